This is an optimization exercise on Yosys and OpenROAD, whose aim is small area, a short achievable clock period and few clock cycles per item, not a production implementation.
RTL that was checked went through simulation tests only; none was proved equivalent to the original.
Runs are listed by start time; runs that overlapped did not see each other's results, and the first one shown may already differ from the original design.
Not every run is shown, and edits may drop behaviour that the tests do not exercise.
No functional check of the RTL was part of runs 2 and 5.
Power is estimated from default activity; no workload was simulated.

[config.mk]
export PLATFORM = sky130hd
export DESIGN_NAME = pu_hbm_top
export DESIGN_NICKNAME = pu_hbm_top
export VERILOG_FILES = /design/flow/design.v
export SDC_FILE = /design/flow/constraint.sdc
export NUM_CORES = 4
export LEC_CHECK = 0
export CAP_MARGIN = 20
export CORE_MARGIN = 2
export CORE_UTILIZATION = 35
export PLACE_DENSITY = 0.45
export SLEW_MARGIN = 20
[constraint.sdc]
create_clock -name core_clock -period 15.0 [get_ports {clk}]
set_input_delay 3.0000 -clock core_clock [delete_from_list [all_inputs] [get_ports {clk}]]
set_output_delay 3.0000 -clock core_clock [all_outputs]
set_load 0.01 [all_outputs]
[design.v]
module  pu_mul#(
    parameter INPUT_WD1      = 20,
    parameter INPUT_WD2      = 16,
    parameter OUTPUT_WD      = 36
)(
    input   signed [INPUT_WD1  -1 : 0]     op1_i ,
    input          [INPUT_WD2  -1 : 0]     op2_i ,
    output  signed [OUTPUT_WD  -1 : 0]     mul_o  
);
    wire signed  [INPUT_WD2 : 0]                 op2_w;
    assign op2_w = {1'b0, op2_i};
    assign mul_o = op1_i * op2_w;
   endmodule
module  pu_hbm_pipe #(
    parameter HBM_IN_WD         = 20    ,
    parameter HBM_PARAM_WD     = 16     ,  
    parameter HBM_MUL_WD       = 36    , 
    parameter HBM_OUT_WD        = 8     ,
    parameter PE_COL_NUM        = 32    
)(
    input                                                                  clk                         ,
    input                                                                  rstn                        ,
    input                                                                   hbm_vld_i                   ,
    output                                                                  hbm_rdy_o                   ,   
    input  [4 -1 : 0]                                                       layer_cnt_i                 ,
    input    [6                                    -1: 0]                   pu_hbm_shift_i              ,        
    input                                                                   pu_prelu_en_i               ,              
    input    [HBM_IN_WD * PE_COL_NUM               -1: 0]                  conv_oc0_i                  ,   
    input    [HBM_IN_WD * PE_COL_NUM               -1: 0]                  conv_oc1_i                  ,   
    input    [HBM_IN_WD * PE_COL_NUM               -1: 0]                  conv_oc2_i                  ,   
    input    [HBM_IN_WD * PE_COL_NUM               -1: 0]                  conv_oc3_i                  ,   
    input    [HBM_PARAM_WD                         -1: 0]                  hbm_para_oc0_i              ,
    input    [HBM_PARAM_WD                         -1: 0]                  hbm_para_oc1_i              ,
    input    [HBM_PARAM_WD                         -1: 0]                  hbm_para_oc2_i              ,
    input    [HBM_PARAM_WD                         -1: 0]                  hbm_para_oc3_i              ,  
    output                                                                  hbm_vld_o                   ,
    input                                                                   hbm_rdy_i                   ,
    output   [HBM_OUT_WD  * PE_COL_NUM              -1: 0]                 hbm_oc0_o                   ,
    output   [HBM_OUT_WD  * PE_COL_NUM              -1: 0]                 hbm_oc1_o                   ,
    output   [HBM_OUT_WD  * PE_COL_NUM              -1: 0]                 hbm_oc2_o                   ,
    output   [HBM_OUT_WD  * PE_COL_NUM              -1: 0]                 hbm_oc3_o               
);
    wire    [HBM_MUL_WD * PE_COL_NUM                 -1: 0]          hbm_mul_oc0_w            ;
    wire    [HBM_MUL_WD * PE_COL_NUM                 -1: 0]          hbm_mul_oc1_w            ;
    wire    [HBM_MUL_WD * PE_COL_NUM                 -1: 0]          hbm_mul_oc2_w            ;
    wire    [HBM_MUL_WD * PE_COL_NUM                 -1: 0]          hbm_mul_oc3_w            ;
    reg     [HBM_IN_WD * PE_COL_NUM               -1: 0]             prelu_mux_c_0_w                 ;
    reg     [HBM_IN_WD * PE_COL_NUM               -1: 0]             prelu_mux_c_1_w                 ;
    reg     [HBM_IN_WD * PE_COL_NUM               -1: 0]             prelu_mux_c_2_w                 ;
    reg     [HBM_IN_WD * PE_COL_NUM               -1: 0]             prelu_mux_c_3_w                 ;
    reg     [HBM_IN_WD * PE_COL_NUM               -1: 0]             pipe_00_c_0_dat_r              ;
    reg     [HBM_IN_WD * PE_COL_NUM               -1: 0]             pipe_00_c_1_dat_r              ; 
    reg     [HBM_IN_WD * PE_COL_NUM               -1: 0]             pipe_00_c_2_dat_r              ; 
    reg     [HBM_IN_WD * PE_COL_NUM               -1: 0]             pipe_00_c_3_dat_r              ;                                                                
    wire    [HBM_MUL_WD * PE_COL_NUM                 -1: 0]          pipe_0_c_0_dat_w                ;
    wire    [HBM_MUL_WD * PE_COL_NUM                 -1: 0]          pipe_0_c_1_dat_w                ;
    wire    [HBM_MUL_WD * PE_COL_NUM                 -1: 0]          pipe_0_c_2_dat_w                ;
    wire    [HBM_MUL_WD * PE_COL_NUM                 -1: 0]          pipe_0_c_3_dat_w                ;
    reg     [HBM_MUL_WD * PE_COL_NUM                 -1: 0]          pipe_0_c_0_dat_r                ;
    reg     [HBM_MUL_WD * PE_COL_NUM                 -1: 0]          pipe_0_c_1_dat_r                ;
    reg     [HBM_MUL_WD * PE_COL_NUM                 -1: 0]          pipe_0_c_2_dat_r                ;
    reg     [HBM_MUL_WD * PE_COL_NUM                 -1: 0]          pipe_0_c_3_dat_r                ;
    wire    [HBM_MUL_WD * PE_COL_NUM                 -1: 0]          pipe_1_c_0_dat_w                ;
    wire    [HBM_MUL_WD * PE_COL_NUM                 -1: 0]          pipe_1_c_1_dat_w                ;
    wire    [HBM_MUL_WD * PE_COL_NUM                 -1: 0]          pipe_1_c_2_dat_w                ;
    wire    [HBM_MUL_WD * PE_COL_NUM                 -1: 0]          pipe_1_c_3_dat_w                ;
    reg     [HBM_MUL_WD * PE_COL_NUM                 -1: 0]          pipe_1_c_0_dat_r                ;
    reg     [HBM_MUL_WD * PE_COL_NUM                 -1: 0]          pipe_1_c_1_dat_r                ;
    reg     [HBM_MUL_WD * PE_COL_NUM                 -1: 0]          pipe_1_c_2_dat_r                ;
    reg     [HBM_MUL_WD * PE_COL_NUM                 -1: 0]          pipe_1_c_3_dat_r                ;
    wire    [HBM_OUT_WD * PE_COL_NUM                 -1: 0]          pipe_2_c_0_dat_w                ;
    wire    [HBM_OUT_WD * PE_COL_NUM                 -1: 0]          pipe_2_c_1_dat_w                ;
    wire    [HBM_OUT_WD * PE_COL_NUM                 -1: 0]          pipe_2_c_2_dat_w                ;
    wire    [HBM_OUT_WD * PE_COL_NUM                 -1: 0]          pipe_2_c_3_dat_w                ;
    reg     [HBM_OUT_WD * PE_COL_NUM                 -1: 0]          pipe_2_c_0_dat_r                ;
    reg     [HBM_OUT_WD * PE_COL_NUM                 -1: 0]          pipe_2_c_1_dat_r                ;
    reg     [HBM_OUT_WD * PE_COL_NUM                 -1: 0]          pipe_2_c_2_dat_r                ;
    reg     [HBM_OUT_WD * PE_COL_NUM                 -1: 0]          pipe_2_c_3_dat_r                ;
genvar i;
generate 
    for(i = 0; i < PE_COL_NUM; i = i + 1)begin:IN_MUX_0_3
        always @(*)begin
            if(pu_prelu_en_i)begin
                prelu_mux_c_0_w[PE_COL_NUM * HBM_IN_WD - 1 - i * HBM_IN_WD -: HBM_IN_WD] = conv_oc0_i[PE_COL_NUM * HBM_IN_WD - 1 - i * HBM_IN_WD -: 1] ? 'd0 : conv_oc0_i[PE_COL_NUM * HBM_IN_WD - 1 - i * HBM_IN_WD -: HBM_IN_WD];
                prelu_mux_c_1_w[PE_COL_NUM * HBM_IN_WD - 1 - i * HBM_IN_WD -: HBM_IN_WD] = conv_oc1_i[PE_COL_NUM * HBM_IN_WD - 1 - i * HBM_IN_WD -: 1] ? 'd0 : conv_oc1_i[PE_COL_NUM * HBM_IN_WD - 1 - i * HBM_IN_WD -: HBM_IN_WD];
                prelu_mux_c_2_w[PE_COL_NUM * HBM_IN_WD - 1 - i * HBM_IN_WD -: HBM_IN_WD] = conv_oc2_i[PE_COL_NUM * HBM_IN_WD - 1 - i * HBM_IN_WD -: 1] ? 'd0 : conv_oc2_i[PE_COL_NUM * HBM_IN_WD - 1 - i * HBM_IN_WD -: HBM_IN_WD];
                prelu_mux_c_3_w[PE_COL_NUM * HBM_IN_WD - 1 - i * HBM_IN_WD -: HBM_IN_WD] = conv_oc3_i[PE_COL_NUM * HBM_IN_WD - 1 - i * HBM_IN_WD -: 1] ? 'd0 : conv_oc3_i[PE_COL_NUM * HBM_IN_WD - 1 - i * HBM_IN_WD -: HBM_IN_WD];
            end
            else begin
                prelu_mux_c_0_w[PE_COL_NUM * HBM_IN_WD - 1 - i * HBM_IN_WD -: HBM_IN_WD] = conv_oc0_i[PE_COL_NUM * HBM_IN_WD - 1 - i * HBM_IN_WD -: HBM_IN_WD];
                prelu_mux_c_1_w[PE_COL_NUM * HBM_IN_WD - 1 - i * HBM_IN_WD -: HBM_IN_WD] = conv_oc1_i[PE_COL_NUM * HBM_IN_WD - 1 - i * HBM_IN_WD -: HBM_IN_WD];
                prelu_mux_c_2_w[PE_COL_NUM * HBM_IN_WD - 1 - i * HBM_IN_WD -: HBM_IN_WD] = conv_oc2_i[PE_COL_NUM * HBM_IN_WD - 1 - i * HBM_IN_WD -: HBM_IN_WD];
                prelu_mux_c_3_w[PE_COL_NUM * HBM_IN_WD - 1 - i * HBM_IN_WD -: HBM_IN_WD] = conv_oc3_i[PE_COL_NUM * HBM_IN_WD - 1 - i * HBM_IN_WD -: HBM_IN_WD];
             end
        end
    end
endgenerate
generate 
    for(i = 0; i < PE_COL_NUM; i = i + 1)begin:OC0
        pu_mul #(
            .INPUT_WD1(HBM_IN_WD       ),
            .INPUT_WD2(HBM_PARAM_WD    ),
            .OUTPUT_WD(HBM_MUL_WD      )
        )
        pu_relu_mul_oc0(
            .op1_i(pipe_00_c_0_dat_r[PE_COL_NUM * HBM_IN_WD - 1 - i * HBM_IN_WD -: HBM_IN_WD]                  ) ,
            .op2_i(hbm_para_oc0_i                                                                       ) ,       
            .mul_o(hbm_mul_oc0_w[PE_COL_NUM * HBM_MUL_WD - 1 - i * HBM_MUL_WD -: HBM_MUL_WD]            )
        );
        assign pipe_0_c_0_dat_w[PE_COL_NUM * HBM_MUL_WD - 1 - i * HBM_MUL_WD -: HBM_MUL_WD] = hbm_mul_oc0_w[PE_COL_NUM * HBM_MUL_WD - 1 - i * HBM_MUL_WD -: HBM_MUL_WD] ;
    end
endgenerate
generate 
    for(i = 0; i < PE_COL_NUM; i = i + 1)begin:OC1
        pu_mul #(
            .INPUT_WD1(HBM_IN_WD       ),
            .INPUT_WD2(HBM_PARAM_WD    ),
            .OUTPUT_WD(HBM_MUL_WD      )
        )
        pu_relu_mul_oc1(
            .op1_i(pipe_00_c_1_dat_r[PE_COL_NUM * HBM_IN_WD - 1 - i * HBM_IN_WD -: HBM_IN_WD]                  ) ,
            .op2_i(hbm_para_oc1_i                                                                       ) ,       
            .mul_o(hbm_mul_oc1_w[PE_COL_NUM * HBM_MUL_WD - 1 - i * HBM_MUL_WD -: HBM_MUL_WD]            )
        );
        assign pipe_0_c_1_dat_w[PE_COL_NUM * HBM_MUL_WD - 1 - i * HBM_MUL_WD -: HBM_MUL_WD] = hbm_mul_oc1_w[PE_COL_NUM * HBM_MUL_WD - 1 - i * HBM_MUL_WD -: HBM_MUL_WD] ;
    end
endgenerate
generate 
    for(i = 0; i < PE_COL_NUM; i = i + 1)begin:OC2
        pu_mul #(
            .INPUT_WD1(HBM_IN_WD       ),
            .INPUT_WD2(HBM_PARAM_WD    ),
            .OUTPUT_WD(HBM_MUL_WD      )
        )
        pu_relu_mul_oc2(
            .op1_i(pipe_00_c_2_dat_r[PE_COL_NUM * HBM_IN_WD - 1 - i * HBM_IN_WD -: HBM_IN_WD]                  ) ,
            .op2_i(hbm_para_oc2_i                                                                       ) ,       
            .mul_o(hbm_mul_oc2_w[PE_COL_NUM * HBM_MUL_WD - 1 - i * HBM_MUL_WD -: HBM_MUL_WD]            )
        );
        assign pipe_0_c_2_dat_w[PE_COL_NUM * HBM_MUL_WD - 1 - i * HBM_MUL_WD -: HBM_MUL_WD] =  hbm_mul_oc2_w[PE_COL_NUM * HBM_MUL_WD - 1 - i * HBM_MUL_WD -: HBM_MUL_WD] ;
    end
endgenerate
generate 
    for(i = 0; i < PE_COL_NUM; i = i + 1)begin:OC3
        pu_mul #(
            .INPUT_WD1(HBM_IN_WD       ),
            .INPUT_WD2(HBM_PARAM_WD    ),
            .OUTPUT_WD(HBM_MUL_WD      )
        )
        pu_relu_mul_oc3(
            .op1_i(pipe_00_c_3_dat_r[PE_COL_NUM * HBM_IN_WD - 1 - i * HBM_IN_WD -: HBM_IN_WD]                  ) ,
            .op2_i(hbm_para_oc3_i                                                                       ) ,       
            .mul_o(hbm_mul_oc3_w[PE_COL_NUM * HBM_MUL_WD - 1 - i * HBM_MUL_WD -: HBM_MUL_WD]            )
        );
        assign pipe_0_c_3_dat_w[PE_COL_NUM * HBM_MUL_WD - 1 - i * HBM_MUL_WD -: HBM_MUL_WD] =   hbm_mul_oc3_w[PE_COL_NUM * HBM_MUL_WD - 1 - i * HBM_MUL_WD -: HBM_MUL_WD] ; 
    end
endgenerate
wire      pipe_00_vld_w ;
reg       pipe_00_vld_r ;
wire      pipe_00_rdy_w ;
wire      pipe_0_vld_w ;
reg       pipe_0_vld_r ;
wire      pipe_0_rdy_w ;
wire      pipe_1_vld_w ;
reg       pipe_1_vld_r ;
wire      pipe_1_rdy_w ;
wire      pipe_2_vld_w ;
reg       pipe_2_vld_r ;
wire      pipe_2_rdy_w ;
wire      pipe_3_vld_w ;
wire      pipe_3_rdy_w ;
assign hbm_rdy_o     = pipe_00_rdy_w ;
assign pipe_00_vld_w = hbm_vld_i     ;
always @(posedge clk or negedge rstn)begin
    if(~rstn)begin
        pipe_00_vld_r <= 1'b0;
    end
    else if(pipe_00_rdy_w)begin
        pipe_00_vld_r <= pipe_00_vld_w;
    end
end
assign pipe_00_rdy_w = ~pipe_0_vld_w | pipe_0_rdy_w ;
assign pipe_0_vld_w  = pipe_00_vld_r ;
always @(posedge clk or negedge rstn)begin
    if(~rstn)begin
        pipe_0_vld_r <= 1'b0;
    end
    else if(pipe_0_rdy_w)begin
        pipe_0_vld_r <= pipe_0_vld_w ;
    end
end
assign pipe_0_rdy_w = ~pipe_1_vld_w | pipe_1_rdy_w ;
assign pipe_1_vld_w = pipe_0_vld_r ;
always @(posedge clk or negedge rstn)begin
    if(~rstn)begin
        pipe_1_vld_r <= 1'b0;
    end
    else if(pipe_1_rdy_w)begin
        pipe_1_vld_r <= pipe_1_vld_w ;
    end
end
assign pipe_1_rdy_w = ~pipe_2_vld_w | pipe_2_rdy_w ;
assign pipe_2_vld_w = pipe_1_vld_r ;
always @(posedge clk or negedge rstn)begin
    if(~rstn)begin
        pipe_2_vld_r <= 1'b0;
    end
    else if(pipe_2_rdy_w)begin
        pipe_2_vld_r <= pipe_2_vld_w ;
    end
end
assign pipe_2_rdy_w = ~pipe_3_vld_w | pipe_3_rdy_w ;
assign pipe_3_vld_w = pipe_2_vld_r ;
assign hbm_vld_o    = pipe_3_vld_w ;
assign pipe_3_rdy_w = hbm_rdy_i    ;
always @(posedge clk)begin
    if(pipe_00_vld_w & pipe_00_rdy_w)
    begin
            pipe_00_c_0_dat_r <= prelu_mux_c_0_w ;
            pipe_00_c_1_dat_r <= prelu_mux_c_1_w ; 
            pipe_00_c_2_dat_r <= prelu_mux_c_2_w ; 
            pipe_00_c_3_dat_r <= prelu_mux_c_3_w ; 
    end
end
always @(posedge clk)begin
    if(pipe_0_vld_w & pipe_0_rdy_w)
    begin
            pipe_0_c_0_dat_r <= pipe_0_c_0_dat_w ;
            pipe_0_c_1_dat_r <= pipe_0_c_1_dat_w ; 
            pipe_0_c_2_dat_r <= pipe_0_c_2_dat_w ; 
            pipe_0_c_3_dat_r <= pipe_0_c_3_dat_w ; 
    end
end
generate 
    for(i = 0 ; i < PE_COL_NUM ; i = i + 1 ) begin : Shift_C_0
        ArithmeticShift#(
            .DATA_WD(HBM_MUL_WD   )            
        ) shift_c0_u
        (
            .data_i (pipe_0_c_0_dat_r[PE_COL_NUM * HBM_MUL_WD - 1 - i * HBM_MUL_WD -: HBM_MUL_WD]),
            .shift_i(pu_hbm_shift_i                                                              ),
            .data_o (pipe_1_c_0_dat_w[PE_COL_NUM * HBM_MUL_WD - 1 - i * HBM_MUL_WD -: HBM_MUL_WD])
        );
    end
endgenerate
generate 
    for(i = 0 ; i < PE_COL_NUM ; i = i + 1 ) begin : Shift_C_1
        ArithmeticShift#(
            .DATA_WD(HBM_MUL_WD   )            
        )shift_c1_u
        (
            .data_i (pipe_0_c_1_dat_r[PE_COL_NUM * HBM_MUL_WD - 1 - i * HBM_MUL_WD -: HBM_MUL_WD]),
            .shift_i(pu_hbm_shift_i                                                              ),
            .data_o (pipe_1_c_1_dat_w[PE_COL_NUM * HBM_MUL_WD - 1 - i * HBM_MUL_WD -: HBM_MUL_WD])
        );
    end
endgenerate
generate 
    for(i = 0 ; i < PE_COL_NUM ; i = i + 1 ) begin : Shift_C_2
        ArithmeticShift#(
            .DATA_WD(HBM_MUL_WD   )           
        )shift_c2_u
        (
            .data_i (pipe_0_c_2_dat_r[PE_COL_NUM * HBM_MUL_WD - 1 - i * HBM_MUL_WD -: HBM_MUL_WD]),
            .shift_i(pu_hbm_shift_i                                                              ),
            .data_o (pipe_1_c_2_dat_w[PE_COL_NUM * HBM_MUL_WD - 1 - i * HBM_MUL_WD -: HBM_MUL_WD])
        );
    end
endgenerate
generate 
    for(i = 0 ; i < PE_COL_NUM ; i = i + 1 ) begin : Shift_C_3
        ArithmeticShift#(
            .DATA_WD(HBM_MUL_WD   )            
        ) shift_c3_u
        (
            .data_i (pipe_0_c_3_dat_r[PE_COL_NUM * HBM_MUL_WD - 1 - i * HBM_MUL_WD -: HBM_MUL_WD]),
            .shift_i(pu_hbm_shift_i                                                              ),
            .data_o (pipe_1_c_3_dat_w[PE_COL_NUM * HBM_MUL_WD - 1 - i * HBM_MUL_WD -: HBM_MUL_WD])
        );
    end
endgenerate
    wire    [HBM_MUL_WD * PE_COL_NUM                 -1: 0]          pipe_1_c_0_sub_dat_w                ;
    wire    [HBM_MUL_WD * PE_COL_NUM                 -1: 0]          pipe_1_c_1_sub_dat_w                ;
    wire    [HBM_MUL_WD * PE_COL_NUM                 -1: 0]          pipe_1_c_2_sub_dat_w                ;
    wire    [HBM_MUL_WD * PE_COL_NUM                 -1: 0]          pipe_1_c_3_sub_dat_w                ;
generate 
    for(i = 0 ; i < PE_COL_NUM ; i = i + 1 ) begin : SUB_C_0_3
        assign pipe_1_c_0_sub_dat_w[PE_COL_NUM * HBM_MUL_WD - 1 - i * HBM_MUL_WD -: HBM_MUL_WD] = layer_cnt_i == 4'd4 ? $signed(pipe_1_c_0_dat_w[PE_COL_NUM * HBM_MUL_WD - 1 - i * HBM_MUL_WD -: HBM_MUL_WD]) - $signed('d128) : $signed(pipe_1_c_0_dat_w[PE_COL_NUM * HBM_MUL_WD - 1 - i * HBM_MUL_WD -: HBM_MUL_WD]) - $signed('d128);
        assign pipe_1_c_1_sub_dat_w[PE_COL_NUM * HBM_MUL_WD - 1 - i * HBM_MUL_WD -: HBM_MUL_WD] = layer_cnt_i == 4'd4 ? $signed(pipe_1_c_1_dat_w[PE_COL_NUM * HBM_MUL_WD - 1 - i * HBM_MUL_WD -: HBM_MUL_WD]) - $signed('d128) : $signed(pipe_1_c_1_dat_w[PE_COL_NUM * HBM_MUL_WD - 1 - i * HBM_MUL_WD -: HBM_MUL_WD]) - $signed('d128);
        assign pipe_1_c_2_sub_dat_w[PE_COL_NUM * HBM_MUL_WD - 1 - i * HBM_MUL_WD -: HBM_MUL_WD] = layer_cnt_i == 4'd4 ? $signed(pipe_1_c_2_dat_w[PE_COL_NUM * HBM_MUL_WD - 1 - i * HBM_MUL_WD -: HBM_MUL_WD]) - $signed('d128) : $signed(pipe_1_c_2_dat_w[PE_COL_NUM * HBM_MUL_WD - 1 - i * HBM_MUL_WD -: HBM_MUL_WD]) - $signed('d128);
        assign pipe_1_c_3_sub_dat_w[PE_COL_NUM * HBM_MUL_WD - 1 - i * HBM_MUL_WD -: HBM_MUL_WD] = layer_cnt_i == 4'd4 ? $signed(pipe_1_c_3_dat_w[PE_COL_NUM * HBM_MUL_WD - 1 - i * HBM_MUL_WD -: HBM_MUL_WD]) - $signed('d128) : $signed(pipe_1_c_3_dat_w[PE_COL_NUM * HBM_MUL_WD - 1 - i * HBM_MUL_WD -: HBM_MUL_WD]) - $signed('d128);
    end
endgenerate
always @(posedge clk)begin
    if(pipe_1_vld_w & pipe_1_rdy_w)
    begin
        pipe_1_c_0_dat_r <= pipe_1_c_0_sub_dat_w ;
        pipe_1_c_1_dat_r <= pipe_1_c_1_sub_dat_w ;
        pipe_1_c_2_dat_r <= pipe_1_c_2_sub_dat_w ;
        pipe_1_c_3_dat_r <= pipe_1_c_3_sub_dat_w ;
    end
end
generate
    for(i = 0 ; i < PE_COL_NUM ; i = i + 1)begin:Clip_C_0_3
        ArithmeticClip#(
            .DATA_WD(HBM_MUL_WD )      ,
            .CLIP_WD(HBM_OUT_WD ) 
        )clip_c0_u
        (
            .data_i(pipe_1_c_0_dat_r[PE_COL_NUM * HBM_MUL_WD - 1 - i * HBM_MUL_WD -: HBM_MUL_WD]),
            .data_o(pipe_2_c_0_dat_w[PE_COL_NUM * HBM_OUT_WD - 1 - i * HBM_OUT_WD -: HBM_OUT_WD])
        );
        ArithmeticClip#(
            .DATA_WD(HBM_MUL_WD )      ,
            .CLIP_WD(HBM_OUT_WD ) 
        )clip_c1_u
        (
            .data_i(pipe_1_c_1_dat_r[PE_COL_NUM * HBM_MUL_WD - 1 - i * HBM_MUL_WD -: HBM_MUL_WD]),
            .data_o(pipe_2_c_1_dat_w[PE_COL_NUM * HBM_OUT_WD - 1 - i * HBM_OUT_WD -: HBM_OUT_WD])
        );
        ArithmeticClip#(
            .DATA_WD(HBM_MUL_WD )      ,
            .CLIP_WD(HBM_OUT_WD ) 
        )clip_c2_u
        (
            .data_i(pipe_1_c_2_dat_r[PE_COL_NUM * HBM_MUL_WD - 1 - i * HBM_MUL_WD -: HBM_MUL_WD]),
            .data_o(pipe_2_c_2_dat_w[PE_COL_NUM * HBM_OUT_WD - 1 - i * HBM_OUT_WD -: HBM_OUT_WD])
        );
        ArithmeticClip#(
            .DATA_WD(HBM_MUL_WD )      ,
            .CLIP_WD(HBM_OUT_WD ) 
        )clip_c3_u
        (
            .data_i(pipe_1_c_3_dat_r[PE_COL_NUM * HBM_MUL_WD - 1 - i * HBM_MUL_WD -: HBM_MUL_WD]),
            .data_o(pipe_2_c_3_dat_w[PE_COL_NUM * HBM_OUT_WD - 1 - i * HBM_OUT_WD -: HBM_OUT_WD])
        );
    end
endgenerate
always @(posedge clk)begin
    if(pipe_2_vld_w & pipe_2_rdy_w)
    begin
        pipe_2_c_0_dat_r <= pipe_2_c_0_dat_w ;
        pipe_2_c_1_dat_r <= pipe_2_c_1_dat_w ;
        pipe_2_c_2_dat_r <= pipe_2_c_2_dat_w ;
        pipe_2_c_3_dat_r <= pipe_2_c_3_dat_w ;
    end
end
assign hbm_oc0_o = pipe_2_c_0_dat_r ;
assign hbm_oc1_o = pipe_2_c_1_dat_r ;
assign hbm_oc2_o = pipe_2_c_2_dat_r ;
assign hbm_oc3_o = pipe_2_c_3_dat_r ;
endmodule
module ArithmeticShift#(
    parameter DATA_WD  =  32            ,
    parameter SHIFT_WD = $clog2(DATA_WD)
)
(
    input  signed   [DATA_WD - 1 : 0]   data_i ,
    input           [SHIFT_WD -1 : 0]   shift_i,
    output signed  [DATA_WD - 1 : 0]   data_o
);
    wire signed  [DATA_WD - 1 : 0] data_w ;
    wire signed  [DATA_WD - 1 : 0] sft_dat_w [SHIFT_WD - 1 : 0] ;
    assign data_w = data_i + $signed(1<<(shift_i - 'd1));
    genvar i ;
    generate 
    for(i = 0 ; i  < SHIFT_WD ; i = i + 1)begin: sft_levl
        if(i ==0)begin
            assign sft_dat_w[0] = shift_i[0] ? (data_w >>> (1<<i)) : data_w ;
        end
        else begin
            assign sft_dat_w[i] = shift_i[i] ? ( sft_dat_w[i - 1] >>> (1<<i) ) : sft_dat_w[i - 1 ];
        end
    end
    endgenerate
    assign data_o = sft_dat_w[SHIFT_WD - 1] ;
endmodule
module ArithmeticClip#(
    parameter DATA_WD  =  32            ,
    parameter CLIP_WD  =  8 
)
(
    input    [DATA_WD - 1 : 0]   data_i ,
    output   [CLIP_WD - 1 : 0]   data_o
);
    wire    [CLIP_WD - 1 : 0]   pos_clip_data_w ;
    wire    [CLIP_WD - 1 : 0]   neg_clip_data_w ;
    assign neg_clip_data_w =  (& data_i[DATA_WD - 2 : CLIP_WD - 1]) ? {1'b1 , data_i[CLIP_WD - 2 : 0]} : 8'b10000000 ;
    assign pos_clip_data_w =  (| data_i[DATA_WD - 2 : CLIP_WD - 1]) ? 8'b01111111 : {1'b0 , data_i[CLIP_WD - 2 : 0]} ;
    assign data_o = data_i[DATA_WD - 1] ? neg_clip_data_w : pos_clip_data_w ;
endmodule
module pu_hbm_top #(
    parameter PE_COL_NUM = 2
)(
    input                            clk            ,
    input                            rstn           ,
    input                            hbm_vld_i      ,
    output                           hbm_rdy_o      ,
    input   [5:0]                    pu_hbm_shift_i ,
    input                            pu_prelu_en_i  ,
    input   [20 * PE_COL_NUM -1: 0]  conv_oc0_i     ,
    input   [20 * PE_COL_NUM -1: 0]  conv_oc1_i     ,
    input   [20 * PE_COL_NUM -1: 0]  conv_oc2_i     ,
    input   [20 * PE_COL_NUM -1: 0]  conv_oc3_i     ,
    input   [15:0]                   hbm_para_oc0_i ,
    input   [15:0]                   hbm_para_oc1_i ,
    input   [15:0]                   hbm_para_oc2_i ,
    input   [15:0]                   hbm_para_oc3_i ,
    output                           hbm_vld_o      ,
    input                            hbm_rdy_i      ,
    output  [8 * PE_COL_NUM -1: 0]   hbm_oc0_o      ,
    output  [8 * PE_COL_NUM -1: 0]   hbm_oc1_o      ,
    output  [8 * PE_COL_NUM -1: 0]   hbm_oc2_o      ,
    output  [8 * PE_COL_NUM -1: 0]   hbm_oc3_o
);
pu_hbm_pipe #(
    .HBM_IN_WD    (20         ),
    .HBM_PARAM_WD (16         ),
    .HBM_MUL_WD   (36         ),
    .HBM_OUT_WD   (8          ),
    .PE_COL_NUM   (PE_COL_NUM )
) u_hbm (
    .clk            (clk            ),
    .rstn           (rstn           ),
    .hbm_vld_i      (hbm_vld_i      ),
    .hbm_rdy_o      (hbm_rdy_o      ),
    .layer_cnt_i    (4'd0           ),
    .pu_hbm_shift_i (pu_hbm_shift_i ),
    .pu_prelu_en_i  (pu_prelu_en_i  ),
    .conv_oc0_i     (conv_oc0_i     ),
    .conv_oc1_i     (conv_oc1_i     ),
    .conv_oc2_i     (conv_oc2_i     ),
    .conv_oc3_i     (conv_oc3_i     ),
    .hbm_para_oc0_i (hbm_para_oc0_i ),
    .hbm_para_oc1_i (hbm_para_oc1_i ),
    .hbm_para_oc2_i (hbm_para_oc2_i ),
    .hbm_para_oc3_i (hbm_para_oc3_i ),
    .hbm_vld_o      (hbm_vld_o      ),
    .hbm_rdy_i      (hbm_rdy_i      ),
    .hbm_oc0_o      (hbm_oc0_o      ),
    .hbm_oc1_o      (hbm_oc1_o      ),
    .hbm_oc2_o      (hbm_oc2_o      ),
    .hbm_oc3_o      (hbm_oc3_o      )
);
endmodule
[run.sh]
#!/bin/bash
# synth_recipe.tcl (not shown) runs the flow's synth.tcl, then flattens the netlist and writes it again
# the make line also repeats each setting of config.mk as NAME=value (left out here)
make -C /OpenROAD-flow-scripts/flow DESIGN_CONFIG=/design/flow/config.mk WORK_HOME=/design/flow/orfs CLKGATE_MAP_FILE= SYNTH_SCRIPT=/design/flow/synth_recipe.tcl finish
==> results of run 1 <==
-- layout make-up --
| type | count | area, sq um |
|---|---|---|
| antenna | 37 | 92.6 |
| clock buffer | 129 | 2950 |
| clock inverter | 71 | 724 |
| fill | 49600 | 296000 |
| inverter | 3062 | 11500 |
| multi-input combinational | 14400 | 129000 |
| sequential | 804 | 24100 |
| tap | 6400 | 8010 |
| timing repair buffer | 725 | 6200 |
-- sequential cells by signal, indices dropped and copies added, names as in the netlist --
register                 count
u_hbm.pipe_0_c_0_dat_r      72
u_hbm.pipe_0_c_1_dat_r      72
u_hbm.pipe_0_c_2_dat_r      72
u_hbm.pipe_0_c_3_dat_r      72
u_hbm.pipe_1_c_0_dat_r      72
u_hbm.pipe_1_c_1_dat_r      72
u_hbm.pipe_1_c_2_dat_r      72
u_hbm.pipe_1_c_3_dat_r      72
u_hbm.pipe_00_c_0_dat_r     40
u_hbm.pipe_00_c_1_dat_r     40
u_hbm.pipe_00_c_2_dat_r     40
u_hbm.pipe_00_c_3_dat_r     40
u_hbm.pipe_2_c_0_dat_r      16
u_hbm.pipe_2_c_1_dat_r      16
u_hbm.pipe_2_c_2_dat_r      16
u_hbm.pipe_2_c_3_dat_r      16
u_hbm.pipe_00_vld_r          1
u_hbm.pipe_0_vld_r           1
u_hbm.pipe_1_vld_r           1
u_hbm.pipe_2_vld_r           1
-- worst max-delay path: cells and delay by family --
kind	cells	cell delay, ns
fa+ha+maj	3	1.28
buf+inv	3	0.65
simple gates	7	2.78
compound gates	10	3.83
xor+xnor	3	1.29
-- placed cells by master, fill, tap and decap left out, types with 68 or more instances in the layout --
| master | n |
|---|---|
| sky130_fd_sc_hd__inv_1 | 3055 |
| sky130_fd_sc_hd__fa_1 | 2536 |
| sky130_fd_sc_hd__nand2_1 | 2381 |
| sky130_fd_sc_hd__and2_1 | 1339 |
| sky130_fd_sc_hd__ha_1 | 969 |
| sky130_fd_sc_hd__nor2_1 | 839 |
| sky130_fd_sc_hd__a21oi_1 | 806 |
| sky130_fd_sc_hd__edfxtp_1 | 800 |
| sky130_fd_sc_hd__o21ai_0 | 641 |
| sky130_fd_sc_hd__xnor2_1 | 456 |
| sky130_fd_sc_hd__buf_4 | 420 |
| sky130_fd_sc_hd__a21o_1 | 325 |
| sky130_fd_sc_hd__nand3_1 | 324 |
| sky130_fd_sc_hd__nor3_1 | 293 |
| sky130_fd_sc_hd__clkdlybuf4s50_1 | 276 |
| sky130_fd_sc_hd__xor2_1 | 216 |
| sky130_fd_sc_hd__nand4_1 | 207 |
| sky130_fd_sc_hd__a211oi_1 | 199 |
| sky130_fd_sc_hd__mux2i_1 | 199 |
| sky130_fd_sc_hd__nor4_1 | 151 |
| sky130_fd_sc_hd__o211ai_1 | 141 |
| sky130_fd_sc_hd__and3_1 | 125 |
| sky130_fd_sc_hd__or3_1 | 116 |
| sky130_fd_sc_hd__clkbuf_16 | 116 |
| sky130_fd_sc_hd__a31oi_1 | 114 |
| sky130_fd_sc_hd__o21a_1 | 104 |
| sky130_fd_sc_hd__nand2b_1 | 93 |
| sky130_fd_sc_hd__o21bai_1 | 89 |
| sky130_fd_sc_hd__nor2b_1 | 86 |
| sky130_fd_sc_hd__mux2_2 | 83 |
| sky130_fd_sc_hd__a21boi_0 | 82 |
| sky130_fd_sc_hd__a221oi_1 | 82 |
| sky130_fd_sc_hd__o31ai_1 | 80 |
| sky130_fd_sc_hd__o22ai_1 | 76 |
| sky130_fd_sc_hd__a22oi_1 | 70 |
| sky130_fd_sc_hd__mux4_2 | 68 |
-- path summary, 6_finish.rpt --
check	from	endpoint	cells after the start
max	pu_hbm_shift_i[0]	u_hbm.pipe_1_c_0_dat_r[61]$_DFFE_PP_	26
min	u_hbm.pipe_00_vld_r$_DFFE_PN0N_	u_hbm.pipe_0_vld_r$_DFFE_PN0P_	1
min in group asynchronous	rstn	u_hbm.pipe_0_vld_r$_DFFE_PN0P_	1
max reg2reg	u_hbm.pipe_00_c_3_dat_r[6]$_DFFE_PP_	u_hbm.pipe_0_c_3_dat_r[35]$_DFFE_PP_	27
min reg2reg	u_hbm.pipe_00_vld_r$_DFFE_PN0N_	u_hbm.pipe_0_vld_r$_DFFE_PN0P_	1
max in group asynchronous	rstn	u_hbm.pipe_2_vld_r$_DFFE_PN0P_	1
-- synth_stat cells, types with 207 or more instances --
cell type	count
sky130_fd_sc_hd__xor2_1	217
sky130_fd_sc_hd__nand4_1	207
sky130_fd_sc_hd__nand3_1	324
sky130_fd_sc_hd__nor3_1	299
sky130_fd_sc_hd__edfxtp_1	800
sky130_fd_sc_hd__xnor2_1	458
sky130_fd_sc_hd__a21o_1	325
sky130_fd_sc_hd__ha_1	969
sky130_fd_sc_hd__clkbuf_1	901
sky130_fd_sc_hd__nand2_1	2391
sky130_fd_sc_hd__inv_1	3057
sky130_fd_sc_hd__o21ai_0	645
sky130_fd_sc_hd__nor2_1	905
sky130_fd_sc_hd__and2_1	1342
sky130_fd_sc_hd__fa_1	2536
sky130_fd_sc_hd__a21oi_1	807
-- cell families after synthesis --
| kind of cell | Yosys count | share of synthesized area (%) |
|---|---|---|
| AO/OA/AOI/OAI | 3567 | 14.5 |
| XOR/XNOR | 679 | 3.56 |
| adder cells (fa/ha/maj) | 3510 | 37.4 |
| buffers and inverters | 4087 | 9.19 |
| flip-flops | 804 | 14.3 |
| multiplexers | 352 | 2.66 |
| AND/OR/NAND/NOR | 6301 | 18.4 |
-- metrics by stage --
stage / hold WS [ns] / area, sq um / worst slack, ns / std cells / util, %
global route: 0.540 / 183000 / 2.56 / 25600 / 38.2
CTS: 0.499 / 183000 / 3.21 / 25600 / 38.2
global placement: 0.487 / 179000 / 1.96 / 25400 / 37.4
finish: 0.491 / 183000 / 2.66 / 25600 / 38.2
detailed placement: 0.482 / 179000 / 2.25 / 25400 / 37.4
floorplan: 0.437 / 168000 / 1.43 / 19300 / -
-- metal layers --
layer / part of all wire, % / wire (um) / vias to the layer above / global-route usage (%)
li1: - / - / 63800 / -
met1: 46 / 337000 / 74600 / 43.7
met2: 40 / 298000 / 6795 / 42.5
met3: 9.1 / 67500 / 1338 / 6.68
met4: 5.0 / 36800 / 34 / 12.6
met5: 0.073 / 540 / - / 0.353
==> PnR_summary.wiki, run 1 <==
{| class="wikitable"
! Metric !! Value
|-
| Core Area || 479000 sq um
|-
| Share of synthesized area occupied by flip-flops and latches || 14.3%
|-
| Crit end category || flip-flop
|-
| Detailed placement HPWL || 581000 um
|-
| Post-route clock skew || 0.119 ns
|-
| Overall global routing resource usage || 30.0%
|-
| Worst R2R Setup Slack || 6.90 ns
|-
| Post-CTS setup buffers || 0
|-
| Die Span X || 698 um
|-
| Slew Limit Fails || 0
|-
| Most instantiated flip-flop cell in the synthesis netlist || sky130_fd_sc_hd__edfxtp_1
|-
| Floorplan die area || 487000 sq um
|-
| Area Overhead vs Synth || 8.60%
|-
| Final hold violation count || 0
|-
| Share of layout cells above drive strength 1 || 5.52%
|-
| Max capacitance violation total || 0
|-
| Worst hold path type || flip-flop to flip-flop
|-
| Number of synthesized flops with an enable pin || 800
|-
| # port buffers || 300
|-
| Clock Tree Buf Depth || 4
|-
| Result of the run || no timing/DRC/antenna violations
|-
| Synthesis warning total || 2
|-
| RSZ-0062 raised after global routing || false
|-
| Detail-routed net length per standard cell || 28.9 um
|-
| Pin slew with the least headroom to its limit || 1.33 ns
|-
| Biggest cell delay along the critical path || 0.99 ns
|-
| Start-to-end type of the worst setup path || input pin to flip-flop
|-
| Die boundary height || 698 um
|-
| DRC viols || 0
|-
| Setup Viol. Count Final || 0
|-
| Data arrival, critical path || 12.95 ns
|-
| Cell count after synthesis || 19300
|-
| Library cell with the largest summed area after synthesis || sky130_fd_sc_hd__fa_1
|-
| Cell occurring most often along the worst timing path || sky130_fd_sc_hd__o21ai_0
|-
| Data required time at the worst endpoint || 15.61 ns
|-
| Cell at the root of the clock tree || sky130_fd_sc_hd__clkbuf_16
|-
| Number of iterations in the first detailed-routing pass || 9
|-
| Depth of the CTS H-tree || 3
|-
| Residual antenna-violating net count after detailed routing || 0
|-
| Worst-case headroom to the max-slew limit || 8.81%
|-
| Max Fanout on Critical Path || 42
|-
| Number of clock sinks || 804
|-
| Final period utilization || 82.3%
|-
| Antenna violations before repair || 64
|-
| Inserted Clock Buffers || 114
|-
| Post-CTS clock slew at the launch and capture registers of the worst setup and hold paths || 0.06 ns
|-
| Global-route wire length before repair || 1070000 um
|-
| Synth Register Bits || 804
|-
| CTS tree || built
|-
| CP startpoint kind || input pin
|-
| Via/cell ratio || 5.72
|-
| Via count || 147000
|-
| CP max stage cell || sky130_fd_sc_hd__nor2_4
|-
| Starting density of the core || 35.2%
|-
| Number of buffers added to fix hold violations after cts || 0
|-
| Total I/O pin count || 301
|-
| Total length of routed wires || 740000 um
|-
| Clock latency of the later-clocked register in the worst-skew pair || 0.97 ns
|-
| Vias in the first global route || 145000
|-
| Maximum number of pins on one net before global-route repair || 144
|-
| Distinct cells, synth || 129
|-
| Count of standard-cell rows || 254
|-
| Maximum clock frequency || 0.0810 GHz
|-
| Proportion of register bits with asynchronous set or reset after synthesis || 0.498%
|-
| RePlAce Congestion || 1.05
|-
| Yosys top cell area share || 30.2%
|-
| Setup tns final || 0 ns
|-
| Final Critical Period || 12.34 ns
|-
| Nets || 22900
|-
| Detailed router's first-iteration violation count || 16500
|-
| Total congestion overflow after global routing || 0
|-
| Post-CTS Resized || 0
|-
| Average cell area after synthesis || 8.72 sq um
|-
| Biggest area contributors in the synthesized netlist || sky130_fd_sc_hd__fa_1, sky130_fd_sc_hd__edfxtp_1, sky130_fd_sc_hd__ha_1
|-
| Post-synthesis instance area || 168000 sq um
|}
Testbench counts, summed over its fixed seeds: cycles 4,224, items 4,096.
Power of run 1 is not shown: the default activity estimate is doubtful for this run.
==> inputs of run 2 (changes only) <==
==> design.v (replaced) <==
module pu_mul (
    input  [19:0] x_i   ,
    input  [7:0]  one_i ,
    input  [7:0]  two_i ,
    input  [7:0]  neg_i ,
    input         p15_i ,
    input  [35:0] c_i   ,
    output [35:0] ra_o  ,
    output [35:0] rb_o
);
    wire pp0_0;
    wire pp0_1;
    wire pp0_2;
    wire pp0_3;
    wire pp0_4;
    wire pp0_5;
    wire pp0_6;
    wire pp0_7;
    wire pp0_8;
    wire pp0_9;
    wire pp0_10;
    wire pp0_11;
    wire pp0_12;
    wire pp0_13;
    wire pp0_14;
    wire pp0_15;
    wire pp0_16;
    wire pp0_17;
    wire pp0_18;
    wire pp0_19;
    wire pp0_20;
    wire pp1_0;
    wire pp1_1;
    wire pp1_2;
    wire pp1_3;
    wire pp1_4;
    wire pp1_5;
    wire pp1_6;
    wire pp1_7;
    wire pp1_8;
    wire pp1_9;
    wire pp1_10;
    wire pp1_11;
    wire pp1_12;
    wire pp1_13;
    wire pp1_14;
    wire pp1_15;
    wire pp1_16;
    wire pp1_17;
    wire pp1_18;
    wire pp1_19;
    wire pp1_20;
    wire pp2_0;
    wire pp2_1;
    wire pp2_2;
    wire pp2_3;
    wire pp2_4;
    wire pp2_5;
    wire pp2_6;
    wire pp2_7;
    wire pp2_8;
    wire pp2_9;
    wire pp2_10;
    wire pp2_11;
    wire pp2_12;
    wire pp2_13;
    wire pp2_14;
    wire pp2_15;
    wire pp2_16;
    wire pp2_17;
    wire pp2_18;
    wire pp2_19;
    wire pp2_20;
    wire pp3_0;
    wire pp3_1;
    wire pp3_2;
    wire pp3_3;
    wire pp3_4;
    wire pp3_5;
    wire pp3_6;
    wire pp3_7;
    wire pp3_8;
    wire pp3_9;
    wire pp3_10;
    wire pp3_11;
    wire pp3_12;
    wire pp3_13;
    wire pp3_14;
    wire pp3_15;
    wire pp3_16;
    wire pp3_17;
    wire pp3_18;
    wire pp3_19;
    wire pp3_20;
    wire pp4_0;
    wire pp4_1;
    wire pp4_2;
    wire pp4_3;
    wire pp4_4;
    wire pp4_5;
    wire pp4_6;
    wire pp4_7;
    wire pp4_8;
    wire pp4_9;
    wire pp4_10;
    wire pp4_11;
    wire pp4_12;
    wire pp4_13;
    wire pp4_14;
    wire pp4_15;
    wire pp4_16;
    wire pp4_17;
    wire pp4_18;
    wire pp4_19;
    wire pp4_20;
    wire pp5_0;
    wire pp5_1;
    wire pp5_2;
    wire pp5_3;
    wire pp5_4;
    wire pp5_5;
    wire pp5_6;
    wire pp5_7;
    wire pp5_8;
    wire pp5_9;
    wire pp5_10;
    wire pp5_11;
    wire pp5_12;
    wire pp5_13;
    wire pp5_14;
    wire pp5_15;
    wire pp5_16;
    wire pp5_17;
    wire pp5_18;
    wire pp5_19;
    wire pp5_20;
    wire pp6_0;
    wire pp6_1;
    wire pp6_2;
    wire pp6_3;
    wire pp6_4;
    wire pp6_5;
    wire pp6_6;
    wire pp6_7;
    wire pp6_8;
    wire pp6_9;
    wire pp6_10;
    wire pp6_11;
    wire pp6_12;
    wire pp6_13;
    wire pp6_14;
    wire pp6_15;
    wire pp6_16;
    wire pp6_17;
    wire pp6_18;
    wire pp6_19;
    wire pp6_20;
    wire pp7_0;
    wire pp7_1;
    wire pp7_2;
    wire pp7_3;
    wire pp7_4;
    wire pp7_5;
    wire pp7_6;
    wire pp7_7;
    wire pp7_8;
    wire pp7_9;
    wire pp7_10;
    wire pp7_11;
    wire pp7_12;
    wire pp7_13;
    wire pp7_14;
    wire pp7_15;
    wire pp7_16;
    wire pp7_17;
    wire pp7_18;
    wire pp7_19;
    wire pp7_20;
    wire pp8_0;
    wire pp8_1;
    wire pp8_2;
    wire pp8_3;
    wire pp8_4;
    wire pp8_5;
    wire pp8_6;
    wire pp8_7;
    wire pp8_8;
    wire pp8_9;
    wire pp8_10;
    wire pp8_11;
    wire pp8_12;
    wire pp8_13;
    wire pp8_14;
    wire pp8_15;
    wire pp8_16;
    wire pp8_17;
    wire pp8_18;
    wire pp8_19;
    wire hs0, hc0;
    wire hs1, hc1;
    wire fs2, fc2;
    wire fs3, fc3;
    wire fs4, fc4;
    wire fs5, fc5;
    wire fs6, fc6;
    wire hs7, hc7;
    wire hs8, hc8;
    wire hs9, hc9;
    wire hs10, hc10;
    wire fs11, fc11;
    wire hs12, hc12;
    wire fs13, fc13;
    wire hs14, hc14;
    wire fs15, fc15;
    wire fs16, fc16;
    wire hs17, hc17;
    wire fs18, fc18;
    wire fs19, fc19;
    wire hs20, hc20;
    wire fs21, fc21;
    wire fs22, fc22;
    wire fs23, fc23;
    wire fs24, fc24;
    wire fs25, fc25;
    wire fs26, fc26;
    wire fs27, fc27;
    wire fs28, fc28;
    wire fs29, fc29;
    wire fs30, fc30;
    wire fs31, fc31;
    wire fs32, fc32;
    wire fs33, fc33;
    wire fs34, fc34;
    wire fs35, fc35;
    wire fs36, fc36;
    wire fs37, fc37;
    wire fs38, fc38;
    wire fs39, fc39;
    wire fs40, fc40;
    wire fs41, fc41;
    wire fs42, fc42;
    wire fs43, fc43;
    wire fs44, fc44;
    wire fs45, fc45;
    wire fs46, fc46;
    wire fs47, fc47;
    wire fs48, fc48;
    wire fs49, fc49;
    wire fs50, fc50;
    wire fs51, fc51;
    wire fs52, fc52;
    wire hs53, hc53;
    wire fs54, fc54;
    wire fs55, fc55;
    wire fs56, fc56;
    wire hs57, hc57;
    wire fs58, fc58;
    wire hs59, hc59;
    wire hs60, hc60;
    wire hs61, hc61;
    wire fs62, fc62;
    wire hs63, hc63;
    wire fs64, fc64;
    wire hs65, hc65;
    wire fs66, fc66;
    wire fs67, fc67;
    wire fs68, fc68;
    wire fs69, fc69;
    wire fs70, fc70;
    wire fs71, fc71;
    wire fs72, fc72;
    wire fs73, fc73;
    wire fs74, fc74;
    wire fs75, fc75;
    wire fs76, fc76;
    wire fs77, fc77;
    wire fs78, fc78;
    wire fs79, fc79;
    wire fs80, fc80;
    wire fs81, fc81;
    wire fs82, fc82;
    wire fs83, fc83;
    wire fs84, fc84;
    wire fs85, fc85;
    wire fs86, fc86;
    wire fs87, fc87;
    wire fs88, fc88;
    wire fs89, fc89;
    wire fs90, fc90;
    wire fs91, fc91;
    wire fs92, fc92;
    wire fs93, fc93;
    wire fs94, fc94;
    wire fs95, fc95;
    wire fs96, fc96;
    wire fs97, fc97;
    wire fs98, fc98;
    wire fs99, fc99;
    wire fs100, fc100;
    wire fs101, fc101;
    wire fs102, fc102;
    wire fs103, fc103;
    wire fs104, fc104;
    wire fs105, fc105;
    wire fs106, fc106;
    wire fs107, fc107;
    wire fs108, fc108;
    wire fs109, fc109;
    wire fs110, fc110;
    wire hs111, hc111;
    wire fs112, fc112;
    wire hs113, hc113;
    wire hs114, hc114;
    wire hs115, hc115;
    wire fs116, fc116;
    wire fs117, fc117;
    wire fs118, fc118;
    wire fs119, fc119;
    wire fs120, fc120;
    wire fs121, fc121;
    wire fs122, fc122;
    wire fs123, fc123;
    wire fs124, fc124;
    wire fs125, fc125;
    wire fs126, fc126;
    wire fs127, fc127;
    wire fs128, fc128;
    wire fs129, fc129;
    wire fs130, fc130;
    wire fs131, fc131;
    wire fs132, fc132;
    wire fs133, fc133;
    wire fs134, fc134;
    wire fs135, fc135;
    wire fs136, fc136;
    wire fs137, fc137;
    wire fs138, fc138;
    wire fs139, fc139;
    wire fs140, fc140;
    wire fs141, fc141;
    wire fs142, fc142;
    wire fs143, fc143;
    wire fs144, fc144;
    wire fs145, fc145;
    wire hs146, hc146;
    wire hs147, hc147;
    wire hs148, hc148;
    wire fs149, fc149;
    wire fs150, fc150;
    wire fs151, fc151;
    wire fs152, fc152;
    wire fs153, fc153;
    wire fs154, fc154;
    wire fs155, fc155;
    wire fs156, fc156;
    wire fs157, fc157;
    wire fs158, fc158;
    wire fs159, fc159;
    wire fs160, fc160;
    wire fs161, fc161;
    wire fs162, fc162;
    wire fs163, fc163;
    wire fs164, fc164;
    wire fs165, fc165;
    wire fs166, fc166;
    wire fs167, fc167;
    wire fs168, fc168;
    wire fs169, fc169;
    wire fs170, fc170;
    wire fs171, fc171;
    wire fs172, fc172;
    wire fs173, fc173;
    wire fs174, fc174;
    wire fs175, fc175;
    wire fs176, fc176;
    wire fs177, fc177;
    wire fs178, fc178;
    wire fs179, fc179;
    wire fs180, fc180;
    wire fs181, fc181;
    wire fs182, fc182;
    assign pp0_0 = (one_i[0] & x_i[0]) ^ neg_i[0];
    assign pp0_1 = ((one_i[0] & x_i[1]) | (two_i[0] & x_i[0])) ^ neg_i[0];
    assign pp0_2 = ((one_i[0] & x_i[2]) | (two_i[0] & x_i[1])) ^ neg_i[0];
    assign pp0_3 = ((one_i[0] & x_i[3]) | (two_i[0] & x_i[2])) ^ neg_i[0];
    assign pp0_4 = ((one_i[0] & x_i[4]) | (two_i[0] & x_i[3])) ^ neg_i[0];
    assign pp0_5 = ((one_i[0] & x_i[5]) | (two_i[0] & x_i[4])) ^ neg_i[0];
    assign pp0_6 = ((one_i[0] & x_i[6]) | (two_i[0] & x_i[5])) ^ neg_i[0];
    assign pp0_7 = ((one_i[0] & x_i[7]) | (two_i[0] & x_i[6])) ^ neg_i[0];
    assign pp0_8 = ((one_i[0] & x_i[8]) | (two_i[0] & x_i[7])) ^ neg_i[0];
    assign pp0_9 = ((one_i[0] & x_i[9]) | (two_i[0] & x_i[8])) ^ neg_i[0];
    assign pp0_10 = ((one_i[0] & x_i[10]) | (two_i[0] & x_i[9])) ^ neg_i[0];
    assign pp0_11 = ((one_i[0] & x_i[11]) | (two_i[0] & x_i[10])) ^ neg_i[0];
    assign pp0_12 = ((one_i[0] & x_i[12]) | (two_i[0] & x_i[11])) ^ neg_i[0];
    assign pp0_13 = ((one_i[0] & x_i[13]) | (two_i[0] & x_i[12])) ^ neg_i[0];
    assign pp0_14 = ((one_i[0] & x_i[14]) | (two_i[0] & x_i[13])) ^ neg_i[0];
    assign pp0_15 = ((one_i[0] & x_i[15]) | (two_i[0] & x_i[14])) ^ neg_i[0];
    assign pp0_16 = ((one_i[0] & x_i[16]) | (two_i[0] & x_i[15])) ^ neg_i[0];
    assign pp0_17 = ((one_i[0] & x_i[17]) | (two_i[0] & x_i[16])) ^ neg_i[0];
    assign pp0_18 = ((one_i[0] & x_i[18]) | (two_i[0] & x_i[17])) ^ neg_i[0];
    assign pp0_19 = ((one_i[0] & x_i[19]) | (two_i[0] & x_i[18])) ^ neg_i[0];
    assign pp0_20 = ~((((one_i[0] | two_i[0]) & x_i[19])) ^ neg_i[0]);
    assign pp1_0 = (one_i[1] & x_i[0]) ^ neg_i[1];
    assign pp1_1 = ((one_i[1] & x_i[1]) | (two_i[1] & x_i[0])) ^ neg_i[1];
    assign pp1_2 = ((one_i[1] & x_i[2]) | (two_i[1] & x_i[1])) ^ neg_i[1];
    assign pp1_3 = ((one_i[1] & x_i[3]) | (two_i[1] & x_i[2])) ^ neg_i[1];
    assign pp1_4 = ((one_i[1] & x_i[4]) | (two_i[1] & x_i[3])) ^ neg_i[1];
    assign pp1_5 = ((one_i[1] & x_i[5]) | (two_i[1] & x_i[4])) ^ neg_i[1];
    assign pp1_6 = ((one_i[1] & x_i[6]) | (two_i[1] & x_i[5])) ^ neg_i[1];
    assign pp1_7 = ((one_i[1] & x_i[7]) | (two_i[1] & x_i[6])) ^ neg_i[1];
    assign pp1_8 = ((one_i[1] & x_i[8]) | (two_i[1] & x_i[7])) ^ neg_i[1];
    assign pp1_9 = ((one_i[1] & x_i[9]) | (two_i[1] & x_i[8])) ^ neg_i[1];
    assign pp1_10 = ((one_i[1] & x_i[10]) | (two_i[1] & x_i[9])) ^ neg_i[1];
    assign pp1_11 = ((one_i[1] & x_i[11]) | (two_i[1] & x_i[10])) ^ neg_i[1];
    assign pp1_12 = ((one_i[1] & x_i[12]) | (two_i[1] & x_i[11])) ^ neg_i[1];
    assign pp1_13 = ((one_i[1] & x_i[13]) | (two_i[1] & x_i[12])) ^ neg_i[1];
    assign pp1_14 = ((one_i[1] & x_i[14]) | (two_i[1] & x_i[13])) ^ neg_i[1];
    assign pp1_15 = ((one_i[1] & x_i[15]) | (two_i[1] & x_i[14])) ^ neg_i[1];
    assign pp1_16 = ((one_i[1] & x_i[16]) | (two_i[1] & x_i[15])) ^ neg_i[1];
    assign pp1_17 = ((one_i[1] & x_i[17]) | (two_i[1] & x_i[16])) ^ neg_i[1];
    assign pp1_18 = ((one_i[1] & x_i[18]) | (two_i[1] & x_i[17])) ^ neg_i[1];
    assign pp1_19 = ((one_i[1] & x_i[19]) | (two_i[1] & x_i[18])) ^ neg_i[1];
    assign pp1_20 = ~((((one_i[1] | two_i[1]) & x_i[19])) ^ neg_i[1]);
    assign pp2_0 = (one_i[2] & x_i[0]) ^ neg_i[2];
    assign pp2_1 = ((one_i[2] & x_i[1]) | (two_i[2] & x_i[0])) ^ neg_i[2];
    assign pp2_2 = ((one_i[2] & x_i[2]) | (two_i[2] & x_i[1])) ^ neg_i[2];
    assign pp2_3 = ((one_i[2] & x_i[3]) | (two_i[2] & x_i[2])) ^ neg_i[2];
    assign pp2_4 = ((one_i[2] & x_i[4]) | (two_i[2] & x_i[3])) ^ neg_i[2];
    assign pp2_5 = ((one_i[2] & x_i[5]) | (two_i[2] & x_i[4])) ^ neg_i[2];
    assign pp2_6 = ((one_i[2] & x_i[6]) | (two_i[2] & x_i[5])) ^ neg_i[2];
    assign pp2_7 = ((one_i[2] & x_i[7]) | (two_i[2] & x_i[6])) ^ neg_i[2];
    assign pp2_8 = ((one_i[2] & x_i[8]) | (two_i[2] & x_i[7])) ^ neg_i[2];
    assign pp2_9 = ((one_i[2] & x_i[9]) | (two_i[2] & x_i[8])) ^ neg_i[2];
    assign pp2_10 = ((one_i[2] & x_i[10]) | (two_i[2] & x_i[9])) ^ neg_i[2];
    assign pp2_11 = ((one_i[2] & x_i[11]) | (two_i[2] & x_i[10])) ^ neg_i[2];
    assign pp2_12 = ((one_i[2] & x_i[12]) | (two_i[2] & x_i[11])) ^ neg_i[2];
    assign pp2_13 = ((one_i[2] & x_i[13]) | (two_i[2] & x_i[12])) ^ neg_i[2];
    assign pp2_14 = ((one_i[2] & x_i[14]) | (two_i[2] & x_i[13])) ^ neg_i[2];
    assign pp2_15 = ((one_i[2] & x_i[15]) | (two_i[2] & x_i[14])) ^ neg_i[2];
    assign pp2_16 = ((one_i[2] & x_i[16]) | (two_i[2] & x_i[15])) ^ neg_i[2];
    assign pp2_17 = ((one_i[2] & x_i[17]) | (two_i[2] & x_i[16])) ^ neg_i[2];
    assign pp2_18 = ((one_i[2] & x_i[18]) | (two_i[2] & x_i[17])) ^ neg_i[2];
    assign pp2_19 = ((one_i[2] & x_i[19]) | (two_i[2] & x_i[18])) ^ neg_i[2];
    assign pp2_20 = ~((((one_i[2] | two_i[2]) & x_i[19])) ^ neg_i[2]);
    assign pp3_0 = (one_i[3] & x_i[0]) ^ neg_i[3];
    assign pp3_1 = ((one_i[3] & x_i[1]) | (two_i[3] & x_i[0])) ^ neg_i[3];
    assign pp3_2 = ((one_i[3] & x_i[2]) | (two_i[3] & x_i[1])) ^ neg_i[3];
    assign pp3_3 = ((one_i[3] & x_i[3]) | (two_i[3] & x_i[2])) ^ neg_i[3];
    assign pp3_4 = ((one_i[3] & x_i[4]) | (two_i[3] & x_i[3])) ^ neg_i[3];
    assign pp3_5 = ((one_i[3] & x_i[5]) | (two_i[3] & x_i[4])) ^ neg_i[3];
    assign pp3_6 = ((one_i[3] & x_i[6]) | (two_i[3] & x_i[5])) ^ neg_i[3];
    assign pp3_7 = ((one_i[3] & x_i[7]) | (two_i[3] & x_i[6])) ^ neg_i[3];
    assign pp3_8 = ((one_i[3] & x_i[8]) | (two_i[3] & x_i[7])) ^ neg_i[3];
    assign pp3_9 = ((one_i[3] & x_i[9]) | (two_i[3] & x_i[8])) ^ neg_i[3];
    assign pp3_10 = ((one_i[3] & x_i[10]) | (two_i[3] & x_i[9])) ^ neg_i[3];
    assign pp3_11 = ((one_i[3] & x_i[11]) | (two_i[3] & x_i[10])) ^ neg_i[3];
    assign pp3_12 = ((one_i[3] & x_i[12]) | (two_i[3] & x_i[11])) ^ neg_i[3];
    assign pp3_13 = ((one_i[3] & x_i[13]) | (two_i[3] & x_i[12])) ^ neg_i[3];
    assign pp3_14 = ((one_i[3] & x_i[14]) | (two_i[3] & x_i[13])) ^ neg_i[3];
    assign pp3_15 = ((one_i[3] & x_i[15]) | (two_i[3] & x_i[14])) ^ neg_i[3];
    assign pp3_16 = ((one_i[3] & x_i[16]) | (two_i[3] & x_i[15])) ^ neg_i[3];
    assign pp3_17 = ((one_i[3] & x_i[17]) | (two_i[3] & x_i[16])) ^ neg_i[3];
    assign pp3_18 = ((one_i[3] & x_i[18]) | (two_i[3] & x_i[17])) ^ neg_i[3];
    assign pp3_19 = ((one_i[3] & x_i[19]) | (two_i[3] & x_i[18])) ^ neg_i[3];
    assign pp3_20 = ~((((one_i[3] | two_i[3]) & x_i[19])) ^ neg_i[3]);
    assign pp4_0 = (one_i[4] & x_i[0]) ^ neg_i[4];
    assign pp4_1 = ((one_i[4] & x_i[1]) | (two_i[4] & x_i[0])) ^ neg_i[4];
    assign pp4_2 = ((one_i[4] & x_i[2]) | (two_i[4] & x_i[1])) ^ neg_i[4];
    assign pp4_3 = ((one_i[4] & x_i[3]) | (two_i[4] & x_i[2])) ^ neg_i[4];
    assign pp4_4 = ((one_i[4] & x_i[4]) | (two_i[4] & x_i[3])) ^ neg_i[4];
    assign pp4_5 = ((one_i[4] & x_i[5]) | (two_i[4] & x_i[4])) ^ neg_i[4];
    assign pp4_6 = ((one_i[4] & x_i[6]) | (two_i[4] & x_i[5])) ^ neg_i[4];
    assign pp4_7 = ((one_i[4] & x_i[7]) | (two_i[4] & x_i[6])) ^ neg_i[4];
    assign pp4_8 = ((one_i[4] & x_i[8]) | (two_i[4] & x_i[7])) ^ neg_i[4];
    assign pp4_9 = ((one_i[4] & x_i[9]) | (two_i[4] & x_i[8])) ^ neg_i[4];
    assign pp4_10 = ((one_i[4] & x_i[10]) | (two_i[4] & x_i[9])) ^ neg_i[4];
    assign pp4_11 = ((one_i[4] & x_i[11]) | (two_i[4] & x_i[10])) ^ neg_i[4];
    assign pp4_12 = ((one_i[4] & x_i[12]) | (two_i[4] & x_i[11])) ^ neg_i[4];
    assign pp4_13 = ((one_i[4] & x_i[13]) | (two_i[4] & x_i[12])) ^ neg_i[4];
    assign pp4_14 = ((one_i[4] & x_i[14]) | (two_i[4] & x_i[13])) ^ neg_i[4];
    assign pp4_15 = ((one_i[4] & x_i[15]) | (two_i[4] & x_i[14])) ^ neg_i[4];
    assign pp4_16 = ((one_i[4] & x_i[16]) | (two_i[4] & x_i[15])) ^ neg_i[4];
    assign pp4_17 = ((one_i[4] & x_i[17]) | (two_i[4] & x_i[16])) ^ neg_i[4];
    assign pp4_18 = ((one_i[4] & x_i[18]) | (two_i[4] & x_i[17])) ^ neg_i[4];
    assign pp4_19 = ((one_i[4] & x_i[19]) | (two_i[4] & x_i[18])) ^ neg_i[4];
    assign pp4_20 = ~((((one_i[4] | two_i[4]) & x_i[19])) ^ neg_i[4]);
    assign pp5_0 = (one_i[5] & x_i[0]) ^ neg_i[5];
    assign pp5_1 = ((one_i[5] & x_i[1]) | (two_i[5] & x_i[0])) ^ neg_i[5];
    assign pp5_2 = ((one_i[5] & x_i[2]) | (two_i[5] & x_i[1])) ^ neg_i[5];
    assign pp5_3 = ((one_i[5] & x_i[3]) | (two_i[5] & x_i[2])) ^ neg_i[5];
    assign pp5_4 = ((one_i[5] & x_i[4]) | (two_i[5] & x_i[3])) ^ neg_i[5];
    assign pp5_5 = ((one_i[5] & x_i[5]) | (two_i[5] & x_i[4])) ^ neg_i[5];
    assign pp5_6 = ((one_i[5] & x_i[6]) | (two_i[5] & x_i[5])) ^ neg_i[5];
    assign pp5_7 = ((one_i[5] & x_i[7]) | (two_i[5] & x_i[6])) ^ neg_i[5];
    assign pp5_8 = ((one_i[5] & x_i[8]) | (two_i[5] & x_i[7])) ^ neg_i[5];
    assign pp5_9 = ((one_i[5] & x_i[9]) | (two_i[5] & x_i[8])) ^ neg_i[5];
    assign pp5_10 = ((one_i[5] & x_i[10]) | (two_i[5] & x_i[9])) ^ neg_i[5];
    assign pp5_11 = ((one_i[5] & x_i[11]) | (two_i[5] & x_i[10])) ^ neg_i[5];
    assign pp5_12 = ((one_i[5] & x_i[12]) | (two_i[5] & x_i[11])) ^ neg_i[5];
    assign pp5_13 = ((one_i[5] & x_i[13]) | (two_i[5] & x_i[12])) ^ neg_i[5];
    assign pp5_14 = ((one_i[5] & x_i[14]) | (two_i[5] & x_i[13])) ^ neg_i[5];
    assign pp5_15 = ((one_i[5] & x_i[15]) | (two_i[5] & x_i[14])) ^ neg_i[5];
    assign pp5_16 = ((one_i[5] & x_i[16]) | (two_i[5] & x_i[15])) ^ neg_i[5];
    assign pp5_17 = ((one_i[5] & x_i[17]) | (two_i[5] & x_i[16])) ^ neg_i[5];
    assign pp5_18 = ((one_i[5] & x_i[18]) | (two_i[5] & x_i[17])) ^ neg_i[5];
    assign pp5_19 = ((one_i[5] & x_i[19]) | (two_i[5] & x_i[18])) ^ neg_i[5];
    assign pp5_20 = ~((((one_i[5] | two_i[5]) & x_i[19])) ^ neg_i[5]);
    assign pp6_0 = (one_i[6] & x_i[0]) ^ neg_i[6];
    assign pp6_1 = ((one_i[6] & x_i[1]) | (two_i[6] & x_i[0])) ^ neg_i[6];
    assign pp6_2 = ((one_i[6] & x_i[2]) | (two_i[6] & x_i[1])) ^ neg_i[6];
    assign pp6_3 = ((one_i[6] & x_i[3]) | (two_i[6] & x_i[2])) ^ neg_i[6];
    assign pp6_4 = ((one_i[6] & x_i[4]) | (two_i[6] & x_i[3])) ^ neg_i[6];
    assign pp6_5 = ((one_i[6] & x_i[5]) | (two_i[6] & x_i[4])) ^ neg_i[6];
    assign pp6_6 = ((one_i[6] & x_i[6]) | (two_i[6] & x_i[5])) ^ neg_i[6];
    assign pp6_7 = ((one_i[6] & x_i[7]) | (two_i[6] & x_i[6])) ^ neg_i[6];
    assign pp6_8 = ((one_i[6] & x_i[8]) | (two_i[6] & x_i[7])) ^ neg_i[6];
    assign pp6_9 = ((one_i[6] & x_i[9]) | (two_i[6] & x_i[8])) ^ neg_i[6];
    assign pp6_10 = ((one_i[6] & x_i[10]) | (two_i[6] & x_i[9])) ^ neg_i[6];
    assign pp6_11 = ((one_i[6] & x_i[11]) | (two_i[6] & x_i[10])) ^ neg_i[6];
    assign pp6_12 = ((one_i[6] & x_i[12]) | (two_i[6] & x_i[11])) ^ neg_i[6];
    assign pp6_13 = ((one_i[6] & x_i[13]) | (two_i[6] & x_i[12])) ^ neg_i[6];
    assign pp6_14 = ((one_i[6] & x_i[14]) | (two_i[6] & x_i[13])) ^ neg_i[6];
    assign pp6_15 = ((one_i[6] & x_i[15]) | (two_i[6] & x_i[14])) ^ neg_i[6];
    assign pp6_16 = ((one_i[6] & x_i[16]) | (two_i[6] & x_i[15])) ^ neg_i[6];
    assign pp6_17 = ((one_i[6] & x_i[17]) | (two_i[6] & x_i[16])) ^ neg_i[6];
    assign pp6_18 = ((one_i[6] & x_i[18]) | (two_i[6] & x_i[17])) ^ neg_i[6];
    assign pp6_19 = ((one_i[6] & x_i[19]) | (two_i[6] & x_i[18])) ^ neg_i[6];
    assign pp6_20 = ~((((one_i[6] | two_i[6]) & x_i[19])) ^ neg_i[6]);
    assign pp7_0 = (one_i[7] & x_i[0]) ^ neg_i[7];
    assign pp7_1 = ((one_i[7] & x_i[1]) | (two_i[7] & x_i[0])) ^ neg_i[7];
    assign pp7_2 = ((one_i[7] & x_i[2]) | (two_i[7] & x_i[1])) ^ neg_i[7];
    assign pp7_3 = ((one_i[7] & x_i[3]) | (two_i[7] & x_i[2])) ^ neg_i[7];
    assign pp7_4 = ((one_i[7] & x_i[4]) | (two_i[7] & x_i[3])) ^ neg_i[7];
    assign pp7_5 = ((one_i[7] & x_i[5]) | (two_i[7] & x_i[4])) ^ neg_i[7];
    assign pp7_6 = ((one_i[7] & x_i[6]) | (two_i[7] & x_i[5])) ^ neg_i[7];
    assign pp7_7 = ((one_i[7] & x_i[7]) | (two_i[7] & x_i[6])) ^ neg_i[7];
    assign pp7_8 = ((one_i[7] & x_i[8]) | (two_i[7] & x_i[7])) ^ neg_i[7];
    assign pp7_9 = ((one_i[7] & x_i[9]) | (two_i[7] & x_i[8])) ^ neg_i[7];
    assign pp7_10 = ((one_i[7] & x_i[10]) | (two_i[7] & x_i[9])) ^ neg_i[7];
    assign pp7_11 = ((one_i[7] & x_i[11]) | (two_i[7] & x_i[10])) ^ neg_i[7];
    assign pp7_12 = ((one_i[7] & x_i[12]) | (two_i[7] & x_i[11])) ^ neg_i[7];
    assign pp7_13 = ((one_i[7] & x_i[13]) | (two_i[7] & x_i[12])) ^ neg_i[7];
    assign pp7_14 = ((one_i[7] & x_i[14]) | (two_i[7] & x_i[13])) ^ neg_i[7];
    assign pp7_15 = ((one_i[7] & x_i[15]) | (two_i[7] & x_i[14])) ^ neg_i[7];
    assign pp7_16 = ((one_i[7] & x_i[16]) | (two_i[7] & x_i[15])) ^ neg_i[7];
    assign pp7_17 = ((one_i[7] & x_i[17]) | (two_i[7] & x_i[16])) ^ neg_i[7];
    assign pp7_18 = ((one_i[7] & x_i[18]) | (two_i[7] & x_i[17])) ^ neg_i[7];
    assign pp7_19 = ((one_i[7] & x_i[19]) | (two_i[7] & x_i[18])) ^ neg_i[7];
    assign pp7_20 = ~((((one_i[7] | two_i[7]) & x_i[19])) ^ neg_i[7]);
    assign pp8_0 = p15_i & x_i[0];
    assign pp8_1 = p15_i & x_i[1];
    assign pp8_2 = p15_i & x_i[2];
    assign pp8_3 = p15_i & x_i[3];
    assign pp8_4 = p15_i & x_i[4];
    assign pp8_5 = p15_i & x_i[5];
    assign pp8_6 = p15_i & x_i[6];
    assign pp8_7 = p15_i & x_i[7];
    assign pp8_8 = p15_i & x_i[8];
    assign pp8_9 = p15_i & x_i[9];
    assign pp8_10 = p15_i & x_i[10];
    assign pp8_11 = p15_i & x_i[11];
    assign pp8_12 = p15_i & x_i[12];
    assign pp8_13 = p15_i & x_i[13];
    assign pp8_14 = p15_i & x_i[14];
    assign pp8_15 = p15_i & x_i[15];
    assign pp8_16 = p15_i & x_i[16];
    assign pp8_17 = p15_i & x_i[17];
    assign pp8_18 = p15_i & x_i[18];
    assign pp8_19 = ~(p15_i & x_i[19]);
    pu_ha u_ha0 (.a(pp0_14), .b(pp1_12), .s(hs0), .co(hc0));
    pu_ha u_ha1 (.a(pp0_15), .b(pp1_13), .s(hs1), .co(hc1));
    pu_fa u_fa2 (.a(pp0_16), .b(pp1_14), .c(pp2_12), .s(fs2), .co(fc2));
    pu_fa u_fa3 (.a(pp0_17), .b(pp1_15), .c(pp2_13), .s(fs3), .co(fc3));
    pu_fa u_fa4 (.a(pp0_18), .b(pp1_16), .c(pp2_14), .s(fs4), .co(fc4));
    pu_fa u_fa5 (.a(pp0_19), .b(pp1_17), .c(pp2_15), .s(fs5), .co(fc5));
    pu_fa u_fa6 (.a(pp0_20), .b(pp1_18), .c(pp2_16), .s(fs6), .co(fc6));
    pu_ha u_ha7 (.a(pp1_19), .b(pp2_17), .s(hs7), .co(hc7));
    pu_ha u_ha8 (.a(pp1_20), .b(pp2_18), .s(hs8), .co(hc8));
    pu_ha u_ha9 (.a(pp0_8), .b(pp1_6), .s(hs9), .co(hc9));
    pu_ha u_ha10 (.a(pp0_9), .b(pp1_7), .s(hs10), .co(hc10));
    pu_fa u_fa11 (.a(pp0_10), .b(pp1_8), .c(pp2_6), .s(fs11), .co(fc11));
    pu_ha u_ha12 (.a(pp3_4), .b(pp4_2), .s(hs12), .co(hc12));
    pu_fa u_fa13 (.a(pp0_11), .b(pp1_9), .c(pp2_7), .s(fs13), .co(fc13));
    pu_ha u_ha14 (.a(pp3_5), .b(pp4_3), .s(hs14), .co(hc14));
    pu_fa u_fa15 (.a(pp0_12), .b(pp1_10), .c(pp2_8), .s(fs15), .co(fc15));
    pu_fa u_fa16 (.a(pp3_6), .b(pp4_4), .c(pp5_2), .s(fs16), .co(fc16));
    pu_ha u_ha17 (.a(pp6_0), .b(neg_i[6]), .s(hs17), .co(hc17));
    pu_fa u_fa18 (.a(pp0_13), .b(pp1_11), .c(pp2_9), .s(fs18), .co(fc18));
    pu_fa u_fa19 (.a(pp3_7), .b(pp4_5), .c(pp5_3), .s(fs19), .co(fc19));
    pu_ha u_ha20 (.a(pp6_1), .b(c_i[13]), .s(hs20), .co(hc20));
    pu_fa u_fa21 (.a(hs0), .b(pp2_10), .c(pp3_8), .s(fs21), .co(fc21));
    pu_fa u_fa22 (.a(pp4_6), .b(pp5_4), .c(pp6_2), .s(fs22), .co(fc22));
    pu_fa u_fa23 (.a(pp7_0), .b(neg_i[7]), .c(c_i[14]), .s(fs23), .co(fc23));
    pu_fa u_fa24 (.a(hc0), .b(hs1), .c(pp2_11), .s(fs24), .co(fc24));
    pu_fa u_fa25 (.a(pp3_9), .b(pp4_7), .c(pp5_5), .s(fs25), .co(fc25));
    pu_fa u_fa26 (.a(pp6_3), .b(pp7_1), .c(c_i[15]), .s(fs26), .co(fc26));
    pu_fa u_fa27 (.a(hc1), .b(fs2), .c(pp3_10), .s(fs27), .co(fc27));
    pu_fa u_fa28 (.a(pp4_8), .b(pp5_6), .c(pp6_4), .s(fs28), .co(fc28));
    pu_fa u_fa29 (.a(pp7_2), .b(pp8_0), .c(c_i[16]), .s(fs29), .co(fc29));
    pu_fa u_fa30 (.a(fc2), .b(fs3), .c(pp3_11), .s(fs30), .co(fc30));
    pu_fa u_fa31 (.a(pp4_9), .b(pp5_7), .c(pp6_5), .s(fs31), .co(fc31));
    pu_fa u_fa32 (.a(pp7_3), .b(pp8_1), .c(c_i[17]), .s(fs32), .co(fc32));
    pu_fa u_fa33 (.a(fc3), .b(fs4), .c(pp3_12), .s(fs33), .co(fc33));
    pu_fa u_fa34 (.a(pp4_10), .b(pp5_8), .c(pp6_6), .s(fs34), .co(fc34));
    pu_fa u_fa35 (.a(pp7_4), .b(pp8_2), .c(c_i[18]), .s(fs35), .co(fc35));
    pu_fa u_fa36 (.a(fc4), .b(fs5), .c(pp3_13), .s(fs36), .co(fc36));
    pu_fa u_fa37 (.a(pp4_11), .b(pp5_9), .c(pp6_7), .s(fs37), .co(fc37));
    pu_fa u_fa38 (.a(pp7_5), .b(pp8_3), .c(c_i[19]), .s(fs38), .co(fc38));
    pu_fa u_fa39 (.a(fc5), .b(fs6), .c(pp3_14), .s(fs39), .co(fc39));
    pu_fa u_fa40 (.a(pp4_12), .b(pp5_10), .c(pp6_8), .s(fs40), .co(fc40));
    pu_fa u_fa41 (.a(pp7_6), .b(pp8_4), .c(c_i[20]), .s(fs41), .co(fc41));
    pu_fa u_fa42 (.a(fc6), .b(hs7), .c(pp3_15), .s(fs42), .co(fc42));
    pu_fa u_fa43 (.a(pp4_13), .b(pp5_11), .c(pp6_9), .s(fs43), .co(fc43));
    pu_fa u_fa44 (.a(pp7_7), .b(pp8_5), .c(c_i[21]), .s(fs44), .co(fc44));
    pu_fa u_fa45 (.a(hc7), .b(hs8), .c(pp3_16), .s(fs45), .co(fc45));
    pu_fa u_fa46 (.a(pp4_14), .b(pp5_12), .c(pp6_10), .s(fs46), .co(fc46));
    pu_fa u_fa47 (.a(pp7_8), .b(pp8_6), .c(c_i[22]), .s(fs47), .co(fc47));
    pu_fa u_fa48 (.a(hc8), .b(pp2_19), .c(pp3_17), .s(fs48), .co(fc48));
    pu_fa u_fa49 (.a(pp4_15), .b(pp5_13), .c(pp6_11), .s(fs49), .co(fc49));
    pu_fa u_fa50 (.a(pp7_9), .b(pp8_7), .c(c_i[23]), .s(fs50), .co(fc50));
    pu_fa u_fa51 (.a(pp2_20), .b(pp3_18), .c(pp4_16), .s(fs51), .co(fc51));
    pu_fa u_fa52 (.a(pp5_14), .b(pp6_12), .c(pp7_10), .s(fs52), .co(fc52));
    pu_ha u_ha53 (.a(pp8_8), .b(c_i[24]), .s(hs53), .co(hc53));
    pu_fa u_fa54 (.a(pp3_19), .b(pp4_17), .c(pp5_15), .s(fs54), .co(fc54));
    pu_fa u_fa55 (.a(pp6_13), .b(pp7_11), .c(pp8_9), .s(fs55), .co(fc55));
    pu_fa u_fa56 (.a(pp3_20), .b(pp4_18), .c(pp5_16), .s(fs56), .co(fc56));
    pu_ha u_ha57 (.a(pp6_14), .b(pp7_12), .s(hs57), .co(hc57));
    pu_fa u_fa58 (.a(pp4_19), .b(pp5_17), .c(pp6_15), .s(fs58), .co(fc58));
    pu_ha u_ha59 (.a(pp4_20), .b(pp5_18), .s(hs59), .co(hc59));
    pu_ha u_ha60 (.a(pp0_4), .b(pp1_2), .s(hs60), .co(hc60));
    pu_ha u_ha61 (.a(pp0_5), .b(pp1_3), .s(hs61), .co(hc61));
    pu_fa u_fa62 (.a(pp0_6), .b(pp1_4), .c(pp2_2), .s(fs62), .co(fc62));
    pu_ha u_ha63 (.a(pp3_0), .b(neg_i[3]), .s(hs63), .co(hc63));
    pu_fa u_fa64 (.a(pp0_7), .b(pp1_5), .c(pp2_3), .s(fs64), .co(fc64));
    pu_ha u_ha65 (.a(pp3_1), .b(c_i[7]), .s(hs65), .co(hc65));
    pu_fa u_fa66 (.a(hs9), .b(pp2_4), .c(pp3_2), .s(fs66), .co(fc66));
    pu_fa u_fa67 (.a(pp4_0), .b(neg_i[4]), .c(c_i[8]), .s(fs67), .co(fc67));
    pu_fa u_fa68 (.a(hc9), .b(hs10), .c(pp2_5), .s(fs68), .co(fc68));
    pu_fa u_fa69 (.a(pp3_3), .b(pp4_1), .c(c_i[9]), .s(fs69), .co(fc69));
    pu_fa u_fa70 (.a(hc10), .b(fs11), .c(hs12), .s(fs70), .co(fc70));
    pu_fa u_fa71 (.a(pp5_0), .b(neg_i[5]), .c(c_i[10]), .s(fs71), .co(fc71));
    pu_fa u_fa72 (.a(fc11), .b(hc12), .c(fs13), .s(fs72), .co(fc72));
    pu_fa u_fa73 (.a(hs14), .b(pp5_1), .c(c_i[11]), .s(fs73), .co(fc73));
    pu_fa u_fa74 (.a(fc13), .b(hc14), .c(fs15), .s(fs74), .co(fc74));
    pu_fa u_fa75 (.a(fs16), .b(hs17), .c(c_i[12]), .s(fs75), .co(fc75));
    pu_fa u_fa76 (.a(fc15), .b(fc16), .c(hc17), .s(fs76), .co(fc76));
    pu_fa u_fa77 (.a(fs18), .b(fs19), .c(hs20), .s(fs77), .co(fc77));
    pu_fa u_fa78 (.a(fc18), .b(fc19), .c(hc20), .s(fs78), .co(fc78));
    pu_fa u_fa79 (.a(fs21), .b(fs22), .c(fs23), .s(fs79), .co(fc79));
    pu_fa u_fa80 (.a(fc21), .b(fc22), .c(fc23), .s(fs80), .co(fc80));
    pu_fa u_fa81 (.a(fs24), .b(fs25), .c(fs26), .s(fs81), .co(fc81));
    pu_fa u_fa82 (.a(fc24), .b(fc25), .c(fc26), .s(fs82), .co(fc82));
    pu_fa u_fa83 (.a(fs27), .b(fs28), .c(fs29), .s(fs83), .co(fc83));
    pu_fa u_fa84 (.a(fc27), .b(fc28), .c(fc29), .s(fs84), .co(fc84));
    pu_fa u_fa85 (.a(fs30), .b(fs31), .c(fs32), .s(fs85), .co(fc85));
    pu_fa u_fa86 (.a(fc30), .b(fc31), .c(fc32), .s(fs86), .co(fc86));
    pu_fa u_fa87 (.a(fs33), .b(fs34), .c(fs35), .s(fs87), .co(fc87));
    pu_fa u_fa88 (.a(fc33), .b(fc34), .c(fc35), .s(fs88), .co(fc88));
    pu_fa u_fa89 (.a(fs36), .b(fs37), .c(fs38), .s(fs89), .co(fc89));
    pu_fa u_fa90 (.a(fc36), .b(fc37), .c(fc38), .s(fs90), .co(fc90));
    pu_fa u_fa91 (.a(fs39), .b(fs40), .c(fs41), .s(fs91), .co(fc91));
    pu_fa u_fa92 (.a(fc39), .b(fc40), .c(fc41), .s(fs92), .co(fc92));
    pu_fa u_fa93 (.a(fs42), .b(fs43), .c(fs44), .s(fs93), .co(fc93));
    pu_fa u_fa94 (.a(fc42), .b(fc43), .c(fc44), .s(fs94), .co(fc94));
    pu_fa u_fa95 (.a(fs45), .b(fs46), .c(fs47), .s(fs95), .co(fc95));
    pu_fa u_fa96 (.a(fc45), .b(fc46), .c(fc47), .s(fs96), .co(fc96));
    pu_fa u_fa97 (.a(fs48), .b(fs49), .c(fs50), .s(fs97), .co(fc97));
    pu_fa u_fa98 (.a(fc48), .b(fc49), .c(fc50), .s(fs98), .co(fc98));
    pu_fa u_fa99 (.a(fs51), .b(fs52), .c(hs53), .s(fs99), .co(fc99));
    pu_fa u_fa100 (.a(fc51), .b(fc52), .c(hc53), .s(fs100), .co(fc100));
    pu_fa u_fa101 (.a(fs54), .b(fs55), .c(c_i[25]), .s(fs101), .co(fc101));
    pu_fa u_fa102 (.a(fc54), .b(fc55), .c(fs56), .s(fs102), .co(fc102));
    pu_fa u_fa103 (.a(hs57), .b(pp8_10), .c(c_i[26]), .s(fs103), .co(fc103));
    pu_fa u_fa104 (.a(fc56), .b(hc57), .c(fs58), .s(fs104), .co(fc104));
    pu_fa u_fa105 (.a(pp7_13), .b(pp8_11), .c(c_i[27]), .s(fs105), .co(fc105));
    pu_fa u_fa106 (.a(fc58), .b(hs59), .c(pp6_16), .s(fs106), .co(fc106));
    pu_fa u_fa107 (.a(pp7_14), .b(pp8_12), .c(c_i[28]), .s(fs107), .co(fc107));
    pu_fa u_fa108 (.a(hc59), .b(pp5_19), .c(pp6_17), .s(fs108), .co(fc108));
    pu_fa u_fa109 (.a(pp7_15), .b(pp8_13), .c(c_i[29]), .s(fs109), .co(fc109));
    pu_fa u_fa110 (.a(pp5_20), .b(pp6_18), .c(pp7_16), .s(fs110), .co(fc110));
    pu_ha u_ha111 (.a(pp8_14), .b(c_i[30]), .s(hs111), .co(hc111));
    pu_fa u_fa112 (.a(pp6_19), .b(pp7_17), .c(pp8_15), .s(fs112), .co(fc112));
    pu_ha u_ha113 (.a(pp6_20), .b(pp7_18), .s(hs113), .co(hc113));
    pu_ha u_ha114 (.a(pp0_2), .b(pp1_0), .s(hs114), .co(hc114));
    pu_ha u_ha115 (.a(pp0_3), .b(pp1_1), .s(hs115), .co(hc115));
    pu_fa u_fa116 (.a(hs60), .b(pp2_0), .c(neg_i[2]), .s(fs116), .co(fc116));
    pu_fa u_fa117 (.a(hc60), .b(hs61), .c(pp2_1), .s(fs117), .co(fc117));
    pu_fa u_fa118 (.a(hc61), .b(fs62), .c(hs63), .s(fs118), .co(fc118));
    pu_fa u_fa119 (.a(fc62), .b(hc63), .c(fs64), .s(fs119), .co(fc119));
    pu_fa u_fa120 (.a(fc64), .b(hc65), .c(fs66), .s(fs120), .co(fc120));
    pu_fa u_fa121 (.a(fc66), .b(fc67), .c(fs68), .s(fs121), .co(fc121));
    pu_fa u_fa122 (.a(fc68), .b(fc69), .c(fs70), .s(fs122), .co(fc122));
    pu_fa u_fa123 (.a(fc70), .b(fc71), .c(fs72), .s(fs123), .co(fc123));
    pu_fa u_fa124 (.a(fc72), .b(fc73), .c(fs74), .s(fs124), .co(fc124));
    pu_fa u_fa125 (.a(fc74), .b(fc75), .c(fs76), .s(fs125), .co(fc125));
    pu_fa u_fa126 (.a(fc76), .b(fc77), .c(fs78), .s(fs126), .co(fc126));
    pu_fa u_fa127 (.a(fc78), .b(fc79), .c(fs80), .s(fs127), .co(fc127));
    pu_fa u_fa128 (.a(fc80), .b(fc81), .c(fs82), .s(fs128), .co(fc128));
    pu_fa u_fa129 (.a(fc82), .b(fc83), .c(fs84), .s(fs129), .co(fc129));
    pu_fa u_fa130 (.a(fc84), .b(fc85), .c(fs86), .s(fs130), .co(fc130));
    pu_fa u_fa131 (.a(fc86), .b(fc87), .c(fs88), .s(fs131), .co(fc131));
    pu_fa u_fa132 (.a(fc88), .b(fc89), .c(fs90), .s(fs132), .co(fc132));
    pu_fa u_fa133 (.a(fc90), .b(fc91), .c(fs92), .s(fs133), .co(fc133));
    pu_fa u_fa134 (.a(fc92), .b(fc93), .c(fs94), .s(fs134), .co(fc134));
    pu_fa u_fa135 (.a(fc94), .b(fc95), .c(fs96), .s(fs135), .co(fc135));
    pu_fa u_fa136 (.a(fc96), .b(fc97), .c(fs98), .s(fs136), .co(fc136));
    pu_fa u_fa137 (.a(fc98), .b(fc99), .c(fs100), .s(fs137), .co(fc137));
    pu_fa u_fa138 (.a(fc100), .b(fc101), .c(fs102), .s(fs138), .co(fc138));
    pu_fa u_fa139 (.a(fc102), .b(fc103), .c(fs104), .s(fs139), .co(fc139));
    pu_fa u_fa140 (.a(fc104), .b(fc105), .c(fs106), .s(fs140), .co(fc140));
    pu_fa u_fa141 (.a(fc106), .b(fc107), .c(fs108), .s(fs141), .co(fc141));
    pu_fa u_fa142 (.a(fc108), .b(fc109), .c(fs110), .s(fs142), .co(fc142));
    pu_fa u_fa143 (.a(fc110), .b(hc111), .c(fs112), .s(fs143), .co(fc143));
    pu_fa u_fa144 (.a(fc112), .b(hs113), .c(pp8_16), .s(fs144), .co(fc144));
    pu_fa u_fa145 (.a(hc113), .b(pp7_19), .c(pp8_17), .s(fs145), .co(fc145));
    pu_ha u_ha146 (.a(pp7_20), .b(pp8_18), .s(hs146), .co(hc146));
    pu_ha u_ha147 (.a(pp0_0), .b(neg_i[0]), .s(hs147), .co(hc147));
    pu_ha u_ha148 (.a(pp0_1), .b(c_i[1]), .s(hs148), .co(hc148));
    pu_fa u_fa149 (.a(hs114), .b(neg_i[1]), .c(c_i[2]), .s(fs149), .co(fc149));
    pu_fa u_fa150 (.a(hc114), .b(hs115), .c(c_i[3]), .s(fs150), .co(fc150));
    pu_fa u_fa151 (.a(hc115), .b(fs116), .c(c_i[4]), .s(fs151), .co(fc151));
    pu_fa u_fa152 (.a(fc116), .b(fs117), .c(c_i[5]), .s(fs152), .co(fc152));
    pu_fa u_fa153 (.a(fc117), .b(fs118), .c(c_i[6]), .s(fs153), .co(fc153));
    pu_fa u_fa154 (.a(fc118), .b(fs119), .c(hs65), .s(fs154), .co(fc154));
    pu_fa u_fa155 (.a(fc119), .b(fs120), .c(fs67), .s(fs155), .co(fc155));
    pu_fa u_fa156 (.a(fc120), .b(fs121), .c(fs69), .s(fs156), .co(fc156));
    pu_fa u_fa157 (.a(fc121), .b(fs122), .c(fs71), .s(fs157), .co(fc157));
    pu_fa u_fa158 (.a(fc122), .b(fs123), .c(fs73), .s(fs158), .co(fc158));
    pu_fa u_fa159 (.a(fc123), .b(fs124), .c(fs75), .s(fs159), .co(fc159));
    pu_fa u_fa160 (.a(fc124), .b(fs125), .c(fs77), .s(fs160), .co(fc160));
    pu_fa u_fa161 (.a(fc125), .b(fs126), .c(fs79), .s(fs161), .co(fc161));
    pu_fa u_fa162 (.a(fc126), .b(fs127), .c(fs81), .s(fs162), .co(fc162));
    pu_fa u_fa163 (.a(fc127), .b(fs128), .c(fs83), .s(fs163), .co(fc163));
    pu_fa u_fa164 (.a(fc128), .b(fs129), .c(fs85), .s(fs164), .co(fc164));
    pu_fa u_fa165 (.a(fc129), .b(fs130), .c(fs87), .s(fs165), .co(fc165));
    pu_fa u_fa166 (.a(fc130), .b(fs131), .c(fs89), .s(fs166), .co(fc166));
    pu_fa u_fa167 (.a(fc131), .b(fs132), .c(fs91), .s(fs167), .co(fc167));
    pu_fa u_fa168 (.a(fc132), .b(fs133), .c(fs93), .s(fs168), .co(fc168));
    pu_fa u_fa169 (.a(fc133), .b(fs134), .c(fs95), .s(fs169), .co(fc169));
    pu_fa u_fa170 (.a(fc134), .b(fs135), .c(fs97), .s(fs170), .co(fc170));
    pu_fa u_fa171 (.a(fc135), .b(fs136), .c(fs99), .s(fs171), .co(fc171));
    pu_fa u_fa172 (.a(fc136), .b(fs137), .c(fs101), .s(fs172), .co(fc172));
    pu_fa u_fa173 (.a(fc137), .b(fs138), .c(fs103), .s(fs173), .co(fc173));
    pu_fa u_fa174 (.a(fc138), .b(fs139), .c(fs105), .s(fs174), .co(fc174));
    pu_fa u_fa175 (.a(fc139), .b(fs140), .c(fs107), .s(fs175), .co(fc175));
    pu_fa u_fa176 (.a(fc140), .b(fs141), .c(fs109), .s(fs176), .co(fc176));
    pu_fa u_fa177 (.a(fc141), .b(fs142), .c(hs111), .s(fs177), .co(fc177));
    pu_fa u_fa178 (.a(fc142), .b(fs143), .c(c_i[31]), .s(fs178), .co(fc178));
    pu_fa u_fa179 (.a(fc143), .b(fs144), .c(c_i[32]), .s(fs179), .co(fc179));
    pu_fa u_fa180 (.a(fc144), .b(fs145), .c(c_i[33]), .s(fs180), .co(fc180));
    pu_fa u_fa181 (.a(fc145), .b(hs146), .c(c_i[34]), .s(fs181), .co(fc181));
    pu_fa u_fa182 (.a(hc146), .b(pp8_19), .c(c_i[35]), .s(fs182), .co(fc182));
    wire [35:0] ra = {fc181, fc180, fc179, fc178, fc177, fc176, fc175, fc174, fc173, fc172, fc171, fc170, fc169, fc168, fc167, fc166, fc165, fc164, fc163, fc162, fc161, fc160, fc159, fc158, fc157, fc156, fc155, fc154, fc153, fc152, fc151, fc150, fc149, hc148, hc147, hs147};
    wire [35:0] rb = {fs182, fs181, fs180, fs179, fs178, fs177, fs176, fs175, fs174, fs173, fs172, fs171, fs170, fs169, fs168, fs167, fs166, fs165, fs164, fs163, fs162, fs161, fs160, fs159, fs158, fs157, fs156, fs155, fs154, fs153, fs152, fs151, fs150, fs149, hs148, c_i[0]};
    assign ra_o = ra;
    assign rb_o = rb;
endmodule
module pu_fa (
    input  a, b, c,
    output s, co
);
    assign s  = a ^ b ^ c;
    assign co = (a & b) | (a & c) | (b & c);
endmodule
module pu_ha (
    input  a, b,
    output s, co
);
    assign s  = a ^ b;
    assign co = a & b;
endmodule
module pu_hbm_win (
    input  [35:0] a_i   ,
    input  [35:0] b_i   ,
    input  [5:0]  s_i   ,
    input  [34:0] ovm_i ,   
    output [7:0]  w_o   ,
    output        ovf_o ,
    output        neg_o
);
    wire [35:0] v_i = a_i + b_i;
    wire [34:0] sh = v_i[34:0] >> s_i;
    assign w_o   = sh[7:0];
    assign ovf_o = |(v_i[34:0] & ovm_i);
    assign neg_o = v_i[35];
endmodule
module pu_hbm_clip (
    input  [7:0] w_i   ,
    input        ovf_i ,
    input        neg_i ,
    output [7:0] q_o
);
    assign q_o = neg_i ? 8'h80 : (ovf_i ? 8'h7f : {~w_i[7], w_i[6:0]});
endmodule
module pu_hbm_top #(
    parameter PE_COL_NUM = 2
)(
    input                            clk            ,
    input                            rstn           ,
    input                            hbm_vld_i      ,
    output                           hbm_rdy_o      ,
    input   [5:0]                    pu_hbm_shift_i ,
    input                            pu_prelu_en_i  ,
    input   [20 * PE_COL_NUM -1: 0]  conv_oc0_i     ,
    input   [20 * PE_COL_NUM -1: 0]  conv_oc1_i     ,
    input   [20 * PE_COL_NUM -1: 0]  conv_oc2_i     ,
    input   [20 * PE_COL_NUM -1: 0]  conv_oc3_i     ,
    input   [15:0]                   hbm_para_oc0_i ,
    input   [15:0]                   hbm_para_oc1_i ,
    input   [15:0]                   hbm_para_oc2_i ,
    input   [15:0]                   hbm_para_oc3_i ,
    output                           hbm_vld_o      ,
    input                            hbm_rdy_i      ,
    output  [8 * PE_COL_NUM -1: 0]   hbm_oc0_o      ,
    output  [8 * PE_COL_NUM -1: 0]   hbm_oc1_o      ,
    output  [8 * PE_COL_NUM -1: 0]   hbm_oc2_o      ,
    output  [8 * PE_COL_NUM -1: 0]   hbm_oc3_o
);
    localparam NL = 4 * PE_COL_NUM;
    localparam QW = 8 * NL;
    reg        vld_a_r, vld_m_r, full_r;
    reg  [2:0] cnt_r;
    wire       acc   = hbm_vld_i & ~full_r;
    wire       vin   = vld_m_r;                  
    reg        vld_b_r;                          
    wire       pop   = vld_b_r & hbm_rdy_i;
    wire [2:0] cnt_n = cnt_r + {2'b0, acc} - {2'b0, pop};
    assign hbm_rdy_o = ~full_r;
    assign hbm_vld_o = vld_b_r;
    always @(posedge clk or negedge rstn) begin
        if (~rstn) begin
            vld_a_r <= 1'b0;
            vld_m_r <= 1'b0;
            cnt_r   <= 3'd0;
            full_r  <= 1'b0;
        end else begin
            vld_a_r <= acc;
            vld_m_r <= vld_a_r;
            cnt_r   <= cnt_n;
            full_r  <= cnt_n[2];
        end
    end
    reg [5:0]  shift_r;
    reg [35:0] crow_r;
    reg [34:0] ovm_r;
    reg [7:0]  one_r [0:3];
    reg [7:0]  two_r [0:3];
    reg [7:0]  neg_r [0:3];
    reg [3:0]  p15_r;
    wire [31:0] k32  = (pu_hbm_shift_i == 6'd0 || pu_hbm_shift_i > 6'd32) ? 32'd0 : (32'd1 << (pu_hbm_shift_i - 6'd1));
    wire [35:0] crow = {{4{k32[31]}}, k32} + 36'h2aab00000;
    wire [34:0] ovm;
    genvar b;
    generate
        for (b = 0; b < 35; b = b + 1) begin : OVM
            assign ovm[b] = ({1'b0, pu_hbm_shift_i} + 7'd8) <= b;
        end
    endgenerate
    always @(posedge clk) begin
        shift_r <= pu_hbm_shift_i;
        crow_r  <= crow;
        ovm_r   <= ovm;
    end
    wire [63:0] para = {hbm_para_oc3_i, hbm_para_oc2_i, hbm_para_oc1_i, hbm_para_oc0_i};
    genvar c, d;
    generate
        for (c = 0; c < 4; c = c + 1) begin : ENC
            wire [16:0] pe = {para[16*c +: 16], 1'b0};
            wire [7:0]  one, two, neg;
            for (d = 0; d < 8; d = d + 1) begin : DIG
                wire b0 = pe[2*d];
                wire b1 = pe[2*d+1];
                wire b2 = pe[2*d+2];
                assign one[d] = b1 ^ b0;
                assign two[d] = (b2 & ~b1 & ~b0) | (~b2 & b1 & b0);
                assign neg[d] = b2 & ~(b1 & b0);
            end
            always @(posedge clk) begin
                one_r[c] <= one;
                two_r[c] <= two;
                neg_r[c] <= neg;
                p15_r[c] <= pe[16];
            end
        end
    endgenerate
    wire [20*NL-1:0] conv = {conv_oc3_i, conv_oc2_i, conv_oc1_i, conv_oc0_i};
    reg  [20*NL-1:0] x_r;
    integer j;
    always @(posedge clk) begin
        for (j = 0; j < NL; j = j + 1)
            x_r[20*j +: 20] <= (pu_prelu_en_i & conv[20*j+19]) ? 20'd0 : conv[20*j +: 20];
    end
    wire [QW-1:0] res;
    genvar i;
    generate
        for (i = 0; i < NL; i = i + 1) begin : LANE
            wire [35:0] ra, rb;
            reg  [35:0] ra_r, rb_r;
            wire [7:0]  w;
            wire        ovf, ng;
            pu_mul u_mul (
                .x_i   (x_r[20*i +: 20]),
                .one_i (one_r[i/PE_COL_NUM]),
                .two_i (two_r[i/PE_COL_NUM]),
                .neg_i (neg_r[i/PE_COL_NUM]),
                .p15_i (p15_r[i/PE_COL_NUM]),
                .c_i   (crow_r),
                .ra_o  (ra),
                .rb_o  (rb)
            );
            always @(posedge clk) begin
                ra_r <= ra;
                rb_r <= rb;
            end
            pu_hbm_win u_win (
                .a_i   (ra_r),
                .b_i   (rb_r),
                .s_i   (shift_r),
                .ovm_i (ovm_r),
                .w_o   (w),
                .ovf_o (ovf),
                .neg_o (ng)
            );
            pu_hbm_clip u_clip (
                .w_i   (w),
                .ovf_i (ovf),
                .neg_i (ng),
                .q_o   (res[8*i +: 8])
            );
        end
    endgenerate
    reg  [QW-1:0] ob_r;
    reg  [QW-1:0] sq_r [0:2];
    reg  [1:0]    wp_r, rp_r, sn_r;
    wire          b_free = ~vld_b_r | hbm_rdy_i;
    wire          from_q = sn_r != 2'd0;
    wire          ld_b   = b_free & (from_q | vin);
    wire          wr_q   = vin & ~(b_free & ~from_q);
    wire          rd_q   = b_free & from_q;
    wire [1:0]    wp_n   = (wp_r == 2'd2) ? 2'd0 : wp_r + 2'd1;
    wire [1:0]    rp_n   = (rp_r == 2'd2) ? 2'd0 : rp_r + 2'd1;
    always @(posedge clk or negedge rstn) begin
        if (~rstn) begin
            vld_b_r <= 1'b0;
            wp_r    <= 2'd0;
            rp_r    <= 2'd0;
            sn_r    <= 2'd0;
        end else begin
            if (b_free) vld_b_r <= from_q | vin;
            if (wr_q) wp_r <= wp_n;
            if (rd_q) rp_r <= rp_n;
            sn_r <= sn_r + {1'b0, wr_q} - {1'b0, rd_q};
        end
    end
    always @(posedge clk) begin
        if (ld_b) ob_r <= from_q ? sq_r[rp_r] : res;
        if (wr_q && wp_r == 2'd0) sq_r[0] <= res;
        if (wr_q && wp_r == 2'd1) sq_r[1] <= res;
        if (wr_q && wp_r == 2'd2) sq_r[2] <= res;
    end
    assign hbm_oc0_o = ob_r[0*8*PE_COL_NUM +: 8*PE_COL_NUM];
    assign hbm_oc1_o = ob_r[1*8*PE_COL_NUM +: 8*PE_COL_NUM];
    assign hbm_oc2_o = ob_r[2*8*PE_COL_NUM +: 8*PE_COL_NUM];
    assign hbm_oc3_o = ob_r[3*8*PE_COL_NUM +: 8*PE_COL_NUM];
endmodule
==> flow/run.sh (new file) <==
#!/bin/bash
# Standard layout, with timing repair aiming past the clock period: repair_timing
# is asked for SETUP_SLACK_MARGIN ns of extra setup slack.
set -euo pipefail
bash standard.sh SETUP_SLACK_MARGIN=10.6 finish > standard_flow.log 2>&1
==> standard.sh (new file) <==
#!/bin/bash
# synth_recipe.tcl (not shown) runs the flow's synth.tcl, then flattens the netlist and writes it again
# the make line also repeats each setting of config.mk as NAME=value (left out here)
make -C /OpenROAD-flow-scripts/flow DESIGN_CONFIG=/design/flow/config.mk WORK_HOME=/design/flow/orfs CLKGATE_MAP_FILE= SYNTH_SCRIPT=/design/flow/synth_recipe.tcl "${@:-finish}"
--- a/config.mk
+++ b/config.mk
@@ -8,5 +8,9 @@
 export CAP_MARGIN = 20
 export CORE_MARGIN = 2
-export CORE_UTILIZATION = 35
-export PLACE_DENSITY = 0.45
+export CORE_UTILIZATION = 45
+export CTS_CLUSTER_DIAMETER = 80
+export CTS_CLUSTER_SIZE = 30
+export PLACE_DENSITY = 0.55
 export SLEW_MARGIN = 20
+export SYNTH_HIERARCHICAL = 1
+export SYNTH_MINIMUM_KEEP_SIZE = 0
removed: run.sh
==> run 2 against run 1 <==
Compared with the run above: clock-buffer cell count fell by 25; fmax rose to 2.6 times the previous value; setup slack improved by 7.5 ns; cell area fell by 28%; clock skew fell by 0.066 ns; sequential cell count rose by 374; sequential share of layout area rose by 6.9 points; critical endpoint is now hbm_oc1_o[14]; largest cell class unchanged; highest routed layer unchanged.
==> PnR_summary.wiki, run 2 <==
{| class="wikitable"
! Metric !! Value
|-
| Result of the run || no timing/DRC/antenna violations
|-
| Biggest cell delay along the critical path || 0.68 ns
|-
| Post-synthesis instance area || 131000 sq um
|-
| Floorplan die area || 295000 sq um
|-
| Via count || 92800
|-
| Cell count after synthesis || 12100
|-
| Number of synthesized flops with an enable pin || 256
|-
| Antenna violations before repair || 22
|-
| Cell at the root of the clock tree || sky130_fd_sc_hd__clkbuf_16
|-
| Proportion of register bits with asynchronous set or reset after synthesis || 1.02%
|-
| Worst R2R Setup Slack || 10.63 ns
|-
| Share of layout cells above drive strength 1 || 20.3%
|-
| DRC viols || 0
|-
| Slew Limit Fails || 0
|-
| Detailed placement HPWL || 304000 um
|-
| Synthesis warning total || 15
|-
| Data arrival, critical path || 1.80 ns
|-
| Post-layout worst setup margin || 10.20 ns
|-
| Post-route clock skew || 0.0524 ns
|-
| Yosys top cell area share || 19.6%
|-
| Overall global routing resource usage || 28.9%
|-
| Share of synthesized area occupied by flip-flops and latches || 20.0%
|-
| Average cell area after synthesis || 10.8 sq um
|-
| Biggest area contributors in the synthesized netlist || sky130_fd_sc_hd__fa_1, sky130_fd_sc_hd__dfxtp_1, sky130_fd_sc_hd__a22oi_2
|-
| Global-route wire length before repair || 643000 um
|-
| Total congestion overflow after global routing || 0
|-
| Maximum number of pins on one net before global-route repair || 144
|-
| Leading cell types in the layout, fill and taps excluded || sky130_fd_sc_hd__xnor2_1, sky130_fd_sc_hd__fa_1, sky130_fd_sc_hd__a22oi_2, sky130_fd_sc_hd__nand2_1, sky130_fd_sc_hd__dfxtp_1
|-
| Clock Tree Buf Depth || 4
|-
| CP max stage cell || sky130_fd_sc_hd__edfxtp_1
|-
| Peak ir drop on the vdd network || 0.124 mV
|-
| Number of clock sinks || 1178
|-
| Detailed router's first-iteration violation count || 8507
|-
| Routed metal-1 wirelength || 179000 um
|-
| Count of standard-cell rows || 197
|-
| Metal3 WL || 31700 um
|-
| # port buffers || 300
|-
| WP buf/inv || 1
|-
| Critical path cell sequence || buf_2
|-
| Core Area || 289000 sq um
|-
| Fillcell total || 26700
|-
| RSZ-0062 raised after global routing || true
|-
| Final period utilization || 32.0%
|-
| Hold path cells || 0
|-
| Pwr per Cell Area || 235 nW/um^2
|-
| RePlAce Congestion || 0.955
|-
| CTS tree || built
|-
| Synth cell count leaders || sky130_fd_sc_hd__xnor2_1, sky130_fd_sc_hd__fa_1, sky130_fd_sc_hd__a22oi_2
|-
| Max Fanout on Critical Path || 1
|-
| Detail-routed net length per standard cell || 28.8 um
|-
| Largest registers || LANE.ra_r (288), LANE.rb_r (288), sq_r (192)
|-
| Worst hold path type || flip-flop to flip-flop
|-
| Post-CTS clock slew at the launch and capture registers of the worst setup and hold paths || 0.11 ns
|-
| Nets || 13100
|-
| Starting density of the core || 45.3%
|-
| Total I/O pin count || 301
|-
| Critical Path Start || ob_r[30]$_DFFE_PP_
|-
| Start of the worst register-to-register path || shift_r[3]$_DFF_P_
|-
| Pin slew with the least headroom to its limit || 1.24 ns
|-
| Area Overhead vs Synth || 0.567%
|-
| Most frequent cell after synthesis || sky130_fd_sc_hd__xnor2_1
|-
| Vias in the first global route || 96800
|-
| Residual antenna-violating net count after detailed routing || 0
|-
| R2r endpoint || ob_r[40]$_DFFE_PP_
|-
| Data required time at the worst endpoint || 12.00 ns
|-
| Wire length on met2 || 200000 um
|-
| Worst-case headroom to the max-slew limit || 17.2%
|-
| Die Span X || 543 um
|-
| Die boundary height || 543 um
|-
| Max capacitance violation total || 0
|-
| Commonest non-fill, non-tap cell in the layout || sky130_fd_sc_hd__xnor2_1
|-
| CP delay by family, top || flip-flops
|-
| Library cell with the largest summed area after synthesis || sky130_fd_sc_hd__fa_1
|-
| Setup Viol. Count Final || 0
|-
| Clock latency of the later-clocked register in the worst-skew pair || 0.89 ns
|-
| Endpoint of the most critical setup path || hbm_oc1_o[14]
|-
| Depth of the CTS H-tree || 3
|-
| Maximum clock frequency || 0.208 GHz
|-
| Start-to-end type of the worst setup path || flip-flop to output port
|-
| Inserted Clock Buffers || 100
|-
| Total length of routed wires || 433000 um
|-
| Final Critical Period || 4.80 ns
|-
| Setup Slack @ Placement || 9.08 ns
|-
| Crit end category || output port
|-
| Setup tns final || 0 ns
|-
| Distinct cells, synth || 105
|-
| Static leakage power || 0.0477 uW
|-
| Number of cells on the worst reg-to-reg path || 12
|-
| CP startpoint kind || flip-flop
|-
| Highest routed layer || met5
|-
| Logic depth of the worst setup path including buffers || 1
|-
| Most instantiated flip-flop cell in the synthesis netlist || sky130_fd_sc_hd__dfxtp_1
|-
| Final hold violation count || 0
|-
| Number of iterations in the first detailed-routing pass || 8
|-
| Via/cell ratio || 6.18
|-
| Synth Register Bits || 1178
|}
-- run 2: changes by cell type in the layout (fill, tap and decap cells not counted), sizes merged, moves of 544 or more --
| cell | change |
|---|---|
| nand2 | -1619 |
| inv | -2864 |
| a22oi | +1272 |
| and2 | -987 |
| dfxtp | +910 |
| xnor2 | +962 |
| edfxtp | -544 |
| fa | -1255 |
-- run 2: final cells by class --
cell class | count | area (sq um) | area share (%)
Multi-Input combinational cell | 9060 | 91100 | 69.3
Sequential cell | 1178 | 26500 | 20.1
Inverter | 176 | 692 | 0.526
Antenna cell | 16 | 40.0 | 0.0304
Tap cell | 3880 | 4850 | 3.69
Clock buffer | 104 | 2520 | 1.91
Clock inverter | 76 | 1210 | 0.918
Timing Repair inverter | 5 | 25.0 | 0.0190
Timing Repair Buffer | 526 | 4620 | 3.51
-- run 2: worst min path at each step --
| stage | start | end | slack, ns |
|---|---|---|---|
| 3_3_place_gp | vld_a_r$_DFF_PN0_ | vld_m_r$_DFF_PN0_ | 0.34 |
| 4_1_cts | vld_a_r$_DFF_PN0_ | vld_m_r$_DFF_PN0_ | 0.37 |
| 3_5_place_dp | vld_a_r$_DFF_PN0_ | vld_m_r$_DFF_PN0_ | 0.35 |
| 5_1_grt | vld_a_r$_DFF_PN0_ | vld_m_r$_DFF_PN0_ | 0.38 |
| 2_1_floorplan | vld_a_r$_DFF_PN0_ | vld_m_r$_DFF_PN0_ | 0.33 |
| 6_report | vld_a_r$_DFF_PN0_ | vld_m_r$_DFF_PN0_ | 0.37 |
-- run 2: modules after synthesis (local to each module, per instance) --
module	copies in the design	cells inside
pu_hbm_top	1	2073
pu_mul	8	526
pu_ha	192	1
pu_fa	1272	1
pu_hbm_clip	8	9
pu_hbm_win	8	532
-- run 2: cells by family (layout without fill, tap and decap cells) --
| logic type | Yosys count | after routing | synth area share [%] |
|---|---|---|---|
| compound gates | 3241 | 3241 | 22.8 |
| simple gates | 2102 | 2102 | 7.91 |
| buf+inv | 1858 | 887 | 10.8 |
| fa+ha+maj | 1797 | 1797 | 24.5 |
| xor+xnor | 1582 | 1582 | 10.7 |
| flops | 1178 | 1178 | 20.0 |
| mux | 313 | 313 | 3.21 |
| other cells | 2 | 41 | 0.00574 |
-- run 2: metal layers --
layer  GRT usage, %  vias up
met1           37.5    47800
li1               -    40100
met4           13.7       10
met2           46.5     3964
met3           5.11      883
met5              0        -
-- run 2: timing repair --
action                     4_1_cts  5_1_grt
buffers inserted                 5        9
resized for setup              298      117
hold buffers                     0        0
pin swaps                        4       20
gates cloned                     2        4
setup endpoints to repair      114      331
-- run 2: per-stage QoR --
| step | std cells | area (sq um) | total power (uW) | utilization, % | hold WS [ns] |
|---|---|---|---|---|---|
| after global placement | 14800 | 127000 | 27300 | 44.1 | 0.343 |
| after floorplan | 12100 | 131000 | 24200 | - | 0.331 |
| after global routing | 15000 | 131000 | 33200 | 45.6 | 0.384 |
| after detailed placement | 14800 | 127000 | 27500 | 44.1 | 0.348 |
| final | 15000 | 132000 | 30900 | 45.6 | 0.366 |
| after CTS | 15000 | 131000 | 30500 | 45.3 | 0.374 |
-- run 2: where the power goes --
part / switching, uW / total, uW / internal [uW]
combinational: 13500 / 22300 / 8880
sequential: 832 / 5570 / 4740
clock: 1570 / 2960 / 1390
total: 15900 / 30900 / 15000
==> inputs of run 3 (changes only) <==
--- a/design.v
+++ b/design.v
@@ -6,6 +6,5 @@
     input         p15_i ,
     input  [35:0] c_i   ,
-    output [35:0] ra_o  ,
-    output [35:0] rb_o
+    output [35:0] v_o
 );
     wire pp0_0;
@@ -753,6 +752,5 @@
     wire [35:0] ra = {fc181, fc180, fc179, fc178, fc177, fc176, fc175, fc174, fc173, fc172, fc171, fc170, fc169, fc168, fc167, fc166, fc165, fc164, fc163, fc162, fc161, fc160, fc159, fc158, fc157, fc156, fc155, fc154, fc153, fc152, fc151, fc150, fc149, hc148, hc147, hs147};
     wire [35:0] rb = {fs182, fs181, fs180, fs179, fs178, fs177, fs176, fs175, fs174, fs173, fs172, fs171, fs170, fs169, fs168, fs167, fs166, fs165, fs164, fs163, fs162, fs161, fs160, fs159, fs158, fs157, fs156, fs155, fs154, fs153, fs152, fs151, fs150, fs149, hs148, c_i[0]};
-    assign ra_o = ra;
-    assign rb_o = rb;
+    assign v_o = ra + rb;
 endmodule
 module pu_fa (
@@ -771,6 +769,5 @@
 endmodule
 module pu_hbm_win (
-    input  [35:0] a_i   ,
-    input  [35:0] b_i   ,
+    input  [35:0] v_i   ,
     input  [5:0]  s_i   ,
     input  [34:0] ovm_i ,   
@@ -779,5 +776,4 @@
     output        neg_o
 );
-    wire [35:0] v_i = a_i + b_i;
     wire [34:0] sh = v_i[34:0] >> s_i;
     assign w_o   = sh[7:0];
@@ -895,6 +891,6 @@
     generate
         for (i = 0; i < NL; i = i + 1) begin : LANE
-            wire [35:0] ra, rb;
-            reg  [35:0] ra_r, rb_r;
+            wire [35:0] v;
+            reg  [35:0] v_r;
             wire [7:0]  w;
             wire        ovf, ng;
@@ -906,14 +902,9 @@
                 .p15_i (p15_r[i/PE_COL_NUM]),
                 .c_i   (crow_r),
-                .ra_o  (ra),
-                .rb_o  (rb)
+                .v_o   (v)
             );
-            always @(posedge clk) begin
-                ra_r <= ra;
-                rb_r <= rb;
-            end
+            always @(posedge clk) v_r <= v;
             pu_hbm_win u_win (
-                .a_i   (ra_r),
-                .b_i   (rb_r),
+                .v_i   (v_r),
                 .s_i   (shift_r),
                 .ovm_i (ovm_r),
==> flow/run.sh (replaced) <==
#!/bin/bash
# Standard layout, with timing repair aiming past the clock period: repair_timing
# is asked for SETUP_SLACK_MARGIN ns of extra setup slack.
set -euo pipefail
bash standard.sh SETUP_SLACK_MARGIN=10.5 finish > standard_flow.log 2>&1
--- a/config.mk
+++ b/config.mk
@@ -8,8 +8,6 @@
 export CAP_MARGIN = 20
 export CORE_MARGIN = 2
-export CORE_UTILIZATION = 45
-export CTS_CLUSTER_DIAMETER = 80
-export CTS_CLUSTER_SIZE = 30
-export PLACE_DENSITY = 0.55
+export CORE_UTILIZATION = 35
+export PLACE_DENSITY = 0.45
 export SLEW_MARGIN = 20
 export SYNTH_HIERARCHICAL = 1
==> run 3 against run 2 <==
Compared with the run above: still clean on timing, DRC and antenna; register-to-register slack got worse by 0.90 ns; synthesized cell count down 15%; die area is 5.6% higher; via count fell by 5.2%; critical path depth rose by 16; setup slack worse by 0.47 ns; sequential cell count is 288 lower; cell area up 0.87%; critical path type is now flip-flop to flip-flop.
==> PnR_summary.wiki, run 3 <==
{| class="wikitable"
! Metric !! Value
|-
| Via count || 88000
|-
| R2r endpoint || LANE[0].v_r[31]$_DFF_P_
|-
| Worst-case headroom to the max-slew limit || 11.6%
|-
| Biggest cell delay along the critical path || 0.56 ns
|-
| Fraction of met1 tracks used by global routing || 38.0%
|-
| Yosys top cell area share || 23.9%
|-
| Cell count after synthesis || 10200
|-
| Share of the synthesized netlist area taken by xor and xnor gates || 13.0%
|-
| Detail-routed net length per standard cell || 30.8 um
|-
| CP startpoint kind || flip-flop
|-
| Number of iterations in the first detailed-routing pass || 7
|-
| Flip-flop count of the largest register, all copies and words added || 288
|-
| Dominant combinational cell family by area after synthesis || adder cells
|-
| RePlAce Congestion || 0.927
|-
| Synthesized-area fraction occupied by ao, oa, aoi and oai cells || 19.1%
|-
| Largest registers || LANE.v_r (288), sq_r (192), x_r (160)
|-
| Global-route track usage on met2 || 44.0%
|-
| Detailed placement HPWL || 291000 um
|-
| Proportion of register bits with asynchronous set or reset after synthesis || 1.35%
|-
| Post-synthesis instance area || 107000 sq um
|-
| Simple-gate share of the synthesized area || 8.00%
|-
| Share of synthesized area occupied by flip-flops and latches || 19.0%
|-
| Max Fanout on Critical Path || 5
|-
| Crit end category || flip-flop
|-
| Setup tns final || 0 ns
|-
| Via/cell ratio || 6.01
|-
| Data required time at the worst endpoint || 15.76 ns
|-
| Result of the run || no timing/DRC/antenna violations
|-
| Overall global routing resource usage || 28.4%
|-
| Clock latency of the later-clocked register in the worst-skew pair || 0.90 ns
|-
| Antenna violations before repair || 23
|-
| Max capacitance violation total || 0
|-
| Total I/O pin count || 301
|-
| Number of synthesized flops with an enable pin || 256
|-
| Most instantiated flip-flop cell in the synthesis netlist || sky130_fd_sc_hd__dfxtp_1
|-
| Floorplan die area || 311000 sq um
|-
| Worst R2R Setup Slack || 9.73 ns
|-
| Setup Viol. Count Final || 0
|-
| HP Start || vld_a_r$_DFF_PN0_
|-
| # port buffers || 300
|-
| RSZ-0062 raised after global routing || true
|-
| Post-route clock skew || 0.0951 ns
|-
| Global-route wire length before repair || 651000 um
|-
| Hold path cells || 0
|-
| Final Critical Period || 5.27 ns
|-
| Pin slew with the least headroom to its limit || 1.32 ns
|-
| Final hold violation count || 0
|-
| Most Used Layer, Global Route || met2
|-
| Vias in the first global route || 91500
|-
| Area share of fa/ha/maj cells after synthesis || 29.9%
|-
| Reg with most FFs || LANE.v_r
|-
| Distinct cells, synth || 82
|-
| Maximum clock frequency || 0.190 GHz
|-
| Inserted Clock Buffers || 114
|-
| Count of standard-cell rows || 203
|-
| DRC viols || 0
|-
| Synth cell count leaders || sky130_fd_sc_hd__xnor2_1, sky130_fd_sc_hd__a22oi_1, sky130_fd_sc_hd__fa_1
|-
| Biggest area contributors in the synthesized netlist || sky130_fd_sc_hd__fa_1, sky130_fd_sc_hd__xnor2_1, sky130_fd_sc_hd__dfxtp_1
|-
| Clock Tree Buf Depth || 4
|-
| Synthesis warning total || 15
|-
| Total length of routed wires || 451000 um
|-
| Depth of the CTS H-tree || 3
|-
| Slew Limit Fails || 0
|-
| Maximum number of pins on one net before global-route repair || 162
|-
| Cell occurring most often along the worst timing path || sky130_fd_sc_hd__fa_1
|-
| Start of the worst register-to-register path || two_r[0][2]$_DFF_P_
|-
| Share of layout cells above drive strength 1 || 26.9%
|-
| Leading cell types in the layout, fill and taps excluded || sky130_fd_sc_hd__xnor2_1, sky130_fd_sc_hd__a22oi_1, sky130_fd_sc_hd__fa_1, sky130_fd_sc_hd__nand2_1, sky130_fd_sc_hd__buf_4
|-
| Core Area || 306000 sq um
|-
| Worst hold path type || flip-flop to flip-flop
|-
| WP buf/inv || 1
|-
| Met3 Resource Use GR || 5.81%
|-
| Synth Register Bits || 890
|-
| Total congestion overflow after global routing || 0
|-
| Cell at the root of the clock tree || sky130_fd_sc_hd__clkbuf_16
|-
| CP delay by family, top || adder cells
|-
| Library cell with the largest summed area after synthesis || sky130_fd_sc_hd__fa_1
|-
| CP max stage cell || sky130_fd_sc_hd__fa_1
|-
| Area Overhead vs Synth || 23.5%
|-
| Die boundary height || 558 um
|-
| Nets || 12500
|-
| Commonest non-fill, non-tap cell in the layout || sky130_fd_sc_hd__xnor2_1
|-
| Multiplexer share of the synthesized area || 6.51%
|-
| Number of cells on the worst reg-to-reg path || 17
|-
| Start-to-end type of the worst setup path || flip-flop to flip-flop
|-
| Critical path cell sequence || buf_12 -> a22oi_2 -> xnor2_2 -> fa_1 -> fa_2 -> fa_2 -> fa_1 -> fa_1 -> ha_4 -> a21o_1 -> a221oi_2 -> nor2b_1 -> nor3_2 -> o21bai_4 -> a211oi_4 -> o21bai_2 -> xor2_2
|-
| Most frequent cell after synthesis || sky130_fd_sc_hd__xnor2_1
|-
| Number of clock sinks || 890
|-
| Endpoint of the worst hold path || vld_m_r$_DFF_PN0_
|-
| Number of buffers added to fix hold violations after cts || 0
|-
| Detailed router's first-iteration violation count || 8749
|-
| Starting density of the core || 35.2%
|-
| Residual antenna-violating net count after detailed routing || 0
|-
| Die Span X || 558 um
|-
| Final period utilization || 35.2%
|-
| Post-CTS clock slew at the launch and capture registers of the worst setup and hold paths || 0.06 ns
|-
| Average cell area after synthesis || 10.5 sq um
|-
| Data arrival, critical path || 6.03 ns
|-
| CTS tree || built
|}
==> run 3: worst max path at each step <==
stage,slack (ns),depth (start not counted),from,end
2_1_floorplan,9.57,3,hbm_rdy_i,sq_r[1][0]$_DFFE_PP_
3_3_place_gp,9.06,16,two_r[0][1]$_DFF_P_,LANE[0].v_r[31]$_DFF_P_
3_5_place_dp,9.00,16,two_r[2][1]$_DFF_P_,LANE[4].v_r[35]$_DFF_P_
4_1_cts,9.74,17,two_r[0][1]$_DFF_P_,LANE[0].v_r[31]$_DFF_P_
5_1_grt,9.60,17,two_r[0][2]$_DFF_P_,LANE[0].v_r[31]$_DFF_P_
6_report,9.73,17,two_r[0][2]$_DFF_P_,LANE[0].v_r[31]$_DFF_P_
==> run 3: Yosys stat by module, one instance, submodules excluded <==
module | flops+latches | copies in the design | cells inside
pu_hbm_win | 0 | 8 | 156
pu_ha | 0 | 192 | 1
pu_fa | 0 | 1272 | 1
pu_hbm_top | 890 | 1 | 1782
pu_mul | 0 | 8 | 707
pu_hbm_clip | 0 | 8 | 9
==> run 3: cells by family (layout without fill, tap and decap cells) <==
logic type               Yosys count  after routing
XOR/XNOR                        1600           1600
AND/OR/NAND/NOR                 1619           1619
flip-flops                       890            890
adder cells (fa/ha/maj)         1797           1797
AO/OA/AOI/OAI                   2809           2809
buffers and inverters           1113           1394
multiplexers                     392            392
other                              2             42
==> run 3: repair_timing <==
item	4_1_cts	5_1_grt
setup endpoints to repair	331	261
gates cloned	69	2
pin swaps	707	385
buffers inserted	392	122
gates resized for setup	1568	347
==> run 3: layout make-up <==
class,instances,area [sq um]
fillers,28300,173000
multi-input cells,8242,89600
flip-flops and latches,890,21100
repair buffers,1074,12400
well taps,4100,5130
clock buffers,140,3130
clock inverters,67,830
inverters,113,433
diodes,17,42.5
==> run 3: per-stage QoR <==
| step | utilization, % | std cells | hold slack, ns | area (sq um) | setup slack (ns) |
|---|---|---|---|---|---|
| final | 43.4 | 14600 | 0.364 | 133000 | 9.73 |
| after global placement | 37.7 | 13800 | 0.342 | 115000 | 9.06 |
| after floorplan | - | 10200 | 0.331 | 111000 | 9.57 |
| after CTS | 42.5 | 14500 | 0.370 | 130000 | 9.74 |
| after detailed placement | 37.7 | 13800 | 0.340 | 115000 | 9.00 |
| after global routing | 43.4 | 14600 | 0.370 | 133000 | 9.60 |
==> run 3: routing by layer <==
metal / vias to the layer above / wire [um]
li1: 37300 / -
met1: 45600 / 190000
met2: 4065 / 202000
met3: 921 / 35900
met4: 2 / 23000
met5: - / 54
==> run 3: worst register-to-register path, stage by stage (launching register included) <==
cell and delay [ns]:
sky130_fd_sc_hd__dfxtp_4 0.37, sky130_fd_sc_hd__buf_12 0.14, sky130_fd_sc_hd__a22oi_2 0.21, sky130_fd_sc_hd__xnor2_2 0.11
sky130_fd_sc_hd__fa_1 0.57, sky130_fd_sc_hd__fa_2 0.47, sky130_fd_sc_hd__fa_2 0.37, sky130_fd_sc_hd__fa_1 0.49
sky130_fd_sc_hd__fa_1 0.56, sky130_fd_sc_hd__ha_4 0.22, sky130_fd_sc_hd__a21o_1 0.21, sky130_fd_sc_hd__a221oi_2 0.28
sky130_fd_sc_hd__nor2b_1 0.11, sky130_fd_sc_hd__nor3_2 0.23, sky130_fd_sc_hd__o21bai_4 0.10, sky130_fd_sc_hd__a211oi_4 0.32
sky130_fd_sc_hd__o21bai_2 0.13, sky130_fd_sc_hd__xor2_2 0.24
Testbench counts for the RTL of run 3, summed over its fixed seeds: cycles 4,192, items 4,096.
Power of run 3 is not shown: default switching activity piles up to over one toggle a cycle in this logic, so the estimate is an artifact.
==> inputs of run 4 (changes only) <==
==> design.v (replaced) <==
module pu_fa (
    input  a, b, c,
    output s, co
);
    assign s  = a ^ b ^ c;
    assign co = (a & b) | (a & c) | (b & c);
endmodule
module pu_ha (
    input  a, b,
    output s, co
);
    assign s  = a ^ b;
    assign co = a & b;
endmodule
module pu_hbm_win (
    input  [35:0] a_i   ,
    input  [35:0] b_i   ,
    input  [5:0]  s_i   ,
    input  [34:0] ovm_i ,   
    output [7:0]  w_o   ,
    output        ovf_o ,
    output        neg_o
);
    wire [35:0] v_i = a_i + b_i;
    wire [34:0] sh = v_i[34:0] >> s_i;
    assign w_o   = sh[7:0];
    assign ovf_o = |(v_i[34:0] & ovm_i);
    assign neg_o = v_i[35];
endmodule
module pu_hbm_clip (
    input  [7:0] w_i   ,
    input        ovf_i ,
    input        neg_i ,
    output [7:0] q_o
);
    assign q_o = neg_i ? 8'h80 : (ovf_i ? 8'h7f : {~w_i[7], w_i[6:0]});
endmodule
module pu_hbm_top #(
    parameter PE_COL_NUM = 2
)(
    input                            clk            ,
    input                            rstn           ,
    input                            hbm_vld_i      ,
    output                           hbm_rdy_o      ,
    input   [5:0]                    pu_hbm_shift_i ,
    input                            pu_prelu_en_i  ,
    input   [20 * PE_COL_NUM -1: 0]  conv_oc0_i     ,
    input   [20 * PE_COL_NUM -1: 0]  conv_oc1_i     ,
    input   [20 * PE_COL_NUM -1: 0]  conv_oc2_i     ,
    input   [20 * PE_COL_NUM -1: 0]  conv_oc3_i     ,
    input   [15:0]                   hbm_para_oc0_i ,
    input   [15:0]                   hbm_para_oc1_i ,
    input   [15:0]                   hbm_para_oc2_i ,
    input   [15:0]                   hbm_para_oc3_i ,
    output                           hbm_vld_o      ,
    input                            hbm_rdy_i      ,
    output  [8 * PE_COL_NUM -1: 0]   hbm_oc0_o      ,
    output  [8 * PE_COL_NUM -1: 0]   hbm_oc1_o      ,
    output  [8 * PE_COL_NUM -1: 0]   hbm_oc2_o      ,
    output  [8 * PE_COL_NUM -1: 0]   hbm_oc3_o
);
    localparam NL = 4 * PE_COL_NUM;
    localparam QW = 8 * NL;
    reg        vld_a_r, vld_m_r, rdy_r;
    reg  [2:0] cnt_r;
    wire       acc   = hbm_vld_i & rdy_r;
    wire       vin   = vld_m_r;                  
    reg        vld_b_r;                          
    wire       pop   = vld_b_r & hbm_rdy_i;
    wire [2:0] cnt_n = cnt_r + {2'b0, acc} - {2'b0, pop};
    assign hbm_rdy_o = rdy_r;
    assign hbm_vld_o = vld_b_r;
    always @(posedge clk or negedge rstn) begin
        if (~rstn) begin
            vld_a_r <= 1'b0;
            vld_m_r <= 1'b0;
            cnt_r   <= 3'd0;
            rdy_r   <= 1'b1;
        end else begin
            vld_a_r <= acc;
            vld_m_r <= vld_a_r;
            cnt_r   <= cnt_n;
            rdy_r   <= ~cnt_n[2];
        end
    end
    reg [5:0]  shift_r;
    reg [35:0] crow_r;
    reg [7:0]  one_r [0:3];
    reg [7:0]  two_r [0:3];
    reg [7:0]  neg_r [0:3];
    reg [3:0]  p15_r;
    wire [31:0] k32  = (pu_hbm_shift_i == 6'd0 || pu_hbm_shift_i > 6'd32) ? 32'd0 : (32'd1 << (pu_hbm_shift_i - 6'd1));
    wire [35:0] crow = {{4{k32[31]}}, k32} + 36'h2aab00000;
    wire [34:0] ovm;
    genvar b;
    generate
        for (b = 0; b < 35; b = b + 1) begin : OVM
            assign ovm[b] = ({1'b0, shift_r} + 7'd8) <= b;
        end
    endgenerate
    always @(posedge clk) begin
        shift_r <= pu_hbm_shift_i;
        crow_r  <= crow;
    end
    wire [63:0] para = {hbm_para_oc3_i, hbm_para_oc2_i, hbm_para_oc1_i, hbm_para_oc0_i};
    genvar c, d;
    generate
        for (c = 0; c < 4; c = c + 1) begin : ENC
            wire [16:0] pe = {para[16*c +: 16], 1'b0};
            wire [7:0]  one, two, neg;
            for (d = 0; d < 8; d = d + 1) begin : DIG
                wire b0 = pe[2*d];
                wire b1 = pe[2*d+1];
                wire b2 = pe[2*d+2];
                assign one[d] = b1 ^ b0;
                assign two[d] = (b2 & ~b1 & ~b0) | (~b2 & b1 & b0);
                assign neg[d] = b2 & ~(b1 & b0);
            end
            always @(posedge clk) begin
                one_r[c] <= one;
                two_r[c] <= two;
                neg_r[c] <= neg;
                p15_r[c] <= pe[16];
            end
        end
    endgenerate
    wire [20*NL-1:0] conv = {conv_oc3_i, conv_oc2_i, conv_oc1_i, conv_oc0_i};
    reg  [20*NL-1:0] x_r;
    integer j;
    always @(posedge clk) begin
        for (j = 0; j < NL; j = j + 1)
            x_r[20*j +: 20] <= (pu_prelu_en_i & conv[20*j+19]) ? 20'd0 : conv[20*j +: 20];
    end
    wire [QW-1:0] res;
    genvar i;
    generate
        for (i = 0; i < NL; i = i + 1) begin : LANE
            wire [35:0] ra, rb;
            reg  [35:0] ra_r, rb_r;
            wire [7:0]  w;
            wire        ovf, ng;
            wire [19:0] x_i   = x_r[20*i +: 20];
            wire [7:0]  one_i = one_r[i/PE_COL_NUM];
            wire [7:0]  two_i = two_r[i/PE_COL_NUM];
            wire [7:0]  neg_i = neg_r[i/PE_COL_NUM];
            wire        p15_i = p15_r[i/PE_COL_NUM];
            wire [35:0] c_i   = crow_r;
            wire pp0_0;
            wire pp0_1;
            wire pp0_2;
            wire pp0_3;
            wire pp0_4;
            wire pp0_5;
            wire pp0_6;
            wire pp0_7;
            wire pp0_8;
            wire pp0_9;
            wire pp0_10;
            wire pp0_11;
            wire pp0_12;
            wire pp0_13;
            wire pp0_14;
            wire pp0_15;
            wire pp0_16;
            wire pp0_17;
            wire pp0_18;
            wire pp0_19;
            wire pp0_20;
            wire pp1_0;
            wire pp1_1;
            wire pp1_2;
            wire pp1_3;
            wire pp1_4;
            wire pp1_5;
            wire pp1_6;
            wire pp1_7;
            wire pp1_8;
            wire pp1_9;
            wire pp1_10;
            wire pp1_11;
            wire pp1_12;
            wire pp1_13;
            wire pp1_14;
            wire pp1_15;
            wire pp1_16;
            wire pp1_17;
            wire pp1_18;
            wire pp1_19;
            wire pp1_20;
            wire pp2_0;
            wire pp2_1;
            wire pp2_2;
            wire pp2_3;
            wire pp2_4;
            wire pp2_5;
            wire pp2_6;
            wire pp2_7;
            wire pp2_8;
            wire pp2_9;
            wire pp2_10;
            wire pp2_11;
            wire pp2_12;
            wire pp2_13;
            wire pp2_14;
            wire pp2_15;
            wire pp2_16;
            wire pp2_17;
            wire pp2_18;
            wire pp2_19;
            wire pp2_20;
            wire pp3_0;
            wire pp3_1;
            wire pp3_2;
            wire pp3_3;
            wire pp3_4;
            wire pp3_5;
            wire pp3_6;
            wire pp3_7;
            wire pp3_8;
            wire pp3_9;
            wire pp3_10;
            wire pp3_11;
            wire pp3_12;
            wire pp3_13;
            wire pp3_14;
            wire pp3_15;
            wire pp3_16;
            wire pp3_17;
            wire pp3_18;
            wire pp3_19;
            wire pp3_20;
            wire pp4_0;
            wire pp4_1;
            wire pp4_2;
            wire pp4_3;
            wire pp4_4;
            wire pp4_5;
            wire pp4_6;
            wire pp4_7;
            wire pp4_8;
            wire pp4_9;
            wire pp4_10;
            wire pp4_11;
            wire pp4_12;
            wire pp4_13;
            wire pp4_14;
            wire pp4_15;
            wire pp4_16;
            wire pp4_17;
            wire pp4_18;
            wire pp4_19;
            wire pp4_20;
            wire pp5_0;
            wire pp5_1;
            wire pp5_2;
            wire pp5_3;
            wire pp5_4;
            wire pp5_5;
            wire pp5_6;
            wire pp5_7;
            wire pp5_8;
            wire pp5_9;
            wire pp5_10;
            wire pp5_11;
            wire pp5_12;
            wire pp5_13;
            wire pp5_14;
            wire pp5_15;
            wire pp5_16;
            wire pp5_17;
            wire pp5_18;
            wire pp5_19;
            wire pp5_20;
            wire pp6_0;
            wire pp6_1;
            wire pp6_2;
            wire pp6_3;
            wire pp6_4;
            wire pp6_5;
            wire pp6_6;
            wire pp6_7;
            wire pp6_8;
            wire pp6_9;
            wire pp6_10;
            wire pp6_11;
            wire pp6_12;
            wire pp6_13;
            wire pp6_14;
            wire pp6_15;
            wire pp6_16;
            wire pp6_17;
            wire pp6_18;
            wire pp6_19;
            wire pp6_20;
            wire pp7_0;
            wire pp7_1;
            wire pp7_2;
            wire pp7_3;
            wire pp7_4;
            wire pp7_5;
            wire pp7_6;
            wire pp7_7;
            wire pp7_8;
            wire pp7_9;
            wire pp7_10;
            wire pp7_11;
            wire pp7_12;
            wire pp7_13;
            wire pp7_14;
            wire pp7_15;
            wire pp7_16;
            wire pp7_17;
            wire pp7_18;
            wire pp7_19;
            wire pp7_20;
            wire pp8_0;
            wire pp8_1;
            wire pp8_2;
            wire pp8_3;
            wire pp8_4;
            wire pp8_5;
            wire pp8_6;
            wire pp8_7;
            wire pp8_8;
            wire pp8_9;
            wire pp8_10;
            wire pp8_11;
            wire pp8_12;
            wire pp8_13;
            wire pp8_14;
            wire pp8_15;
            wire pp8_16;
            wire pp8_17;
            wire pp8_18;
            wire pp8_19;
            wire hs0, hc0;
            wire hs1, hc1;
            wire fs2, fc2;
            wire fs3, fc3;
            wire fs4, fc4;
            wire fs5, fc5;
            wire fs6, fc6;
            wire hs7, hc7;
            wire hs8, hc8;
            wire hs9, hc9;
            wire hs10, hc10;
            wire fs11, fc11;
            wire hs12, hc12;
            wire fs13, fc13;
            wire hs14, hc14;
            wire fs15, fc15;
            wire fs16, fc16;
            wire hs17, hc17;
            wire fs18, fc18;
            wire fs19, fc19;
            wire hs20, hc20;
            wire fs21, fc21;
            wire fs22, fc22;
            wire fs23, fc23;
            wire fs24, fc24;
            wire fs25, fc25;
            wire fs26, fc26;
            wire fs27, fc27;
            wire fs28, fc28;
            wire fs29, fc29;
            wire fs30, fc30;
            wire fs31, fc31;
            wire fs32, fc32;
            wire fs33, fc33;
            wire fs34, fc34;
            wire fs35, fc35;
            wire fs36, fc36;
            wire fs37, fc37;
            wire fs38, fc38;
            wire fs39, fc39;
            wire fs40, fc40;
            wire fs41, fc41;
            wire fs42, fc42;
            wire fs43, fc43;
            wire fs44, fc44;
            wire fs45, fc45;
            wire fs46, fc46;
            wire fs47, fc47;
            wire fs48, fc48;
            wire fs49, fc49;
            wire fs50, fc50;
            wire fs51, fc51;
            wire fs52, fc52;
            wire hs53, hc53;
            wire fs54, fc54;
            wire fs55, fc55;
            wire fs56, fc56;
            wire hs57, hc57;
            wire fs58, fc58;
            wire hs59, hc59;
            wire hs60, hc60;
            wire hs61, hc61;
            wire fs62, fc62;
            wire hs63, hc63;
            wire fs64, fc64;
            wire hs65, hc65;
            wire fs66, fc66;
            wire fs67, fc67;
            wire fs68, fc68;
            wire fs69, fc69;
            wire fs70, fc70;
            wire fs71, fc71;
            wire fs72, fc72;
            wire fs73, fc73;
            wire fs74, fc74;
            wire fs75, fc75;
            wire fs76, fc76;
            wire fs77, fc77;
            wire fs78, fc78;
            wire fs79, fc79;
            wire fs80, fc80;
            wire fs81, fc81;
            wire fs82, fc82;
            wire fs83, fc83;
            wire fs84, fc84;
            wire fs85, fc85;
            wire fs86, fc86;
            wire fs87, fc87;
            wire fs88, fc88;
            wire fs89, fc89;
            wire fs90, fc90;
            wire fs91, fc91;
            wire fs92, fc92;
            wire fs93, fc93;
            wire fs94, fc94;
            wire fs95, fc95;
            wire fs96, fc96;
            wire fs97, fc97;
            wire fs98, fc98;
            wire fs99, fc99;
            wire fs100, fc100;
            wire fs101, fc101;
            wire fs102, fc102;
            wire fs103, fc103;
            wire fs104, fc104;
            wire fs105, fc105;
            wire fs106, fc106;
            wire fs107, fc107;
            wire fs108, fc108;
            wire fs109, fc109;
            wire fs110, fc110;
            wire hs111, hc111;
            wire fs112, fc112;
            wire hs113, hc113;
            wire hs114, hc114;
            wire hs115, hc115;
            wire fs116, fc116;
            wire fs117, fc117;
            wire fs118, fc118;
            wire fs119, fc119;
            wire fs120, fc120;
            wire fs121, fc121;
            wire fs122, fc122;
            wire fs123, fc123;
            wire fs124, fc124;
            wire fs125, fc125;
            wire fs126, fc126;
            wire fs127, fc127;
            wire fs128, fc128;
            wire fs129, fc129;
            wire fs130, fc130;
            wire fs131, fc131;
            wire fs132, fc132;
            wire fs133, fc133;
            wire fs134, fc134;
            wire fs135, fc135;
            wire fs136, fc136;
            wire fs137, fc137;
            wire fs138, fc138;
            wire fs139, fc139;
            wire fs140, fc140;
            wire fs141, fc141;
            wire fs142, fc142;
            wire fs143, fc143;
            wire fs144, fc144;
            wire fs145, fc145;
            wire hs146, hc146;
            wire hs147, hc147;
            wire hs148, hc148;
            wire fs149, fc149;
            wire fs150, fc150;
            wire fs151, fc151;
            wire fs152, fc152;
            wire fs153, fc153;
            wire fs154, fc154;
            wire fs155, fc155;
            wire fs156, fc156;
            wire fs157, fc157;
            wire fs158, fc158;
            wire fs159, fc159;
            wire fs160, fc160;
            wire fs161, fc161;
            wire fs162, fc162;
            wire fs163, fc163;
            wire fs164, fc164;
            wire fs165, fc165;
            wire fs166, fc166;
            wire fs167, fc167;
            wire fs168, fc168;
            wire fs169, fc169;
            wire fs170, fc170;
            wire fs171, fc171;
            wire fs172, fc172;
            wire fs173, fc173;
            wire fs174, fc174;
            wire fs175, fc175;
            wire fs176, fc176;
            wire fs177, fc177;
            wire fs178, fc178;
            wire fs179, fc179;
            wire fs180, fc180;
            wire fs181, fc181;
            wire fs182, fc182;
            assign pp0_0 = (one_i[0] & x_i[0]) ^ neg_i[0];
            assign pp0_1 = ((one_i[0] & x_i[1]) | (two_i[0] & x_i[0])) ^ neg_i[0];
            assign pp0_2 = ((one_i[0] & x_i[2]) | (two_i[0] & x_i[1])) ^ neg_i[0];
            assign pp0_3 = ((one_i[0] & x_i[3]) | (two_i[0] & x_i[2])) ^ neg_i[0];
            assign pp0_4 = ((one_i[0] & x_i[4]) | (two_i[0] & x_i[3])) ^ neg_i[0];
            assign pp0_5 = ((one_i[0] & x_i[5]) | (two_i[0] & x_i[4])) ^ neg_i[0];
            assign pp0_6 = ((one_i[0] & x_i[6]) | (two_i[0] & x_i[5])) ^ neg_i[0];
            assign pp0_7 = ((one_i[0] & x_i[7]) | (two_i[0] & x_i[6])) ^ neg_i[0];
            assign pp0_8 = ((one_i[0] & x_i[8]) | (two_i[0] & x_i[7])) ^ neg_i[0];
            assign pp0_9 = ((one_i[0] & x_i[9]) | (two_i[0] & x_i[8])) ^ neg_i[0];
            assign pp0_10 = ((one_i[0] & x_i[10]) | (two_i[0] & x_i[9])) ^ neg_i[0];
            assign pp0_11 = ((one_i[0] & x_i[11]) | (two_i[0] & x_i[10])) ^ neg_i[0];
            assign pp0_12 = ((one_i[0] & x_i[12]) | (two_i[0] & x_i[11])) ^ neg_i[0];
            assign pp0_13 = ((one_i[0] & x_i[13]) | (two_i[0] & x_i[12])) ^ neg_i[0];
            assign pp0_14 = ((one_i[0] & x_i[14]) | (two_i[0] & x_i[13])) ^ neg_i[0];
            assign pp0_15 = ((one_i[0] & x_i[15]) | (two_i[0] & x_i[14])) ^ neg_i[0];
            assign pp0_16 = ((one_i[0] & x_i[16]) | (two_i[0] & x_i[15])) ^ neg_i[0];
            assign pp0_17 = ((one_i[0] & x_i[17]) | (two_i[0] & x_i[16])) ^ neg_i[0];
            assign pp0_18 = ((one_i[0] & x_i[18]) | (two_i[0] & x_i[17])) ^ neg_i[0];
            assign pp0_19 = ((one_i[0] & x_i[19]) | (two_i[0] & x_i[18])) ^ neg_i[0];
            assign pp0_20 = ~((((one_i[0] | two_i[0]) & x_i[19])) ^ neg_i[0]);
            assign pp1_0 = (one_i[1] & x_i[0]) ^ neg_i[1];
            assign pp1_1 = ((one_i[1] & x_i[1]) | (two_i[1] & x_i[0])) ^ neg_i[1];
            assign pp1_2 = ((one_i[1] & x_i[2]) | (two_i[1] & x_i[1])) ^ neg_i[1];
            assign pp1_3 = ((one_i[1] & x_i[3]) | (two_i[1] & x_i[2])) ^ neg_i[1];
            assign pp1_4 = ((one_i[1] & x_i[4]) | (two_i[1] & x_i[3])) ^ neg_i[1];
            assign pp1_5 = ((one_i[1] & x_i[5]) | (two_i[1] & x_i[4])) ^ neg_i[1];
            assign pp1_6 = ((one_i[1] & x_i[6]) | (two_i[1] & x_i[5])) ^ neg_i[1];
            assign pp1_7 = ((one_i[1] & x_i[7]) | (two_i[1] & x_i[6])) ^ neg_i[1];
            assign pp1_8 = ((one_i[1] & x_i[8]) | (two_i[1] & x_i[7])) ^ neg_i[1];
            assign pp1_9 = ((one_i[1] & x_i[9]) | (two_i[1] & x_i[8])) ^ neg_i[1];
            assign pp1_10 = ((one_i[1] & x_i[10]) | (two_i[1] & x_i[9])) ^ neg_i[1];
            assign pp1_11 = ((one_i[1] & x_i[11]) | (two_i[1] & x_i[10])) ^ neg_i[1];
            assign pp1_12 = ((one_i[1] & x_i[12]) | (two_i[1] & x_i[11])) ^ neg_i[1];
            assign pp1_13 = ((one_i[1] & x_i[13]) | (two_i[1] & x_i[12])) ^ neg_i[1];
            assign pp1_14 = ((one_i[1] & x_i[14]) | (two_i[1] & x_i[13])) ^ neg_i[1];
            assign pp1_15 = ((one_i[1] & x_i[15]) | (two_i[1] & x_i[14])) ^ neg_i[1];
            assign pp1_16 = ((one_i[1] & x_i[16]) | (two_i[1] & x_i[15])) ^ neg_i[1];
            assign pp1_17 = ((one_i[1] & x_i[17]) | (two_i[1] & x_i[16])) ^ neg_i[1];
            assign pp1_18 = ((one_i[1] & x_i[18]) | (two_i[1] & x_i[17])) ^ neg_i[1];
            assign pp1_19 = ((one_i[1] & x_i[19]) | (two_i[1] & x_i[18])) ^ neg_i[1];
            assign pp1_20 = ~((((one_i[1] | two_i[1]) & x_i[19])) ^ neg_i[1]);
            assign pp2_0 = (one_i[2] & x_i[0]) ^ neg_i[2];
            assign pp2_1 = ((one_i[2] & x_i[1]) | (two_i[2] & x_i[0])) ^ neg_i[2];
            assign pp2_2 = ((one_i[2] & x_i[2]) | (two_i[2] & x_i[1])) ^ neg_i[2];
            assign pp2_3 = ((one_i[2] & x_i[3]) | (two_i[2] & x_i[2])) ^ neg_i[2];
            assign pp2_4 = ((one_i[2] & x_i[4]) | (two_i[2] & x_i[3])) ^ neg_i[2];
            assign pp2_5 = ((one_i[2] & x_i[5]) | (two_i[2] & x_i[4])) ^ neg_i[2];
            assign pp2_6 = ((one_i[2] & x_i[6]) | (two_i[2] & x_i[5])) ^ neg_i[2];
            assign pp2_7 = ((one_i[2] & x_i[7]) | (two_i[2] & x_i[6])) ^ neg_i[2];
            assign pp2_8 = ((one_i[2] & x_i[8]) | (two_i[2] & x_i[7])) ^ neg_i[2];
            assign pp2_9 = ((one_i[2] & x_i[9]) | (two_i[2] & x_i[8])) ^ neg_i[2];
            assign pp2_10 = ((one_i[2] & x_i[10]) | (two_i[2] & x_i[9])) ^ neg_i[2];
            assign pp2_11 = ((one_i[2] & x_i[11]) | (two_i[2] & x_i[10])) ^ neg_i[2];
            assign pp2_12 = ((one_i[2] & x_i[12]) | (two_i[2] & x_i[11])) ^ neg_i[2];
            assign pp2_13 = ((one_i[2] & x_i[13]) | (two_i[2] & x_i[12])) ^ neg_i[2];
            assign pp2_14 = ((one_i[2] & x_i[14]) | (two_i[2] & x_i[13])) ^ neg_i[2];
            assign pp2_15 = ((one_i[2] & x_i[15]) | (two_i[2] & x_i[14])) ^ neg_i[2];
            assign pp2_16 = ((one_i[2] & x_i[16]) | (two_i[2] & x_i[15])) ^ neg_i[2];
            assign pp2_17 = ((one_i[2] & x_i[17]) | (two_i[2] & x_i[16])) ^ neg_i[2];
            assign pp2_18 = ((one_i[2] & x_i[18]) | (two_i[2] & x_i[17])) ^ neg_i[2];
            assign pp2_19 = ((one_i[2] & x_i[19]) | (two_i[2] & x_i[18])) ^ neg_i[2];
            assign pp2_20 = ~((((one_i[2] | two_i[2]) & x_i[19])) ^ neg_i[2]);
            assign pp3_0 = (one_i[3] & x_i[0]) ^ neg_i[3];
            assign pp3_1 = ((one_i[3] & x_i[1]) | (two_i[3] & x_i[0])) ^ neg_i[3];
            assign pp3_2 = ((one_i[3] & x_i[2]) | (two_i[3] & x_i[1])) ^ neg_i[3];
            assign pp3_3 = ((one_i[3] & x_i[3]) | (two_i[3] & x_i[2])) ^ neg_i[3];
            assign pp3_4 = ((one_i[3] & x_i[4]) | (two_i[3] & x_i[3])) ^ neg_i[3];
            assign pp3_5 = ((one_i[3] & x_i[5]) | (two_i[3] & x_i[4])) ^ neg_i[3];
            assign pp3_6 = ((one_i[3] & x_i[6]) | (two_i[3] & x_i[5])) ^ neg_i[3];
            assign pp3_7 = ((one_i[3] & x_i[7]) | (two_i[3] & x_i[6])) ^ neg_i[3];
            assign pp3_8 = ((one_i[3] & x_i[8]) | (two_i[3] & x_i[7])) ^ neg_i[3];
            assign pp3_9 = ((one_i[3] & x_i[9]) | (two_i[3] & x_i[8])) ^ neg_i[3];
            assign pp3_10 = ((one_i[3] & x_i[10]) | (two_i[3] & x_i[9])) ^ neg_i[3];
            assign pp3_11 = ((one_i[3] & x_i[11]) | (two_i[3] & x_i[10])) ^ neg_i[3];
            assign pp3_12 = ((one_i[3] & x_i[12]) | (two_i[3] & x_i[11])) ^ neg_i[3];
            assign pp3_13 = ((one_i[3] & x_i[13]) | (two_i[3] & x_i[12])) ^ neg_i[3];
            assign pp3_14 = ((one_i[3] & x_i[14]) | (two_i[3] & x_i[13])) ^ neg_i[3];
            assign pp3_15 = ((one_i[3] & x_i[15]) | (two_i[3] & x_i[14])) ^ neg_i[3];
            assign pp3_16 = ((one_i[3] & x_i[16]) | (two_i[3] & x_i[15])) ^ neg_i[3];
            assign pp3_17 = ((one_i[3] & x_i[17]) | (two_i[3] & x_i[16])) ^ neg_i[3];
            assign pp3_18 = ((one_i[3] & x_i[18]) | (two_i[3] & x_i[17])) ^ neg_i[3];
            assign pp3_19 = ((one_i[3] & x_i[19]) | (two_i[3] & x_i[18])) ^ neg_i[3];
            assign pp3_20 = ~((((one_i[3] | two_i[3]) & x_i[19])) ^ neg_i[3]);
            assign pp4_0 = (one_i[4] & x_i[0]) ^ neg_i[4];
            assign pp4_1 = ((one_i[4] & x_i[1]) | (two_i[4] & x_i[0])) ^ neg_i[4];
            assign pp4_2 = ((one_i[4] & x_i[2]) | (two_i[4] & x_i[1])) ^ neg_i[4];
            assign pp4_3 = ((one_i[4] & x_i[3]) | (two_i[4] & x_i[2])) ^ neg_i[4];
            assign pp4_4 = ((one_i[4] & x_i[4]) | (two_i[4] & x_i[3])) ^ neg_i[4];
            assign pp4_5 = ((one_i[4] & x_i[5]) | (two_i[4] & x_i[4])) ^ neg_i[4];
            assign pp4_6 = ((one_i[4] & x_i[6]) | (two_i[4] & x_i[5])) ^ neg_i[4];
            assign pp4_7 = ((one_i[4] & x_i[7]) | (two_i[4] & x_i[6])) ^ neg_i[4];
            assign pp4_8 = ((one_i[4] & x_i[8]) | (two_i[4] & x_i[7])) ^ neg_i[4];
            assign pp4_9 = ((one_i[4] & x_i[9]) | (two_i[4] & x_i[8])) ^ neg_i[4];
            assign pp4_10 = ((one_i[4] & x_i[10]) | (two_i[4] & x_i[9])) ^ neg_i[4];
            assign pp4_11 = ((one_i[4] & x_i[11]) | (two_i[4] & x_i[10])) ^ neg_i[4];
            assign pp4_12 = ((one_i[4] & x_i[12]) | (two_i[4] & x_i[11])) ^ neg_i[4];
            assign pp4_13 = ((one_i[4] & x_i[13]) | (two_i[4] & x_i[12])) ^ neg_i[4];
            assign pp4_14 = ((one_i[4] & x_i[14]) | (two_i[4] & x_i[13])) ^ neg_i[4];
            assign pp4_15 = ((one_i[4] & x_i[15]) | (two_i[4] & x_i[14])) ^ neg_i[4];
            assign pp4_16 = ((one_i[4] & x_i[16]) | (two_i[4] & x_i[15])) ^ neg_i[4];
            assign pp4_17 = ((one_i[4] & x_i[17]) | (two_i[4] & x_i[16])) ^ neg_i[4];
            assign pp4_18 = ((one_i[4] & x_i[18]) | (two_i[4] & x_i[17])) ^ neg_i[4];
            assign pp4_19 = ((one_i[4] & x_i[19]) | (two_i[4] & x_i[18])) ^ neg_i[4];
            assign pp4_20 = ~((((one_i[4] | two_i[4]) & x_i[19])) ^ neg_i[4]);
            assign pp5_0 = (one_i[5] & x_i[0]) ^ neg_i[5];
            assign pp5_1 = ((one_i[5] & x_i[1]) | (two_i[5] & x_i[0])) ^ neg_i[5];
            assign pp5_2 = ((one_i[5] & x_i[2]) | (two_i[5] & x_i[1])) ^ neg_i[5];
            assign pp5_3 = ((one_i[5] & x_i[3]) | (two_i[5] & x_i[2])) ^ neg_i[5];
            assign pp5_4 = ((one_i[5] & x_i[4]) | (two_i[5] & x_i[3])) ^ neg_i[5];
            assign pp5_5 = ((one_i[5] & x_i[5]) | (two_i[5] & x_i[4])) ^ neg_i[5];
            assign pp5_6 = ((one_i[5] & x_i[6]) | (two_i[5] & x_i[5])) ^ neg_i[5];
            assign pp5_7 = ((one_i[5] & x_i[7]) | (two_i[5] & x_i[6])) ^ neg_i[5];
            assign pp5_8 = ((one_i[5] & x_i[8]) | (two_i[5] & x_i[7])) ^ neg_i[5];
            assign pp5_9 = ((one_i[5] & x_i[9]) | (two_i[5] & x_i[8])) ^ neg_i[5];
            assign pp5_10 = ((one_i[5] & x_i[10]) | (two_i[5] & x_i[9])) ^ neg_i[5];
            assign pp5_11 = ((one_i[5] & x_i[11]) | (two_i[5] & x_i[10])) ^ neg_i[5];
            assign pp5_12 = ((one_i[5] & x_i[12]) | (two_i[5] & x_i[11])) ^ neg_i[5];
            assign pp5_13 = ((one_i[5] & x_i[13]) | (two_i[5] & x_i[12])) ^ neg_i[5];
            assign pp5_14 = ((one_i[5] & x_i[14]) | (two_i[5] & x_i[13])) ^ neg_i[5];
            assign pp5_15 = ((one_i[5] & x_i[15]) | (two_i[5] & x_i[14])) ^ neg_i[5];
            assign pp5_16 = ((one_i[5] & x_i[16]) | (two_i[5] & x_i[15])) ^ neg_i[5];
            assign pp5_17 = ((one_i[5] & x_i[17]) | (two_i[5] & x_i[16])) ^ neg_i[5];
            assign pp5_18 = ((one_i[5] & x_i[18]) | (two_i[5] & x_i[17])) ^ neg_i[5];
            assign pp5_19 = ((one_i[5] & x_i[19]) | (two_i[5] & x_i[18])) ^ neg_i[5];
            assign pp5_20 = ~((((one_i[5] | two_i[5]) & x_i[19])) ^ neg_i[5]);
            assign pp6_0 = (one_i[6] & x_i[0]) ^ neg_i[6];
            assign pp6_1 = ((one_i[6] & x_i[1]) | (two_i[6] & x_i[0])) ^ neg_i[6];
            assign pp6_2 = ((one_i[6] & x_i[2]) | (two_i[6] & x_i[1])) ^ neg_i[6];
            assign pp6_3 = ((one_i[6] & x_i[3]) | (two_i[6] & x_i[2])) ^ neg_i[6];
            assign pp6_4 = ((one_i[6] & x_i[4]) | (two_i[6] & x_i[3])) ^ neg_i[6];
            assign pp6_5 = ((one_i[6] & x_i[5]) | (two_i[6] & x_i[4])) ^ neg_i[6];
            assign pp6_6 = ((one_i[6] & x_i[6]) | (two_i[6] & x_i[5])) ^ neg_i[6];
            assign pp6_7 = ((one_i[6] & x_i[7]) | (two_i[6] & x_i[6])) ^ neg_i[6];
            assign pp6_8 = ((one_i[6] & x_i[8]) | (two_i[6] & x_i[7])) ^ neg_i[6];
            assign pp6_9 = ((one_i[6] & x_i[9]) | (two_i[6] & x_i[8])) ^ neg_i[6];
            assign pp6_10 = ((one_i[6] & x_i[10]) | (two_i[6] & x_i[9])) ^ neg_i[6];
            assign pp6_11 = ((one_i[6] & x_i[11]) | (two_i[6] & x_i[10])) ^ neg_i[6];
            assign pp6_12 = ((one_i[6] & x_i[12]) | (two_i[6] & x_i[11])) ^ neg_i[6];
            assign pp6_13 = ((one_i[6] & x_i[13]) | (two_i[6] & x_i[12])) ^ neg_i[6];
            assign pp6_14 = ((one_i[6] & x_i[14]) | (two_i[6] & x_i[13])) ^ neg_i[6];
            assign pp6_15 = ((one_i[6] & x_i[15]) | (two_i[6] & x_i[14])) ^ neg_i[6];
            assign pp6_16 = ((one_i[6] & x_i[16]) | (two_i[6] & x_i[15])) ^ neg_i[6];
            assign pp6_17 = ((one_i[6] & x_i[17]) | (two_i[6] & x_i[16])) ^ neg_i[6];
            assign pp6_18 = ((one_i[6] & x_i[18]) | (two_i[6] & x_i[17])) ^ neg_i[6];
            assign pp6_19 = ((one_i[6] & x_i[19]) | (two_i[6] & x_i[18])) ^ neg_i[6];
            assign pp6_20 = ~((((one_i[6] | two_i[6]) & x_i[19])) ^ neg_i[6]);
            assign pp7_0 = (one_i[7] & x_i[0]) ^ neg_i[7];
            assign pp7_1 = ((one_i[7] & x_i[1]) | (two_i[7] & x_i[0])) ^ neg_i[7];
            assign pp7_2 = ((one_i[7] & x_i[2]) | (two_i[7] & x_i[1])) ^ neg_i[7];
            assign pp7_3 = ((one_i[7] & x_i[3]) | (two_i[7] & x_i[2])) ^ neg_i[7];
            assign pp7_4 = ((one_i[7] & x_i[4]) | (two_i[7] & x_i[3])) ^ neg_i[7];
            assign pp7_5 = ((one_i[7] & x_i[5]) | (two_i[7] & x_i[4])) ^ neg_i[7];
            assign pp7_6 = ((one_i[7] & x_i[6]) | (two_i[7] & x_i[5])) ^ neg_i[7];
            assign pp7_7 = ((one_i[7] & x_i[7]) | (two_i[7] & x_i[6])) ^ neg_i[7];
            assign pp7_8 = ((one_i[7] & x_i[8]) | (two_i[7] & x_i[7])) ^ neg_i[7];
            assign pp7_9 = ((one_i[7] & x_i[9]) | (two_i[7] & x_i[8])) ^ neg_i[7];
            assign pp7_10 = ((one_i[7] & x_i[10]) | (two_i[7] & x_i[9])) ^ neg_i[7];
            assign pp7_11 = ((one_i[7] & x_i[11]) | (two_i[7] & x_i[10])) ^ neg_i[7];
            assign pp7_12 = ((one_i[7] & x_i[12]) | (two_i[7] & x_i[11])) ^ neg_i[7];
            assign pp7_13 = ((one_i[7] & x_i[13]) | (two_i[7] & x_i[12])) ^ neg_i[7];
            assign pp7_14 = ((one_i[7] & x_i[14]) | (two_i[7] & x_i[13])) ^ neg_i[7];
            assign pp7_15 = ((one_i[7] & x_i[15]) | (two_i[7] & x_i[14])) ^ neg_i[7];
            assign pp7_16 = ((one_i[7] & x_i[16]) | (two_i[7] & x_i[15])) ^ neg_i[7];
            assign pp7_17 = ((one_i[7] & x_i[17]) | (two_i[7] & x_i[16])) ^ neg_i[7];
            assign pp7_18 = ((one_i[7] & x_i[18]) | (two_i[7] & x_i[17])) ^ neg_i[7];
            assign pp7_19 = ((one_i[7] & x_i[19]) | (two_i[7] & x_i[18])) ^ neg_i[7];
            assign pp7_20 = ~((((one_i[7] | two_i[7]) & x_i[19])) ^ neg_i[7]);
            assign pp8_0 = p15_i & x_i[0];
            assign pp8_1 = p15_i & x_i[1];
            assign pp8_2 = p15_i & x_i[2];
            assign pp8_3 = p15_i & x_i[3];
            assign pp8_4 = p15_i & x_i[4];
            assign pp8_5 = p15_i & x_i[5];
            assign pp8_6 = p15_i & x_i[6];
            assign pp8_7 = p15_i & x_i[7];
            assign pp8_8 = p15_i & x_i[8];
            assign pp8_9 = p15_i & x_i[9];
            assign pp8_10 = p15_i & x_i[10];
            assign pp8_11 = p15_i & x_i[11];
            assign pp8_12 = p15_i & x_i[12];
            assign pp8_13 = p15_i & x_i[13];
            assign pp8_14 = p15_i & x_i[14];
            assign pp8_15 = p15_i & x_i[15];
            assign pp8_16 = p15_i & x_i[16];
            assign pp8_17 = p15_i & x_i[17];
            assign pp8_18 = p15_i & x_i[18];
            assign pp8_19 = ~(p15_i & x_i[19]);
            pu_ha u_ha0 (.a(pp0_14), .b(pp1_12), .s(hs0), .co(hc0));
            pu_ha u_ha1 (.a(pp0_15), .b(pp1_13), .s(hs1), .co(hc1));
            pu_fa u_fa2 (.a(pp0_16), .b(pp1_14), .c(pp2_12), .s(fs2), .co(fc2));
            pu_fa u_fa3 (.a(pp0_17), .b(pp1_15), .c(pp2_13), .s(fs3), .co(fc3));
            pu_fa u_fa4 (.a(pp0_18), .b(pp1_16), .c(pp2_14), .s(fs4), .co(fc4));
            pu_fa u_fa5 (.a(pp0_19), .b(pp1_17), .c(pp2_15), .s(fs5), .co(fc5));
            pu_fa u_fa6 (.a(pp0_20), .b(pp1_18), .c(pp2_16), .s(fs6), .co(fc6));
            pu_ha u_ha7 (.a(pp1_19), .b(pp2_17), .s(hs7), .co(hc7));
            pu_ha u_ha8 (.a(pp1_20), .b(pp2_18), .s(hs8), .co(hc8));
            pu_ha u_ha9 (.a(pp0_8), .b(pp1_6), .s(hs9), .co(hc9));
            pu_ha u_ha10 (.a(pp0_9), .b(pp1_7), .s(hs10), .co(hc10));
            pu_fa u_fa11 (.a(pp0_10), .b(pp1_8), .c(pp2_6), .s(fs11), .co(fc11));
            pu_ha u_ha12 (.a(pp3_4), .b(pp4_2), .s(hs12), .co(hc12));
            pu_fa u_fa13 (.a(pp0_11), .b(pp1_9), .c(pp2_7), .s(fs13), .co(fc13));
            pu_ha u_ha14 (.a(pp3_5), .b(pp4_3), .s(hs14), .co(hc14));
            pu_fa u_fa15 (.a(pp0_12), .b(pp1_10), .c(pp2_8), .s(fs15), .co(fc15));
            pu_fa u_fa16 (.a(pp3_6), .b(pp4_4), .c(pp5_2), .s(fs16), .co(fc16));
            pu_ha u_ha17 (.a(pp6_0), .b(neg_i[6]), .s(hs17), .co(hc17));
            pu_fa u_fa18 (.a(pp0_13), .b(pp1_11), .c(pp2_9), .s(fs18), .co(fc18));
            pu_fa u_fa19 (.a(pp3_7), .b(pp4_5), .c(pp5_3), .s(fs19), .co(fc19));
            pu_ha u_ha20 (.a(pp6_1), .b(c_i[13]), .s(hs20), .co(hc20));
            pu_fa u_fa21 (.a(hs0), .b(pp2_10), .c(pp3_8), .s(fs21), .co(fc21));
            pu_fa u_fa22 (.a(pp4_6), .b(pp5_4), .c(pp6_2), .s(fs22), .co(fc22));
            pu_fa u_fa23 (.a(pp7_0), .b(neg_i[7]), .c(c_i[14]), .s(fs23), .co(fc23));
            pu_fa u_fa24 (.a(hc0), .b(hs1), .c(pp2_11), .s(fs24), .co(fc24));
            pu_fa u_fa25 (.a(pp3_9), .b(pp4_7), .c(pp5_5), .s(fs25), .co(fc25));
            pu_fa u_fa26 (.a(pp6_3), .b(pp7_1), .c(c_i[15]), .s(fs26), .co(fc26));
            pu_fa u_fa27 (.a(hc1), .b(fs2), .c(pp3_10), .s(fs27), .co(fc27));
            pu_fa u_fa28 (.a(pp4_8), .b(pp5_6), .c(pp6_4), .s(fs28), .co(fc28));
            pu_fa u_fa29 (.a(pp7_2), .b(pp8_0), .c(c_i[16]), .s(fs29), .co(fc29));
            pu_fa u_fa30 (.a(fc2), .b(fs3), .c(pp3_11), .s(fs30), .co(fc30));
            pu_fa u_fa31 (.a(pp4_9), .b(pp5_7), .c(pp6_5), .s(fs31), .co(fc31));
            pu_fa u_fa32 (.a(pp7_3), .b(pp8_1), .c(c_i[17]), .s(fs32), .co(fc32));
            pu_fa u_fa33 (.a(fc3), .b(fs4), .c(pp3_12), .s(fs33), .co(fc33));
            pu_fa u_fa34 (.a(pp4_10), .b(pp5_8), .c(pp6_6), .s(fs34), .co(fc34));
            pu_fa u_fa35 (.a(pp7_4), .b(pp8_2), .c(c_i[18]), .s(fs35), .co(fc35));
            pu_fa u_fa36 (.a(fc4), .b(fs5), .c(pp3_13), .s(fs36), .co(fc36));
            pu_fa u_fa37 (.a(pp4_11), .b(pp5_9), .c(pp6_7), .s(fs37), .co(fc37));
            pu_fa u_fa38 (.a(pp7_5), .b(pp8_3), .c(c_i[19]), .s(fs38), .co(fc38));
            pu_fa u_fa39 (.a(fc5), .b(fs6), .c(pp3_14), .s(fs39), .co(fc39));
            pu_fa u_fa40 (.a(pp4_12), .b(pp5_10), .c(pp6_8), .s(fs40), .co(fc40));
            pu_fa u_fa41 (.a(pp7_6), .b(pp8_4), .c(c_i[20]), .s(fs41), .co(fc41));
            pu_fa u_fa42 (.a(fc6), .b(hs7), .c(pp3_15), .s(fs42), .co(fc42));
            pu_fa u_fa43 (.a(pp4_13), .b(pp5_11), .c(pp6_9), .s(fs43), .co(fc43));
            pu_fa u_fa44 (.a(pp7_7), .b(pp8_5), .c(c_i[21]), .s(fs44), .co(fc44));
            pu_fa u_fa45 (.a(hc7), .b(hs8), .c(pp3_16), .s(fs45), .co(fc45));
            pu_fa u_fa46 (.a(pp4_14), .b(pp5_12), .c(pp6_10), .s(fs46), .co(fc46));
            pu_fa u_fa47 (.a(pp7_8), .b(pp8_6), .c(c_i[22]), .s(fs47), .co(fc47));
            pu_fa u_fa48 (.a(hc8), .b(pp2_19), .c(pp3_17), .s(fs48), .co(fc48));
            pu_fa u_fa49 (.a(pp4_15), .b(pp5_13), .c(pp6_11), .s(fs49), .co(fc49));
            pu_fa u_fa50 (.a(pp7_9), .b(pp8_7), .c(c_i[23]), .s(fs50), .co(fc50));
            pu_fa u_fa51 (.a(pp2_20), .b(pp3_18), .c(pp4_16), .s(fs51), .co(fc51));
            pu_fa u_fa52 (.a(pp5_14), .b(pp6_12), .c(pp7_10), .s(fs52), .co(fc52));
            pu_ha u_ha53 (.a(pp8_8), .b(c_i[24]), .s(hs53), .co(hc53));
            pu_fa u_fa54 (.a(pp3_19), .b(pp4_17), .c(pp5_15), .s(fs54), .co(fc54));
            pu_fa u_fa55 (.a(pp6_13), .b(pp7_11), .c(pp8_9), .s(fs55), .co(fc55));
            pu_fa u_fa56 (.a(pp3_20), .b(pp4_18), .c(pp5_16), .s(fs56), .co(fc56));
            pu_ha u_ha57 (.a(pp6_14), .b(pp7_12), .s(hs57), .co(hc57));
            pu_fa u_fa58 (.a(pp4_19), .b(pp5_17), .c(pp6_15), .s(fs58), .co(fc58));
            pu_ha u_ha59 (.a(pp4_20), .b(pp5_18), .s(hs59), .co(hc59));
            pu_ha u_ha60 (.a(pp0_4), .b(pp1_2), .s(hs60), .co(hc60));
            pu_ha u_ha61 (.a(pp0_5), .b(pp1_3), .s(hs61), .co(hc61));
            pu_fa u_fa62 (.a(pp0_6), .b(pp1_4), .c(pp2_2), .s(fs62), .co(fc62));
            pu_ha u_ha63 (.a(pp3_0), .b(neg_i[3]), .s(hs63), .co(hc63));
            pu_fa u_fa64 (.a(pp0_7), .b(pp1_5), .c(pp2_3), .s(fs64), .co(fc64));
            pu_ha u_ha65 (.a(pp3_1), .b(c_i[7]), .s(hs65), .co(hc65));
            pu_fa u_fa66 (.a(hs9), .b(pp2_4), .c(pp3_2), .s(fs66), .co(fc66));
            pu_fa u_fa67 (.a(pp4_0), .b(neg_i[4]), .c(c_i[8]), .s(fs67), .co(fc67));
            pu_fa u_fa68 (.a(hc9), .b(hs10), .c(pp2_5), .s(fs68), .co(fc68));
            pu_fa u_fa69 (.a(pp3_3), .b(pp4_1), .c(c_i[9]), .s(fs69), .co(fc69));
            pu_fa u_fa70 (.a(hc10), .b(fs11), .c(hs12), .s(fs70), .co(fc70));
            pu_fa u_fa71 (.a(pp5_0), .b(neg_i[5]), .c(c_i[10]), .s(fs71), .co(fc71));
            pu_fa u_fa72 (.a(fc11), .b(hc12), .c(fs13), .s(fs72), .co(fc72));
            pu_fa u_fa73 (.a(hs14), .b(pp5_1), .c(c_i[11]), .s(fs73), .co(fc73));
            pu_fa u_fa74 (.a(fc13), .b(hc14), .c(fs15), .s(fs74), .co(fc74));
            pu_fa u_fa75 (.a(fs16), .b(hs17), .c(c_i[12]), .s(fs75), .co(fc75));
            pu_fa u_fa76 (.a(fc15), .b(fc16), .c(hc17), .s(fs76), .co(fc76));
            pu_fa u_fa77 (.a(fs18), .b(fs19), .c(hs20), .s(fs77), .co(fc77));
            pu_fa u_fa78 (.a(fc18), .b(fc19), .c(hc20), .s(fs78), .co(fc78));
            pu_fa u_fa79 (.a(fs21), .b(fs22), .c(fs23), .s(fs79), .co(fc79));
            pu_fa u_fa80 (.a(fc21), .b(fc22), .c(fc23), .s(fs80), .co(fc80));
            pu_fa u_fa81 (.a(fs24), .b(fs25), .c(fs26), .s(fs81), .co(fc81));
            pu_fa u_fa82 (.a(fc24), .b(fc25), .c(fc26), .s(fs82), .co(fc82));
            pu_fa u_fa83 (.a(fs27), .b(fs28), .c(fs29), .s(fs83), .co(fc83));
            pu_fa u_fa84 (.a(fc27), .b(fc28), .c(fc29), .s(fs84), .co(fc84));
            pu_fa u_fa85 (.a(fs30), .b(fs31), .c(fs32), .s(fs85), .co(fc85));
            pu_fa u_fa86 (.a(fc30), .b(fc31), .c(fc32), .s(fs86), .co(fc86));
            pu_fa u_fa87 (.a(fs33), .b(fs34), .c(fs35), .s(fs87), .co(fc87));
            pu_fa u_fa88 (.a(fc33), .b(fc34), .c(fc35), .s(fs88), .co(fc88));
            pu_fa u_fa89 (.a(fs36), .b(fs37), .c(fs38), .s(fs89), .co(fc89));
            pu_fa u_fa90 (.a(fc36), .b(fc37), .c(fc38), .s(fs90), .co(fc90));
            pu_fa u_fa91 (.a(fs39), .b(fs40), .c(fs41), .s(fs91), .co(fc91));
            pu_fa u_fa92 (.a(fc39), .b(fc40), .c(fc41), .s(fs92), .co(fc92));
            pu_fa u_fa93 (.a(fs42), .b(fs43), .c(fs44), .s(fs93), .co(fc93));
            pu_fa u_fa94 (.a(fc42), .b(fc43), .c(fc44), .s(fs94), .co(fc94));
            pu_fa u_fa95 (.a(fs45), .b(fs46), .c(fs47), .s(fs95), .co(fc95));
            pu_fa u_fa96 (.a(fc45), .b(fc46), .c(fc47), .s(fs96), .co(fc96));
            pu_fa u_fa97 (.a(fs48), .b(fs49), .c(fs50), .s(fs97), .co(fc97));
            pu_fa u_fa98 (.a(fc48), .b(fc49), .c(fc50), .s(fs98), .co(fc98));
            pu_fa u_fa99 (.a(fs51), .b(fs52), .c(hs53), .s(fs99), .co(fc99));
            pu_fa u_fa100 (.a(fc51), .b(fc52), .c(hc53), .s(fs100), .co(fc100));
            pu_fa u_fa101 (.a(fs54), .b(fs55), .c(c_i[25]), .s(fs101), .co(fc101));
            pu_fa u_fa102 (.a(fc54), .b(fc55), .c(fs56), .s(fs102), .co(fc102));
            pu_fa u_fa103 (.a(hs57), .b(pp8_10), .c(c_i[26]), .s(fs103), .co(fc103));
            pu_fa u_fa104 (.a(fc56), .b(hc57), .c(fs58), .s(fs104), .co(fc104));
            pu_fa u_fa105 (.a(pp7_13), .b(pp8_11), .c(c_i[27]), .s(fs105), .co(fc105));
            pu_fa u_fa106 (.a(fc58), .b(hs59), .c(pp6_16), .s(fs106), .co(fc106));
            pu_fa u_fa107 (.a(pp7_14), .b(pp8_12), .c(c_i[28]), .s(fs107), .co(fc107));
            pu_fa u_fa108 (.a(hc59), .b(pp5_19), .c(pp6_17), .s(fs108), .co(fc108));
            pu_fa u_fa109 (.a(pp7_15), .b(pp8_13), .c(c_i[29]), .s(fs109), .co(fc109));
            pu_fa u_fa110 (.a(pp5_20), .b(pp6_18), .c(pp7_16), .s(fs110), .co(fc110));
            pu_ha u_ha111 (.a(pp8_14), .b(c_i[30]), .s(hs111), .co(hc111));
            pu_fa u_fa112 (.a(pp6_19), .b(pp7_17), .c(pp8_15), .s(fs112), .co(fc112));
            pu_ha u_ha113 (.a(pp6_20), .b(pp7_18), .s(hs113), .co(hc113));
            pu_ha u_ha114 (.a(pp0_2), .b(pp1_0), .s(hs114), .co(hc114));
            pu_ha u_ha115 (.a(pp0_3), .b(pp1_1), .s(hs115), .co(hc115));
            pu_fa u_fa116 (.a(hs60), .b(pp2_0), .c(neg_i[2]), .s(fs116), .co(fc116));
            pu_fa u_fa117 (.a(hc60), .b(hs61), .c(pp2_1), .s(fs117), .co(fc117));
            pu_fa u_fa118 (.a(hc61), .b(fs62), .c(hs63), .s(fs118), .co(fc118));
            pu_fa u_fa119 (.a(fc62), .b(hc63), .c(fs64), .s(fs119), .co(fc119));
            pu_fa u_fa120 (.a(fc64), .b(hc65), .c(fs66), .s(fs120), .co(fc120));
            pu_fa u_fa121 (.a(fc66), .b(fc67), .c(fs68), .s(fs121), .co(fc121));
            pu_fa u_fa122 (.a(fc68), .b(fc69), .c(fs70), .s(fs122), .co(fc122));
            pu_fa u_fa123 (.a(fc70), .b(fc71), .c(fs72), .s(fs123), .co(fc123));
            pu_fa u_fa124 (.a(fc72), .b(fc73), .c(fs74), .s(fs124), .co(fc124));
            pu_fa u_fa125 (.a(fc74), .b(fc75), .c(fs76), .s(fs125), .co(fc125));
            pu_fa u_fa126 (.a(fc76), .b(fc77), .c(fs78), .s(fs126), .co(fc126));
            pu_fa u_fa127 (.a(fc78), .b(fc79), .c(fs80), .s(fs127), .co(fc127));
            pu_fa u_fa128 (.a(fc80), .b(fc81), .c(fs82), .s(fs128), .co(fc128));
            pu_fa u_fa129 (.a(fc82), .b(fc83), .c(fs84), .s(fs129), .co(fc129));
            pu_fa u_fa130 (.a(fc84), .b(fc85), .c(fs86), .s(fs130), .co(fc130));
            pu_fa u_fa131 (.a(fc86), .b(fc87), .c(fs88), .s(fs131), .co(fc131));
            pu_fa u_fa132 (.a(fc88), .b(fc89), .c(fs90), .s(fs132), .co(fc132));
            pu_fa u_fa133 (.a(fc90), .b(fc91), .c(fs92), .s(fs133), .co(fc133));
            pu_fa u_fa134 (.a(fc92), .b(fc93), .c(fs94), .s(fs134), .co(fc134));
            pu_fa u_fa135 (.a(fc94), .b(fc95), .c(fs96), .s(fs135), .co(fc135));
            pu_fa u_fa136 (.a(fc96), .b(fc97), .c(fs98), .s(fs136), .co(fc136));
            pu_fa u_fa137 (.a(fc98), .b(fc99), .c(fs100), .s(fs137), .co(fc137));
            pu_fa u_fa138 (.a(fc100), .b(fc101), .c(fs102), .s(fs138), .co(fc138));
            pu_fa u_fa139 (.a(fc102), .b(fc103), .c(fs104), .s(fs139), .co(fc139));
            pu_fa u_fa140 (.a(fc104), .b(fc105), .c(fs106), .s(fs140), .co(fc140));
            pu_fa u_fa141 (.a(fc106), .b(fc107), .c(fs108), .s(fs141), .co(fc141));
            pu_fa u_fa142 (.a(fc108), .b(fc109), .c(fs110), .s(fs142), .co(fc142));
            pu_fa u_fa143 (.a(fc110), .b(hc111), .c(fs112), .s(fs143), .co(fc143));
            pu_fa u_fa144 (.a(fc112), .b(hs113), .c(pp8_16), .s(fs144), .co(fc144));
            pu_fa u_fa145 (.a(hc113), .b(pp7_19), .c(pp8_17), .s(fs145), .co(fc145));
            pu_ha u_ha146 (.a(pp7_20), .b(pp8_18), .s(hs146), .co(hc146));
            pu_ha u_ha147 (.a(pp0_0), .b(neg_i[0]), .s(hs147), .co(hc147));
            pu_ha u_ha148 (.a(pp0_1), .b(c_i[1]), .s(hs148), .co(hc148));
            pu_fa u_fa149 (.a(hs114), .b(neg_i[1]), .c(c_i[2]), .s(fs149), .co(fc149));
            pu_fa u_fa150 (.a(hc114), .b(hs115), .c(c_i[3]), .s(fs150), .co(fc150));
            pu_fa u_fa151 (.a(hc115), .b(fs116), .c(c_i[4]), .s(fs151), .co(fc151));
            pu_fa u_fa152 (.a(fc116), .b(fs117), .c(c_i[5]), .s(fs152), .co(fc152));
            pu_fa u_fa153 (.a(fc117), .b(fs118), .c(c_i[6]), .s(fs153), .co(fc153));
            pu_fa u_fa154 (.a(fc118), .b(fs119), .c(hs65), .s(fs154), .co(fc154));
            pu_fa u_fa155 (.a(fc119), .b(fs120), .c(fs67), .s(fs155), .co(fc155));
            pu_fa u_fa156 (.a(fc120), .b(fs121), .c(fs69), .s(fs156), .co(fc156));
            pu_fa u_fa157 (.a(fc121), .b(fs122), .c(fs71), .s(fs157), .co(fc157));
            pu_fa u_fa158 (.a(fc122), .b(fs123), .c(fs73), .s(fs158), .co(fc158));
            pu_fa u_fa159 (.a(fc123), .b(fs124), .c(fs75), .s(fs159), .co(fc159));
            pu_fa u_fa160 (.a(fc124), .b(fs125), .c(fs77), .s(fs160), .co(fc160));
            pu_fa u_fa161 (.a(fc125), .b(fs126), .c(fs79), .s(fs161), .co(fc161));
            pu_fa u_fa162 (.a(fc126), .b(fs127), .c(fs81), .s(fs162), .co(fc162));
            pu_fa u_fa163 (.a(fc127), .b(fs128), .c(fs83), .s(fs163), .co(fc163));
            pu_fa u_fa164 (.a(fc128), .b(fs129), .c(fs85), .s(fs164), .co(fc164));
            pu_fa u_fa165 (.a(fc129), .b(fs130), .c(fs87), .s(fs165), .co(fc165));
            pu_fa u_fa166 (.a(fc130), .b(fs131), .c(fs89), .s(fs166), .co(fc166));
            pu_fa u_fa167 (.a(fc131), .b(fs132), .c(fs91), .s(fs167), .co(fc167));
            pu_fa u_fa168 (.a(fc132), .b(fs133), .c(fs93), .s(fs168), .co(fc168));
            pu_fa u_fa169 (.a(fc133), .b(fs134), .c(fs95), .s(fs169), .co(fc169));
            pu_fa u_fa170 (.a(fc134), .b(fs135), .c(fs97), .s(fs170), .co(fc170));
            pu_fa u_fa171 (.a(fc135), .b(fs136), .c(fs99), .s(fs171), .co(fc171));
            pu_fa u_fa172 (.a(fc136), .b(fs137), .c(fs101), .s(fs172), .co(fc172));
            pu_fa u_fa173 (.a(fc137), .b(fs138), .c(fs103), .s(fs173), .co(fc173));
            pu_fa u_fa174 (.a(fc138), .b(fs139), .c(fs105), .s(fs174), .co(fc174));
            pu_fa u_fa175 (.a(fc139), .b(fs140), .c(fs107), .s(fs175), .co(fc175));
            pu_fa u_fa176 (.a(fc140), .b(fs141), .c(fs109), .s(fs176), .co(fc176));
            pu_fa u_fa177 (.a(fc141), .b(fs142), .c(hs111), .s(fs177), .co(fc177));
            pu_fa u_fa178 (.a(fc142), .b(fs143), .c(c_i[31]), .s(fs178), .co(fc178));
            pu_fa u_fa179 (.a(fc143), .b(fs144), .c(c_i[32]), .s(fs179), .co(fc179));
            pu_fa u_fa180 (.a(fc144), .b(fs145), .c(c_i[33]), .s(fs180), .co(fc180));
            pu_fa u_fa181 (.a(fc145), .b(hs146), .c(c_i[34]), .s(fs181), .co(fc181));
            pu_fa u_fa182 (.a(hc146), .b(pp8_19), .c(c_i[35]), .s(fs182), .co(fc182));
            assign ra = {fc181, fc180, fc179, fc178, fc177, fc176, fc175, fc174, fc173, fc172, fc171, fc170, fc169, fc168, fc167, fc166, fc165, fc164, fc163, fc162, fc161, fc160, fc159, fc158, fc157, fc156, fc155, fc154, fc153, fc152, fc151, fc150, fc149, hc148, hc147, hs147};
            assign rb = {fs182, fs181, fs180, fs179, fs178, fs177, fs176, fs175, fs174, fs173, fs172, fs171, fs170, fs169, fs168, fs167, fs166, fs165, fs164, fs163, fs162, fs161, fs160, fs159, fs158, fs157, fs156, fs155, fs154, fs153, fs152, fs151, fs150, fs149, hs148, c_i[0]};
            always @(posedge clk) begin
                ra_r <= ra;
                rb_r <= rb;
            end
            pu_hbm_win u_win (
                .a_i   (ra_r),
                .b_i   (rb_r),
                .s_i   (shift_r),
                .ovm_i (ovm),
                .w_o   (w),
                .ovf_o (ovf),
                .neg_o (ng)
            );
            pu_hbm_clip u_clip (
                .w_i   (w),
                .ovf_i (ovf),
                .neg_i (ng),
                .q_o   (res[8*i +: 8])
            );
        end
    endgenerate
    reg  [QW-1:0] ob_r;
    reg  [QW-1:0] q_r [0:3];
    reg  [1:0]    wp_r, rp_r;
    reg  [2:0]    qn_r;
    wire [1:0]    rp_n = rp_r + {1'b0, pop};
    wire [2:0]    ql   = qn_r - {2'b0, pop};     
    wire [2:0]    qn_n = ql + {2'b0, vin};
    always @(posedge clk or negedge rstn) begin
        if (~rstn) begin
            vld_b_r <= 1'b0;
            wp_r    <= 2'd0;
            rp_r    <= 2'd0;
            qn_r    <= 3'd0;
        end else begin
            vld_b_r <= qn_n != 3'd0;
            if (vin) wp_r <= wp_r + 2'd1;
            rp_r    <= rp_n;
            qn_r    <= qn_n;
        end
    end
    always @(posedge clk) begin
        if (vin && wp_r == 2'd0) q_r[0] <= res;
        if (vin && wp_r == 2'd1) q_r[1] <= res;
        if (vin && wp_r == 2'd2) q_r[2] <= res;
        if (vin && wp_r == 2'd3) q_r[3] <= res;
        ob_r <= (ql != 3'd0) ? q_r[rp_n] : res;
    end
    assign hbm_oc0_o = ob_r[0*8*PE_COL_NUM +: 8*PE_COL_NUM];
    assign hbm_oc1_o = ob_r[1*8*PE_COL_NUM +: 8*PE_COL_NUM];
    assign hbm_oc2_o = ob_r[2*8*PE_COL_NUM +: 8*PE_COL_NUM];
    assign hbm_oc3_o = ob_r[3*8*PE_COL_NUM +: 8*PE_COL_NUM];
endmodule
==> flow/run.sh (replaced) <==
#!/bin/bash
# Standard layout, with timing repair aiming past the clock period: repair_timing
# is asked for SETUP_SLACK_MARGIN ns of extra setup slack.
set -euo pipefail
bash standard.sh SETUP_SLACK_MARGIN=10.6 finish > standard_flow.log 2>&1
--- a/config.mk
+++ b/config.mk
@@ -8,6 +8,8 @@
 export CAP_MARGIN = 20
 export CORE_MARGIN = 2
-export CORE_UTILIZATION = 35
-export PLACE_DENSITY = 0.45
+export CORE_UTILIZATION = 45
+export CTS_CLUSTER_DIAMETER = 80
+export CTS_CLUSTER_SIZE = 30
+export PLACE_DENSITY = 0.55
 export SLEW_MARGIN = 20
 export SYNTH_HIERARCHICAL = 1
==> run 4 against run 3 <==
Compared with the run above: still clean; synthesized area rose by 9.1%; cell count fell by 0.88%; sequential share of layout area rose by 5.2 points; sequential cell count rose by 312; first-iteration DRC count rose by 19%; global-route usage rose by 3.5 points; synthesized cell count rose by 12%; critical path type is now flip-flop to output port; largest cell class unchanged.
==> PnR_summary.wiki, run 4 <==
{| class="wikitable"
! Metric !! Value
|-
| Result of the run || no timing/DRC/antenna violations
|-
| Start-to-end type of the worst setup path || flip-flop to output port
|-
| Count of standard-cell rows || 187
|-
| Total congestion overflow after global routing || 0
|-
| Final period utilization || 29.6%
|-
| Cell count after synthesis || 11400
|-
| Number of clock sinks || 1202
|-
| Setup tns final || 0 ns
|-
| CP startpoint kind || flip-flop
|-
| Flip-flop count of the largest register, all copies and words added || 288
|-
| CP max stage cell || sky130_fd_sc_hd__dfstp_2
|-
| Endpoint of the worst hold path || LANE[0].rb_r[0]$_DFF_P_
|-
| Core Area || 259000 sq um
|-
| Data arrival, critical path || 1.43 ns
|-
| RSZ-0062 raised after global routing || true
|-
| Vias in the first global route || 96100
|-
| Global-route wire length before repair || 638000 um
|-
| Setup Viol. Count Final || 0
|-
| Crit end category || output port
|-
| Die Span X || 514 um
|-
| Post-CTS clock slew at the launch and capture registers of the worst setup and hold paths || 0.11 ns
|-
| RePlAce Congestion || 0.949
|-
| Proportion of register bits with asynchronous set or reset after synthesis || 1.16%
|-
| Critical Path Start || rdy_r$_DFF_PN1_
|-
| Final cell area excluding filler cells || 128000 sq um
|-
| Biggest area contributors in the synthesized netlist || sky130_fd_sc_hd__fa_1, sky130_fd_sc_hd__dfxtp_1, sky130_fd_sc_hd__xnor2_1
|-
| Residual antenna-violating net count after detailed routing || 0
|-
| HP Start || crow_r[0]$_SDFF_PP0_
|-
| Cell at the root of the clock tree || sky130_fd_sc_hd__clkbuf_16
|-
| Via/cell ratio || 6.46
|-
| Max capacitance violation total || 0
|-
| Final hold violation count || 0
|-
| Worst-case headroom to the max-slew limit || 15.0%
|-
| Overall global routing resource usage || 31.9%
|-
| Reg with most FFs || LANE.ra_r
|-
| Maximum number of pins on one net before global-route repair || 127
|-
| Clock Tree Buf Depth || 3
|-
| Leading cell types in the layout, fill and taps excluded || sky130_fd_sc_hd__xnor2_1, sky130_fd_sc_hd__fa_1, sky130_fd_sc_hd__a22oi_1, sky130_fd_sc_hd__dfxtp_1, sky130_fd_sc_hd__nand2_1
|-
| Hold path cells || 0
|-
| Synthesis warning total || 11
|-
| Inserted Clock Buffers || 101
|-
| Commonest non-fill, non-tap cell in the layout || sky130_fd_sc_hd__xnor2_1
|-
| CTS tree || built
|-
| Synth cell count leaders || sky130_fd_sc_hd__xnor2_1, sky130_fd_sc_hd__fa_1, sky130_fd_sc_hd__a22oi_1
|-
| Worst hold path type || flip-flop to flip-flop
|-
| Detailed placement HPWL || 299000 um
|-
| Antenna violations before repair || 20
|-
| Post-layout util || 49.2%
|-
| Number of synthesized flops with an enable pin || 256
|-
| Worst R2R Setup Slack || 10.68 ns
|-
| Placed instance area || 122000 sq um
|-
| Number of cells on the worst reg-to-reg path || 18
|-
| Total length of routed wires || 432000 um
|-
| # port buffers || 300
|-
| Slew Limit Fails || 0
|-
| WP buf/inv || 1
|-
| Library cell with the largest summed area after synthesis || sky130_fd_sc_hd__fa_1
|-
| Maximum clock frequency || 0.226 GHz
|-
| Area Overhead vs Synth || 8.88%
|-
| Average cell area after synthesis || 10.3 sq um
|-
| Post-route clock skew || 0.0588 ns
|-
| Max Fanout on Critical Path || 2
|-
| Total I/O pin count || 301
|-
| DRC viols || 0
|-
| Start of the worst register-to-register path || LANE[0].rb_r[0]$_DFF_P_
|-
| Synth Register Bits || 1202
|-
| Data required time at the worst endpoint || 12.00 ns
|-
| Largest registers || LANE.ra_r (288), LANE.rb_r (281), q_r (256)
|-
| Yosys top cell area share || 21.9%
|-
| Share of synthesized area occupied by flip-flops and latches || 22.8%
|-
| CP delay by family, top || flip-flops
|-
| Biggest cell delay along the critical path || 0.55 ns
|-
| Floorplan die area || 265000 sq um
|-
| Clock latency of the later-clocked register in the worst-skew pair || 0.82 ns
|-
| Critical path cell sequence || buf_6
|-
| Via count || 93700
|-
| Final Critical Period || 4.43 ns
|-
| Pin slew with the least headroom to its limit || 1.27 ns
|-
| Number of buffers added to fix hold violations after cts || 0
|-
| Detail-routed net length per standard cell || 29.8 um
|-
| Nets || 13000
|-
| Most instantiated flip-flop cell in the synthesis netlist || sky130_fd_sc_hd__dfxtp_1
|-
| Most frequent cell after synthesis || sky130_fd_sc_hd__xnor2_1
|-
| Distinct cells, synth || 96
|-
| Share of layout cells above drive strength 1 || 10.6%
|-
| Depth of the CTS H-tree || 3
|-
| Post-synthesis instance area || 117000 sq um
|-
| Die boundary height || 514 um
|-
| Number of iterations in the first detailed-routing pass || 8
|-
| R2r endpoint || ob_r[35]$_DFF_P_
|-
| Starting density of the core || 45.2%
|-
| Detailed router's first-iteration violation count || 10400
|}
-- run 4: cell types whose count changed after synthesis, moves of 111 or more --
| cell | change |
|---|---|
| sky130_fd_sc_hd__buf_1 | -111 |
| sky130_fd_sc_hd__buf_2 | +122 |
| sky130_fd_sc_hd__dfxtp_1 | +310 |
| sky130_fd_sc_hd__mux2i_1 | +210 |
| sky130_fd_sc_hd__nand2_1 | +174 |
| sky130_fd_sc_hd__nor2_1 | +278 |
-- run 4: layout make-up --
class,count,area (sq um)
diodes,23,57.6
multi-input cells,8977,86600
repair inverters,1,7.51
clock buffers,106,2580
flip-flops and latches,1202,26900
repair buffers,539,5110
fillers,23700,132000
inverters,178,672
well taps,3402,4260
clock inverters,86,1460
-- run 4: cell families after synthesis --
kind of cell / after synthesis / share of synthesized area (%)
AOI/OAI and AO/OA: 3100 / 20.1
xor gates and xnor gates: 1584 / 12.0
adders and majority gates: 1797 / 27.4
buffers and inverters: 1272 / 4.56
DFF: 1202 / 22.8
muxes: 440 / 4.70
other: 2 / 0.00641
and+or+nand+nor: 2030 / 8.55
-- run 4: how the worst max path moves through the flow --
| stage | end | slack [ns] | depth (start not counted) |
|---|---|---|---|
| 3_5_place_dp | ob_r[23]$_DFF_P_ | 9.19 | 9 |
| 3_3_place_gp | ob_r[23]$_DFF_P_ | 9.22 | 9 |
| 6_report | hbm_rdy_o | 10.57 | 1 |
| 2_1_floorplan | ob_r[10]$_DFF_P_ | 10.56 | 9 |
| 4_1_cts | hbm_rdy_o | 10.50 | 1 |
| 5_1_grt | hbm_rdy_o | 10.51 | 1 |
-- run 4: modules after synthesis, one instance, submodules excluded --
| module | copies in the design | flops+latches |
|---|---|---|
| pu_hbm_win | 8 | 0 |
| pu_ha | 192 | 0 |
| pu_hbm_clip | 8 | 0 |
| pu_hbm_top | 1 | 1202 |
| pu_fa | 1272 | 0 |
-- run 4: repair_timing --
action / CTS / global route
buffers inserted: 8 / 25
pin swaps: 11 / 61
setup endpoints to repair: 386 / 339
resized for setup: 491 / 169
cloned: 4 / 4
-- run 4: stage by stage --
step,instances,setup WS [ns],hold slack (ns)
2_1_floorplan,11500,10.56,0.310
3_3_place_gp,14300,9.22,0.337
3_5_place_dp,14300,9.19,0.359
4_1_cts,14500,10.50,0.358
5_1_grt,14500,10.51,0.368
6_report,14500,10.57,0.373
-- run 4: routing by layer --
metal	GRT usage [%]	vias to the layer above	part of all wire (%)
met5	0	-	0.015
met4	18.0	10	6.2
met3	6.49	1055	9.1
met2	49.8	5146	45
met1	41.3	47500	40
li1	-	40000	-
Testbench counts for the RTL of run 4, summed over its fixed seeds: cycles 4,192, items 4,096.
Power of run 4 is not shown: the default activity estimate is doubtful for this run.
==> inputs of run 5 (changes only) <==
--- a/design.v
+++ b/design.v
@@ -90,6 +90,42 @@
     reg [7:0]  neg_r [0:3];
     reg [3:0]  p15_r;
-    wire [31:0] k32  = (pu_hbm_shift_i == 6'd0 || pu_hbm_shift_i > 6'd32) ? 32'd0 : (32'd1 << (pu_hbm_shift_i - 6'd1));
-    wire [35:0] crow = {{4{k32[31]}}, k32} + 36'h2aab00000;
+    reg [35:0] crow;
+    always @(*) begin
+        case (pu_hbm_shift_i)
+            6'd1: crow = 36'h2aab00001;
+            6'd2: crow = 36'h2aab00002;
+            6'd3: crow = 36'h2aab00004;
+            6'd4: crow = 36'h2aab00008;
+            6'd5: crow = 36'h2aab00010;
+            6'd6: crow = 36'h2aab00020;
+            6'd7: crow = 36'h2aab00040;
+            6'd8: crow = 36'h2aab00080;
+            6'd9: crow = 36'h2aab00100;
+            6'd10: crow = 36'h2aab00200;
+            6'd11: crow = 36'h2aab00400;
+            6'd12: crow = 36'h2aab00800;
+            6'd13: crow = 36'h2aab01000;
+            6'd14: crow = 36'h2aab02000;
+            6'd15: crow = 36'h2aab04000;
+            6'd16: crow = 36'h2aab08000;
+            6'd17: crow = 36'h2aab10000;
+            6'd18: crow = 36'h2aab20000;
+            6'd19: crow = 36'h2aab40000;
+            6'd20: crow = 36'h2aab80000;
+            6'd21: crow = 36'h2aac00000;
+            6'd22: crow = 36'h2aad00000;
+            6'd23: crow = 36'h2aaf00000;
+            6'd24: crow = 36'h2ab300000;
+            6'd25: crow = 36'h2abb00000;
+            6'd26: crow = 36'h2acb00000;
+            6'd27: crow = 36'h2aeb00000;
+            6'd28: crow = 36'h2b2b00000;
+            6'd29: crow = 36'h2bab00000;
+            6'd30: crow = 36'h2cab00000;
+            6'd31: crow = 36'h2eab00000;
+            6'd32: crow = 36'h22ab00000;
+            default: crow = 36'h2aab00000;
+        endcase
+    end
     wire [34:0] ovm;
     genvar b;
--- a/config.mk
+++ b/config.mk
@@ -8,8 +8,8 @@
 export CAP_MARGIN = 20
 export CORE_MARGIN = 2
-export CORE_UTILIZATION = 45
+export CORE_UTILIZATION = 55
 export CTS_CLUSTER_DIAMETER = 80
-export CTS_CLUSTER_SIZE = 30
-export PLACE_DENSITY = 0.55
+export CTS_CLUSTER_SIZE = 25
+export PLACE_DENSITY = 0.65
 export SLEW_MARGIN = 20
 export SYNTH_HIERARCHICAL = 1
==> run 5 against run 4 <==
Compared with the run above: cell area shrank 1.4%; utilization grew 11 points; critical endpoint unchanged; clock-buffer cell count shrank 5; synthesized area shrank 0.57%; critical path depth is the same; via count grew 2.6%; still clean.
==> PnR_summary.wiki, run 5 <==
{| class="wikitable"
! Metric !! Value
|-
| Hold path cells || 0
|-
| Number of iterations in the first detailed-routing pass || 11
|-
| Core Area || 210000 sq um
|-
| Data arrival, critical path || 1.42 ns
|-
| Total length of routed wires || 421000 um
|-
| Via/cell ratio || 6.87
|-
| Start-to-end type of the worst setup path || flip-flop to output port
|-
| Cell at the root of the clock tree || sky130_fd_sc_hd__clkbuf_16
|-
| Final Critical Period || 4.42 ns
|-
| Setup tns final || 0 ns
|-
| CTS tree || built
|-
| Biggest area contributors in the synthesized netlist || sky130_fd_sc_hd__fa_1, sky130_fd_sc_hd__dfxtp_1, sky130_fd_sc_hd__xnor2_1
|-
| Post-route clock skew || 0.0512 ns
|-
| Crit end category || output port
|-
| Critical Path Start || rdy_r$_DFF_PN1_
|-
| Fillcell total || 17600
|-
| Floorplan die area || 216000 sq um
|-
| Commonest non-fill, non-tap cell in the layout || sky130_fd_sc_hd__xnor2_1
|-
| Worst R2R Setup Slack || 10.62 ns
|-
| Residual antenna-violating net count after detailed routing || 0
|-
| Cell count after synthesis || 11500
|-
| Detailed placement HPWL || 288000 um
|-
| Non-filler instance count after layout || 14000
|-
| Total I/O pin count || 301
|-
| Depth of the CTS H-tree || 3
|-
| Cell count after placement || 13700
|-
| Number of clock sinks || 1201
|-
| Synthesis warning total || 43
|-
| Max capacitance violation total || 0
|-
| Final hold violation count || 0
|-
| Flip-flop count of the largest register, all copies and words added || 288
|-
| Post-CTS clock slew at the launch and capture registers of the worst setup and hold paths || 0.09 ns
|-
| CP delay by family, top || flip-flops
|-
| Proportion of register bits with asynchronous set or reset after synthesis || 1.17%
|-
| Total congestion overflow after global routing || 0
|-
| Worst hold path type || flip-flop to flip-flop
|-
| Global-route wire length before repair || 623000 um
|-
| Slew Limit Fails || 0
|-
| Clock Tree Buf Depth || 3
|-
| Antenna violations before repair || 25
|-
| Detailed router's first-iteration violation count || 13000
|-
| Overall global routing resource usage || 37.8%
|-
| Number of buffers added to fix hold violations after cts || 0
|-
| Pin slew with the least headroom to its limit || 1.31 ns
|-
| Post-layout worst setup margin || 10.58 ns
|-
| WP buf/inv || 1
|-
| Area Overhead vs Synth || 8.00%
|-
| Vias in the first global route || 97600
|-
| CP startpoint kind || flip-flop
|-
| Logic depth of the worst setup path including buffers || 1
|-
| Detail-routed net length per standard cell || 30.1 um
|-
| Largest registers || LANE.ra_r (288), LANE.rb_r (281), q_r (256)
|-
| Reg with most FFs || LANE.ra_r
|-
| Endpoint of the most critical setup path || hbm_rdy_o
|-
| Most instantiated flip-flop cell in the synthesis netlist || sky130_fd_sc_hd__dfxtp_1
|-
| Via count || 96100
|-
| Count of standard-cell rows || 168
|-
| Average cell area after synthesis || 10.1 sq um
|-
| Critical path cell sequence || buf_6
|-
| Biggest cell delay along the critical path || 0.55 ns
|-
| Synth Register Bits || 1201
|-
| RePlAce Congestion || 0.996
|-
| Result of the run || no timing/DRC/antenna violations
|-
| Library cell with the largest summed area after synthesis || sky130_fd_sc_hd__fa_1
|-
| Nets || 13100
|-
| Yosys top cell area share || 22.0%
|-
| Synth cell count leaders || sky130_fd_sc_hd__xnor2_1, sky130_fd_sc_hd__fa_1, sky130_fd_sc_hd__a22oi_1
|-
| # port buffers || 300
|-
| Start of the worst register-to-register path || LANE[0].rb_r[0]$_DFF_P_
|-
| Setup Slack @ Placement || 8.97 ns
|-
| RSZ-0062 raised after global routing || true
|-
| Die boundary height || 464 um
|-
| Maximum number of pins on one net before global-route repair || 133
|-
| CP max stage cell || sky130_fd_sc_hd__dfstp_2
|-
| Placed instance area || 120000 sq um
|-
| R2r endpoint || ob_r[53]$_DFF_P_
|-
| Worst-case headroom to the max-slew limit || 12.6%
|-
| Leading cell types in the layout, fill and taps excluded || sky130_fd_sc_hd__xnor2_1, sky130_fd_sc_hd__a22oi_1, sky130_fd_sc_hd__fa_1, sky130_fd_sc_hd__dfxtp_1, sky130_fd_sc_hd__nand2_1
|-
| Most frequent cell after synthesis || sky130_fd_sc_hd__xnor2_1
|-
| Distinct cells, synth || 95
|-
| Max Fanout on Critical Path || 2
|-
| Setup Viol. Count Final || 0
|-
| Number of cells on the worst reg-to-reg path || 16
|-
| Maximum clock frequency || 0.226 GHz
|-
| DRC viols || 0
|-
| Final cell area excluding filler cells || 126000 sq um
|-
| Die Span X || 464 um
|-
| Number of synthesized flops with an enable pin || 256
|-
| Final period utilization || 29.5%
|-
| Post-synthesis instance area || 117000 sq um
|-
| Starting density of the core || 55.5%
|-
| Share of synthesized area occupied by flip-flops and latches || 22.9%
|-
| Data required time at the worst endpoint || 12.00 ns
|-
| Share of layout cells above drive strength 1 || 10.0%
|-
| Inserted Clock Buffers || 87
|-
| Clock latency of the later-clocked register in the worst-skew pair || 0.80 ns
|}
-- run 5: cell count changes in the layout (fill, tap and decap cells not counted), moves of 14 or more --
| cell | change |
|---|---|
| sky130_fd_sc_hd__o21ai_1 | +63 |
| sky130_fd_sc_hd__and2_1 | +16 |
| sky130_fd_sc_hd__o21ai_0 | +65 |
| sky130_fd_sc_hd__buf_2 | +41 |
| sky130_fd_sc_hd__xor2_1 | -14 |
| sky130_fd_sc_hd__clkinv_16 | -15 |
| sky130_fd_sc_hd__nand2b_1 | +58 |
| sky130_fd_sc_hd__a222oi_1 | +64 |
| sky130_fd_sc_hd__a221oi_2 | -57 |
| sky130_fd_sc_hd__nand2_1 | +66 |
| sky130_fd_sc_hd__nor2_1 | -66 |
| sky130_fd_sc_hd__buf_6 | -38 |
| sky130_fd_sc_hd__mux2i_1 | -122 |
-- run 5: logic make-up after synthesis --
group | Yosys count | synth area share [%]
other cells | 2 | 0.00644
simple gates | 2099 | 8.96
fa+ha+maj | 1802 | 27.6
buf+inv | 1283 | 4.47
flops | 1201 | 22.9
mux | 312 | 3.59
xor+xnor | 1583 | 12.0
compound gates | 3227 | 20.5
-- run 5: worst min path at each step --
| stage | end | slack, ns | from |
|---|---|---|---|
| finish | vld_m_r$_DFF_PN0_ | 0.36 | vld_a_r$_DFF_PN0_ |
| global route | LANE[0].rb_r[0]$_DFF_P_ | 0.37 | LANE[0].c_i[0]$_SDFF_PP0_ |
| CTS | vld_m_r$_DFF_PN0_ | 0.36 | vld_a_r$_DFF_PN0_ |
| detailed placement | vld_m_r$_DFF_PN0_ | 0.35 | vld_a_r$_DFF_PN0_ |
| global placement | vld_m_r$_DFF_PN0_ | 0.35 | vld_a_r$_DFF_PN0_ |
| floorplan | LANE[0].rb_r[0]$_DFF_P_ | 0.31 | LANE[0].c_i[0]$_SDFF_PP0_ |
-- run 5: stage by stage --
step,hold slack [ns],utilization [%]
global placement,0.347,57.3
CTS,0.362,59.2
global route,0.369,59.9
finish,0.365,59.9
detailed placement,0.346,57.3
floorplan,0.310,-
-- run 5: per-module statistics from Yosys, one instance, submodules excluded --
module / copies in the design / flip-flops and latches / cells inside
pu_hbm_top: 1 / 1201 / 5717
pu_hbm_win: 8 / 0 / 532
pu_fa: 1272 / 0 / 1
pu_hbm_clip: 8 / 0 / 9
pu_ha: 192 / 0 / 1
-- run 5: what timing repair did --
action	CTS	global route
pin swaps	22	69
gates resized for setup	457	206
setup buffers	19	33
cloned	10	5
hold endpoints to repair	0	0
setup endpoints to repair	386	325
-- run 5: per-layer routing --
metal,wire length (um),track usage [%],vias up,share of wire [%]
met5,147,0,-,0.035
met4,22300,18.1,22,5.3
met3,53100,11.2,1233,13
met2,181000,56.1,6462,43
met1,164000,50.6,48100,39
li1,-,-,40300,-
-- run 5: final cells by class --
type	count	area [sq um]	share of cell area (%)
clock buffer	101	2320	1.85
sequential	1201	26900	21.4
clock inverter	60	880	0.699
tap	2805	3510	2.79
inverter	179	681	0.541
multi-input combinational	9062	86600	68.8
antenna	31	77.6	0.0616
timing repair buffer	546	4980	3.95
timing repair inverter	1	5.00	0.00398
Power of run 5 is not shown: the default activity estimate is doubtful for this run.
==> inputs of run 6 (changes only) <==
--- a/design.v
+++ b/design.v
@@ -76,12 +76,11 @@
             vld_m_r <= 1'b0;
             cnt_r   <= 3'd0;
-            rdy_r   <= 1'b1;
         end else begin
             vld_a_r <= acc;
             vld_m_r <= vld_a_r;
             cnt_r   <= cnt_n;
-            rdy_r   <= ~cnt_n[2];
         end
     end
+    always @(posedge clk) rdy_r <= ~cnt_n[2];
     reg [5:0]  shift_r;
     reg [35:0] crow_r;
==> flow/run.sh (replaced) <==
#!/bin/bash
# Standard layout, with timing repair aiming past the clock period (repair_timing
# is asked for SETUP_SLACK_MARGIN ns of extra setup slack) and buf_2 cells as the
# port buffers.
set -euo pipefail
bash standard.sh SETUP_SLACK_MARGIN=10.4 'BUFFER_PORTS_ARGS=-buffer_cell sky130_fd_sc_hd__buf_2' finish > standard_flow.log 2>&1
==> run 6 against run 5 <==
Compared with the run above: fmax shrank 3.1%; sequential cell count is the same; sequential share of layout area grew 0.44 points; routed wire length shrank 3.5%; clock skew grew 0.0035 ns; global-route usage shrank 1.2 points; via count shrank 0.53%; still clean; non-clock buffer count shrank 52; cell count shrank 0.21%; setup slack lost 0.14 ns; synthesized cell count is the same.
==> PnR_summary.wiki, run 6 <==
{| class="wikitable"
! Metric !! Value
|-
| Post-route clock skew || 0.0547 ns
|-
| Via/cell ratio || 6.85
|-
| Endpoint of the worst hold path || vld_m_r$_DFF_PN0_
|-
| Worst R2R Setup Slack || 10.52 ns
|-
| Pin slew with the least headroom to its limit || 1.36 ns
|-
| Vias in the first global route || 97500
|-
| Proportion of register bits with asynchronous set or reset after synthesis || 1.08%
|-
| Share of the synthesized netlist area taken by xor and xnor gates || 12.0%
|-
| Synthesized-area fraction occupied by ao, oa, aoi and oai cells || 20.5%
|-
| Starting density of the core || 55.5%
|-
| Start of the worst register-to-register path || shift_r[4]$_DFF_P_
|-
| Worst hold path type || flip-flop to flip-flop
|-
| Most frequent cell after synthesis || sky130_fd_sc_hd__xnor2_1
|-
| Clock Tree Buf Depth || 3
|-
| Residual antenna-violating net count after detailed routing || 0
|-
| HP Start || vld_a_r$_DFF_PN0_
|-
| Global-route wire length before repair || 608000 um
|-
| DRC viols || 0
|-
| Floorplan die area || 216000 sq um
|-
| Inserted Clock Buffers || 89
|-
| Number of cells on the worst reg-to-reg path || 15
|-
| Worst-case headroom to the max-slew limit || 9.19%
|-
| Synthesis warning total || 43
|-
| Setup Viol. Count Final || 0
|-
| Area share of fa/ha/maj cells after synthesis || 27.6%
|-
| Slew Limit Fails || 0
|-
| Number of iterations in the first detailed-routing pass || 10
|-
| Count of standard-cell rows || 168
|-
| Clock latency of the later-clocked register in the worst-skew pair || 0.79 ns
|-
| Depth of the CTS H-tree || 3
|-
| CP max stage cell || sky130_fd_sc_hd__dfxtp_1
|-
| Number of synthesized flops with an enable pin || 256
|-
| Total I/O pin count || 301
|-
| Area Overhead vs Synth || 5.31%
|-
| Library cell with the largest summed area after synthesis || sky130_fd_sc_hd__fa_1
|-
| Simple-gate share of the synthesized area || 8.96%
|-
| Post-layout util || 58.4%
|-
| Hold path cells || 0
|-
| CP startpoint kind || flip-flop
|-
| Largest registers || LANE.ra_r (288), LANE.rb_r (281), q_r (256)
|-
| Final Critical Period || 4.57 ns
|-
| Cell at the root of the clock tree || sky130_fd_sc_hd__clkbuf_16
|-
| Data arrival, critical path || 1.57 ns
|-
| Via count || 95600
|-
| # port buffers || 300
|-
| Antenna violations before repair || 43
|-
| Die Span X || 464 um
|-
| Commonest non-fill, non-tap cell in the layout || sky130_fd_sc_hd__xnor2_1
|-
| Reg with most FFs || LANE.ra_r
|-
| CTS tree || built
|-
| Synth Register Bits || 1201
|-
| Maximum clock frequency || 0.219 GHz
|-
| Average cell area after synthesis || 10.1 sq um
|-
| Crit end category || output port
|-
| Number of buffers added to fix hold violations after cts || 0
|-
| Most instantiated flip-flop cell in the synthesis netlist || sky130_fd_sc_hd__dfxtp_1
|-
| R2r endpoint || ob_r[41]$_DFF_P_
|-
| Share of synthesized area occupied by flip-flops and latches || 22.9%
|-
| Final period utilization || 30.4%
|-
| Setup tns final || 0 ns
|-
| Core Area || 210000 sq um
|-
| Detailed placement HPWL || 278000 um
|-
| Flip-flop count of the largest register, all copies and words added || 288
|-
| Distinct cells, synth || 94
|-
| Total congestion overflow after global routing || 0
|-
| Data required time at the worst endpoint || 12.00 ns
|-
| Biggest cell delay along the critical path || 0.57 ns
|-
| Number of clock sinks || 1201
|-
| CP delay by family, top || flip-flops
|-
| Maximum number of pins on one net before global-route repair || 157
|-
| Post-CTS clock slew at the launch and capture registers of the worst setup and hold paths || 0.10 ns
|-
| Final hold violation count || 0
|-
| Post-synthesis instance area || 117000 sq um
|-
| Start-to-end type of the worst setup path || flip-flop to output port
|-
| Max Fanout on Critical Path || 1
|-
| Yosys top cell area share || 22.0%
|-
| RePlAce Congestion || 0.961
|-
| Max capacitance violation total || 0
|-
| Overall global routing resource usage || 36.7%
|-
| Die boundary height || 464 um
|-
| Biggest area contributors in the synthesized netlist || sky130_fd_sc_hd__fa_1, sky130_fd_sc_hd__dfxtp_1, sky130_fd_sc_hd__xnor2_1
|-
| Detailed router's first-iteration violation count || 12200
|-
| RSZ-0062 raised after global routing || false
|-
| Cell count after synthesis || 11500
|-
| Multiplexer share of the synthesized area || 3.59%
|-
| Synth cell count leaders || sky130_fd_sc_hd__xnor2_1, sky130_fd_sc_hd__fa_1, sky130_fd_sc_hd__a22oi_1
|-
| Share of layout cells above drive strength 1 || 9.71%
|-
| Dominant combinational cell family by area after synthesis || adder cells
|-
| Fillcell total || 18000
|-
| Nets || 13100
|-
| Detail-routed net length per standard cell || 29.1 um
|-
| WP buf/inv || 1
|-
| Critical path cell sequence || buf_2
|-
| Leading cell types in the layout, fill and taps excluded || sky130_fd_sc_hd__xnor2_1, sky130_fd_sc_hd__fa_1, sky130_fd_sc_hd__a22oi_1, sky130_fd_sc_hd__dfxtp_1, sky130_fd_sc_hd__nand2_1
|-
| Total length of routed wires || 406000 um
|-
| Result of the run || no timing/DRC/antenna violations
|}
-- run 6: cell count changes in the layout (fill, tap and decap cells not counted), sizes merged, moves of 7 or more --
cell           previous run  this run
buf                     299       493
clkbuf                  105        98
clkdlybuf4s15             7         0
clkdlybuf4s50           232         0
diode                    31        56
inv                     206       216
-- run 6: layout make-up --
| class | count | area, sq um | share of cell area (%) |
|---|---|---|---|
| multi-input combinational | 9055 | 85200 | 69.4 |
| sequential | 1201 | 26800 | 21.8 |
| tap | 2805 | 3510 | 2.86 |
| timing repair buffer | 494 | 3180 | 2.59 |
| clock buffer | 97 | 2280 | 1.86 |
| clock inverter | 69 | 1040 | 0.848 |
| inverter | 179 | 676 | 0.550 |
| antenna | 56 | 140 | 0.114 |
-- run 6: worst max-delay path by stage --
stage	startpoint	to	slack, ns	cells past startpoint
after floorplan	hbm_rdy_i	ob_r[0]$_DFF_P_	10.42	10
after global placement	hbm_rdy_i	ob_r[60]$_DFF_P_	8.97	9
after detailed placement	hbm_rdy_i	ob_r[29]$_DFF_P_	8.87	9
after CTS	shift_r[4]$_DFF_P_	ob_r[15]$_DFF_P_	10.39	15
after global routing	ob_r[17]$_DFF_P_	hbm_oc1_o[1]	10.41	1
final	ob_r[46]$_DFF_P_	hbm_oc2_o[14]	10.43	1
-- run 6: modules after synthesis (local to each module, per instance) --
module / times used / cell area, sq um / flops+latches / cells inside
pu_hbm_clip: 8 / 88.8 / 0 / 9
pu_fa: 1272 / 20.0 / 0 / 1
pu_hbm_win: 8 / 3800 / 0 / 532
pu_hbm_top: 1 / 57600 / 1201 / 5717
pu_ha: 192 / 12.5 / 0 / 1
-- run 6: timing repair --
action / 4_1_cts / 5_1_grt
hold endpoints to repair: 0 / 0
setup buffers: 4 / 13
endpoints found under the setup margin: 323 / 321
resized for setup: 31 / 30
gates cloned: 0 / 2
pin swaps: 0 / 7
-- run 6: kinds of logic after synthesis --
kind of cell | Yosys count
compound gates | 3227
xor+xnor | 1583
fa+ha+maj | 1802
buf+inv | 1283
flops | 1201
mux | 312
other cells | 2
simple gates | 2099
-- run 6: worst register-to-register path, cell delays in order (launching register included) --
cell	delay [ns]
sky130_fd_sc_hd__dfxtp_2	0.33
sky130_fd_sc_hd__buf_6	0.29
sky130_fd_sc_hd__ha_2	0.35
sky130_fd_sc_hd__and2_1	0.21
sky130_fd_sc_hd__a21oi_4	0.07
sky130_fd_sc_hd__buf_4	0.26
sky130_fd_sc_hd__nor2_4	0.68
sky130_fd_sc_hd__o21a_2	0.79
sky130_fd_sc_hd__a22oi_1	0.25
sky130_fd_sc_hd__nand4_1	0.18
sky130_fd_sc_hd__nor3_1	0.08
sky130_fd_sc_hd__nand4_1	0.10
sky130_fd_sc_hd__a211o_1	0.37
sky130_fd_sc_hd__o21ba_1	0.33
sky130_fd_sc_hd__nand2_1	0.08
sky130_fd_sc_hd__o21ai_1	0.09
-- run 6: metal layers --
layer / global-route usage (%) / vias to the layer above / wire (um)
met5: 0 / - / 100
met4: 17.1 / 12 / 19300
met3: 11.5 / 1125 / 48900
met2: 55.2 / 6368 / 178000
met1: 48.1 / 47800 / 159000
li1: - / 40300 / -
-- run 6: metrics by stage --
| step | instances | setup WS (ns) | area [sq um] | hold slack [ns] |
|---|---|---|---|---|
| detailed placement | 13700 | 8.87 | 119000 | 0.340 |
| global placement | 13700 | 8.97 | 119000 | 0.316 |
| finish | 14000 | 10.43 | 123000 | 0.358 |
| floorplan | 11500 | 10.42 | 117000 | 0.310 |
| CTS | 13900 | 10.39 | 122000 | 0.361 |
| global route | 13900 | 10.41 | 123000 | 0.374 |
Testbench counts for the RTL of run 6, summed over its fixed seeds: cycles 4,192, items 4,096.
Power of run 6 is not shown: the default activity estimate is doubtful for this run.
==> inputs of run 7 (changes only) <==
==> flow/run.sh (replaced) <==
#!/bin/bash
# Standard layout, with timing repair aiming past the clock period (repair_timing
# is asked for SETUP_SLACK_MARGIN ns of extra setup slack) and buf_2 cells as the
# port buffers.
set -euo pipefail
bash standard.sh SETUP_SLACK_MARGIN=10.75 'BUFFER_PORTS_ARGS=-buffer_cell sky130_fd_sc_hd__buf_2' finish > standard_flow.log 2>&1
==> run 7 against run 6 <==
Compared with the run above: still clean on timing, DRC and antenna; critical path depth did not move; sequential share of layout area shrank 0.48 points; routed wire length is 4.0% higher; hold slack got worse by 0.022 ns; synthesized area stayed put; cell area up 2.8%; clock skew fell by 0.0042 ns; largest cell class unchanged; highest routed layer unchanged.
==> PnR_summary.wiki, run 7 <==
{| class="wikitable"
! Metric !! Value
|-
| Data arrival, critical path || 1.38 ns
|-
| Post-synthesis instance area || 117000 sq um
|-
| Critical path cell sequence || buf_6
|-
| Start of the worst register-to-register path || LANE[0].rb_r[0]$_DFF_P_
|-
| CP max stage cell || sky130_fd_sc_hd__dfxtp_4
|-
| Setup tns final || 0 ns
|-
| Post-route clock skew || 0.0505 ns
|-
| HP Start || LANE[0].c_i[0]$_SDFF_PP0_
|-
| RePlAce Congestion || 1.04
|-
| Via count || 96900
|-
| Start-to-end type of the worst setup path || flip-flop to output port
|-
| Area Overhead vs Synth || 8.27%
|-
| Hold path cells || 0
|-
| DRC viols || 0
|-
| Worst-case headroom to the max-slew limit || 13.3%
|-
| Slew Limit Fails || 0
|-
| Die Span X || 464 um
|-
| CP delay by family, top || flip-flops
|-
| Max capacitance violation total || 0
|-
| Final Critical Period || 4.38 ns
|-
| Worst R2R Setup Slack || 10.74 ns
|-
| Data required time at the worst endpoint || 12.00 ns
|-
| Commonest non-fill, non-tap cell in the layout || sky130_fd_sc_hd__xnor2_1
|-
| Global-route wire length before repair || 627000 um
|-
| Cell at the root of the clock tree || sky130_fd_sc_hd__clkbuf_16
|-
| Area of combinational cells with multiple inputs || 87000 sq um
|-
| Post-CTS clock slew at the launch and capture registers of the worst setup and hold paths || 0.09 ns
|-
| Detailed placement HPWL || 289000 um
|-
| Via/cell ratio || 6.92
|-
| Final hold violation count || 0
|-
| WP buf/inv || 1
|-
| Most frequent cell after synthesis || sky130_fd_sc_hd__xnor2_1
|-
| Synthesis warning total || 43
|-
| Inserted Clock Buffers || 99
|-
| Number of synthesized flops with an enable pin || 256
|-
| Depth of the CTS H-tree || 3
|-
| Starting density of the core || 55.5%
|-
| Clock Tree Buf Depth || 3
|-
| Total congestion overflow after global routing || 0
|-
| Overall global routing resource usage || 37.9%
|-
| Nets || 13100
|-
| Most instantiated flip-flop cell in the synthesis netlist || sky130_fd_sc_hd__dfxtp_1
|-
| Share of synthesized area occupied by flip-flops and latches || 22.9%
|-
| CTS tree || built
|-
| R2r endpoint || ob_r[12]$_DFF_P_
|-
| Sequential cell area || 26900 sq um
|-
| Leading cell types in the layout, fill and taps excluded || sky130_fd_sc_hd__xnor2_1, sky130_fd_sc_hd__a22oi_1, sky130_fd_sc_hd__fa_1, sky130_fd_sc_hd__dfxtp_1, sky130_fd_sc_hd__nand2_1
|-
| Largest registers || LANE.ra_r (288), LANE.rb_r (281), q_r (256)
|-
| Core Area || 210000 sq um
|-
| CP startpoint kind || flip-flop
|-
| Result of the run || no timing/DRC/antenna violations
|-
| Number of iterations in the first detailed-routing pass || 10
|-
| Library cell with the largest summed area after synthesis || sky130_fd_sc_hd__fa_1
|-
| Antenna violations before repair || 24
|-
| Setup Viol. Count Final || 0
|-
| Number of clock sinks || 1201
|-
| Final period utilization || 29.2%
|-
| Yosys top cell area share || 22.0%
|-
| Count of standard-cell rows || 168
|-
| Endpoint of the worst hold path || LANE[0].rb_r[0]$_DFF_P_
|-
| Cell count after synthesis || 11500
|-
| Detailed router's first-iteration violation count || 13000
|-
| Fillcell total || 17500
|-
| Flip-flop count of the largest register, all copies and words added || 288
|-
| Share of layout cells above drive strength 1 || 13.2%
|-
| RSZ-0062 raised after global routing || true
|-
| Synth cell count leaders || sky130_fd_sc_hd__xnor2_1, sky130_fd_sc_hd__fa_1, sky130_fd_sc_hd__a22oi_1
|-
| Biggest area contributors in the synthesized netlist || sky130_fd_sc_hd__fa_1, sky130_fd_sc_hd__dfxtp_1, sky130_fd_sc_hd__xnor2_1
|-
| Max Fanout on Critical Path || 1
|-
| Total I/O pin count || 301
|-
| Die boundary height || 464 um
|-
| Floorplan die area || 216000 sq um
|-
| Vias in the first global route || 97700
|-
| # port buffers || 300
|-
| Total length of routed wires || 422000 um
|-
| Biggest cell delay along the critical path || 0.44 ns
|-
| Crit end category || output port
|-
| Maximum clock frequency || 0.228 GHz
|-
| Residual antenna-violating net count after detailed routing || 0
|-
| Proportion of register bits with asynchronous set or reset after synthesis || 1.08%
|-
| Pin slew with the least headroom to its limit || 1.30 ns
|-
| Synth Register Bits || 1201
|-
| Clock latency of the later-clocked register in the worst-skew pair || 0.83 ns
|-
| Number of cells on the worst reg-to-reg path || 18
|-
| Distinct cells, synth || 94
|-
| Maximum number of pins on one net before global-route repair || 138
|-
| Reg with most FFs || LANE.ra_r
|-
| Average cell area after synthesis || 10.1 sq um
|-
| Detail-routed net length per standard cell || 30.1 um
|-
| Worst hold path type || flip-flop to flip-flop
|}
[run 7: stage by stage]
stage	cells	area, sq um	utilization [%]	worst slack, ns	hold slack (ns)
3_3_place_gp	13700	119000	56.5	9.14	0.338
4_1_cts	13900	125000	59.3	10.57	0.329
2_1_floorplan	11500	117000	-	10.63	0.310
5_1_grt	14000	126000	60.0	10.59	0.332
3_5_place_dp	13700	119000	56.5	9.01	0.325
6_report	14000	126000	60.0	10.62	0.336
[run 7: area by class of cell]
type / count / area share, %
multi-input combinational: 9059 / 68.9
sequential: 1201 / 21.3
timing repair buffer: 549 / 3.29
tap: 2805 / 2.78
clock buffer: 108 / 2.06
clock inverter: 78 / 0.999
inverter: 179 / 0.545
antenna: 28 / 0.0555
timing repair inverter: 3 / 0.0119
[run 7: cells by family (layout without fill, tap and decap cells)]
| logic type | count (synthesis) | after routing | synth area share [%] |
|---|---|---|---|
| multiplexers | 312 | 312 | 3.59 |
| AND/OR/NAND/NOR | 2099 | 2103 | 8.96 |
| other | 2 | 60 | 0.00644 |
| AO/OA/AOI/OAI | 3227 | 3227 | 20.5 |
| adder cells (fa/ha/maj) | 1802 | 1802 | 27.6 |
| XOR/XNOR | 1583 | 1583 | 12.0 |
| flip-flops | 1201 | 1201 | 22.9 |
| buffers and inverters | 1283 | 917 | 4.47 |
[run 7: worst max-delay path by stage]
stage                             startpoint                to  depth (start not counted)  slack [ns]
after floorplan                    hbm_rdy_i  ob_r[50]$_DFF_P_                         10       10.63
after global placement    shift_r[3]$_DFF_P_  ob_r[15]$_DFF_P_                         18        9.14
after detailed placement  shift_r[3]$_DFF_P_  ob_r[15]$_DFF_P_                         18        9.01
after CTS                   ob_r[30]$_DFF_P_     hbm_oc1_o[14]                          1       10.57
after global routing        ob_r[27]$_DFF_P_     hbm_oc1_o[11]                          1       10.59
final                       ob_r[17]$_DFF_P_      hbm_oc1_o[1]                          1       10.62
[run 7: per-layer routing]
| metal | part of all wire (%) | GRT usage [%] | vias up |
|---|---|---|---|
| li1 | - | - | 40300 |
| met1 | 39 | 50.4 | 48400 |
| met2 | 43 | 56.1 | 6719 |
| met3 | 13 | 12.2 | 1363 |
| met4 | 5.5 | 17.8 | 26 |
| met5 | 0.065 | 0 | - |
[run 7: what timing repair did]
item                       4_1_cts  5_1_grt
hold buffers                     0        0
resized for setup              335      264
gates cloned                     5        7
buffers inserted                39       29
setup endpoints to repair      386      386
pin swaps                       38       93
[run 7: Yosys stat by module (local to each module, per instance)]
module,cells,copies in the design,cell area (sq um),flip-flops and latches
pu_ha,1,192,12.5,0
pu_hbm_win,532,8,3800,0
pu_hbm_clip,9,8,88.8,0
pu_fa,1,1272,20.0,0
pu_hbm_top,5717,1,57600,1201
Power of run 7 is not shown: the default activity estimate is doubtful for this run.
==> inputs of run 8 (changes only) <==
--- a/config.mk
+++ b/config.mk
@@ -8,8 +8,8 @@
 export CAP_MARGIN = 20
 export CORE_MARGIN = 2
-export CORE_UTILIZATION = 55
+export CORE_UTILIZATION = 65
 export CTS_CLUSTER_DIAMETER = 80
 export CTS_CLUSTER_SIZE = 25
-export PLACE_DENSITY = 0.65
+export PLACE_DENSITY = 0.75
 export SLEW_MARGIN = 20
 export SYNTH_HIERARCHICAL = 1
==> run 8 against run 7 <==
Compared with the run above: utilization grew 9.5 points; clock skew decreased by 0.0036 ns; first-iteration DRC count is 4.4% higher; hold slack better by 0.015 ns; largest cell class unchanged.
==> PnR_summary.wiki, run 8 <==
{| class="wikitable"
! Metric !! Value
|-
| Result of the run || no timing/DRC/antenna violations
|-
| Cell at the root of the clock tree || sky130_fd_sc_hd__clkbuf_16
|-
| Global-route wire length before repair || 603000 um
|-
| Worst-case headroom to the max-slew limit || 7.63%
|-
| DRC viols || 0
|-
| Detailed router's first-iteration violation count || 13600
|-
| CTS tree || built
|-
| Setup tns final || 0 ns
|-
| Max capacitance violation total || 0
|-
| Distinct cells, synth || 94
|-
| Via count || 98000
|-
| Synthesis warning total || 43
|-
| Core Area || 178000 sq um
|-
| Post-CTS clock slew at the launch and capture registers of the worst setup and hold paths || 0.10 ns
|-
| Biggest cell delay along the critical path || 0.43 ns
|-
| Area Overhead vs Synth || 6.32%
|-
| Yosys top cell area share || 22.0%
|-
| CP max stage cell || sky130_fd_sc_hd__dfrtp_2
|-
| Number of clock sinks || 1201
|-
| RSZ-0062 raised after global routing || true
|-
| Final period utilization || 29.0%
|-
| Leading cell types in the layout, fill and taps excluded || sky130_fd_sc_hd__xnor2_1, sky130_fd_sc_hd__fa_1, sky130_fd_sc_hd__a22oi_1, sky130_fd_sc_hd__dfxtp_1, sky130_fd_sc_hd__nand2_1
|-
| Die Span X || 427 um
|-
| Endpoint of the worst hold path || LANE[0].rb_r[0]$_DFF_P_
|-
| Maximum clock frequency || 0.230 GHz
|-
| Residual antenna-violating net count after detailed routing || 0
|-
| Average cell area after synthesis || 10.1 sq um
|-
| Detailed placement HPWL || 272000 um
|-
| Most frequent cell after synthesis || sky130_fd_sc_hd__xnor2_1
|-
| Maximum number of pins on one net before global-route repair || 72
|-
| Reg with most FFs || LANE.ra_r
|-
| Share of layout cells above drive strength 1 || 11.7%
|-
| Clock latency of the later-clocked register in the worst-skew pair || 0.80 ns
|-
| Commonest non-fill, non-tap cell in the layout || sky130_fd_sc_hd__xnor2_1
|-
| Post-synthesis instance area || 117000 sq um
|-
| Final hold violation count || 0
|-
| Overall global routing resource usage || 43.3%
|-
| Number of cells on the worst reg-to-reg path || 18
|-
| Detail-routed net length per standard cell || 30.1 um
|-
| Nets || 13100
|-
| Cell count after synthesis || 11500
|-
| Synth Register Bits || 1201
|-
| Clock Tree Buf Depth || 3
|-
| Final Critical Period || 4.35 ns
|-
| Worst hold path type || flip-flop to flip-flop
|-
| Number of buffers added to fix hold violations after cts || 0
|-
| Data required time at the worst endpoint || 12.00 ns
|-
| WP buf/inv || 1
|-
| CP startpoint kind || flip-flop
|-
| R2r endpoint || ob_r[1]$_DFF_P_
|-
| Critical path cell sequence || buf_6
|-
| Post-route clock skew || 0.0469 ns
|-
| Setup Viol. Count Final || 0
|-
| Worst R2R Setup Slack || 10.76 ns
|-
| Inserted Clock Buffers || 89
|-
| Start of the worst register-to-register path || LANE[0].rb_r[0]$_DFF_P_
|-
| Pin slew with the least headroom to its limit || 1.39 ns
|-
| Biggest area contributors in the synthesized netlist || sky130_fd_sc_hd__fa_1, sky130_fd_sc_hd__dfxtp_1, sky130_fd_sc_hd__xnor2_1
|-
| Share of synthesized area occupied by flip-flops and latches || 22.9%
|-
| Vias in the first global route || 98700
|-
| Starting density of the core || 65.4%
|-
| Crit end category || output port
|-
| Synth cell count leaders || sky130_fd_sc_hd__xnor2_1, sky130_fd_sc_hd__fa_1, sky130_fd_sc_hd__a22oi_1
|-
| Number of iterations in the first detailed-routing pass || 10
|-
| Flip-flop count of the largest register, all copies and words added || 288
|-
| Fillcell total || 13300
|-
| Max Fanout on Critical Path || 2
|-
| Count of standard-cell rows || 155
|-
| Die boundary height || 427 um
|-
| # port buffers || 300
|-
| Slew Limit Fails || 0
|-
| HP Start || LANE[0].c_i[0]$_SDFF_PP0_
|-
| Antenna violations before repair || 29
|-
| Library cell with the largest summed area after synthesis || sky130_fd_sc_hd__fa_1
|-
| Largest registers || LANE.ra_r (288), LANE.rb_r (281), q_r (256)
|-
| Depth of the CTS H-tree || 3
|-
| Hold path cells || 0
|-
| Via/cell ratio || 7.25
|-
| CP delay by family, top || flip-flops
|-
| RePlAce Congestion || 0.998
|-
| Total length of routed wires || 407000 um
|-
| Total I/O pin count || 301
|-
| Total congestion overflow after global routing || 0
|-
| Data arrival, critical path || 1.35 ns
|-
| Floorplan die area || 183000 sq um
|-
| Number of synthesized flops with an enable pin || 256
|-
| Most instantiated flip-flop cell in the synthesis netlist || sky130_fd_sc_hd__dfxtp_1
|-
| Start-to-end type of the worst setup path || flip-flop to output port
|-
| Proportion of register bits with asynchronous set or reset after synthesis || 1.08%
|}
[run 8: cell counts after synthesis]
No cell type changed its count.
[run 8: cell type report]
| cell class | count | area [sq um] | share of cell area [%] |
|---|---|---|---|
| inverters | 179 | 696 | 0.561 |
| diodes | 52 | 130 | 0.105 |
| clock buffers | 101 | 2320 | 1.88 |
| well taps | 2355 | 2950 | 2.38 |
| repair inverters | 5 | 32.5 | 0.0262 |
| flip-flops and latches | 1201 | 26900 | 21.7 |
| clock inverters | 64 | 1020 | 0.821 |
| repair buffers | 510 | 3840 | 3.10 |
| multi-input cells | 9060 | 86100 | 69.4 |
[run 8: routing by layer]
metal / wire length (um) / part of all wire (%) / track usage (%)
met2: 177000 / 43 / 64.4
met4: 25500 / 6.3 / 24.4
met1: 148000 / 36 / 54.7
met3: 56800 / 14 / 15.6
met5: 249 / 0.061 / 0.0265
[run 8: timing repair]
| item | 4_1_cts | 5_1_grt |
|---|---|---|
| resized for setup | 221 | 214 |
| buffers inserted | 18 | 22 |
| gates cloned | 7 | 7 |
| endpoints found under the setup margin | 386 | 396 |
| pin swaps | 10 | 43 |
[run 8: worst max-delay path by stage]
stage	start	endpoint	slack, ns	cells past startpoint
3_5_place_dp	hbm_rdy_i	ob_r[30]$_DFF_P_	9.01	10
4_1_cts	vld_b_r$_DFF_PN0_	hbm_vld_o	10.61	1
6_report	vld_b_r$_DFF_PN0_	hbm_vld_o	10.65	1
2_1_floorplan	hbm_rdy_i	ob_r[50]$_DFF_P_	10.63	10
5_1_grt	vld_b_r$_DFF_PN0_	hbm_vld_o	10.61	1
3_3_place_gp	hbm_rdy_i	ob_r[30]$_DFF_P_	9.11	10
[run 8: modules after synthesis, one instance, submodules excluded]
module | times used | cells | flip-flops and latches
pu_hbm_top | 1 | 5717 | 1201
pu_hbm_win | 8 | 532 | 0
pu_hbm_clip | 8 | 9 | 0
pu_fa | 1272 | 1 | 0
pu_ha | 192 | 1 | 0
[run 8: per-stage QoR]
stage	area, sq um	setup WS, ns	hold slack (ns)	util (%)	instances
4_1_cts	123000	10.61	0.368	68.8	13400
2_1_floorplan	117000	10.63	0.310	-	11500
3_3_place_gp	118000	9.11	0.315	66.3	13300
3_5_place_dp	118000	9.01	0.312	66.3	13300
5_1_grt	124000	10.61	0.361	69.5	13500
6_report	124000	10.65	0.351	69.5	13500
[run 8: cell families after synthesis]
family	after synthesis	synth area share, %
other	2	0.00644
and+or+nand+nor	2099	8.96
adders and majority gates	1802	27.6
AOI/OAI and AO/OA	3227	20.5
muxes	312	3.59
xor gates and xnor gates	1583	12.0
buffers and inverters	1283	4.47
DFF	1201	22.9
Power of run 8 is not shown: the default activity estimate is doubtful for this run.

-- re-timing with driven ports --
The flow's constraints put no driver on any port. The routed layouts listed below were extracted and timed again, unchanged, in two steps.
Step 1 assumes that a clkbuf_16 drives the clock port and a buf_2 every other input.
Step 2 moves the port delays by t, midway between the first and last clock arrival at a register: inputs arrive t later, outputs are due t later. That takes back most of the time a late clock gives input paths.
Three values: no drivers, after step 1, after step 2; two values: the first two.
| run | t, ns | setup WS [ns] | latest minus earliest clock arrival (ns) | slew at the worst register clock pin (ns) | cell pins on the clock port's net |
|---|---|---|---|---|---|
| run 1 | 1.029 | 2.660 / 2.695 / 1.666 | 0.119 / 0.120 | 0.08 / 0.08 | 1 |
| run 2 | 0.960 | 10.198 / 10.105 / 9.576 | 0.062 / 0.062 | 0.11 / 0.11 | 1 |
| run 3 | 0.967 | 9.726 / 9.726 / 9.537 | 0.110 / 0.111 | 0.08 / 0.08 | 1 |
| run 4 | 0.885 | 10.567 / 10.471 / 9.801 | 0.068 / 0.068 | 0.11 / 0.11 | 1 |
| run 5 | 0.864 | 10.577 / 10.484 / 10.010 | 0.052 / 0.052 | 0.10 / 0.10 | 1 |
| run 6 | 0.857 | 10.434 / 10.341 / 9.738 | 0.057 / 0.056 | 0.10 / 0.10 | 1 |
| run 7 | 0.892 | 10.617 / 10.526 / 9.918 | 0.050 / 0.050 | 0.10 / 0.10 | 1 |
| run 8 | 0.865 | 10.651 / 10.559 / 9.946 | 0.049 / 0.049 | 0.10 / 0.10 | 1 |
After both steps every run listed still meets setup and hold. The setup slack of run 1, which loses most, moves by +0.035 ns with the drivers and by -0.994 ns with both steps.
